What follows belongs to an exercise in optimizing a design on an open flow for small area; a production flow would make more cautious choices. Where RTL was checked, it was by simulation tests only, not by an equivalence proof against the original. The runs stand in the order in which they began. Some may have run side by side, so a run need not build on the results above it, and the first need not be the original design. The series may have gaps, and a smaller design here may also do less where the tests do not look. The RTL of run 3 was laid out without a check of its function. Power and IR drop assume default switching activity.

`flow/run.sh`:
```
#!/bin/bash
# synth_recipe.tcl (not shown) runs the flow's synth.tcl, then flattens the netlist and writes it again
# the make line also repeats each setting of config.mk as NAME=value (left out here)
make -C /OpenROAD-flow-scripts/flow DESIGN_CONFIG=/design/flow/config.mk WORK_HOME=/design/flow/orfs CLKGATE_MAP_FILE= SYNTH_SCRIPT=/design/flow/synth_recipe.tcl finish
```
`flow/config.mk`:
```
export PLATFORM = sky130hd
export DESIGN_NAME = spi_denetleyici
export DESIGN_NICKNAME = spi_denetleyici
export VERILOG_FILES = /design/flow/design.v
export SDC_FILE = /design/flow/constraint.sdc
export NUM_CORES = 4
export LEC_CHECK = 0
export CAP_MARGIN = 20
export CORE_MARGIN = 2
export CORE_UTILIZATION = 40
export SLEW_MARGIN = 20
```
`flow/constraint.sdc`:
```
create_clock -name core_clock -period 8.0 [get_ports {clk_i}]
set_input_delay 1.6000 -clock core_clock [delete_from_list [all_inputs] [get_ports {clk_i}]]
set_output_delay 1.6000 -clock core_clock [all_outputs]
set_load 0.01 [all_outputs]
```
`flow/design.v`:
```
`timescale 1ps / 1ps
module spi_denetleyici (
   input clk_i,
   input rst_i,
   input  [ 7:0] wb_adr_i,
   input  [31:0] wb_dat_i,
   input         wb_we_i,
   input         wb_stb_i,
   input  [ 3:0] wb_sel_i,
   input         wb_cyc_i,
   output        wb_ack_o,
   output [31:0] wb_dat_o,
   input  [3:0] qspi_data_i,
   output [3:0] qspi_data_o,
   output [3:0] qspi_data_oe,
   output spi_cs_o,
   output spi_sck_o
);
   localparam [4:0]
   IDLE  = 5'b00001,
   WRITE = 5'b00010,
   READ  = 5'b00100,
   DUMMY = 5'b01000,
   INST  = 5'b10000;
   localparam [1:0]
   sr = 2'b01,
   dr = 2'b10,
   qr = 2'b11;
   reg [319:0] control_register_r;
   reg [3:0] word_ctr;
   reg [4:0] state;
   reg [31:0] t_buffer;
   reg [31:0] r_buffer;
   wire new_inst = wb_stb_i;  
   reg [10:0] bit_ctr;
   wire [31:0] QSPI_CCR = control_register_r[0 +: 32];
   wire [31:0] QSPI_ADR = control_register_r[32 +: 32];
   wire [7:0] instruction_value = QSPI_CCR[7:0];
   wire [1:0] data_mod = QSPI_CCR[9:8];
   wire write_flash = QSPI_CCR[10];
   wire [4:0] dummy_cycles = QSPI_CCR[15:11];
   wire [8:0] data_size = QSPI_CCR[24:16];
   wire [5:0] prescale = QSPI_CCR[30:25];
   wire [2:0] data_rate = (data_mod==2'b11) ? 3'd4 : (data_mod==2'b10) ? 3'd2 : 3'd1;
   reg ack;
   assign wb_ack_o = ack || wb_stb_i && (wb_adr_i!=0);
   reg inst_flag;
   reg clock_en;
   reg [5:0] prescale_ctr;
   always @(posedge clk_i) begin
      if(rst_i) begin
         prescale_ctr <= 0;
         clock_en <= 0;
      end
      else begin
         if(prescale_ctr < prescale) begin
            clock_en <= 0;
            prescale_ctr <= prescale_ctr + 1;
         end
         else begin
            clock_en <= 1;
            prescale_ctr <= 0;
         end
      end
   end
   wire busy = state != IDLE;
   wire [4:0] t_idx = {1'b0, word_ctr} + 5'd2;
   wire [5:0] rd_idx = wb_adr_i[7:2];
   reg [31:0] rd_data;
   reg [31:0] t_next;
   integer k;
   always @(*) begin
      rd_data = 32'b0;
      t_next = 32'b0;
      for(k=0; k<10; k=k+1) begin
         if(rd_idx == k) rd_data = control_register_r[32*k +: 32];
         if(t_idx == k) t_next = control_register_r[32*k +: 32];
      end
   end
   assign wb_dat_o = rd_data;
   wire [4:0] r_idx = {1'b0, word_ctr} + 5'd1;
   reg [31:0] r_next;
   always @(*) begin
      case(data_mod)
      dr: r_next = {r_buffer[29:0], qspi_data_i[1:0]};
      qr: r_next = {r_buffer[27:0], qspi_data_i[3:0]};
      default: r_next = {r_buffer[30:0], qspi_data_i[0]};
      endcase
   end
   wire [31:0] bit_left = {21'b0, bit_ctr} - {29'b0, data_rate};
   reg [1:0] out_mod;
   assign qspi_data_o  = out_mod==2'b11 ? t_buffer[31:28] :
                         out_mod==2'b10 ? {t_buffer[31:30],2'b00} :
                         out_mod==2'b01 ? {3'b000, t_buffer[31]} : 4'b0000;
   assign qspi_data_oe = out_mod==2'b11 ? 4'b1111 :
                         out_mod==2'b10 ? 4'b1100 :
                         out_mod==2'b01 ? 4'b0001 : 4'b0000;
   integer i;
   always @(posedge clk_i) begin
      if(rst_i) begin
         control_register_r <= 320'b0;
         inst_flag <= 0;
         state <= IDLE;
         word_ctr <= 0;
         bit_ctr <= 0;
         t_buffer <= 0;
         r_buffer <= 0;
         ack <= 0;
         out_mod <= 2'b01;
      end
      else begin
         if(wb_we_i && ~busy) begin
            for(i=0; i<10; i=i+1)
               if(rd_idx == i) control_register_r[32*i +: 32] <= wb_dat_i;
            if(wb_adr_i==0 && !wb_ack_o) begin
               inst_flag <= 1;
            end
         end
         if (clock_en) begin
            case(state)
            IDLE: begin
               ack <= 0;
               if(new_inst && inst_flag) begin
                  state <= INST;
                  bit_ctr <= (QSPI_ADR==32'b0) ? 11'd8 : 11'd32;
                  t_buffer <= (QSPI_ADR==32'b0) ? {instruction_value, 24'b0} : {instruction_value, QSPI_ADR[23:0]};
               end
            end
            INST: begin
               if(bit_ctr != 0) begin
                  t_buffer <= t_buffer << 1;
                  bit_ctr <= bit_ctr - 1;
                  inst_flag <= 0;
                  if(bit_ctr==1) begin
                     out_mod <= (!write_flash) ? 2'b00 : data_mod;
                     if(dummy_cycles!=0) begin
                        state <= DUMMY;
                        bit_ctr <= {6'b0, dummy_cycles};
                     end
                     else begin
                        state <= (write_flash) ? WRITE : READ;
                        bit_ctr <= ({2'b0, data_size}+11'd1)<<3;
                        word_ctr <= 1;
                        t_buffer <= control_register_r[64 +: 32];
                     end
                  end
               end
            end
            DUMMY: begin
               if(bit_ctr != 0) begin
                  bit_ctr <= bit_ctr - 1;
               end
               else begin
                  state <= (write_flash) ? WRITE : READ;
                  bit_ctr <= ({2'b0, data_size}+11'd1)<<3;
                  word_ctr <= 1;
                  t_buffer <= control_register_r[64 +: 32];
               end
            end
            WRITE: begin
               if(bit_ctr != 0) begin
                  bit_ctr <= bit_ctr - data_rate;
                  t_buffer <= t_buffer << data_rate;
                  if(bit_left[4:0]==5'b0) begin
                     word_ctr <= word_ctr + 1;
                     t_buffer <= t_next;
                  end
               end
               else begin
                  ack <= 1;
                  state <= IDLE;
                  bit_ctr <= 0;
                  out_mod <= 2'b01;
               end
            end
            READ: begin
               if(bit_ctr != 0) begin
                  r_buffer <= r_next;
                  bit_ctr <= bit_ctr - data_rate;
                  if(bit_left[4:0]==5'b0) begin
                     word_ctr <= word_ctr + 1;
                     for(i=0; i<10; i=i+1)
                        if(r_idx == i) control_register_r[32*i +: 32] <= r_next;
                  end
               end
               else begin
                  ack <= 1;
                  state <= IDLE;
                  bit_ctr <= 0;
                  out_mod <= 2'b01;
               end
            end
            default: ;
            endcase
         end
      end
   end
   assign spi_cs_o = (state==IDLE);
   assign spi_sck_o = busy && ((prescale==0) || clock_en);
endmodule
```
==> flow_metrics.py, run 1 <==
metrics = {
    "drt": {
        "dr.pass1.iters": 9,
        "vias_per_cell": 7.059,
        "ant_nets": 0,
        "drc_errors": 0,
        "finalWirelength_um": 129800,
        "vias": 28710,
        "wl_per_cell_um": 31.92,
        "drt-initial-drc-count": 4533,
    },
    "critical_path": {
        "end_kind": "output port",
        "reg2regPathDepth": 11,
        "reg2reg_from": "control_register_r[9]$_SDFF_PP0_",
        "crit_required_ns": 6.40,
        "rrSetupSlack_ns": 3.08,
        "critPathLaunchType": "primary input",
        "crit_path_max_fanout": 21,
        "endpoint": "wb_dat_o[6]",
        "path_class": "in -> out",
        "crit_path_start": "wb_adr_i[5]",
        "r2r_end": "control_register_r[89]$_SDFF_PP0_",
        "worst_ep_arrival_time_ns": 5.31,
    },
    "timing": {
        "fin_crit_ns": 6.909,
        "setup_viol": 0,
        "fmax_mhz": 144.7,
        "rsz0062_at_grt": "false",
        "slew_headroom_pct": 14.16,
        "setup_ws_ns": 1.091,
        "fin_skew_ns": 0.02404,
        "worst_pin_slew_ns": 1.283,
        "tns_ns": 0,
        "period_share_pct": 86.36,
        "slew_violations": 0,
        "hold_viol": 0,
    },
    "synth": {
        "synthCells": 3308,
        "synth_top_family_by_area": "compound AO/OA/AOI/OAI gates",
        "synth-edff-count": 0,
        "netlist_area_um2": 26200,
        "synth_compound_area_share_pct": 28.79,
        "synth_area_per_cell_um2": 7.920,
        "synthXorXnorAreaFrac_pct": 0.5683,
        "synth_simple_gate_area_share_pct": 16.30,
        "async_reset_ff_share_pct": 0,
        "synth_ff_type": "dfxtp_1",
        "synth-seq-cells": 414,
        "yosysUniqueCellTypes": 85,
        "synthAdderAreaFrac_pct": 0.8883,
        "yosysWarnings": 1,
        "synth.yosys.seq_area_share_pct": 31.63,
        "synth.mux.area_fraction_pct": 15.52,
    },
    "floorplanning": {
        "io_pins": 96,
        "dieArea_um2": 67560,
        "start_util_pct": 40.57,
        "die_h_um": 259.9,
        "rows": 93,
        "coreArea_um2": 64580,
        "die-width_um": 259.9,
    },
    "pwr": {
        "p_leak_uw": 0.009629,
        "power_frac_seq_pct": 43.2,
        "internal_power_uw": 3594,
        "p_per_area_nw_per_um2": 166.3,
        "pwr-share-comb_pct": 6.8,
        "p_sw_uw": 1284,
        "power_frac_clock_pct": 50.1,
        "p_sw_share_pct": 26.33,
        "ir_drop_v": 0.0001628,
    },
    "global_route": {
        "grt_pass1_vias": 26980,
        "grt_usage_pct": 37.29,
        "grt_pass1_wl_um": 187100,
        "grt_max_degree": 101,
        "grt_antenna_before_repair": 7,
        "overflow": 0,
    },
    "clock_tree": {
        "post_cts_resized": 0,
        "cts-buffers-inserted": 51,
        "post_cts_buffers": 0,
        "clockBufferDepth": 3,
        "ctsHoldBuffers": 0,
        "clk_pin_slew_ns": 0.06,
        "cts_tree": "done",
        "clockRootBuffer": "clkbuf_16",
        "htreeDepth": 2,
        "cts.sinks": 414,
        "clkLatencyLatePin_ns": 0.63,
    },
    "run": {
        "cap_violations": 0,
    },
    "place": {
        "dpl_cell_area_um2": 27540,
        "hpwl_um": 80360,
        "dp_slack_ns": 1.298,
        "dp.cells": 3966,
        "io_buffers": 90,
        "gp_congestion": 1.013,
    },
    "layout": {
        "nets": 3239,
        "fin_util_pct": 45.42,
        "fin_area_um2": 29330,
        "final_cells": 4068,
        "areaGrowthSynthToFinish_pct": 11.96,
        "drive_gt1_share_pct": 8.227,
    },
    "run_status": {
        "run_status": "complete, no violations",
    },
    "worst_hold_path": {
        "hp-class": "reg -> reg",
    },
}
-- Yosys cell counts (all sizes together), types with 10 or more instances --
master,n,area share [%]
a211oi,311,8.9
a21oi,161,3.1
a221o,24,0.92
a221oi,74,2.5
a22oi,66,1.9
a2bb2oi,13,0.43
a311oi,36,1.2
a31oi,18,0.43
and2,13,0.32
and3,16,0.38
buf,119,2.2
clkbuf,262,3.8
dfxtp,414,32
ha,17,0.81
inv,24,0.34
mux2i,377,14
mux4,11,0.95
nand2,245,3.5
nand2b,19,0.45
nand3,62,1.2
nor2,497,7.1
nor3,31,0.65
nor4,18,0.48
o2111ai,20,0.69
o211ai,42,1.2
o21ai,184,3.6
o22ai,46,1.1
o31ai,10,0.29
or3,20,0.48
or4,24,0.72
xor2,10,0.33
-- kinds of logic after synthesis --
logic type | count (synthesis)
buf+inv | 408
mux | 392
fa+ha+maj | 18
xor+xnor | 17
flops | 414
compound gates | 1079
simple gates | 980
-- registers in the layout (all words and copies together) (netlist names) --
signal and count:
bit_ctr 11, control_register_r 320, state 5, prescale_ctr 6, t_buffer 32, word_ctr 4, out_mod 2, inst_flag 1
clock_en 1, r_buffer 31, ack 1
-- metal layers --
layer | vias to the layer above | wire (um) | track usage, %
li1 | 12090 | - | -
met1 | 13750 | 49640 | 48.15
met2 | 2297 | 52710 | 53.16
met3 | 573 | 17810 | 11.71
met4 | 8 | 9631 | 24.54
met5 | - | 46 | 0
-- area by class of cell --
type                    count  area, um2
diodes                      4      10.01
clock buffers              76       1523
clock inverters            18      197.7
fillers                  6319      35250
inverters                  27      101.3
multi-input cells        2486      16470
flip-flops and latches    414       8295
well taps                 855       1070
repair buffers            188       1667
-- power by group through the flow --
stage	logic [uW]	registers [uW]	clock network, uW
2_1_floorplan	197	2140	0
3_3_place_gp	310	2150	0
3_5_place_dp	315	2150	0
4_1_cts	316	2100	2440
5_1_grt	343	2110	2510
6_report	331	2110	2440
-- through the flow --
step | total power [uW] | hold WS (ns)
after CTS | 4856 | 0.4633
after floorplan | 2334 | 0.4252
final | 4878 | 0.4635
after global placement | 2459 | 0.4420
after global routing | 4962 | 0.4915
after detailed placement | 2464 | 0.4547
-- cell usage in the layout, fill, tap and decap left out, types with 73 or more instances in the layout --
cell / count
o21ai_0: 180
a211oi_1: 311
clkdlybuf4s50_1: 87
mux2i_1: 377
a221oi_1: 73
nand2_1: 234
nor2_1: 493
a21oi_1: 157
dfxtp_1: 412
buf_4: 93
-- worst min-delay path by stage --
stage,startpoint,to,cells past startpoint
6_report,r_buffer[30]$_SDFFE_PP0P_,r_buffer[30]$_SDFFE_PP0P_,2
5_1_grt,prescale_ctr[0]$_SDFF_PP0_,prescale_ctr[0]$_SDFF_PP0_,1
4_1_cts,r_buffer[30]$_SDFFE_PP0P_,r_buffer[30]$_SDFFE_PP0P_,2
3_5_place_dp,r_buffer[30]$_SDFFE_PP0P_,r_buffer[30]$_SDFFE_PP0P_,2
3_3_place_gp,r_buffer[30]$_SDFFE_PP0P_,r_buffer[30]$_SDFFE_PP0P_,2
2_1_floorplan,prescale_ctr[0]$_SDFF_PP0_,prescale_ctr[0]$_SDFF_PP0_,1
-- critical path, cell delays in order --
cell	delay (ns)
clkdlybuf4s50_1	0.54
nor4b_2	0.38
buf_4	0.47
nand3_1	0.83
o22ai_1	0.44
a21oi_1	0.07
a221o_1	0.39
clkdlybuf4s50_1	0.55
==> inputs of run 2 (changes only) <==
==> flow/design.v (replaced) <==
`timescale 1ps / 1ps
module spi_denetleyici (
   input clk_i,
   input rst_i,
   input  [ 7:0] wb_adr_i,
   input  [31:0] wb_dat_i,
   input         wb_we_i,
   input         wb_stb_i,
   input  [ 3:0] wb_sel_i,
   input         wb_cyc_i,
   output        wb_ack_o,
   output [31:0] wb_dat_o,
   input  [3:0] qspi_data_i,
   output [3:0] qspi_data_o,
   output [3:0] qspi_data_oe,
   output spi_cs_o,
   output spi_sck_o
);
   localparam [1:0] S_IDLE = 2'd0, S_INST = 2'd1, S_DUMMY = 2'd2, S_DATA = 2'd3;
   reg [31:0] rf0, rf1, rf2, rf3, rf4, rf5, rf6, rf7, rf8, rf9;
   reg [1:0]  state;
   reg [3:0]  word_ctr;
   reg [10:0] bit_ctr;
   reg [31:0] t_buffer;
   reg [31:0] r_buffer;
   reg        ack;
   reg        inst_flag;
   reg        clock_en;
   reg [5:0]  prescale_ctr;
   wire [7:0] instruction_value = rf0[7:0];
   wire [1:0] data_mod = rf0[9:8];
   wire write_flash = rf0[10];
   wire [4:0] dummy_cycles = rf0[15:11];
   wire [8:0] data_size = rf0[24:16];
   wire [5:0] prescale = rf0[30:25];
   wire x4 = data_mod == 2'b11;
   wire x2 = data_mod == 2'b10;
   wire x1 = ~x4 & ~x2;
   wire idle = state == S_IDLE;
   wire st_inst = state == S_INST;
   wire st_dummy = state == S_DUMMY;
   wire st_data = state == S_DATA;
   wire nrst = ~rst_i;
   assign wb_ack_o = ack | (wb_stb_i & (wb_adr_i != 8'd0));
   always @(posedge clk_i) begin
      if (rst_i) begin
         prescale_ctr <= 6'd0;
         clock_en <= 1'b0;
      end else if (prescale_ctr < prescale) begin
         clock_en <= 1'b0;
         prescale_ctr <= prescale_ctr + 6'd1;
      end else begin
         clock_en <= 1'b1;
         prescale_ctr <= 6'd0;
      end
   end
   wire bc_zero = bit_ctr == 11'd0;
   wire bc_one = bit_ctr == 11'd1;
   wire word_end = bit_ctr[4:0] == {2'b0, x4, x2, x1};
   wire adr0 = rf1 == 32'd0;
   wire dummy0 = dummy_cycles == 5'd0;
   wire [10:0] nbits = {data_size + 9'd1, 3'b000};
   wire start = clock_en & idle & wb_stb_i & inst_flag;
   wire inst_tick = clock_en & st_inst;
   wire inst_end = inst_tick & bc_one;
   wire dum_end = clock_en & st_dummy & bc_zero;
   wire enter = (inst_end & dummy0) | dum_end;
   wire data_tick = clock_en & st_data & ~bc_zero;
   wire adv = data_tick & word_end;
   wire store = adv & ~write_flash;
   wire wload = enter | (adv & write_flash);
   wire bus_we = wb_we_i & idle;
   always @(posedge clk_i) begin
      if (rst_i) begin
         state <= S_IDLE;
         word_ctr <= 4'd0;
         bit_ctr <= 11'd0;
         ack <= 1'b0;
         inst_flag <= 1'b0;
      end else begin
         if (bus_we & (wb_adr_i == 8'd0) & ~ack)
            inst_flag <= 1'b1;
         if (inst_tick)
            inst_flag <= 1'b0;
         if (clock_en & idle) ack <= 1'b0;
         if (clock_en & st_data & bc_zero) ack <= 1'b1;
         if (start) word_ctr <= 4'd0;
         if (enter | adv) word_ctr <= word_ctr + 4'd1;
         if (start) state <= S_INST;
         if (inst_end) state <= dummy0 ? S_DATA : S_DUMMY;
         if (dum_end) state <= S_DATA;
         if (clock_en & st_data & bc_zero) state <= S_IDLE;
         if (start) bit_ctr <= adr0 ? 11'd8 : 11'd32;
         if (clock_en & (st_inst | st_dummy) & ~bc_zero) bit_ctr <= bit_ctr - 11'd1;
         if (data_tick) bit_ctr <= bit_ctr - {8'd0, x4, x2, x1};
         if (inst_end & ~dummy0) bit_ctr <= {6'd0, dummy_cycles};
         if (enter) bit_ctr <= nbits;
      end
   end
   wire [5:0] rd_idx = wb_adr_i[7:2];
   wire [9:0] rsel;      
   wire [9:0] wen;       
   wire [9:2] usel;      
   genvar g;
   generate
      for (g = 0; g < 10; g = g + 1) begin : dec
         assign rsel[g] = rd_idx == g;
         if (g == 0) begin : w0
            assign wen[g] = rst_i | (bus_we & rsel[g]);
         end else begin : wn
            assign wen[g] = rst_i | (bus_we & rsel[g]) | (store & (word_ctr == g - 1));
         end
         if (g >= 2) begin : u
            assign usel[g] = nrst & wload & (word_ctr == g - 2);
         end
      end
   endgenerate
   wire usel_i = nrst & start;
   wire t_shift = inst_tick | (data_tick & write_flash);
   wire h1 = nrst & ~wload & (inst_tick | (data_tick & write_flash & x1));
   wire h2 = nrst & ~wload & data_tick & write_flash & x2;
   wire h4 = nrst & ~wload & data_tick & write_flash & x4;
   wire t_en = rst_i | start | t_shift | enter;
   wire r_en = rst_i | (data_tick & ~write_flash);
   wire idle_nr = nrst & idle;
   wire busy_nr = nrst & ~idle;
   wire bx4 = busy_nr & x4;
   wire bx2 = busy_nr & x2;
   wire bx1 = busy_nr & x1;
   wire [31:0] iw = {instruction_value, rf1[23:0]};
   wire [31:0] wd;       
   wire [31:0] t_d;      
   wire [31:0] rdat;
   generate
      for (g = 0; g < 32; g = g + 1) begin : dp
         wire ra, rb, rc, rd;
         g_a222oi ra_i (.a1(rsel[0]), .a2(rf0[g]), .b1(rsel[1]), .b2(rf1[g]), .c1(rsel[2]), .c2(rf2[g]), .y(ra));
         g_a222oi rb_i (.a1(rsel[3]), .a2(rf3[g]), .b1(rsel[4]), .b2(rf4[g]), .c1(rsel[5]), .c2(rf5[g]), .y(rb));
         g_a222oi rc_i (.a1(rsel[6]), .a2(rf6[g]), .b1(rsel[7]), .b2(rf7[g]), .c1(rsel[8]), .c2(rf8[g]), .y(rc));
         g_nand2  rd_i (.a(rsel[9]), .b(rf9[g]), .y(rd));
         g_nand4  ro_i (.a(ra), .b(rb), .c(rc), .d(rd), .y(rdat[g]));
         wire ta, tb, tc, td;
         g_a222oi ta_i (.a1(usel[2]), .a2(rf2[g]), .b1(usel[3]), .b2(rf3[g]), .c1(usel[4]), .c2(rf4[g]), .y(ta));
         g_a222oi tb_i (.a1(usel[5]), .a2(rf5[g]), .b1(usel[6]), .b2(rf6[g]), .c1(usel[7]), .c2(rf7[g]), .y(tb));
         g_a222oi tc_i (.a1(usel[8]), .a2(rf8[g]), .b1(usel[9]), .b2(rf9[g]), .c1(usel_i), .c2(iw[g]), .y(tc));
         if (g >= 4) begin : sh4
            g_a222oi td_i (.a1(h1), .a2(t_buffer[g-1]), .b1(h2), .b2(t_buffer[g-2]), .c1(h4), .c2(t_buffer[g-4]), .y(td));
         end else if (g >= 2) begin : sh2
            g_a22oi td_i (.a1(h1), .a2(t_buffer[g-1]), .b1(h2), .b2(t_buffer[g-2]), .y(td));
         end else if (g == 1) begin : sh1
            g_nand2 td_i (.a(h1), .b(t_buffer[0]), .y(td));
         end else begin : sh0
            assign td = 1'b1;
         end
         if (g >= 1) begin : t4
            g_nand4 to_i (.a(ta), .b(tb), .c(tc), .d(td), .y(t_d[g]));
         end else begin : t3
            g_nand3 to_i (.a(ta), .b(tb), .c(tc), .y(t_d[g]));
         end
         if (g >= 4) begin : wd4
            wire wa, wc;
            g_a222oi wa_i (.a1(idle_nr), .a2(wb_dat_i[g]), .b1(bx4), .b2(r_buffer[g-4]), .c1(bx2), .c2(r_buffer[g-2]), .y(wa));
            g_nand2  wc_i (.a(bx1), .b(r_buffer[g-1]), .y(wc));
            g_nand2  wo_i (.a(wa), .b(wc), .y(wd[g]));
         end
      end
   endgenerate
   assign wd[3] = (idle_nr & wb_dat_i[3]) | (bx4 & qspi_data_i[3]) | (bx2 & r_buffer[1]) | (bx1 & r_buffer[2]);
   assign wd[2] = (idle_nr & wb_dat_i[2]) | (bx4 & qspi_data_i[2]) | (bx2 & r_buffer[0]) | (bx1 & r_buffer[1]);
   assign wd[1] = (idle_nr & wb_dat_i[1]) | ((bx4 | bx2) & qspi_data_i[1]) | (bx1 & r_buffer[0]);
   assign wd[0] = (idle_nr & wb_dat_i[0]) | (busy_nr & qspi_data_i[0]);
   assign wb_dat_o = rdat;
   always @(posedge clk_i) begin
      if (wen[0]) rf0 <= wd;
      if (wen[1]) rf1 <= wd;
      if (wen[2]) rf2 <= wd;
      if (wen[3]) rf3 <= wd;
      if (wen[4]) rf4 <= wd;
      if (wen[5]) rf5 <= wd;
      if (wen[6]) rf6 <= wd;
      if (wen[7]) rf7 <= wd;
      if (wen[8]) rf8 <= wd;
      if (wen[9]) rf9 <= wd;
      if (r_en) r_buffer <= wd;
      if (t_en) t_buffer <= t_d;
   end
   wire [1:0] out_mod = (st_dummy | st_data) ? (write_flash ? data_mod : 2'b00) : 2'b01;
   assign qspi_data_o  = out_mod == 2'b11 ? t_buffer[31:28] :
                         out_mod == 2'b10 ? {t_buffer[31:30], 2'b00} :
                         out_mod == 2'b01 ? {3'b000, t_buffer[31]} : 4'b0000;
   assign qspi_data_oe = out_mod == 2'b11 ? 4'b1111 :
                         out_mod == 2'b10 ? 4'b1100 :
                         out_mod == 2'b01 ? 4'b0001 : 4'b0000;
   assign spi_cs_o = idle;
   assign spi_sck_o = ~idle & ((prescale == 6'd0) | clock_en);
endmodule
module g_a222oi (input a1, input a2, input b1, input b2, input c1, input c2, output y);
   assign y = ~((a1 & a2) | (b1 & b2) | (c1 & c2));
endmodule
module g_a22oi (input a1, input a2, input b1, input b2, output y);
   assign y = ~((a1 & a2) | (b1 & b2));
endmodule
module g_nand2 (input a, input b, output y);
   assign y = ~(a & b);
endmodule
module g_nand3 (input a, input b, input c, output y);
   assign y = ~(a & b & c);
endmodule
module g_nand4 (input a, input b, input c, input d, output y);
   assign y = ~(a & b & c & d);
endmodule
--- a/flow/config.mk
+++ b/flow/config.mk
@@ -11 +11,2 @@
 export SLEW_MARGIN = 20
+export SYNTH_HIERARCHICAL = 1
==> run 2 against run 1 <==
Critical path depth up 1; still clean on timing, DRC and antenna; synthesized cell count down 64%; clock-buffer cell count down 24; area after synthesis down 32%; non-clock buffer count down 56; global-route usage down 11 points.
==> flow_metrics.py, run 2 <==
metrics = {
    "synth": {
        "synthTopCellsByArea": "edfxtp_1 (65%), a222oi_1 (14%), dfxtp_1 (2.9%)",
        "synth.yosys.seq_area_share_pct": 67.76,
        "synthTopCellsByCount": "edfxtp_1 (383), a222oi_1 (248), nand2_1 (122), nand4_1 (68), nor2_1 (43)",
        "synthCells": 1190,
        "synth_ff_type": "edfxtp_1",
        "netlist.top_cell.by_area": "edfxtp_1",
        "async_reset_ff_share_pct": 0,
        "synth-seq-cells": 409,
        "yosysMostFrequentCell": "edfxtp_1",
        "synth_area_per_cell_um2": 14.91,
        "synth-edff-count": 383,
        "netlist_area_um2": 17740,
        "yosysWarnings": 7,
        "yosysUniqueCellTypes": 71,
        "yosys.area.top_type_share_pct": 64.82,
    },
    "critical_path": {
        "worst_ep_arrival_time_ns": 5.02,
        "path_class": "in -> out",
        "cp_slowest_cell": "inv_1",
        "critPathLaunchType": "primary input",
        "rrSetupSlack_ns": 4.01,
        "reg2regPathDepth": 7,
        "r2r_end": "rf6[27]$_DFFE_PP_",
        "crit_path_max_fanout": 19,
        "path_buf_inv": 4,
        "crit_family": "buffers and inverters",
        "crit_top_cell": "clkdlybuf4s50_1",
        "crit_required_ns": 6.40,
        "endpoint": "wb_dat_o[7]",
        "critPathMaxStageDelay_ns": 0.81,
        "cp.depth": 9,
        "reg2reg_from": "rf0[9]$_DFFE_PP_",
        "end_kind": "output port",
        "crit_path_start": "wb_adr_i[5]",
        "cp_cell_sequence": "clkdlybuf4s50_1 > nor3_1 > nand2b_1 > or3_1 > inv_1 > buf_4 > a222oi_1 > nand4_1 > clkdlybuf4s50_1",
    },
    "timing": {
        "fin_hold_ws_ns": 0.4807,
        "slew_violations": 0,
        "worst_pin_slew_ns": 1.188,
        "fmax_mhz": 151.1,
        "fin_skew_ns": 0.03098,
        "setup_viol": 0,
        "period_share_pct": 82.71,
        "tns_ns": 0,
        "rsz0062_at_grt": "false",
        "fin_crit_ns": 6.617,
        "hold_viol": 0,
        "slew_headroom_pct": 20.80,
    },
    "floorplanning": {
        "coreArea_um2": 44030,
        "die-width_um": 214.6,
        "die_h_um": 214.6,
        "io_pins": 96,
        "start_util_pct": 40.30,
        "dieArea_um2": 46060,
        "rows": 77,
    },
    "clock_tree": {
        "clockRootBuffer": "clkbuf_16",
        "post_cts_buffers": 0,
        "clockBufferDepth": 3,
        "cts.sinks": 409,
        "htreeDepth": 2,
        "ctsHoldBuffers": 0,
        "post_cts_resized": 0,
        "clkLatencyLatePin_ns": 0.59,
        "clk_pin_slew_ns": 0.05,
        "cts_tree": "done",
        "cts-buffers-inserted": 43,
    },
    "drt": {
        "met3_length_um": 9366,
        "drt-initial-drc-count": 3355,
        "ant_nets": 0,
        "vias_per_cell": 7.113,
        "vias": 14000,
        "drt-met1-wl_um": 23070,
        "wl_per_cell_um": 31.65,
        "routed-wl-met2_um": 27360,
        "topRoutingLayerUsed": "met4",
        "dr.pass1.iters": 13,
        "finalWirelength_um": 62290,
        "drc_errors": 0,
    },
    "place": {
        "gp_congestion": 0.8918,
        "hpwl_um": 35590,
        "dp.cells": 1890,
        "io_buffers": 90,
    },
    "worst_hold_path": {
        "hp-class": "reg -> reg",
        "whs_path_depth": 1,
    },
    "global_route": {
        "grt_antenna_before_repair": 0,
        "grt_pass1_vias": 13500,
        "grt_max_degree": 48,
        "overflow": 0,
        "grt_pass1_wl_um": 89650,
        "grt_usage_pct": 26.41,
    },
    "pwr": {
        "power_uw": 4725,
        "ir_drop_v": 0.0001656,
        "p_per_area_nw_per_um2": 224.9,
        "p_leak_uw": 0.007125,
    },
    "layout": {
        "n_antenna_cell": 0,
        "areaGrowthSynthToFinish_pct": 18.39,
        "final_cells": 1968,
        "drive_gt1_share_pct": 10.32,
        "final_common_cell": "edfxtp_1",
        "layout_common_cells": "edfxtp_1 (383), a222oi_1 (248), nand2_1 (122), clkdlybuf4s50_1 (89), nand4_1 (68)",
        "fin_util_pct": 47.71,
        "nets": 1419,
    },
    "run": {
        "cap_violations": 0,
    },
    "run_status": {
        "run_status": "complete, no violations",
    },
}
==> run 2: cell count changes in the layout (fill, tap and decap cells not counted), sizes merged, moves of 60 or more <==
cell	before	now
dfxtp	414	26
nand4	9	69
a211oi	311	10
o21ai	184	12
nand2	245	123
a21oi	161	24
nor2	497	43
a222oi	6	248
a22oi	66	6
edfxtp	0	383
a221oi	74	3
mux2i	377	7
==> run 2: area by class of cell <==
cell class / count / area [um2]
Sequential cell: 409 / 12020
Tap cell: 592 / 740.7
Multi-Input combinational cell: 741 / 5597
Clock inverter: 25 / 249.0
Clock buffer: 52 / 1110
Inverter: 17 / 63.81
Fill cell: 3801 / 23020
Timing Repair Buffer: 132 / 1224
==> run 2: per-layer routing <==
metal,track usage [%],vias to the layer above
li1,-,5723
met1,36.70,6808
met2,39.90,1289
met3,6.156,178
met4,11.06,0
met5,0,-
==> run 2: worst register-to-register path, stage by stage (launching register included) <==
cell      delay, ns
edfxtp_1       0.77
nand2_1        0.35
ha_1           0.49
and4_1         0.33
nand2_1        0.15
nor4b_1        0.63
a221o_2        0.28
buf_4          0.57
==> run 2: where the power goes <==
part | internal (uW) | switching (uW)
Clock | 1120 | 825
Combinational | 73.4 | 148
Sequential | 2480 | 83.3
Total | 3670 | 1060
==> run 2: logic make-up (layout without fill, tap and decap cells) <==
family / Yosys count / count (layout) / share of synthesized area [%]
DFF: 409 / 409 / 67.76
and+or+nand+nor: 350 / 350 / 10.11
AOI/OAI and AO/OA: 346 / 346 / 18.08
buffers and inverters: 40 / 226 / 1.276
adders and majority gates: 22 / 22 / 1.594
xor gates and xnor gates: 16 / 16 / 0.7899
muxes: 7 / 7 / 0.3949
==> run 2: worst min-delay path by stage <==
stage / start / endpoint / slack (ns)
detailed placement: inst_flag$_SDFFE_PP0P_ / inst_flag$_SDFFE_PP0P_ / 0.48
finish: prescale_ctr[0]$_SDFF_PP0_ / prescale_ctr[0]$_SDFF_PP0_ / 0.48
CTS: prescale_ctr[0]$_SDFF_PP0_ / prescale_ctr[0]$_SDFF_PP0_ / 0.49
global placement: inst_flag$_SDFFE_PP0P_ / inst_flag$_SDFFE_PP0P_ / 0.45
global route: prescale_ctr[0]$_SDFF_PP0_ / prescale_ctr[0]$_SDFF_PP0_ / 0.50
floorplan: inst_flag$_SDFFE_PP0P_ / inst_flag$_SDFFE_PP0P_ / 0.44
==> run 2: per-module statistics from Yosys (local to each module, per instance) <==
| module | flip-flops and latches | cells | copies in the design |
|---|---|---|---|
| g_a222oi | 0 | 1 | 248 |
| g_a22oi | 0 | 1 | 2 |
| g_nand2 | 0 | 1 | 89 |
| g_nand3 | 0 | 1 | 1 |
| g_nand4 | 0 | 1 | 63 |
| spi_denetleyici | 409 | 787 | 1 |
==> run 2: stage by stage <==
step           setup slack (ns)  instance area, um2
2_1_floorplan             1.980               17740
3_3_place_gp              1.448               19610
3_5_place_dp              1.465               19620
4_1_cts                   1.455               20980
5_1_grt                   1.194               21010
6_report                  1.383               21010
==> inputs of run 3 (changes only) <==
--- a/flow/design.v
+++ b/flow/design.v
@@ -56,8 +56,11 @@
    end
-   wire bc_zero = bit_ctr == 11'd0;
-   wire bc_one = bit_ctr == 11'd1;
-   wire word_end = bit_ctr[4:0] == {2'b0, x4, x2, x1};
+   wire lo0 = bit_ctr[2:0] == 3'd0;
+   wire hi0 = bit_ctr[10:3] == 8'h00;
+   wire hi1 = bit_ctr[10:3] == 8'hff;
+   wire bc_zero = hi0 & lo0;
+   wire bc_one = hi0 & (bit_ctr[2:0] == 3'd1);
+   wire d_end = hi1 & lo0;
+   wire word_end = (bit_ctr[4:3] == 2'b11) & (bit_ctr[2:0] == {x4, x2, x1});
    wire adr0 = rf1 == 32'd0;
    wire dummy0 = dummy_cycles == 5'd0;
-   wire [10:0] nbits = {data_size + 9'd1, 3'b000};
    wire start = clock_en & idle & wb_stb_i & inst_flag;
@@ -67,3 +70,4 @@
    wire enter = (inst_end & dummy0) | dum_end;
-   wire data_tick = clock_en & st_data & ~bc_zero;
+   wire data_tick = clock_en & st_data & ~d_end;
+   wire data_end = clock_en & st_data & d_end;
    wire adv = data_tick & word_end;
@@ -72,2 +76,4 @@
    wire bus_we = wb_we_i & idle;
+   wire [2:0] bc_step = st_data ? {x4, x2, x1} : 3'd1;
+   wire [10:0] bc_dec = bit_ctr - {8'd0, bc_step};
    always @(posedge clk_i) begin
@@ -85,3 +91,3 @@
          if (clock_en & idle) ack <= 1'b0;
-         if (clock_en & st_data & bc_zero) ack <= 1'b1;
+         if (data_end) ack <= 1'b1;
          if (start) word_ctr <= 4'd0;
@@ -91,8 +97,7 @@
          if (dum_end) state <= S_DATA;
-         if (clock_en & st_data & bc_zero) state <= S_IDLE;
+         if (data_end) state <= S_IDLE;
          if (start) bit_ctr <= adr0 ? 11'd8 : 11'd32;
-         if (clock_en & (st_inst | st_dummy) & ~bc_zero) bit_ctr <= bit_ctr - 11'd1;
-         if (data_tick) bit_ctr <= bit_ctr - {8'd0, x4, x2, x1};
-         if (inst_end & ~dummy0) bit_ctr <= {6'd0, dummy_cycles};
-         if (enter) bit_ctr <= nbits;
+         else if (enter) bit_ctr <= {data_size[7:0], 3'b000};
+         else if (inst_end) bit_ctr <= {6'd0, dummy_cycles};
+         else if (inst_tick | (clock_en & st_dummy) | data_tick) bit_ctr <= bc_dec;
       end
--- a/flow/config.mk
+++ b/flow/config.mk
@@ -10,2 +10,3 @@
 export CORE_UTILIZATION = 40
+export CTS_BUF_LIST = sky130_fd_sc_hd__clkbuf_4
 export SLEW_MARGIN = 20
==> run 3 against run 2 <==
Design area shrank 2.8%; sequential power is essentially flat; critical path depth shrank 1; combinational power shrank 4%; largest cell class unchanged; largest power group unchanged; synthesized cell count shrank 4.0%; register-to-register slack lost 0.06 ns; die area shrank 2.7%; routed wire length shrank 0.99%; first-iteration DRC count shrank 3.6%; clock-buffer cell count grew 96; critical endpoint is now wb_dat_o[4].
==> flow_metrics.py, run 3 <==
metrics = {
    "clock_tree": {
        "clkLatencyLatePin_ns": 0.83,
        "post_cts_resized": 0,
        "clockRootBuffer": "clkbuf_4",
        "cts_tree": "done",
        "cts-buffers-inserted": 102,
        "ctsHoldBuffers": 0,
        "post_cts_buffers": 0,
        "htreeDepth": 3,
        "clk_pin_slew_ns": 0.07,
        "clockBufferDepth": 3,
        "cts.sinks": 409,
    },
    "worst_hold_path": {
        "hp-start": "inst_flag$_SDFFE_PP0P_",
        "hp-class": "reg -> reg",
        "whs_endpoint": "inst_flag$_SDFFE_PP0P_",
        "whs_path_depth": 1,
    },
    "timing": {
        "tns_ns": 0,
        "fin_crit_ns": 6.249,
        "fin_hold_ws_ns": 0.4745,
        "fin_skew_ns": 0.06143,
        "fmax_mhz": 160.0,
        "rsz0062_at_grt": "false",
        "worst_pin_slew_ns": 1.218,
        "period_share_pct": 78.11,
        "slew_headroom_pct": 18.83,
        "hold_viol": 0,
        "setup_viol": 0,
        "slew_violations": 0,
    },
    "critical_path": {
        "crit_required_ns": 6.40,
        "end_kind": "output port",
        "worst_ep_arrival_time_ns": 4.65,
        "reg2regPathDepth": 7,
        "path_class": "in -> out",
        "rrSetupSlack_ns": 3.95,
        "critPathLaunchType": "primary input",
        "crit_path_max_fanout": 22,
        "r2r_end": "t_buffer[26]$_DFFE_PP_",
        "reg2reg_from": "rf0[11]$_DFFE_PP_",
    },
    "layout": {
        "fin_util_pct": 47.71,
        "fin_area_um2": 20420,
        "nets": 1422,
        "final_common_cell": "edfxtp_1",
        "drive_gt1_share_pct": 17.25,
        "areaGrowthSynthToFinish_pct": 18.33,
        "layout_common_cells": "edfxtp_1 (383), a222oi_1 (248), clkbuf_4 (148), nand2_1 (125), clkdlybuf4s50_1 (89)",
    },
    "global_route": {
        "grt_pass1_wl_um": 87820,
        "grt_antenna_before_repair": 2,
        "overflow": 0,
        "grt_max_degree": 40,
        "grt_usage_pct": 27.20,
        "grt_pass1_vias": 13510,
    },
    "synth": {
        "synth_area_per_cell_um2": 15.11,
        "synth-seq-cells": 409,
        "synthTopCellsByArea": "edfxtp_1 (67%), a222oi_1 (14%), dfxtp_1 (3.0%)",
        "synthCells": 1142,
        "yosysWarnings": 7,
        "synth_ff_type": "edfxtp_1",
        "async_reset_ff_share_pct": 0,
        "yosysUniqueCellTypes": 62,
        "yosysMostFrequentCell": "edfxtp_1",
        "synth.yosys.seq_area_share_pct": 69.68,
        "netlist.top_cell.by_area": "edfxtp_1",
        "synth-edff-count": 383,
        "netlist_area_um2": 17250,
        "yosys.area.top_type_share_pct": 66.66,
        "synthTopCellsByCount": "edfxtp_1 (383), a222oi_1 (248), nand2_1 (125), nand4_1 (67), nor2_1 (46)",
    },
    "floorplanning": {
        "die_h_um": 211.7,
        "dieArea_um2": 44810,
        "rows": 76,
        "die-width_um": 211.7,
        "io_pins": 96,
        "coreArea_um2": 42790,
        "start_util_pct": 40.32,
    },
    "drt": {
        "drt-initial-drc-count": 3235,
        "finalWirelength_um": 61680,
        "drc_errors": 0,
        "ant_nets": 0,
        "dr.pass1.iters": 11,
        "vias_per_cell": 6.979,
        "wl_per_cell_um": 31.36,
        "vias": 13730,
    },
    "place": {
        "dpl_cell_area_um2": 19140,
        "hpwl_um": 34220,
        "io_buffers": 90,
        "gp_congestion": 0.8457,
    },
    "pwr": {
        "ir_drop_v": 0.00009622,
        "p_leak_uw": 0.006991,
        "p_per_area_nw_per_um2": 221.3,
        "power_uw": 4518,
    },
    "run": {
        "cap_violations": 0,
    },
    "run_status": {
        "run_status": "complete, no violations",
    },
}
-- run 3: cell types whose count changed in the layout (fill, tap and decap cells not counted), sizes merged, moves of 4 or more --
cell	before	now
mux2i	7	3
clkinv	20	15
and3	11	2
o21ai	12	19
nand3	22	15
clkbuf	52	148
a21oi	24	19
or2	0	7
ha	21	13
-- run 3: metrics by stage --
stage          setup WS [ns]  instances
5_1_grt                1.675       1967
3_5_place_dp           1.844       1797
3_3_place_gp           1.858       1797
2_1_floorplan          2.177       1142
4_1_cts                1.827       1966
6_report               1.751       1967
-- run 3: final cells by class --
| cell class | count | area [um2] |
|---|---|---|
| Antenna cell | 1 | 2.502 |
| Timing Repair Buffer | 129 | 1189 |
| Multi-Input combinational cell | 699 | 5194 |
| Clock buffer | 148 | 1111 |
| Sequential cell | 409 | 12020 |
| Fill cell | 3758 | 22380 |
| Inverter | 14 | 52.55 |
| Tap cell | 546 | 683.2 |
| Clock inverter | 21 | 162.7 |
-- run 3: where the power goes --
| group | switching, uW | leakage (uW) | internal, uW | total, uW |
|---|---|---|---|---|
| clock network | 836 | 0.000768 | 911 | 1750 |
| logic | 144 | 0.00209 | 68.5 | 213 |
| registers | 82.9 | 0.00413 | 2480 | 2560 |
| total | 1060 | 0.00699 | 3460 | 4520 |
-- run 3: worst max-delay path: stages --
cell and delay, ns:
clkdlybuf4s50_1 0.42, nor3_1 0.25, nand2_1 0.29, nor2_4 0.86, buf_4 0.37, a222oi_1 0.10
nand4_1 0.17, clkdlybuf4s50_1 0.57
-- run 3: Yosys stat by module (local to each module, per instance) --
module | cells | cell area (um2) | times used
g_a222oi | 1 | 10.01 | 248
g_a22oi | 1 | 12.51 | 2
g_nand2 | 1 | 3.754 | 89
g_nand3 | 1 | 5.005 | 1
g_nand4 | 1 | 6.256 | 63
spi_denetleyici | 739 | 14010 | 1
-- run 3: cells by family (layout without fill, tap and decap cells) --
kind of cell | after synthesis | count (layout) | synth area share (%)
DFF | 409 | 409 | 69.68
and+or+nand+nor | 337 | 337 | 9.798
AOI/OAI and AO/OA | 335 | 335 | 17.96
buffers and inverters | 34 | 312 | 0.8267
adders and majority gates | 14 | 14 | 1.059
xor gates and xnor gates | 10 | 10 | 0.5076
muxes | 3 | 3 | 0.1741
other | 0 | 1 | 0
-- run 3: worst max path at each step --
stage                     start      endpoint
finish              wb_adr_i[5]   wb_dat_o[4]
global route        wb_adr_i[2]  wb_dat_o[20]
CTS                 wb_adr_i[5]   wb_dat_o[4]
detailed placement  wb_adr_i[5]   wb_dat_o[4]
global placement    wb_adr_i[5]   wb_dat_o[4]
floorplan           wb_adr_i[5]   wb_dat_o[0]
-- run 3: layer usage --
metal / wire, um / GRT usage [%] / vias up
met3: 8702 / 6.720 / 213
met5: 0 / 0 / -
met1: 22310 / 35.93 / 6625
li1: - / - / 5691
met2: 27770 / 42.18 / 1199
met4: 2896 / 13.11 / 0
==> inputs of run 4 (changes only) <==
--- a/flow/design.v
+++ b/flow/design.v
@@ -123,13 +123,20 @@
    wire usel_i = nrst & start;
-   wire t_shift = inst_tick | (data_tick & write_flash);
-   wire h1 = nrst & ~wload & (inst_tick | (data_tick & write_flash & x1));
-   wire h2 = nrst & ~wload & data_tick & write_flash & x2;
-   wire h4 = nrst & ~wload & data_tick & write_flash & x4;
-   wire t_en = rst_i | start | t_shift | enter;
-   wire r_en = rst_i | (data_tick & ~write_flash);
+   wire [1:0] bl = bit_ctr[1:0];
+   wire nib_last = x4 | (x2 & (bl == 2'd2)) | (x1 & (bl == 2'd1));
+   wire t_sh4 = (inst_tick & (bl == 2'd1)) | (data_tick & write_flash & nib_last);
+   wire h4 = nrst & ~wload & t_sh4;
+   wire t_en = rst_i | start | t_sh4 | enter;
+   wire rd_tick = data_tick & ~write_flash;
+   wire r_en = rst_i | (rd_tick & nib_last);
+   wire rs3_en = rd_tick & ~x4 & (bl == 2'd0);
+   wire rs2_en = rd_tick & ((x1 & (bl == 2'd3)) | (x2 & (bl == 2'd0)));
+   wire rs1_en = rd_tick & x1 & (bl == 2'd2);
+   reg rs3, rs2, rs1;
+   always @(posedge clk_i) begin
+      if (rs3_en) rs3 <= x2 ? qspi_data_i[1] : qspi_data_i[0];
+      if (rs2_en) rs2 <= qspi_data_i[0];
+      if (rs1_en) rs1 <= qspi_data_i[0];
+   end
    wire idle_nr = nrst & idle;
    wire busy_nr = nrst & ~idle;
-   wire bx4 = busy_nr & x4;
-   wire bx2 = busy_nr & x2;
-   wire bx1 = busy_nr & x1;
    wire [31:0] iw = {instruction_value, rf1[23:0]};
@@ -151,26 +158,13 @@
          if (g >= 4) begin : sh4
-            g_a222oi td_i (.a1(h1), .a2(t_buffer[g-1]), .b1(h2), .b2(t_buffer[g-2]), .c1(h4), .c2(t_buffer[g-4]), .y(td));
-         end else if (g >= 2) begin : sh2
-            g_a22oi td_i (.a1(h1), .a2(t_buffer[g-1]), .b1(h2), .b2(t_buffer[g-2]), .y(td));
-         end else if (g == 1) begin : sh1
-            g_nand2 td_i (.a(h1), .b(t_buffer[0]), .y(td));
+            g_nand2 td_i (.a(h4), .b(t_buffer[g-4]), .y(td));
+            g_nand4 to_i (.a(ta), .b(tb), .c(tc), .d(td), .y(t_d[g]));
+            g_a22o wd_i (.a1(idle_nr), .a2(wb_dat_i[g]), .b1(busy_nr), .b2(r_buffer[g-4]), .y(wd[g]));
          end else begin : sh0
-            assign td = 1'b1;
-         end
-         if (g >= 1) begin : t4
-            g_nand4 to_i (.a(ta), .b(tb), .c(tc), .d(td), .y(t_d[g]));
-         end else begin : t3
             g_nand3 to_i (.a(ta), .b(tb), .c(tc), .y(t_d[g]));
          end
-         if (g >= 4) begin : wd4
-            wire wa, wc;
-            g_a222oi wa_i (.a1(idle_nr), .a2(wb_dat_i[g]), .b1(bx4), .b2(r_buffer[g-4]), .c1(bx2), .c2(r_buffer[g-2]), .y(wa));
-            g_nand2  wc_i (.a(bx1), .b(r_buffer[g-1]), .y(wc));
-            g_nand2  wo_i (.a(wa), .b(wc), .y(wd[g]));
-         end
       end
    endgenerate
-   assign wd[3] = (idle_nr & wb_dat_i[3]) | (bx4 & qspi_data_i[3]) | (bx2 & r_buffer[1]) | (bx1 & r_buffer[2]);
-   assign wd[2] = (idle_nr & wb_dat_i[2]) | (bx4 & qspi_data_i[2]) | (bx2 & r_buffer[0]) | (bx1 & r_buffer[1]);
-   assign wd[1] = (idle_nr & wb_dat_i[1]) | ((bx4 | bx2) & qspi_data_i[1]) | (bx1 & r_buffer[0]);
+   assign wd[3] = (idle_nr & wb_dat_i[3]) | (busy_nr & (x4 ? qspi_data_i[3] : rs3));
+   assign wd[2] = (idle_nr & wb_dat_i[2]) | (busy_nr & (x4 ? qspi_data_i[2] : rs2));
+   assign wd[1] = (idle_nr & wb_dat_i[1]) | (busy_nr & (x1 ? rs1 : qspi_data_i[1]));
    assign wd[0] = (idle_nr & wb_dat_i[0]) | (busy_nr & qspi_data_i[0]);
@@ -192,5 +186,17 @@
    wire [1:0] out_mod = (st_dummy | st_data) ? (write_flash ? data_mod : 2'b00) : 2'b01;
-   assign qspi_data_o  = out_mod == 2'b11 ? t_buffer[31:28] :
-                         out_mod == 2'b10 ? {t_buffer[31:30], 2'b00} :
-                         out_mod == 2'b01 ? {3'b000, t_buffer[31]} : 4'b0000;
+   wire om1 = out_mod == 2'b01;
+   wire om2 = out_mod == 2'b10;
+   wire om3 = out_mod == 2'b11;
+   reg x1_bit;
+   always @(*)
+      case (bl)
+         2'd0: x1_bit = t_buffer[31];
+         2'd3: x1_bit = t_buffer[30];
+         2'd2: x1_bit = t_buffer[29];
+         default: x1_bit = t_buffer[28];
+      endcase
+   assign qspi_data_o[0] = (om1 & x1_bit) | (om3 & t_buffer[28]);
+   assign qspi_data_o[1] = om3 & t_buffer[29];
+   assign qspi_data_o[2] = (om3 & t_buffer[30]) | (om2 & (bl[1] ? t_buffer[28] : t_buffer[30]));
+   assign qspi_data_o[3] = (om3 & t_buffer[31]) | (om2 & (bl[1] ? t_buffer[29] : t_buffer[31]));
    assign qspi_data_oe = out_mod == 2'b11 ? 4'b1111 :
@@ -207,2 +213,5 @@
 endmodule
+module g_a22o (input a1, input a2, input b1, input b2, output y);
+   assign y = (a1 & a2) | (b1 & b2);
+endmodule
 module g_nand2 (input a, input b, output y);
--- a/flow/config.mk
+++ b/flow/config.mk
@@ -10,3 +10,5 @@
 export CORE_UTILIZATION = 40
-export CTS_BUF_LIST = sky130_fd_sc_hd__clkbuf_4
+export CTS_BUF_LIST = sky130_fd_sc_hd__clkbuf_16
+export CTS_CLUSTER_DIAMETER = 80
+export CTS_CLUSTER_SIZE = 24
 export SLEW_MARGIN = 20
==> run 4 against run 3 <==
Still clean; die area down 2.5%; maximum frequency down 2.7%; hold slack worse by 0.0073 ns; critical path depth unchanged; combinational power down 2%; cell count down 11%; global-route usage down 2.7 points; clock power down 29%; sequential share of layout area up 3.2 points; largest power group unchanged; highest routed layer unchanged.
==> flow_metrics.py, run 4 <==
metrics = {
    "pwr": {
        "p_per_area_nw_per_um2": 206.9,
        "internal_power_uw": 3088,
        "ir_drop_v": 0.0001431,
        "power_frac_clock_pct": 31.0,
        "pwr-share-comb_pct": 5.2,
        "power_uw": 4003,
        "power_frac_seq_pct": 63.8,
        "p_sw_uw": 914.8,
        "p_leak_uw": 0.006382,
        "p_sw_share_pct": 22.85,
    },
    "global_route": {
        "grt_max_degree": 37,
        "grt_pass1_wl_um": 79490,
        "grtUsageMet3_pct": 4.749,
        "grt_pass1_vias": 11970,
        "overflow": 0,
        "grt_usage_pct": 24.51,
        "use_met2_pct": 37.68,
        "grt_antenna_before_repair": 1,
        "met1_usage_pct": 35.38,
        "grt.busiest_layer": "met2",
    },
    "critical_path": {
        "r2r_end": "t_buffer[28]$_DFFE_PP_",
        "rrSetupSlack_ns": 3.74,
        "path_class": "in -> out",
        "reg2reg_from": "rf0[11]$_DFFE_PP_",
        "worst_ep_arrival_time_ns": 4.83,
        "critPathLaunchType": "primary input",
        "end_kind": "output port",
        "reg2regPathDepth": 9,
        "crit_path_max_fanout": 23,
        "crit_required_ns": 6.40,
    },
    "floorplanning": {
        "io_pins": 96,
        "die_h_um": 209.0,
        "die-width_um": 209.0,
        "start_util_pct": 40.34,
        "dieArea_um2": 43670,
        "coreArea_um2": 41670,
        "rows": 75,
    },
    "layout": {
        "drive_gt1_share_pct": 8.678,
        "nets": 1269,
        "layout_common_cells": "edfxtp_1 (383), a222oi_1 (192), clkdlybuf4s50_1 (90), nand2_1 (87), nand4_1 (64)",
        "final_common_cell": "edfxtp_1",
        "final_cells": 1750,
        "fin_area_um2": 19350,
        "areaGrowthSynthToFinish_pct": 15.13,
    },
    "worst_hold_path": {
        "whs_endpoint": "prescale_ctr[0]$_SDFF_PP0_",
        "hp-class": "reg -> reg",
        "whs_path_depth": 1,
        "hp-start": "prescale_ctr[0]$_SDFF_PP0_",
    },
    "timing": {
        "rsz0062_at_grt": "false",
        "fin_crit_ns": 6.425,
        "fin_skew_ns": 0.02178,
        "period_share_pct": 80.31,
        "worst_pin_slew_ns": 1.153,
        "fin_hold_ws_ns": 0.4672,
        "slew_headroom_pct": 23.10,
        "fmax_mhz": 155.6,
        "tns_ns": 0,
        "setup_viol": 0,
        "slew_violations": 0,
        "hold_viol": 0,
    },
    "synth": {
        "synth_area_per_cell_um2": 15.63,
        "synth-edff-count": 383,
        "netlist_area_um2": 16810,
        "synth_ff_type": "edfxtp_1",
        "synth.yosys.seq_area_share_pct": 71.53,
        "synthTopCellsByCount": "edfxtp_1 (383), a222oi_1 (192), nand2_1 (87), nand4_1 (64), nor2_1 (43)",
        "yosys.area.top_type_share_pct": 68.43,
        "yosysUniqueCellTypes": 59,
        "yosysMostFrequentCell": "edfxtp_1",
        "netlist.top_cell.by_area": "edfxtp_1",
        "synth-seq-cells": 409,
        "synthTopCellsByArea": "edfxtp_1 (68%), a222oi_1 (11%), dfxtp_1 (3.1%)",
        "yosysWarnings": 7,
        "async_reset_ff_share_pct": 0,
        "synthCells": 1075,
    },
    "clock_tree": {
        "cts_tree": "done",
        "ctsHoldBuffers": 0,
        "clockBufferDepth": 3,
        "cts.sinks": 409,
        "clk_pin_slew_ns": 0.09,
        "clkLatencyLatePin_ns": 0.56,
        "post_cts_buffers": 0,
        "htreeDepth": 1,
        "post_cts_resized": 0,
        "cts-buffers-inserted": 23,
        "clockRootBuffer": "clkbuf_16",
    },
    "drt": {
        "drc_errors": 0,
        "wl_per_cell_um": 31.21,
        "vias_per_cell": 6.918,
        "ant_nets": 0,
        "finalWirelength_um": 54620,
        "dr.pass1.iters": 13,
        "vias": 12110,
        "drt-initial-drc-count": 2884,
    },
    "place": {
        "dpl_cell_area_um2": 18610,
        "dp.cells": 1715,
        "hpwl_um": 32140,
        "gp_congestion": 0.8613,
        "io_buffers": 90,
    },
    "run": {
        "cap_violations": 0,
    },
    "run_status": {
        "run_status": "complete, no violations",
    },
}
## run 4: cell count changes after synthesis, sizes merged, moves of 4 or more
cell    before  now
and2        14   10
o21ai       19   15
a222oi     248  192
or3          4    8
a22oi        5    1
nor3        20   16
nand2      125   87
nand3       15   20
a22o         0   31
clkbuf      14   18
## run 4: worst max-delay path, stage by stage
cell	delay (ns)
clkdlybuf4s50_1	0.43
nor3_1	0.35
nand2_1	0.30
nor2_4	0.84
buf_4	0.36
a222oi_1	0.14
nand4_1	0.22
clkdlybuf4s50_1	0.57
## run 4: metal layers
layer	up-vias	wire, um	share of wire [%]
li1	5063	-	-
met1	5940	21290	39
met2	974	24340	45
met3	130	7196	13
met4	0	1797	3.3
met5	-	0	0
## run 4: cells by family after synthesis
| group | synth area share (%) |
|---|---|
| adders and majority gates | 1.087 |
| AOI/OAI and AO/OA | 16.04 |
| muxes | 0.4392 |
| and+or+nand+nor | 9.381 |
| buffers and inverters | 0.9529 |
| xor gates and xnor gates | 0.5732 |
| DFF | 71.53 |
## run 4: how the worst max path moves through the flow
stage / from / endpoint / slack [ns] / cells after the start
finish: wb_adr_i[5] / wb_dat_o[31] / 1.57 / 8
global route: wb_adr_i[5] / wb_dat_o[9] / 1.45 / 8
CTS: wb_adr_i[4] / wb_dat_o[20] / 1.68 / 7
detailed placement: wb_adr_i[4] / wb_dat_o[20] / 1.68 / 7
global placement: wb_adr_i[4] / wb_dat_o[20] / 1.69 / 7
floorplan: wb_adr_i[4] / wb_dat_o[0] / 1.96 / 4
## run 4: per-module statistics from Yosys, one instance, submodules excluded
module	area, um2	flip-flops and latches	copies in the design
spi_denetleyici	14020	409	1
g_a222oi	10.01	0	192
g_nand2	3.754	0	60
g_a22o	8.758	0	28
g_nand3	5.005	0	4
g_nand4	6.256	0	60
## run 4: cell type report
cell class | instances | area (um2)
inverters | 15 | 56.30
clock buffers | 23 | 575.6
flip-flops and latches | 409 | 12020
well taps | 539 | 674.4
repair buffers | 125 | 1184
fillers | 3646 | 22320
clock inverters | 10 | 98.84
multi-input cells | 628 | 4736
diodes | 1 | 2.502
## run 4: power groups by stage
stage          sequential (uW)  clock (uW)  combinational (uW)
2_1_floorplan             2560           0                97.3
3_3_place_gp              2600           0                 202
3_5_place_dp              2600           0                 204
4_1_cts                   2550        1250                 205
5_1_grt                   2560        1320                 222
6_report                  2550        1240                 209
## run 4: metrics by stage
step           utilization (%)  worst slack, ns
2_1_floorplan                -            1.961
3_3_place_gp             44.68            1.688
6_report                 46.44            1.575
5_1_grt                  46.43            1.452
3_5_place_dp             44.68            1.679
4_1_cts                  46.29            1.677
==> inputs of run 5 (changes only) <==
--- a/flow/config.mk
+++ b/flow/config.mk
@@ -10,5 +10,5 @@
 export CORE_UTILIZATION = 40
-export CTS_BUF_LIST = sky130_fd_sc_hd__clkbuf_16
-export CTS_CLUSTER_DIAMETER = 80
-export CTS_CLUSTER_SIZE = 24
+export CTS_BUF_LIST = sky130_fd_sc_hd__clkbuf_8
+export CTS_CLUSTER_DIAMETER = 60
+export CTS_CLUSTER_SIZE = 16
 export SLEW_MARGIN = 20
==> run 5 against run 4 <==
Still clean; power decreased by 1.4%; maximum frequency grew 0.13%; critical path depth unchanged; largest cell class unchanged.
==> flow_metrics.py, run 5 <==
metrics = {
    "synth": {
        "synth.yosys.seq_area_share_pct": 71.53,
        "synth_compound_area_share_pct": 16.04,
        "synth.mux.area_fraction_pct": 0.4392,
        "yosysWarnings": 7,
        "synthCells": 1075,
        "synth-edff-count": 383,
        "synth-seq-cells": 409,
        "async_reset_ff_share_pct": 0,
        "synth_simple_gate_area_share_pct": 9.381,
        "yosys.area.top_type_share_pct": 68.43,
        "netlist_area_um2": 16810,
        "synthAdderAreaFrac_pct": 1.087,
        "synth_ff_type": "edfxtp_1",
        "synthXorXnorAreaFrac_pct": 0.5733,
        "netlist.top_cell.by_area": "edfxtp_1",
        "yosysMostFrequentCell": "edfxtp_1",
        "synth_top_family_by_area": "compound AO/OA/AOI/OAI gates",
        "yosysUniqueCellTypes": 59,
        "synth_area_per_cell_um2": 15.63,
        "synthTopCellsByCount": "edfxtp_1 (383), a222oi_1 (192), nand2_1 (87), nand4_1 (64), nor2_1 (43)",
        "synthTopCellsByArea": "edfxtp_1 (68%), a222oi_1 (11%), dfxtp_1 (3.1%)",
    },
    "clock_tree": {
        "cts.sinks": 409,
        "clkLatencyLatePin_ns": 0.60,
        "post_cts_buffers": 0,
        "cts-buffers-inserted": 35,
        "cts_tree": "done",
        "clockBufferDepth": 3,
        "post_cts_resized": 0,
        "ctsHoldBuffers": 0,
        "clockRootBuffer": "clkbuf_8",
        "htreeDepth": 2,
        "clk_pin_slew_ns": 0.10,
    },
    "timing": {
        "slew_headroom_pct": 23.29,
        "period_share_pct": 80.21,
        "worst_pin_slew_ns": 1.151,
        "fin_skew_ns": 0.03937,
        "tns_ns": 0,
        "fmax_mhz": 155.8,
        "setup_viol": 0,
        "rsz0062_at_grt": "false",
        "fin_crit_ns": 6.417,
        "hold_viol": 0,
        "slew_violations": 0,
    },
    "global_route": {
        "grt_max_degree": 37,
        "grt_pass1_wl_um": 79850,
        "overflow": 0,
        "grt_antenna_before_repair": 0,
        "grt_usage_pct": 24.78,
        "grt_pass1_vias": 12030,
    },
    "pwr": {
        "p_per_area_nw_per_um2": 204.5,
        "p_sw_share_pct": 23.65,
        "internal_power_uw": 3015,
        "power_frac_seq_pct": 64.7,
        "pwr-share-comb_pct": 5.3,
        "p_leak_uw": 0.006380,
        "p_sw_uw": 933.8,
        "power_frac_clock_pct": 30.1,
        "ir_drop_v": 0.0001067,
    },
    "floorplanning": {
        "start_util_pct": 40.34,
        "rows": 75,
        "dieArea_um2": 43670,
        "die-width_um": 209.0,
        "io_pins": 96,
        "coreArea_um2": 41670,
        "die_h_um": 209.0,
    },
    "worst_hold_path": {
        "hp-class": "reg -> reg",
    },
    "critical_path": {
        "crit_top_cell": "clkdlybuf4s50_1",
        "cp_slowest_cell": "nor2_4",
        "cp_cell_sequence": "clkdlybuf4s50_1 > nor3_1 > nand2_1 > nor2_4 > buf_4 > a222oi_1 > nand4_1 > clkdlybuf4s50_1",
        "crit_required_ns": 6.40,
        "critPathMaxStageDelay_ns": 0.83,
        "critPathLaunchType": "primary input",
        "path_class": "in -> out",
        "worst_ep_arrival_time_ns": 4.82,
        "crit_path_max_fanout": 23,
        "end_kind": "output port",
    },
    "drt": {
        "vias": 12200,
        "drc_errors": 0,
        "dr.pass1.iters": 10,
        "finalWirelength_um": 55050,
        "wl_per_cell_um": 31.14,
        "vias_per_cell": 6.902,
        "ant_nets": 0,
        "drt-initial-drc-count": 2808,
    },
    "run": {
        "cap_violations": 0,
    },
    "layout": {
        "areaGrowthSynthToFinish_pct": 14.90,
        "final_common_cell": "edfxtp_1",
        "drive_gt1_share_pct": 9.764,
        "fin_util_pct": 46.35,
        "nets": 1281,
        "n_antenna_cell": 0,
        "fin_area_um2": 19310,
        "layout_common_cells": "edfxtp_1 (383), a222oi_1 (192), clkdlybuf4s50_1 (90), nand2_1 (87), nand4_1 (64)",
    },
    "place": {
        "hpwl_um": 32140,
        "io_buffers": 90,
        "dpl_cell_area_um2": 18610,
        "gp_congestion": 0.8613,
    },
    "run_status": {
        "run_status": "complete, no violations",
    },
}
run 5: changes by cell type in the layout (fill, tap and decap cells not counted), moves of 2 or more:
cell / delta
clkbuf_16: -23
clkbuf_8: +36
clkinv_1: +3
clkinv_4: +2
clkinv_8: -2
inv_6: -3
run 5: logic make-up (layout without fill, tap and decap cells):
kind of cell / after synthesis / after routing
AOI/OAI and AO/OA: 295 / 295
DFF: 409 / 409
adders and majority gates: 14 / 14
muxes: 6 / 6
xor gates and xnor gates: 11 / 11
and+or+nand+nor: 302 / 302
buffers and inverters: 38 / 192
run 5: critical path, delay by kind of cell:
kind / cells / cell delay [ns]
compound gates: 1 / 0.14
buf+inv: 3 / 1.35
simple gates: 4 / 1.69
run 5: layout make-up:
class | instances | area (um2)
Clock buffer | 36 | 495.5
Clock inverter | 16 | 142.6
Fill cell | 3668 | 22360
Inverter | 15 | 56.30
Multi-Input combinational cell | 628 | 4736
Sequential cell | 409 | 12020
Tap cell | 539 | 674.4
Timing Repair Buffer | 125 | 1184
run 5: path summary, 6_finish.rpt:
| check | start | end | slack [ns] | cells after the start |
|---|---|---|---|---|
| setup / recovery | wb_adr_i[5] | wb_dat_o[3] | 1.58 | 8 |
| hold / removal | inst_flag$_SDFFE_PP0P_ | inst_flag$_SDFFE_PP0P_ | 0.48 | 1 |
| setup reg to reg | rf0[11]$_DFFE_PP_ | t_buffer[28]$_DFFE_PP_ | 3.75 | 9 |
| hold reg to reg | inst_flag$_SDFFE_PP0P_ | inst_flag$_SDFFE_PP0P_ | 0.48 | 1 |
run 5: modules after synthesis (local to each module, per instance):
module / flip-flops and latches / cell area (um2)
spi_denetleyici: 409 / 14020
g_a222oi: 0 / 10.01
g_a22o: 0 / 8.758
g_nand4: 0 / 6.256
g_nand3: 0 / 5.005
g_nand2: 0 / 3.754
run 5: stage by stage:
step                      hold slack [ns]  worst slack (ns)  std cells  power (uW)
final                              0.4835             1.583       1768        3949
after CTS                          0.4855             1.677       1767        3955
after global routing               0.5112             1.484       1768        4064
after global placement             0.4470             1.688       1715        2798
after floorplan                    0.4252             1.961       1075        2660
after detailed placement           0.4517             1.679       1715        2803
run 5: power groups by stage:
stage          registers, uW  clock network [uW]  logic (uW)
3_5_place_dp            2600                   0         204
6_report                2550                1190         209
5_1_grt                 2560                1280         221
3_3_place_gp            2600                   0         202
2_1_floorplan           2560                   0        97.3
4_1_cts                 2550                1200         205
run 5: layer usage:
metal	share of wire [%]	up-vias	GRT usage, %
li1	-	5084	-
met1	40	6055	35.65
met2	44	915	37.45
met3	12	148	4.824
met4	3.6	0	9.212
met5	0	-	0
==> inputs of run 6 (changes only) <==
==> flow/flow/run.sh (new file) <==
#!/bin/bash
set -e
export BUFFER_PORTS_ARGS="-buffer_cell sky130_fd_sc_hd__buf_1"
bash standard.sh > standard.log 2>&1
==> flow/standard.sh (new file) <==
#!/bin/bash
# synth_recipe.tcl (not shown) runs the flow's synth.tcl, then flattens the netlist and writes it again
# the make line also repeats each setting of config.mk as NAME=value (left out here)
make -C /OpenROAD-flow-scripts/flow DESIGN_CONFIG=/design/flow/config.mk WORK_HOME=/design/flow/orfs CLKGATE_MAP_FILE= SYNTH_SCRIPT=/design/flow/synth_recipe.tcl "${@:-finish}"
removed: flow/run.sh
==> run 6 against run 5 <==
Synthesized cell count unchanged; clock power about the same; via count down 0.19%; still clean on timing, DRC and antenna; largest cell class unchanged.
==> flow_metrics.py, run 6 <==
metrics = {
    "drt": {
        "met3_length_um": 7580,
        "drt-met1-wl_um": 21700,
        "dr.pass1.iters": 12,
        "ant_nets": 0,
        "drt-initial-drc-count": 2584,
        "vias": 12180,
        "wl_per_cell_um": 31.31,
        "drc_errors": 0,
        "finalWirelength_um": 55330,
        "vias_per_cell": 6.892,
        "routed-wl-met2_um": 24140,
        "topRoutingLayerUsed": "met5",
    },
    "clock_tree": {
        "clockRootBuffer": "clkbuf_8",
        "cts.sinks": 409,
        "cts-buffers-inserted": 34,
        "clockBufferDepth": 3,
        "htreeDepth": 2,
        "clkLatencyLatePin_ns": 0.59,
        "clk_pin_slew_ns": 0.09,
        "post_cts_resized": 0,
        "post_cts_buffers": 0,
        "cts_tree": "done",
        "ctsHoldBuffers": 0,
    },
    "pwr": {
        "p_sw_uw": 909.5,
        "p_per_area_nw_per_um2": 210.8,
        "power_frac_seq_pct": 64.7,
        "power_frac_clock_pct": 30.6,
        "internal_power_uw": 3036,
        "p_sw_share_pct": 23.05,
        "power_uw": 3946,
        "ir_drop_v": 0.0001220,
        "pwr-share-comb_pct": 4.7,
        "p_leak_uw": 0.006156,
    },
    "run": {
        "cap_violations": 0,
    },
    "global_route": {
        "overflow": 0,
        "grt_max_degree": 37,
        "grt_pass1_vias": 11870,
        "grt_pass1_wl_um": 79120,
        "grt_usage_pct": 24.88,
        "grt_antenna_before_repair": 2,
    },
    "critical_path": {
        "critPathLaunchType": "primary input",
        "reg2regPathDepth": 9,
        "crit_family": "simple AND/OR/NAND/NOR gates",
        "crit_path_max_fanout": 18,
        "crit_top_cell": "buf_1",
        "worst_ep_arrival_time_ns": 4.25,
        "cp_cell_sequence": "buf_1 > nor3_1 > nand2_1 > nor2_2 > buf_4 > a222oi_1 > nand4_1 > buf_1",
        "path_buf_inv": 3,
        "end_kind": "output port",
        "cp_slowest_cell": "nor2_2",
        "critPathMaxStageDelay_ns": 0.92,
        "r2r_end": "t_buffer[28]$_DFFE_PP_",
        "cp.depth": 8,
        "crit_required_ns": 6.40,
        "rrSetupSlack_ns": 3.52,
        "reg2reg_from": "rf0[11]$_DFFE_PP_",
        "path_class": "in -> out",
    },
    "synth": {
        "yosysWarnings": 7,
        "synth_area_per_cell_um2": 15.63,
        "synth-edff-count": 383,
        "netlist_area_um2": 16810,
        "synthTopCellsByCount": "edfxtp_1 (383), a222oi_1 (192), nand2_1 (87), nand4_1 (64), nor2_1 (43)",
        "async_reset_ff_share_pct": 0,
        "synth_ff_type": "edfxtp_1",
        "synth.yosys.seq_area_share_pct": 71.53,
        "yosys.area.top_type_share_pct": 68.43,
        "synth-seq-cells": 409,
        "synthCells": 1075,
        "synthTopCellsByArea": "edfxtp_1 (68%), a222oi_1 (11%), dfxtp_1 (3.1%)",
        "yosysUniqueCellTypes": 59,
        "netlist.top_cell.by_area": "edfxtp_1",
        "yosysMostFrequentCell": "edfxtp_1",
    },
    "floorplanning": {
        "dieArea_um2": 43670,
        "io_pins": 96,
        "die-width_um": 209.0,
        "coreArea_um2": 41670,
        "rows": 75,
        "start_util_pct": 40.34,
        "die_h_um": 209.0,
    },
    "timing": {
        "fin_skew_ns": 0.02952,
        "hold_viol": 0,
        "setup_viol": 0,
        "worst_pin_slew_ns": 1.167,
        "setup_ws_ns": 2.154,
        "period_share_pct": 73.08,
        "fin_crit_ns": 5.846,
        "slew_headroom_pct": 22.23,
        "rsz0062_at_grt": "false",
        "slew_violations": 0,
        "fmax_mhz": 171.1,
        "tns_ns": 0,
    },
    "layout": {
        "nets": 1281,
        "layout_common_cells": "edfxtp_1 (383), a222oi_1 (192), buf_1 (89), nand2_1 (87), nand4_1 (64)",
        "n_antenna_cell": 0,
        "final_common_cell": "edfxtp_1",
        "fillers": 3698,
        "final_cells": 1767,
        "drive_gt1_share_pct": 9.853,
        "areaGrowthSynthToFinish_pct": 11.40,
    },
    "run_status": {
        "run_status": "complete, no violations",
    },
    "place": {
        "io_buffers": 90,
        "dp.cells": 1717,
        "dp_slack_ns": 2.269,
        "gp_congestion": 0.8644,
        "hpwl_um": 31780,
    },
    "worst_hold_path": {
        "hp-class": "reg -> reg",
        "whs_endpoint": "prescale_ctr[0]$_SDFF_PP0_",
        "hp-start": "prescale_ctr[0]$_SDFF_PP0_",
        "whs_path_depth": 1,
    },
}
-- run 6: cell counts after synthesis --
Identical to the previous run, type by type.
-- run 6: power groups by stage --
| stage | registers, uW | logic (uW) | clock network (uW) |
|---|---|---|---|
| global route | 2560 | 197 | 1300 |
| global placement | 2590 | 181 | 0 |
| CTS | 2550 | 184 | 1220 |
| finish | 2550 | 185 | 1210 |
| detailed placement | 2600 | 184 | 0 |
| floorplan | 2560 | 97.3 | 0 |
-- run 6: cell families after synthesis --
group / after synthesis / synth area share [%]
AO/OA/AOI/OAI: 295 / 16.04
flip-flops: 409 / 71.53
buffers and inverters: 38 / 0.9529
XOR/XNOR: 11 / 0.5732
AND/OR/NAND/NOR: 302 / 9.381
adder cells (fa/ha/maj): 14 / 1.087
multiplexers: 6 / 0.4392
-- run 6: worst reg2reg max path, cell delays in order, from the launching register on --
cell	delay, ns
edfxtp_1	0.55
or4_1	0.57
or4_1	0.46
a21oi_4	0.39
a31oi_1	0.16
nor4b_2	0.40
and2_1	0.86
buf_4	0.52
a222oi_1	0.18
nand4_1	0.22
-- run 6: worst max path at each step --
stage                   endpoint   startpoint  slack, ns
floorplan            wb_dat_o[0]  wb_adr_i[4]       1.96
global route         wb_dat_o[3]  wb_adr_i[5]       2.10
detailed placement  wb_dat_o[17]  wb_adr_i[5]       2.27
finish              wb_dat_o[17]  wb_adr_i[5]       2.15
global placement    wb_dat_o[21]  wb_adr_i[5]       2.33
CTS                 wb_dat_o[17]  wb_adr_i[5]       2.26
-- run 6: metrics by stage --
step	area (um2)	util [%]	hold WS, ns
3_5_place_dp	18070	43.36	0.4563
2_1_floorplan	16810	-	0.4252
6_report	18720	44.93	0.4691
5_1_grt	18720	44.93	0.5026
4_1_cts	18720	44.93	0.4797
3_3_place_gp	18070	43.36	0.4469
-- run 6: layout make-up --
type	instances	area, um2	share of cell area (%)
clock buffers	35	481.7	2.573
clock inverters	15	172.7	0.9223
inverters	15	56.30	0.3007
multi-input cells	628	4706	25.14
flip-flops and latches	409	12020	64.21
well taps	539	674.4	3.602
repair buffers	126	609.3	3.255
-- run 6: routing by layer --
layer | vias up | global-route usage (%)
met4 | 2 | 8.768
met1 | 6040 | 35.59
met2 | 935 | 37.39
met5 | - | 0
li1 | 5072 | -
met3 | 130 | 5.726
-- run 6: Yosys stat by module (local to each module, per instance) --
module,cells,cell area [um2],copies in the design,flops+latches
spi_denetleyici,731,14020,1,409
g_a222oi,1,10.01,192,0
g_a22o,1,8.758,28,0
g_nand4,1,6.256,60,0
g_nand3,1,5.005,4,0
g_nand2,1,3.754,60,0
==> inputs of run 7 (changes only) <==
==> flow/run.sh (new file) <==
#!/bin/bash
# synth_recipe.tcl (not shown) runs the flow's synth.tcl, then flattens the netlist and writes it again
# the make line also repeats each setting of config.mk as NAME=value (left out here)
make -C /OpenROAD-flow-scripts/flow DESIGN_CONFIG=/design/flow/config.mk WORK_HOME=/design/flow/orfs CLKGATE_MAP_FILE= SYNTH_SCRIPT=/design/flow/synth_recipe.tcl finish
--- a/flow/config.mk
+++ b/flow/config.mk
@@ -7,3 +7,3 @@
 export LEC_CHECK = 0
-export CAP_MARGIN = 20
+export CAP_MARGIN = 5
 export CORE_MARGIN = 2
@@ -13,3 +13,3 @@
 export CTS_CLUSTER_SIZE = 16
-export SLEW_MARGIN = 20
+export SLEW_MARGIN = 5
 export SYNTH_HIERARCHICAL = 1
removed: flow/flow/run.sh
removed: flow/standard.sh
==> run 7 against run 6 <==
Area after synthesis did not move; clock skew is 0.0079 ns higher; die area unchanged; design area grew 2.8%; critical path depth stayed put; critical endpoint is now wb_dat_o[31]; non-clock buffer count fell by 2; hold slack gained 0.015 ns; first-iteration DRC count grew 7.0%; routed wire length decreased by 0.50%; clock-buffer cell count rose by 1; highest routed layer is now met4; flip-flop and latch count is the same; sequential power about the same; still clean.
==> flow_metrics.py, run 7 <==
metrics = {
    "pwr": {
        "p_per_area_nw_per_um2": 205.1,
        "ir_drop_v": 0.0001071,
        "p_leak_uw": 0.006358,
    },
    "critical_path": {
        "cp_slowest_cell": "nor2_4",
        "crit_required_ns": 6.40,
        "worst_ep_arrival_time_ns": 4.81,
        "path_buf_inv": 3,
        "crit_family": "simple AND/OR/NAND/NOR gates",
        "end_kind": "output port",
        "path_class": "in -> out",
        "crit_path_start": "wb_adr_i[5]",
        "crit_path_max_fanout": 23,
        "critPathMaxStageDelay_ns": 0.83,
        "reg2reg_from": "rf0[11]$_DFFE_PP_",
        "cp_cell_sequence": "clkdlybuf4s50_1 > nor3_1 > nand2_1 > nor2_4 > buf_4 > a222oi_1 > nand4_1 > clkdlybuf4s50_1",
        "critPathLaunchType": "primary input",
        "crit_top_cell": "clkdlybuf4s50_1",
    },
    "layout": {
        "final_common_cell": "edfxtp_1",
        "n_antenna_cell": 0,
        "layout_common_cells": "edfxtp_1 (383), a222oi_1 (192), clkdlybuf4s50_1 (90), nand2_1 (87), nand4_1 (64)",
        "drive_gt1_share_pct": 9.691,
        "areaGrowthSynthToFinish_pct": 14.55,
        "fin_util_pct": 46.21,
        "final_cells": 1767,
        "nets": 1280,
    },
    "clock_tree": {
        "cts.sinks": 409,
        "clockRootBuffer": "clkbuf_8",
        "cts_tree": "done",
        "clk_pin_slew_ns": 0.10,
        "ctsHoldBuffers": 0,
        "post_cts_resized": 0,
        "cts-buffers-inserted": 35,
        "post_cts_buffers": 0,
        "clkLatencyLatePin_ns": 0.60,
        "clockBufferDepth": 3,
        "htreeDepth": 2,
    },
    "floorplanning": {
        "dieArea_um2": 43670,
        "die_h_um": 209.0,
        "io_pins": 96,
        "start_util_pct": 40.34,
        "die-width_um": 209.0,
        "coreArea_um2": 41670,
        "rows": 75,
    },
    "synth": {
        "synthCells": 1075,
        "yosys.area.top_type_share_pct": 68.43,
        "yosysWarnings": 7,
        "synth_ff_type": "edfxtp_1",
        "synth_area_per_cell_um2": 15.63,
        "yosysMostFrequentCell": "edfxtp_1",
        "yosysUniqueCellTypes": 59,
        "synthTopCellsByCount": "edfxtp_1 (383), a222oi_1 (192), nand2_1 (87), nand4_1 (64), nor2_1 (43)",
        "netlist.top_cell.by_area": "edfxtp_1",
        "synthTopCellsByArea": "edfxtp_1 (68%), a222oi_1 (11%), dfxtp_1 (3.1%)",
        "synth.yosys.seq_area_share_pct": 71.53,
        "async_reset_ff_share_pct": 0,
        "synth-edff-count": 383,
        "netlist_area_um2": 16810,
        "synth-seq-cells": 409,
    },
    "drt": {
        "drt-initial-drc-count": 2766,
        "ant_nets": 0,
        "dr.pass1.iters": 13,
        "finalWirelength_um": 55060,
        "drc_errors": 0,
        "wl_per_cell_um": 31.16,
        "vias": 12220,
        "vias_per_cell": 6.915,
    },
    "global_route": {
        "grt_pass1_vias": 12030,
        "grt_antenna_before_repair": 0,
        "overflow": 0,
        "grt_pass1_wl_um": 79850,
        "grt_usage_pct": 24.78,
        "grt_max_degree": 37,
    },
    "place": {
        "io_buffers": 90,
        "gp_congestion": 0.8613,
        "dp.cells": 1715,
        "hpwl_um": 32140,
    },
    "timing": {
        "period_share_pct": 80.16,
        "worst_pin_slew_ns": 1.269,
        "fin_crit_ns": 6.413,
        "rsz0062_at_grt": "false",
        "slew_violations": 0,
        "slew_headroom_pct": 15.38,
        "setup_viol": 0,
        "fin_skew_ns": 0.03742,
        "hold_viol": 0,
        "tns_ns": 0,
        "fmax_mhz": 155.9,
    },
    "run": {
        "cap_violations": 0,
    },
    "run_status": {
        "run_status": "complete, no violations",
    },
    "worst_hold_path": {
        "hp-start": "inst_flag$_SDFFE_PP0P_",
        "hp-class": "reg -> reg",
    },
}
## run 7: cell counts after synthesis
No cell type changed its count.
## run 7: layout make-up
cell class                 count  area (um2)
sequential                   409       12020
inverter                      15       56.30
clock buffer                  36       495.5
fill                        3678       22410
timing repair buffer         124        1156
tap                          539       674.4
multi-input combinational    628        4706
clock inverter                16       142.6
## run 7: where the power goes
part	total, uW	internal, uW	switching, uW
Clock	1190	468	721
Combinational	206	69.1	137
Sequential	2550	2480	78.2
## run 7: stage by stage
step	instance area, um2	total power (uW)	hold WS (ns)	setup WS (ns)
floorplan	16810	2660	0.4252	1.961
global placement	18610	2798	0.4470	1.688
detailed placement	18610	2803	0.4517	1.679
CTS	19250	3955	0.4855	1.677
global route	19250	4062	0.5112	1.484
finish	19250	3949	0.4836	1.587
## run 7: modules after synthesis, one instance, submodules excluded
module,flip-flops and latches,cells inside,times used,cell area [um2]
spi_denetleyici,409,731,1,14020
g_nand3,0,1,4,5.005
g_nand2,0,1,60,3.754
g_a222oi,0,1,192,10.01
g_nand4,0,1,60,6.256
g_a22o,0,1,28,8.758
## run 7: final timing paths
| check | endpoint | slack [ns] | cells after the start |
|---|---|---|---|
| worst max-delay path | wb_dat_o[31] | 1.59 | 8 |
| worst min-delay path | inst_flag$_SDFFE_PP0P_ | 0.48 | 1 |
| worst max register to register | t_buffer[31]$_DFFE_PP_ | 3.77 | 9 |
| worst min register to register | inst_flag$_SDFFE_PP0P_ | 0.48 | 1 |
## run 7: kinds of logic after synthesis
family | Yosys count | share of synthesized area, %
muxes | 6 | 0.4392
and+or+nand+nor | 302 | 9.381
DFF | 409 | 71.53
AOI/OAI and AO/OA | 295 | 16.04
buffers and inverters | 38 | 0.9529
xor gates and xnor gates | 11 | 0.5732
adders and majority gates | 14 | 1.087
## run 7: routing by layer
metal	vias to the layer above	wire [um]	track usage, %
met5	-	0	0
met4	0	1987	9.212
met3	144	7008	4.824
met2	977	24150	37.45
met1	6018	21910	35.65
li1	5079	-	-
==> inputs of run 8 (changes only) <==
--- a/flow/design.v
+++ b/flow/design.v
@@ -77,3 +77,5 @@
    wire [2:0] bc_step = st_data ? {x4, x2, x1} : 3'd1;
-   wire [10:0] bc_dec = bit_ctr - {8'd0, bc_step};
+   wire [3:0] bc_lo = {1'b0, bit_ctr[2:0]} - {1'b0, bc_step};
+   wire [7:0] bc_hi = bit_ctr[10:3] - {7'd0, bc_lo[3]};
+   wire [10:0] bc_dec = {bc_hi, bc_lo[2:0]};
    always @(posedge clk_i) begin
@@ -127,3 +129,3 @@
    wire h4 = nrst & ~wload & t_sh4;
-   wire t_en = rst_i | start | t_sh4 | enter;
+   wire t_hold = nrst & ~(start | t_sh4 | enter);
    wire rd_tick = data_tick & ~write_flash;
@@ -158,3 +160,3 @@
          if (g >= 4) begin : sh4
-            g_nand2 td_i (.a(h4), .b(t_buffer[g-4]), .y(td));
+            g_a222oi td_i (.a1(h4), .a2(t_buffer[g-4]), .b1(t_hold), .b2(t_buffer[g]), .c1(1'b0), .c2(1'b0), .y(td));
             g_nand4 to_i (.a(ta), .b(tb), .c(tc), .d(td), .y(t_d[g]));
@@ -162,3 +164,4 @@
          end else begin : sh0
-            g_nand3 to_i (.a(ta), .b(tb), .c(tc), .y(t_d[g]));
+            g_nand2 td_i (.a(t_hold), .b(t_buffer[g]), .y(td));
+            g_nand4 to_i (.a(ta), .b(tb), .c(tc), .d(td), .y(t_d[g]));
          end
@@ -183,3 +186,3 @@
       if (r_en) r_buffer <= wd;
-      if (t_en) t_buffer <= t_d;
+      t_buffer <= t_d;
    end
==> flow/flow/run.sh (new file) <==
#!/bin/bash
set -e
export BUFFER_PORTS_ARGS="-buffer_cell sky130_fd_sc_hd__buf_1"
bash standard.sh > standard.log 2>&1
==> flow/standard.sh (new file) <==
#!/bin/bash
# synth_recipe.tcl (not shown) runs the flow's synth.tcl, then flattens the netlist and writes it again
# the make line also repeats each setting of config.mk as NAME=value (left out here)
make -C /OpenROAD-flow-scripts/flow DESIGN_CONFIG=/design/flow/config.mk WORK_HOME=/design/flow/orfs CLKGATE_MAP_FILE= SYNTH_SCRIPT=/design/flow/synth_recipe.tcl "${@:-finish}"
removed: flow/run.sh
==> run 8 against run 7 <==
Critical path type unchanged; via count grew 2.9%; area after synthesis shrank 0.33%; flip-flop and latch count is the same; critical endpoint is now wb_dat_o[20]; first-iteration DRC count shrank 2.6%; combinational power grew 3%; die area shrank 0.32%; still clean; non-clock buffer count grew 1.
==> flow_metrics.py, run 8 <==
metrics = {
    "drt": {
        "ant_nets": 0,
        "vias_per_cell": 6.866,
        "drc_errors": 0,
        "vias": 12580,
        "dr.pass1.iters": 13,
        "finalWirelength_um": 58410,
        "drt-initial-drc-count": 2694,
        "wl_per_cell_um": 31.88,
    },
    "place": {
        "dp.cells": 1773,
        "hpwl_um": 32410,
        "dpl_cell_area_um2": 18230,
        "gp_congestion": 0.8306,
        "dp_slack_ns": 2.182,
        "io_buffers": 90,
    },
    "run": {
        "cap_violations": 0,
    },
    "synth": {
        "yosys.area.top_type_share_pct": 62.92,
        "netlist.top_cell.by_area": "edfxtp_1",
        "yosysWarnings": 7,
        "yosysUniqueCellTypes": 65,
        "yosysMostFrequentCell": "edfxtp_1",
        "synthTopCellsByCount": "edfxtp_1 (351), a222oi_1 (220), nand4_1 (69), nand2_1 (66), dfxtp_1 (58)",
        "synth.yosys.seq_area_share_pct": 69.85,
        "async_reset_ff_share_pct": 0,
        "synth-seq-cells": 409,
        "synth_area_per_cell_um2": 15.52,
        "synthTopCellsByArea": "edfxtp_1 (63%), a222oi_1 (13%), dfxtp_1 (6.9%)",
        "synth_ff_type": "edfxtp_1",
        "synth-edff-count": 351,
        "synthCells": 1079,
        "netlist_area_um2": 16750,
    },
    "pwr": {
        "p_sw_uw": 954.6,
        "power_frac_seq_pct": 64.1,
        "p_per_area_nw_per_um2": 210.4,
        "ir_drop_v": 0.0001589,
        "pwr-share-comb_pct": 5.4,
        "p_sw_share_pct": 23.99,
        "power_frac_clock_pct": 30.6,
        "internal_power_uw": 3024,
        "p_leak_uw": 0.006375,
    },
    "timing": {
        "setup_ws_ns": 2.196,
        "worst_pin_slew_ns": 1.221,
        "fmax_mhz": 172.3,
        "period_share_pct": 72.56,
        "slew_violations": 0,
        "hold_viol": 0,
        "fin_skew_ns": 0.03817,
        "fin_crit_ns": 5.804,
        "rsz0062_at_grt": "false",
        "slew_headroom_pct": 18.61,
        "setup_viol": 0,
        "tns_ns": 0,
    },
    "floorplanning": {
        "coreArea_um2": 41110,
        "die-width_um": 208.6,
        "die_h_um": 208.6,
        "rows": 74,
        "start_util_pct": 40.75,
        "io_pins": 96,
        "dieArea_um2": 43530,
    },
    "global_route": {
        "grt_usage_pct": 26.21,
        "grt_antenna_before_repair": 0,
        "grt_pass1_wl_um": 83590,
        "overflow": 0,
        "grt_pass1_vias": 12450,
        "grt_max_degree": 44,
    },
    "critical_path": {
        "rrSetupSlack_ns": 3.99,
        "critPathLaunchType": "primary input",
        "crit_path_start": "wb_adr_i[5]",
        "reg2reg_from": "rf0[9]$_DFFE_PP_",
        "end_kind": "output port",
        "path_class": "in -> out",
        "r2r_end": "t_buffer[14]$_DFF_P_",
        "worst_ep_arrival_time_ns": 4.20,
        "crit_required_ns": 6.40,
        "endpoint": "wb_dat_o[20]",
        "reg2regPathDepth": 9,
        "crit_path_max_fanout": 18,
    },
    "run_status": {
        "run_status": "complete, no violations",
    },
    "clock_tree": {
        "clkLatencyLatePin_ns": 0.58,
        "clockBufferDepth": 3,
        "cts-buffers-inserted": 35,
        "cts_tree": "done",
        "clk_pin_slew_ns": 0.09,
        "htreeDepth": 2,
        "cts.sinks": 409,
        "post_cts_resized": 0,
        "ctsHoldBuffers": 0,
        "clockRootBuffer": "clkbuf_8",
        "post_cts_buffers": 0,
    },
    "layout": {
        "fin_util_pct": 45.99,
        "fin_area_um2": 18910,
        "layout_common_cells": "edfxtp_1 (351), a222oi_1 (220), buf_1 (89), nand4_1 (69), nand2_1 (66)",
        "final_common_cell": "edfxtp_1",
        "nets": 1348,
        "n_antenna_cell": 0,
        "drive_gt1_share_pct": 10.00,
        "final_cells": 1832,
        "areaGrowthSynthToFinish_pct": 12.87,
    },
    "worst_hold_path": {
        "hp-class": "reg -> reg",
    },
}
-- run 8: cell families (layout without fill, tap and decap cells) --
kind of cell,Yosys count,after routing,share of synthesized area [%]
flip-flops,409,409,69.85
adder cells (fa/ha/maj),17,17,1.315
AND/OR/NAND/NOR,272,272,8.702
other,1,56,0.02239
multiplexers,7,7,0.5154
AO/OA/AOI/OAI,326,326,18.06
buffers and inverters,37,203,1.008
XOR/XNOR,10,10,0.5228
-- run 8: metrics by stage --
step / power (uW) / hold WS, ns
after floorplan: 2668 / 0.4252
after global placement: 2797 / 0.4477
after detailed placement: 2803 / 0.4492
after CTS: 3993 / 0.4732
after global routing: 4098 / 0.4865
final: 3979 / 0.4730
-- run 8: worst min path at each step --
| stage | startpoint | to | slack, ns | depth (start not counted) |
|---|---|---|---|---|
| detailed placement | prescale_ctr[0]$_SDFF_PP0_ | prescale_ctr[0]$_SDFF_PP0_ | 0.45 | 1 |
| global route | prescale_ctr[0]$_SDFF_PP0_ | prescale_ctr[0]$_SDFF_PP0_ | 0.49 | 1 |
| global placement | prescale_ctr[0]$_SDFF_PP0_ | prescale_ctr[0]$_SDFF_PP0_ | 0.45 | 1 |
| CTS | prescale_ctr[0]$_SDFF_PP0_ | prescale_ctr[0]$_SDFF_PP0_ | 0.47 | 1 |
| floorplan | prescale_ctr[0]$_SDFF_PP0_ | prescale_ctr[0]$_SDFF_PP0_ | 0.43 | 1 |
| finish | prescale_ctr[0]$_SDFF_PP0_ | prescale_ctr[0]$_SDFF_PP0_ | 0.47 | 1 |
-- run 8: routing by layer --
metal / global-route usage (%) / share of wire, % / up-vias
li1: - / - / 5241
met4: 9.803 / 3.7 / 0
met1: 35.76 / 38 / 6202
met5: 0 / 0 / -
met3: 6.402 / 13 / 150
met2: 40.80 / 45 / 985
-- run 8: cell type report --
cell class                      count  area, um2
Fill cell                        3688      22200
Sequential cell                   409      11700
Multi-Input combinational cell    688       5191
Tap cell                          532      665.6
Timing Repair Buffer              125      601.8
Clock buffer                       37      509.2
Clock inverter                     22      166.4
Inverter                           19      71.32
-- run 8: worst max-delay path, stage by stage --
cell      delay (ns)
buf_1           0.08
nor3_1          0.30
nand2_1         0.28
nor2_2          0.82
buf_4           0.50
a222oi_1        0.19
nand4_1         0.23
buf_1           0.18
-- run 8: per-module statistics from Yosys (local to each module, per instance) --
module / cells / flops+latches
g_nand4: 1 / 0
g_nand2: 1 / 0
g_a222oi: 1 / 0
g_a22o: 1 / 0
spi_denetleyici: 731 / 409
-- run 8: power by group through the flow --
stage                     registers, uW  logic, uW  clock network, uW
final                              2550        213               1220
after global placement             2590        207                  0
after CTS                          2540        211               1240
after floorplan                    2550        117                  0
after global routing               2560        229               1310
after detailed placement           2590        210                  0
==> inputs of run 9 (changes only) <==
--- a/flow/design.v
+++ b/flow/design.v
@@ -160,4 +160,4 @@
          if (g >= 4) begin : sh4
-            g_a222oi td_i (.a1(h4), .a2(t_buffer[g-4]), .b1(t_hold), .b2(t_buffer[g]), .c1(1'b0), .c2(1'b0), .y(td));
-            g_nand4 to_i (.a(ta), .b(tb), .c(tc), .d(td), .y(t_d[g]));
+            g_a22o td_i (.a1(h4), .a2(t_buffer[g-4]), .b1(t_hold), .b2(t_buffer[g]), .y(td));
+            g_nand4b to_i (.a_n(td), .b(ta), .c(tb), .d(tc), .y(t_d[g]));
             g_a22o wd_i (.a1(idle_nr), .a2(wb_dat_i[g]), .b1(busy_nr), .b2(r_buffer[g-4]), .y(wd[g]));
@@ -219,2 +219,5 @@
 endmodule
+module g_nand4b (input a_n, input b, input c, input d, output y);
+   assign y = ~(~a_n & b & c & d);
+endmodule
 module g_nand2 (input a, input b, output y);
==> run 9 against run 8 <==
Clock-buffer cell count unchanged; power increased by 0.78%; flip-flop and latch count unchanged; clock skew increased by 0.0013 ns; largest cell class unchanged; design area decreased by 0.19%; still clean on timing, DRC and antenna; via count decreased by 1.3%; critical endpoint is now wb_dat_o[21]; global-route usage decreased by 0.18 points.
==> flow_metrics.py, run 9 <==
metrics = {
    "clock_tree": {
        "clk_pin_slew_ns": 0.08,
        "ctsHoldBuffers": 0,
        "clockRootBuffer": "clkbuf_8",
        "post_cts_resized": 0,
        "cts-buffers-inserted": 36,
        "clockBufferDepth": 3,
        "htreeDepth": 2,
        "post_cts_buffers": 0,
        "clkLatencyLatePin_ns": 0.61,
        "cts_tree": "done",
        "cts.sinks": 409,
    },
    "worst_hold_path": {
        "hp-start": "prescale_ctr[0]$_SDFF_PP0_",
        "whs_path_depth": 1,
        "whs_endpoint": "prescale_ctr[0]$_SDFF_PP0_",
        "hp-class": "reg -> reg",
    },
    "pwr": {
        "p_sw_share_pct": 24.02,
        "p_per_area_nw_per_um2": 212.5,
        "power_uw": 4010,
        "pwr-share-comb_pct": 4.8,
        "internal_power_uw": 3046,
        "p_sw_uw": 963.2,
        "p_leak_uw": 0.006301,
        "power_frac_seq_pct": 62.8,
        "power_frac_clock_pct": 32.4,
        "ir_drop_v": 0.0001211,
    },
    "synth": {
        "synth-edff-count": 351,
        "synthTopCellsByArea": "edfxtp_1 (63%), a222oi_1 (11%), dfxtp_1 (6.9%)",
        "async_reset_ff_share_pct": 0,
        "synth.yosys.seq_area_share_pct": 69.72,
        "netlist.top_cell.by_area": "edfxtp_1",
        "yosys.area.top_type_share_pct": 62.80,
        "synthTopCellsByCount": "edfxtp_1 (351), a222oi_1 (192), nand2_1 (66), dfxtp_1 (58), a22o_1 (56)",
        "yosysWarnings": 7,
        "synth_ff_type": "edfxtp_1",
        "synth-seq-cells": 409,
        "synth_area_per_cell_um2": 15.57,
        "yosysMostFrequentCell": "edfxtp_1",
        "synthCells": 1078,
        "yosysUniqueCellTypes": 64,
        "netlist_area_um2": 16780,
    },
    "drt": {
        "wl_per_cell_um": 32.22,
        "ant_nets": 0,
        "finalWirelength_um": 57750,
        "vias_per_cell": 6.925,
        "drc_errors": 0,
        "dr.pass1.iters": 8,
        "vias": 12410,
        "drt-initial-drc-count": 2619,
    },
    "timing": {
        "period_share_pct": 74.76,
        "slew_headroom_pct": 18.93,
        "setup_viol": 0,
        "tns_ns": 0,
        "rsz0062_at_grt": "false",
        "fin_skew_ns": 0.03946,
        "hold_viol": 0,
        "worst_pin_slew_ns": 1.210,
        "slew_violations": 0,
        "fmax_mhz": 167.2,
        "fin_crit_ns": 5.981,
    },
    "place": {
        "io_buffers": 90,
        "hpwl_um": 32750,
        "gp_congestion": 0.8337,
    },
    "global_route": {
        "grt_pass1_vias": 12080,
        "grt_antenna_before_repair": 0,
        "grt_pass1_wl_um": 82460,
        "grt_usage_pct": 26.03,
        "grt_max_degree": 44,
        "overflow": 0,
    },
    "floorplanning": {
        "die_h_um": 208.8,
        "rows": 75,
        "io_pins": 96,
        "dieArea_um2": 43610,
        "coreArea_um2": 41670,
        "die-width_um": 208.8,
        "start_util_pct": 40.28,
    },
    "critical_path": {
        "reg2regPathDepth": 6,
        "path_class": "in -> out",
        "reg2reg_from": "rf0[8]$_DFFE_PP_",
        "critPathMaxStageDelay_ns": 0.94,
        "crit_required_ns": 6.40,
        "cp_cell_sequence": "buf_1 > or4b_2 > nor3_2 > buf_4 > a222oi_1 > nand4_1 > buf_1",
        "crit_path_max_fanout": 14,
        "crit_top_cell": "buf_1",
        "critPathLaunchType": "primary input",
        "cp_slowest_cell": "nor3_2",
        "end_kind": "output port",
        "r2r_end": "rf1[19]$_DFFE_PP_",
        "worst_ep_arrival_time_ns": 4.38,
        "rrSetupSlack_ns": 4.36,
    },
    "layout": {
        "final_common_cell": "edfxtp_1",
        "n_antenna_cell": 0,
        "drive_gt1_share_pct": 10.93,
        "fin_util_pct": 45.29,
        "layout_common_cells": "edfxtp_1 (351), a222oi_1 (192), buf_1 (89), nand2_1 (66), dfxtp_1 (58)",
        "areaGrowthSynthToFinish_pct": 12.44,
        "nets": 1297,
    },
    "run": {
        "cap_violations": 0,
    },
    "run_status": {
        "run_status": "complete, no violations",
    },
}
[run 9: layout make-up]
type | instances | area, um2
clock buffers | 37 | 509.2
clock inverters | 27 | 257.7
fillers | 3759 | 22790
inverters | 19 | 71.32
multi-input cells | 632 | 5025
flip-flops and latches | 409 | 11700
well taps | 539 | 674.4
repair buffers | 129 | 631.9
[run 9: worst max path at each step]
| stage | start | endpoint | slack, ns |
|---|---|---|---|
| after floorplan | wb_adr_i[4] | wb_dat_o[0] | 1.95 |
| after global placement | wb_adr_i[4] | wb_dat_o[21] | 2.12 |
| after detailed placement | wb_adr_i[4] | wb_dat_o[21] | 2.10 |
| after CTS | wb_adr_i[4] | wb_dat_o[21] | 2.10 |
| after global routing | wb_adr_i[4] | wb_dat_o[20] | 2.01 |
| final | wb_adr_i[4] | wb_dat_o[21] | 2.02 |
[run 9: logic make-up after synthesis]
| family | count (synthesis) | share of synthesized area [%] |
|---|---|---|
| buffers and inverters | 37 | 1.006 |
| AOI/OAI and AO/OA | 326 | 17.82 |
| DFF | 409 | 69.72 |
| muxes | 7 | 0.5144 |
| xor gates and xnor gates | 10 | 0.5219 |
| and+or+nand+nor | 272 | 9.103 |
| adders and majority gates | 17 | 1.312 |
[run 9: power by group through the flow]
stage	registers, uW	clock network [uW]	logic [uW]
CTS	2510	1320	189
global placement	2560	0	186
floorplan	2530	0	96.4
detailed placement	2560	0	188
global route	2530	1400	203
finish	2520	1300	191
[run 9: worst max-delay path: cells and delay by family]
kind	cells	cell delay, ns
simple gates	3	1.92
buf+inv	3	0.71
compound gates	1	0.14
[run 9: modules after synthesis (local to each module, per instance)]
module           copies in the design  area, um2  cells inside
g_a222oi                          192      10.01             1
g_a22o                             56      8.758             1
g_nand2                            36      3.754             1
g_nand4                            36      6.256             1
g_nand4b                           28      8.758             1
spi_denetleyici                     1      13760           730
[run 9: per-layer routing]
metal	vias up	global-route usage [%]	share of wire, %
met5	-	0	0
met4	0	10.32	4.0
met3	160	6.988	14
met2	993	38.85	43
met1	6102	36.28	39
li1	5155	-	-
[run 9: metrics by stage]
step | setup WS, ns | std cells | instance area [um2] | hold WS (ns)
6_report | 2.019 | 1792 | 18870 | 0.4775
5_1_grt | 2.007 | 1792 | 18870 | 0.5088
4_1_cts | 2.103 | 1792 | 18870 | 0.4807
3_5_place_dp | 2.103 | 1728 | 18100 | 0.4612
3_3_place_gp | 2.116 | 1728 | 18100 | 0.4450
2_1_floorplan | 1.946 | 1078 | 16780 | 0.4252
==> inputs of run 10 (changes only) <==
--- a/flow/config.mk
+++ b/flow/config.mk
@@ -7,9 +7,9 @@
 export LEC_CHECK = 0
-export CAP_MARGIN = 5
+export CAP_MARGIN = 0
 export CORE_MARGIN = 2
-export CORE_UTILIZATION = 40
+export CORE_UTILIZATION = 50
 export CTS_BUF_LIST = sky130_fd_sc_hd__clkbuf_8
-export CTS_CLUSTER_DIAMETER = 60
-export CTS_CLUSTER_SIZE = 16
-export SLEW_MARGIN = 5
+export CTS_CLUSTER_DIAMETER = 50
+export CTS_CLUSTER_SIZE = 20
+export SLEW_MARGIN = 0
 export SYNTH_HIERARCHICAL = 1
==> run 10 against run 9 <==
Die area shrank 20%; design area barely moved; routed wire length decreased by 0.15%; critical path type unchanged; largest cell class unchanged; highest routed layer unchanged.
==> flow_metrics.py, run 10 <==
metrics = {
    "timing": {
        "period_share_pct": 67.40,
        "fin_skew_ns": 0.03091,
        "fmax_mhz": 185.5,
        "worst_pin_slew_ns": 1.314,
        "slew_violations": 0,
        "rsz0062_at_grt": "false",
        "setup_viol": 0,
        "slew_headroom_pct": 12.42,
        "fin_crit_ns": 5.392,
        "tns_ns": 0,
        "hold_viol": 0,
    },
    "layout": {
        "fin_area_um2": 18850,
        "n_antenna_cell": 0,
        "layout_common_cells": "edfxtp_1 (351), a222oi_1 (192), buf_1 (89), nand2_1 (66), dfxtp_1 (58)",
        "fillers": 2730,
        "final_common_cell": "edfxtp_1",
        "fin_util_pct": 56.65,
        "nets": 1296,
        "final_cells": 1702,
        "drive_gt1_share_pct": 11.64,
        "areaGrowthSynthToFinish_pct": 12.33,
    },
    "pwr": {
        "ir_drop_v": 0.0001398,
        "power_uw": 4148,
        "p_leak_uw": 0.006323,
        "p_per_area_nw_per_um2": 220.0,
    },
    "global_route": {
        "overflow": 0,
        "grt_pass1_wl_um": 82140,
        "grt_max_degree": 44,
        "grt_pass1_vias": 12110,
        "grt_antenna_before_repair": 1,
        "grt_usage_pct": 32.52,
    },
    "clock_tree": {
        "cts-buffers-inserted": 37,
        "ctsHoldBuffers": 0,
        "clkLatencyLatePin_ns": 0.62,
        "clk_pin_slew_ns": 0.09,
        "cts_tree": "done",
        "clockRootBuffer": "clkbuf_8",
        "cts.sinks": 409,
        "htreeDepth": 2,
        "clockBufferDepth": 3,
        "post_cts_buffers": 0,
        "post_cts_resized": 0,
    },
    "place": {
        "hpwl_um": 31880,
        "dpl_cell_area_um2": 17970,
        "gp_congestion": 0.8842,
        "dp.cells": 1635,
        "io_buffers": 90,
    },
    "synth": {
        "yosys.area.top_type_share_pct": 62.80,
        "async_reset_ff_share_pct": 0,
        "synth-seq-cells": 409,
        "synthCells": 1078,
        "synth-edff-count": 351,
        "yosysUniqueCellTypes": 64,
        "yosysMostFrequentCell": "edfxtp_1",
        "synth_ff_type": "edfxtp_1",
        "netlist_area_um2": 16780,
        "synthTopCellsByCount": "edfxtp_1 (351), a222oi_1 (192), nand2_1 (66), dfxtp_1 (58), a22o_1 (56)",
        "netlist.top_cell.by_area": "edfxtp_1",
        "yosysWarnings": 7,
        "synth.yosys.seq_area_share_pct": 69.72,
        "synth_area_per_cell_um2": 15.57,
        "synthTopCellsByArea": "edfxtp_1 (63%), a222oi_1 (11%), dfxtp_1 (6.9%)",
    },
    "floorplanning": {
        "dieArea_um2": 35050,
        "start_util_pct": 50.43,
        "die_h_um": 187.2,
        "io_pins": 96,
        "die-width_um": 187.2,
        "coreArea_um2": 33280,
        "rows": 67,
    },
    "critical_path": {
        "path_class": "in -> out",
        "end_kind": "output port",
        "worst_ep_arrival_time_ns": 3.79,
        "critPathLaunchType": "primary input",
        "crit_required_ns": 6.40,
        "crit_path_max_fanout": 33,
    },
    "drt": {
        "drc_errors": 0,
        "drt-met1-wl_um": 21440,
        "met3_length_um": 8131,
        "vias_per_cell": 7.388,
        "vias": 12570,
        "finalWirelength_um": 57660,
        "wl_per_cell_um": 33.88,
        "drt-initial-drc-count": 2895,
        "ant_nets": 0,
        "routed-wl-met2_um": 25430,
        "topRoutingLayerUsed": "met4",
        "dr.pass1.iters": 10,
    },
    "run_status": {
        "run_status": "complete, no violations",
    },
    "run": {
        "cap_violations": 0,
    },
    "worst_hold_path": {
        "hp-class": "reg -> reg",
    },
}
## run 10: modules after synthesis (local to each module, per instance)
module / copies in the design / cells
g_a222oi: 192 / 1
g_a22o: 56 / 1
g_nand2: 36 / 1
g_nand4: 36 / 1
g_nand4b: 28 / 1
spi_denetleyici: 1 / 730
## run 10: worst paths after layout
check | start | end | slack (ns) | cells past startpoint
hold / removal | prescale_ctr[0]$_SDFF_PP0_ | prescale_ctr[0]$_SDFF_PP0_ | 0.47 | 1
setup / recovery | wb_adr_i[4] | wb_dat_o[21] | 2.61 | 7
hold reg to reg | prescale_ctr[0]$_SDFF_PP0_ | prescale_ctr[0]$_SDFF_PP0_ | 0.47 | 1
setup reg to reg | rf0[9]$_DFFE_PP_ | t_buffer[31]$_DFF_P_ | 3.75 | 9
## run 10: final cells by class
class | count | area, um2 | share of cell area [%]
multi-input cells | 632 | 5020 | 26.63
flip-flops and latches | 409 | 11700 | 62.07
well taps | 448 | 560.5 | 2.973
inverters | 19 | 71.32 | 0.3783
clock buffers | 40 | 550.5 | 2.920
repair buffers | 127 | 616.8 | 3.272
clock inverters | 27 | 331.6 | 1.759
## run 10: layer usage
metal	up-vias	GRT usage, %
met3	178	7.223
met5	-	0
met4	0	14.56
met2	1081	48.98
met1	6156	45.57
li1	5159	-
## run 10: power by group
group | internal (uW) | total, uW | switching (uW)
combinational | 46.2 | 188 | 141
sequential | 2450 | 2520 | 74.9
clock | 641 | 1440 | 799
## run 10: metrics by stage
stage,hold slack (ns),worst slack [ns]
finish,0.4719,2.608
global route,0.4906,2.576
CTS,0.4728,2.694
detailed placement,0.4501,2.702
global placement,0.4436,2.706
floorplan,0.4252,1.946
## run 10: cell families after synthesis
| kind of cell | count (synthesis) | synth area share (%) |
|---|---|---|
| compound gates | 326 | 17.82 |
| xor+xnor | 10 | 0.5219 |
| fa+ha+maj | 17 | 1.312 |
| buf+inv | 37 | 1.006 |
| flops | 409 | 69.72 |
| mux | 7 | 0.5144 |
| simple gates | 272 | 9.103 |
## run 10: worst max-delay path, cell delays in order
cell and delay, ns:
buf_1 0.09, or4b_2 0.73, nor3_2 0.13, buf_4 0.61, a222oi_1 0.21, nand4_1 0.23
buf_1 0.18
==> inputs of run 11 (changes only) <==
--- a/flow/design.v
+++ b/flow/design.v
@@ -77,5 +77,3 @@
    wire [2:0] bc_step = st_data ? {x4, x2, x1} : 3'd1;
-   wire [3:0] bc_lo = {1'b0, bit_ctr[2:0]} - {1'b0, bc_step};
-   wire [7:0] bc_hi = bit_ctr[10:3] - {7'd0, bc_lo[3]};
-   wire [10:0] bc_dec = {bc_hi, bc_lo[2:0]};
+   wire [10:0] bc_dec = bit_ctr - {8'd0, bc_step};
    always @(posedge clk_i) begin
@@ -129,3 +127,3 @@
    wire h4 = nrst & ~wload & t_sh4;
-   wire t_hold = nrst & ~(start | t_sh4 | enter);
+   wire t_en = rst_i | start | t_sh4 | enter;
    wire rd_tick = data_tick & ~write_flash;
@@ -160,8 +158,7 @@
          if (g >= 4) begin : sh4
-            g_a22o td_i (.a1(h4), .a2(t_buffer[g-4]), .b1(t_hold), .b2(t_buffer[g]), .y(td));
-            g_nand4b to_i (.a_n(td), .b(ta), .c(tb), .d(tc), .y(t_d[g]));
+            g_nand2 td_i (.a(h4), .b(t_buffer[g-4]), .y(td));
+            g_nand4 to_i (.a(ta), .b(tb), .c(tc), .d(td), .y(t_d[g]));
             g_a22o wd_i (.a1(idle_nr), .a2(wb_dat_i[g]), .b1(busy_nr), .b2(r_buffer[g-4]), .y(wd[g]));
          end else begin : sh0
-            g_nand2 td_i (.a(t_hold), .b(t_buffer[g]), .y(td));
-            g_nand4 to_i (.a(ta), .b(tb), .c(tc), .d(td), .y(t_d[g]));
+            g_nand3 to_i (.a(ta), .b(tb), .c(tc), .y(t_d[g]));
          end
@@ -186,3 +183,3 @@
       if (r_en) r_buffer <= wd;
-      t_buffer <= t_d;
+      if (t_en) t_buffer <= t_d;
    end
@@ -219,5 +216,2 @@
 endmodule
-module g_nand4b (input a_n, input b, input c, input d, output y);
-   assign y = ~(~a_n & b & c & d);
-endmodule
 module g_nand2 (input a, input b, output y);
--- a/flow/config.mk
+++ b/flow/config.mk
@@ -7,9 +7,9 @@
 export LEC_CHECK = 0
-export CAP_MARGIN = 0
+export CAP_MARGIN = 5
 export CORE_MARGIN = 2
-export CORE_UTILIZATION = 50
+export CORE_UTILIZATION = 40
 export CTS_BUF_LIST = sky130_fd_sc_hd__clkbuf_8
-export CTS_CLUSTER_DIAMETER = 50
-export CTS_CLUSTER_SIZE = 20
-export SLEW_MARGIN = 0
+export CTS_CLUSTER_DIAMETER = 60
+export CTS_CLUSTER_SIZE = 16
+export SLEW_MARGIN = 5
 export SYNTH_HIERARCHICAL = 1
==> run 11 against run 10 <==
Largest cell class unchanged; hold slack worse by 0.0028 ns; global-route usage down 7.6 points; routed wire length decreased by 4.0%; sequential share of layout area grew 2.1 points; sequential power about the same; die area is 25% higher; critical path depth is 1 higher; combinational power hardly changed; clock power is 16% lower; critical path type unchanged; first-iteration DRC count down 11%; setup slack got worse by 0.45 ns; non-clock buffer count is 1 lower.
==> flow_metrics.py, run 11 <==
metrics = {
    "run_status": {
        "run_status": "complete, no violations",
    },
    "synth": {
        "yosysUniqueCellTypes": 59,
        "synth-seq-cells": 409,
        "synthTopCellsByArea": "edfxtp_1 (68%), a222oi_1 (11%), dfxtp_1 (3.1%)",
        "netlist.top_cell.by_area": "edfxtp_1",
        "synthCells": 1075,
        "yosys.area.top_type_share_pct": 68.43,
        "synthTopCellsByCount": "edfxtp_1 (383), a222oi_1 (192), nand2_1 (87), nand4_1 (64), nor2_1 (43)",
        "yosysMostFrequentCell": "edfxtp_1",
        "yosysWarnings": 7,
        "synth-edff-count": 383,
        "netlist_area_um2": 16810,
        "synth.yosys.seq_area_share_pct": 71.53,
        "synth_ff_type": "edfxtp_1",
        "synth_area_per_cell_um2": 15.63,
        "async_reset_ff_share_pct": 0,
    },
    "layout": {
        "nets": 1281,
        "areaGrowthSynthToFinish_pct": 11.40,
        "n_antenna_cell": 0,
        "fillers": 3698,
        "fin_util_pct": 44.93,
        "fin_area_um2": 18720,
        "layout_common_cells": "edfxtp_1 (383), a222oi_1 (192), buf_1 (89), nand2_1 (87), nand4_1 (64)",
        "drive_gt1_share_pct": 9.853,
        "final_cells": 1767,
        "final_common_cell": "edfxtp_1",
    },
    "drt": {
        "dr.pass1.iters": 12,
        "ant_nets": 0,
        "vias_per_cell": 6.892,
        "drc_errors": 0,
        "drt-initial-drc-count": 2584,
        "finalWirelength_um": 55330,
        "vias": 12180,
        "wl_per_cell_um": 31.31,
    },
    "run": {
        "cap_violations": 0,
    },
    "critical_path": {
        "path_class": "in -> out",
        "end_kind": "output port",
        "reg2reg_from": "rf0[11]$_DFFE_PP_",
        "cp_cell_sequence": "buf_1 > nor3_1 > nand2_1 > nor2_2 > buf_4 > a222oi_1 > nand4_1 > buf_1",
        "path_buf_inv": 3,
        "cp_slowest_cell": "nor2_2",
        "critPathLaunchType": "primary input",
        "crit_path_max_fanout": 18,
        "critPathMaxStageDelay_ns": 0.92,
        "rrSetupSlack_ns": 3.52,
        "worst_ep_arrival_time_ns": 4.25,
        "reg2regPathDepth": 9,
        "r2r_end": "t_buffer[28]$_DFFE_PP_",
        "crit_required_ns": 6.40,
        "crit_family": "simple AND/OR/NAND/NOR gates",
        "crit_top_cell": "buf_1",
    },
    "timing": {
        "fin_skew_ns": 0.02952,
        "slew_headroom_pct": 22.23,
        "hold_viol": 0,
        "fin_crit_ns": 5.846,
        "worst_pin_slew_ns": 1.167,
        "slew_violations": 0,
        "setup_viol": 0,
        "rsz0062_at_grt": "false",
        "fin_hold_ws_ns": 0.4691,
        "period_share_pct": 73.08,
        "fmax_mhz": 171.1,
        "tns_ns": 0,
    },
    "clock_tree": {
        "clk_pin_slew_ns": 0.09,
        "cts.sinks": 409,
        "ctsHoldBuffers": 0,
        "post_cts_buffers": 0,
        "clockRootBuffer": "clkbuf_8",
        "clockBufferDepth": 3,
        "cts-buffers-inserted": 34,
        "cts_tree": "done",
        "post_cts_resized": 0,
        "clkLatencyLatePin_ns": 0.59,
        "htreeDepth": 2,
    },
    "floorplanning": {
        "io_pins": 96,
        "rows": 75,
        "dieArea_um2": 43670,
        "start_util_pct": 40.34,
        "die_h_um": 209.0,
        "coreArea_um2": 41670,
        "die-width_um": 209.0,
    },
    "pwr": {
        "p_leak_uw": 0.006156,
        "p_per_area_nw_per_um2": 210.8,
        "ir_drop_v": 0.0001220,
    },
    "global_route": {
        "grt_max_degree": 37,
        "overflow": 0,
        "grt_antenna_before_repair": 2,
        "grt_pass1_vias": 11870,
        "grt_usage_pct": 24.88,
        "grt_pass1_wl_um": 79120,
    },
    "worst_hold_path": {
        "whs_endpoint": "prescale_ctr[0]$_SDFF_PP0_",
        "whs_path_depth": 1,
        "hp-start": "prescale_ctr[0]$_SDFF_PP0_",
        "hp-class": "reg -> reg",
    },
    "place": {
        "dpl_cell_area_um2": 18070,
        "dp.cells": 1717,
        "gp_congestion": 0.8644,
        "io_buffers": 90,
        "hpwl_um": 31780,
    },
}
run 11: changes by cell type after synthesis, moves of 7 or more:
cell       previous run  this run
dfxtp_1              58        26
edfxtp_1            351       383
nand4b_1             29         2
a22o_1               56        31
nand4_1              41        64
nand2_1              66        87
clkbuf_1              7        18
nand3_1              12        20
o21ai_0               7        14
o2bb2ai_1             7         0
run 11: cell families (layout without fill, tap and decap cells):
logic type,count (synthesis),count (layout),synth area share (%)
buffers and inverters,38,191,0.9529
AND/OR/NAND/NOR,302,302,9.381
AO/OA/AOI/OAI,295,295,16.04
flip-flops,409,409,71.53
adder cells (fa/ha/maj),14,14,1.087
multiplexers,6,6,0.4392
XOR/XNOR,11,11,0.5732
run 11: worst reg2reg max path, delay by kind of cell, from the launching register on:
family	cells	cell delay [ns]
AO/OA/AOI/OAI	3	0.73
buffers and inverters	1	0.52
AND/OR/NAND/NOR	5	2.51
flip-flops	1	0.55
run 11: per-layer routing:
metal	up-vias	track usage, %	wire, um
met5	-	0	9
li1	5072	-	-
met3	130	5.726	7580
met2	935	37.39	24140
met1	6040	35.59	21700
met4	2	8.768	1898
run 11: where the power goes:
part	internal [uW]	total (uW)	switching [uW]	leakage, uW
logic	45.8	185	140	0.00170
registers	2480	2550	75.8	0.00411
clock network	515	1210	694	0.000344
total	3040	3950	909	0.00616
run 11: how the worst max path moves through the flow:
stage | cells past startpoint | end | slack, ns | from
final | 8 | wb_dat_o[17] | 2.15 | wb_adr_i[5]
after CTS | 8 | wb_dat_o[17] | 2.26 | wb_adr_i[5]
after floorplan | 4 | wb_dat_o[0] | 1.96 | wb_adr_i[4]
after detailed placement | 8 | wb_dat_o[17] | 2.27 | wb_adr_i[5]
after global placement | 8 | wb_dat_o[21] | 2.33 | wb_adr_i[5]
after global routing | 8 | wb_dat_o[3] | 2.10 | wb_adr_i[5]
run 11: area by class of cell:
type	count	area (um2)	area share (%)
Tap cell	539	674.4	3.602
Sequential cell	409	12020	64.21
Clock inverter	15	172.7	0.9223
Timing Repair Buffer	126	609.3	3.255
Inverter	15	56.30	0.3007
Multi-Input combinational cell	628	4706	25.14
Clock buffer	35	481.7	2.573
run 11: per-module statistics from Yosys (local to each module, per instance):
module | cell area (um2) | copies in the design
g_a22o | 8.758 | 28
g_nand3 | 5.005 | 4
g_nand2 | 3.754 | 60
spi_denetleyici | 14020 | 1
g_nand4 | 6.256 | 60
g_a222oi | 10.01 | 192
run 11: per-stage QoR:
step / worst slack, ns / total power [uW]
floorplan: 1.961 / 2660
global placement: 2.325 / 2775
detailed placement: 2.269 / 2780
CTS: 2.261 / 3956
global route: 2.099 / 4058
finish: 2.154 / 3946
==> inputs of run 12 (changes only) <==
==> flow/flow/run.sh (replaced) <==
#!/bin/bash
set -e
export BUFFER_PORTS_ARGS="-buffer_cell sky130_fd_sc_hd__buf_1"
export CTS_ARGS="-sink_clustering_enable -repair_clock_nets -dont_use_dummy_load -buf_list sky130_fd_sc_hd__clkbuf_8 -sink_clustering_size 16 -sink_clustering_max_diameter 60"
bash standard.sh > standard.log 2>&1
==> run 12 against run 11 <==
Still clean; area after synthesis stayed put; sequential power barely moved; non-clock buffer count unchanged; clock skew increased by 0.044 ns; combinational power is essentially flat; maximum frequency fell by 0.80%; hold slack got worse by 0.0019 ns; die area is the same; utilization decreased by 0.44 points; sequential share of layout area rose by 0.63 points; critical path type unchanged.
==> flow_metrics.py, run 12 <==
metrics = {
    "run_status": {
        "run_status": "complete, no violations",
    },
    "clock_tree": {
        "htreeDepth": 2,
        "cts.sinks": 409,
        "clkLatencyLatePin_ns": 0.59,
        "post_cts_resized": 0,
        "clockBufferDepth": 3,
        "clockRootBuffer": "clkbuf_8",
        "post_cts_buffers": 0,
        "cts_tree": "done",
        "clk_pin_slew_ns": 0.08,
        "cts-buffers-inserted": 34,
        "ctsHoldBuffers": 0,
    },
    "timing": {
        "worst_pin_slew_ns": 1.154,
        "period_share_pct": 73.67,
        "hold_viol": 0,
        "slew_headroom_pct": 22.99,
        "slew_violations": 0,
        "setup_viol": 0,
        "fin_crit_ns": 5.893,
        "fin_skew_ns": 0.07383,
        "tns_ns": 0,
        "setup_ws_ns": 2.107,
        "fmax_mhz": 169.7,
        "rsz0062_at_grt": "false",
    },
    "layout": {
        "areaGrowthSynthToFinish_pct": 10.32,
        "fillers": 3708,
        "multi_input_area_um2": 4706,
        "final_common_cell": "edfxtp_1",
        "fin_area_um2": 18540,
        "nets": 1281,
        "drive_gt1_share_pct": 8.993,
        "layout_common_cells": "edfxtp_1 (383), a222oi_1 (192), buf_1 (89), nand2_1 (87), nand4_1 (64)",
        "ff_latch_area_um2": 12020,
        "final_cells": 1753,
    },
    "place": {
        "dp.cells": 1717,
        "io_buffers": 90,
        "dpl_cell_area_um2": 18070,
        "hpwl_um": 31780,
        "gp_congestion": 0.8644,
        "dp_slack_ns": 2.269,
    },
    "pwr": {
        "p_leak_uw": 0.006056,
        "power_uw": 3757,
        "ir_drop_v": 0.0001052,
        "p_per_area_nw_per_um2": 202.6,
    },
    "synth": {
        "synth-edff-count": 383,
        "yosysMostFrequentCell": "edfxtp_1",
        "synthXorXnorAreaFrac_pct": 0.5733,
        "synthCells": 1075,
        "yosys.area.top_type_share_pct": 68.43,
        "synth_area_per_cell_um2": 15.63,
        "yosysWarnings": 7,
        "synth.mux.area_fraction_pct": 0.4392,
        "netlist_area_um2": 16810,
        "synth_simple_gate_area_share_pct": 9.381,
        "async_reset_ff_share_pct": 0,
        "yosysUniqueCellTypes": 59,
        "synth-seq-cells": 409,
        "synth_top_family_by_area": "compound AO/OA/AOI/OAI gates",
        "synth_ff_type": "edfxtp_1",
        "synth_compound_area_share_pct": 16.04,
        "netlist.top_cell.by_area": "edfxtp_1",
        "synth.yosys.seq_area_share_pct": 71.53,
        "synthTopCellsByCount": "edfxtp_1 (383), a222oi_1 (192), nand2_1 (87), nand4_1 (64), nor2_1 (43)",
        "synthTopCellsByArea": "edfxtp_1 (68%), a222oi_1 (11%), dfxtp_1 (3.1%)",
        "synthAdderAreaFrac_pct": 1.087,
    },
    "global_route": {
        "overflow": 0,
        "met1_usage_pct": 35.61,
        "grtUsageMet3_pct": 5.561,
        "grt_pass1_vias": 11830,
        "grt_usage_pct": 24.85,
        "grt.busiest_layer": "met2",
        "grt_max_degree": 37,
        "grt_pass1_wl_um": 78980,
        "use_met2_pct": 37.21,
        "grt_antenna_before_repair": 2,
    },
    "drt": {
        "dr.pass1.iters": 9,
        "vias": 12260,
        "drt-initial-drc-count": 2607,
        "finalWirelength_um": 55350,
        "drc_errors": 0,
        "ant_nets": 0,
        "vias_per_cell": 6.995,
        "wl_per_cell_um": 31.57,
    },
    "floorplanning": {
        "start_util_pct": 40.34,
        "io_pins": 96,
        "die-width_um": 209.0,
        "dieArea_um2": 43670,
        "die_h_um": 209.0,
        "coreArea_um2": 41670,
        "rows": 75,
    },
    "worst_hold_path": {
        "whs_path_depth": 1,
        "hp-class": "reg -> reg",
        "hp-start": "prescale_ctr[0]$_SDFF_PP0_",
        "whs_endpoint": "prescale_ctr[0]$_SDFF_PP0_",
    },
    "critical_path": {
        "end_kind": "output port",
        "rrSetupSlack_ns": 3.46,
        "reg2regPathDepth": 9,
        "crit_path_max_fanout": 18,
        "reg2reg_from": "rf0[11]$_DFFE_PP_",
        "r2r_end": "t_buffer[28]$_DFFE_PP_",
        "worst_ep_arrival_time_ns": 4.29,
        "path_class": "in -> out",
        "crit_required_ns": 6.40,
        "critPathLaunchType": "primary input",
    },
    "run": {
        "cap_violations": 0,
    },
}
==> run 12: cell types whose count changed in the layout (fill, tap and decap cells not counted), sizes merged <==
cell	before	now
clkinvlp	1	0
clkinv	3	0
bufinv	3	0
diode	0	2
inv	23	15
clkbuf	36	35
==> run 12: critical path, stage by stage <==
cell and delay [ns]:
buf_1 0.09, nor3_1 0.25, nand2_1 0.29, nor2_2 0.96
buf_4 0.50, a222oi_1 0.18, nand4_1 0.21, buf_1 0.19
==> run 12: worst max path at each step <==
stage              endpoint         from  slack [ns]  cells after the start
4_1_cts        wb_dat_o[17]  wb_adr_i[5]        2.26                      8
3_5_place_dp   wb_dat_o[17]  wb_adr_i[5]        2.27                      8
3_3_place_gp   wb_dat_o[21]  wb_adr_i[5]        2.33                      8
2_1_floorplan   wb_dat_o[0]  wb_adr_i[4]        1.96                      4
6_report       wb_dat_o[17]  wb_adr_i[5]        2.11                      8
5_1_grt         wb_dat_o[3]  wb_adr_i[5]        2.10                      8
==> run 12: metrics by stage <==
step | hold slack (ns) | utilization, %
2_1_floorplan | 0.4252 | -
3_3_place_gp | 0.4469 | 43.36
3_5_place_dp | 0.4563 | 43.36
4_1_cts | 0.4769 | 44.49
5_1_grt | 0.5006 | 44.49
6_report | 0.4672 | 44.50
==> run 12: power by group <==
part / internal [uW] / switching [uW]
combinational: 45.8 / 140
sequential: 2480 / 75.9
clock: 383 / 636
total: 2900 / 852
==> run 12: final cells by class <==
class / count / area share [%]
Timing Repair Buffer: 126 / 3.287
Tap cell: 539 / 3.637
Multi-Input combinational cell: 628 / 25.38
Antenna cell: 2 / 0.02699
Clock buffer: 34 / 2.524
Inverter: 15 / 0.3037
Sequential cell: 409 / 64.84
==> run 12: cells by family after synthesis <==
family	count (synthesis)
multiplexers	6
AND/OR/NAND/NOR	302
XOR/XNOR	11
flip-flops	409
adder cells (fa/ha/maj)	14
buffers and inverters	38
AO/OA/AOI/OAI	295
==> run 12: metal layers <==
| metal | vias to the layer above | part of all wire, % |
|---|---|---|
| met5 | - | 0.016 |
| met4 | 2 | 3.8 |
| met3 | 139 | 13 |
| met2 | 983 | 44 |
| met1 | 6075 | 40 |
| li1 | 5063 | - |
==> run 12: per-module statistics from Yosys, one instance, submodules excluded <==
module	area, um2	cells	flip-flops and latches
g_nand3	5.005	1	0
spi_denetleyici	14020	731	409
g_nand4	6.256	1	0
g_a22o	8.758	1	0
g_nand2	3.754	1	0
g_a222oi	10.01	1	0
==> inputs of run 13 (changes only) <==
--- a/flow/design.v
+++ b/flow/design.v
@@ -77,3 +77,5 @@
    wire [2:0] bc_step = st_data ? {x4, x2, x1} : 3'd1;
-   wire [10:0] bc_dec = bit_ctr - {8'd0, bc_step};
+   wire [3:0] bc_lo = {1'b0, bit_ctr[2:0]} - {1'b0, bc_step};
+   wire [7:0] bc_hi = bit_ctr[10:3] - {7'd0, bc_lo[3]};
+   wire [10:0] bc_dec = {bc_hi, bc_lo[2:0]};
    always @(posedge clk_i) begin
@@ -127,3 +129,3 @@
    wire h4 = nrst & ~wload & t_sh4;
-   wire t_en = rst_i | start | t_sh4 | enter;
+   wire t_hold = nrst & ~(start | t_sh4 | enter);
    wire rd_tick = data_tick & ~write_flash;
@@ -158,7 +160,8 @@
          if (g >= 4) begin : sh4
-            g_nand2 td_i (.a(h4), .b(t_buffer[g-4]), .y(td));
-            g_nand4 to_i (.a(ta), .b(tb), .c(tc), .d(td), .y(t_d[g]));
+            g_a22o td_i (.a1(h4), .a2(t_buffer[g-4]), .b1(t_hold), .b2(t_buffer[g]), .y(td));
+            g_nand4b to_i (.a_n(td), .b(ta), .c(tb), .d(tc), .y(t_d[g]));
             g_a22o wd_i (.a1(idle_nr), .a2(wb_dat_i[g]), .b1(busy_nr), .b2(r_buffer[g-4]), .y(wd[g]));
          end else begin : sh0
-            g_nand3 to_i (.a(ta), .b(tb), .c(tc), .y(t_d[g]));
+            g_nand2 td_i (.a(t_hold), .b(t_buffer[g]), .y(td));
+            g_nand4 to_i (.a(ta), .b(tb), .c(tc), .d(td), .y(t_d[g]));
          end
@@ -183,3 +186,3 @@
       if (r_en) r_buffer <= wd;
-      if (t_en) t_buffer <= t_d;
+      t_buffer <= t_d;
    end
@@ -216,2 +219,5 @@
 endmodule
+module g_nand4b (input a_n, input b, input c, input d, output y);
+   assign y = ~(~a_n & b & c & d);
+endmodule
 module g_nand2 (input a, input b, output y);
==> run 13 against run 12 <==
Still clean on timing, DRC and antenna; critical endpoint is now wb_dat_o[21]; setup slack worse by 0.10 ns; via count increased by 0.73%; critical path type unchanged; power increased by 0.40%.
==> flow_metrics.py, run 13 <==
metrics = {
    "place": {
        "hpwl_um": 32750,
        "io_buffers": 90,
        "dpl_cell_area_um2": 18100,
        "gp_congestion": 0.8337,
    },
    "synth": {
        "yosysMostFrequentCell": "edfxtp_1",
        "synthCells": 1078,
        "synth.yosys.seq_area_share_pct": 69.72,
        "synthTopCellsByCount": "edfxtp_1 (351), a222oi_1 (192), nand2_1 (66), dfxtp_1 (58), a22o_1 (56)",
        "netlist_area_um2": 16780,
        "synth_area_per_cell_um2": 15.57,
        "async_reset_ff_share_pct": 0,
        "yosysWarnings": 7,
        "synth-edff-count": 351,
        "synth_ff_type": "edfxtp_1",
        "netlist.top_cell.by_area": "edfxtp_1",
        "synth-seq-cells": 409,
        "yosysUniqueCellTypes": 64,
        "synthTopCellsByArea": "edfxtp_1 (63%), a222oi_1 (11%), dfxtp_1 (6.9%)",
        "yosys.area.top_type_share_pct": 62.80,
    },
    "layout": {
        "nets": 1297,
        "areaGrowthSynthToFinish_pct": 10.83,
        "fin_area_um2": 18600,
        "n_antenna_cell": 0,
        "final_common_cell": "edfxtp_1",
        "drive_gt1_share_pct": 9.959,
        "layout_common_cells": "edfxtp_1 (351), a222oi_1 (192), buf_1 (89), nand2_1 (66), dfxtp_1 (58)",
    },
    "drt": {
        "vias": 12350,
        "drt-initial-drc-count": 2605,
        "drc_errors": 0,
        "vias_per_cell": 7.002,
        "wl_per_cell_um": 32.72,
        "dr.pass1.iters": 12,
        "ant_nets": 0,
        "finalWirelength_um": 57720,
    },
    "clock_tree": {
        "ctsHoldBuffers": 0,
        "post_cts_resized": 0,
        "cts_tree": "done",
        "htreeDepth": 2,
        "post_cts_buffers": 0,
        "cts-buffers-inserted": 36,
        "clk_pin_slew_ns": 0.05,
        "clkLatencyLatePin_ns": 0.61,
        "clockRootBuffer": "clkbuf_8",
        "clockBufferDepth": 3,
        "cts.sinks": 409,
    },
    "timing": {
        "fin_skew_ns": 0.09311,
        "fmax_mhz": 166.7,
        "setup_viol": 0,
        "fin_crit_ns": 5.997,
        "period_share_pct": 74.97,
        "hold_viol": 0,
        "slew_violations": 0,
        "worst_pin_slew_ns": 1.241,
        "slew_headroom_pct": 16.82,
        "fin_hold_ws_ns": 0.4695,
        "tns_ns": 0,
        "rsz0062_at_grt": "false",
    },
    "worst_hold_path": {
        "hp-start": "prescale_ctr[0]$_SDFF_PP0_",
        "whs_endpoint": "prescale_ctr[0]$_SDFF_PP0_",
        "whs_path_depth": 1,
        "hp-class": "reg -> reg",
    },
    "critical_path": {
        "crit_path_max_fanout": 14,
        "end_kind": "output port",
        "reg2regPathDepth": 6,
        "rrSetupSlack_ns": 4.39,
        "worst_ep_arrival_time_ns": 4.40,
        "path_class": "in -> out",
        "crit_required_ns": 6.40,
        "critPathLaunchType": "primary input",
        "reg2reg_from": "rf0[8]$_DFFE_PP_",
        "r2r_end": "rf1[19]$_DFFE_PP_",
    },
    "pwr": {
        "p_per_area_nw_per_um2": 202.8,
        "p_sw_uw": 874.9,
        "power_frac_clock_pct": 28.2,
        "p_sw_share_pct": 23.20,
        "power_frac_seq_pct": 66.7,
        "ir_drop_v": 0.0001201,
        "p_leak_uw": 0.006131,
        "pwr-share-comb_pct": 5.1,
        "internal_power_uw": 2897,
    },
    "run_status": {
        "run_status": "complete, no violations",
    },
    "floorplanning": {
        "start_util_pct": 40.28,
        "coreArea_um2": 41670,
        "die_h_um": 208.8,
        "rows": 75,
        "dieArea_um2": 43610,
        "die-width_um": 208.8,
        "io_pins": 96,
    },
    "global_route": {
        "grt_pass1_vias": 12050,
        "grt_pass1_wl_um": 81990,
        "grt_max_degree": 44,
        "grt_antenna_before_repair": 0,
        "grt_usage_pct": 25.90,
        "overflow": 0,
    },
    "run": {
        "cap_violations": 0,
    },
}
run 13: area by class of cell:
type / instances / area, um2
flip-flops and latches: 409 / 11700
repair buffers: 129 / 631.9
clock buffers: 36 / 495.5
fillers: 3775 / 23070
multi-input cells: 632 / 5025
well taps: 539 / 674.4
inverters: 19 / 71.32
run 13: how the worst max path moves through the flow:
stage | from | end | cells past startpoint
6_report | wb_adr_i[4] | wb_dat_o[21] | 7
5_1_grt | wb_adr_i[4] | wb_dat_o[20] | 7
4_1_cts | wb_adr_i[4] | wb_dat_o[21] | 7
3_5_place_dp | wb_adr_i[4] | wb_dat_o[21] | 7
3_3_place_gp | wb_adr_i[4] | wb_dat_o[21] | 7
2_1_floorplan | wb_adr_i[4] | wb_dat_o[0] | 4
run 13: critical path, cell delays in order:
cell and delay, ns:
buf_1 0.09, or4b_2 0.75, nor3_2 0.96, buf_4 0.45, a222oi_1 0.14, nand4_1 0.21, buf_1 0.18
run 13: cell families (layout without fill, tap and decap cells):
group,Yosys count,count (layout),share of synthesized area (%)
and+or+nand+nor,272,272,9.103
adders and majority gates,17,17,1.312
muxes,7,7,0.5144
AOI/OAI and AO/OA,326,326,17.82
xor gates and xnor gates,10,10,0.5219
buffers and inverters,37,184,1.006
DFF,409,409,69.72
run 13: metal layers:
metal,wire length (um),vias to the layer above,GRT usage [%]
met5,0,-,0
met2,25060,1004,38.83
met4,2151,0,10.12
li1,-,5119,-
met3,8061,143,6.297
met1,22450,6086,36.42
run 13: power by group through the flow:
stage                     clock, uW  combinational (uW)  sequential [uW]
final                          1060                 191             2520
after detailed placement          0                 188             2560
after global routing           1150                 202             2530
after CTS                      1080                 189             2510
after floorplan                   0                96.4             2530
after global placement            0                 186             2560
run 13: per-stage QoR:
stage          setup WS, ns  std cells  util (%)  power, uW
6_report              2.003       1764     44.64       3772
3_5_place_dp          2.103       1728     43.45       2751
3_3_place_gp          2.116       1728     43.45       2746
5_1_grt               2.007       1764     44.64       3880
4_1_cts               2.103       1764     44.64       3779
2_1_floorplan         1.946       1078         -       2629
run 13: Yosys stat by module, one instance, submodules excluded:
module / flops+latches / cells inside / times used / cell area [um2]
spi_denetleyici: 409 / 730 / 1 / 13760
g_nand4: 0 / 1 / 36 / 6.256
g_nand2: 0 / 1 / 36 / 3.754
g_a222oi: 0 / 1 / 192 / 10.01
g_a22o: 0 / 1 / 56 / 8.758
g_nand4b: 0 / 1 / 28 / 8.758
==> inputs of run 14 (changes only) <==
--- a/flow/design.v
+++ b/flow/design.v
@@ -77,5 +77,3 @@
    wire [2:0] bc_step = st_data ? {x4, x2, x1} : 3'd1;
-   wire [3:0] bc_lo = {1'b0, bit_ctr[2:0]} - {1'b0, bc_step};
-   wire [7:0] bc_hi = bit_ctr[10:3] - {7'd0, bc_lo[3]};
-   wire [10:0] bc_dec = {bc_hi, bc_lo[2:0]};
+   wire [10:0] bc_dec = bit_ctr - {8'd0, bc_step};
    always @(posedge clk_i) begin
@@ -129,3 +127,3 @@
    wire h4 = nrst & ~wload & t_sh4;
-   wire t_hold = nrst & ~(start | t_sh4 | enter);
+   wire t_en = rst_i | start | t_sh4 | enter;
    wire rd_tick = data_tick & ~write_flash;
@@ -160,8 +158,7 @@
          if (g >= 4) begin : sh4
-            g_a22o td_i (.a1(h4), .a2(t_buffer[g-4]), .b1(t_hold), .b2(t_buffer[g]), .y(td));
-            g_nand4b to_i (.a_n(td), .b(ta), .c(tb), .d(tc), .y(t_d[g]));
+            g_nand2 td_i (.a(h4), .b(t_buffer[g-4]), .y(td));
+            g_nand4 to_i (.a(ta), .b(tb), .c(tc), .d(td), .y(t_d[g]));
             g_a22o wd_i (.a1(idle_nr), .a2(wb_dat_i[g]), .b1(busy_nr), .b2(r_buffer[g-4]), .y(wd[g]));
          end else begin : sh0
-            g_nand2 td_i (.a(t_hold), .b(t_buffer[g]), .y(td));
-            g_nand4 to_i (.a(ta), .b(tb), .c(tc), .d(td), .y(t_d[g]));
+            g_nand3 to_i (.a(ta), .b(tb), .c(tc), .y(t_d[g]));
          end
@@ -186,3 +183,3 @@
       if (r_en) r_buffer <= wd;
-      t_buffer <= t_d;
+      if (t_en) t_buffer <= t_d;
    end
@@ -219,5 +216,2 @@
 endmodule
-module g_nand4b (input a_n, input b, input c, input d, output y);
-   assign y = ~(~a_n & b & c & d);
-endmodule
 module g_nand2 (input a, input b, output y);
==> flow/flow/run.sh (replaced) <==
#!/bin/bash
set -e
export BUFFER_PORTS_ARGS="-buffer_cell sky130_fd_sc_hd__buf_1"
export CTS_ARGS="-sink_clustering_enable -repair_clock_nets -dont_use_dummy_load -buf_list sky130_fd_sc_hd__clkbuf_16 -sink_clustering_size 24 -sink_clustering_max_diameter 80"
bash standard.sh > standard.log 2>&1
==> run 14 against run 13 <==
Still clean on timing, DRC and antenna; cell count fell by 1.4%; via count shrank 0.78%; hold slack got worse by 0.0041 ns; critical path depth is 1 higher; critical path type unchanged; critical endpoint is now wb_dat_o[17].
==> flow_metrics.py, run 14 <==
metrics = {
    "pwr": {
        "p_leak_uw": 0.006083,
        "ir_drop_v": 0.0001552,
        "p_per_area_nw_per_um2": 207.3,
    },
    "synth": {
        "synth_ff_type": "edfxtp_1",
        "yosysMostFrequentCell": "edfxtp_1",
        "synthTopCellsByArea": "edfxtp_1 (68%), a222oi_1 (11%), dfxtp_1 (3.1%)",
        "netlist.top_cell.by_area": "edfxtp_1",
        "synth.yosys.seq_area_share_pct": 71.53,
        "synthAdderAreaFrac_pct": 1.087,
        "synth-edff-count": 383,
        "async_reset_ff_share_pct": 0,
        "synthTopCellsByCount": "edfxtp_1 (383), a222oi_1 (192), nand2_1 (87), nand4_1 (64), nor2_1 (43)",
        "synth_top_family_by_area": "compound AO/OA/AOI/OAI gates",
        "synth-seq-cells": 409,
        "synth.mux.area_fraction_pct": 0.4392,
        "synth_area_per_cell_um2": 15.63,
        "synth_simple_gate_area_share_pct": 9.381,
        "synthCells": 1075,
        "netlist_area_um2": 16810,
        "synth_compound_area_share_pct": 16.04,
        "yosysWarnings": 7,
        "yosys.area.top_type_share_pct": 68.43,
        "synthXorXnorAreaFrac_pct": 0.5733,
        "yosysUniqueCellTypes": 59,
    },
    "run_status": {
        "run_status": "complete, no violations",
    },
    "global_route": {
        "grt_pass1_vias": 11690,
        "grt_max_degree": 37,
        "grt_usage_pct": 24.55,
        "overflow": 0,
        "grt_pass1_wl_um": 78530,
        "grt_antenna_before_repair": 0,
    },
    "floorplanning": {
        "die-width_um": 209.0,
        "dieArea_um2": 43670,
        "rows": 75,
        "start_util_pct": 40.34,
        "coreArea_um2": 41670,
        "io_pins": 96,
        "die_h_um": 209.0,
    },
    "clock_tree": {
        "clkLatencyLatePin_ns": 0.57,
        "htreeDepth": 1,
        "cts.sinks": 409,
        "cts_tree": "done",
        "clk_pin_slew_ns": 0.08,
        "ctsHoldBuffers": 0,
        "cts-buffers-inserted": 22,
        "post_cts_resized": 0,
        "clockRootBuffer": "clkbuf_16",
        "post_cts_buffers": 0,
        "clockBufferDepth": 3,
    },
    "worst_hold_path": {
        "hp-class": "reg -> reg",
    },
    "layout": {
        "areaGrowthSynthToFinish_pct": 10.78,
        "n_antenna_cell": 0,
        "final_common_cell": "edfxtp_1",
        "fillers": 3703,
        "nets": 1269,
        "layout_common_cells": "edfxtp_1 (383), a222oi_1 (192), buf_1 (89), nand2_1 (87), nand4_1 (64)",
        "drive_gt1_share_pct": 8.083,
        "fin_util_pct": 44.68,
    },
    "timing": {
        "rsz0062_at_grt": "false",
        "slew_violations": 0,
        "period_share_pct": 72.87,
        "hold_viol": 0,
        "fin_crit_ns": 5.829,
        "worst_pin_slew_ns": 1.146,
        "fmax_mhz": 171.5,
        "tns_ns": 0,
        "fin_skew_ns": 0.06226,
        "slew_headroom_pct": 23.60,
        "setup_viol": 0,
    },
    "critical_path": {
        "crit_top_cell": "buf_1",
        "path_class": "in -> out",
        "end_kind": "output port",
        "cp_slowest_cell": "nor2_2",
        "critPathLaunchType": "primary input",
        "crit_family": "simple AND/OR/NAND/NOR gates",
        "worst_ep_arrival_time_ns": 4.23,
        "crit_path_max_fanout": 18,
        "critPathMaxStageDelay_ns": 0.92,
        "cp_cell_sequence": "buf_1 > nor3_1 > nand2_1 > nor2_2 > buf_4 > a222oi_1 > nand4_1 > buf_1",
        "crit_required_ns": 6.40,
        "path_buf_inv": 3,
    },
    "place": {
        "gp_congestion": 0.8644,
        "io_buffers": 90,
        "hpwl_um": 31780,
    },
    "drt": {
        "drt-initial-drc-count": 2740,
        "wl_per_cell_um": 31.63,
        "dr.pass1.iters": 10,
        "finalWirelength_um": 55000,
        "vias": 12260,
        "vias_per_cell": 7.048,
        "drc_errors": 0,
        "ant_nets": 0,
    },
    "run": {
        "cap_violations": 0,
    },
}
[run 14: changes by cell type after synthesis, sizes merged, moves of 5 or more]
cell,delta
a21o,-5
dfxtp,-32
or4,+5
o2bb2ai,-7
a22o,-25
nand2,+21
nand4b,-27
nand4,+23
buf,-6
edfxtp,+32
clkbuf,+11
o21ai,+7
nand3,+7
[run 14: modules after synthesis (local to each module, per instance)]
module,copies in the design,cell area (um2),cells inside
spi_denetleyici,1,14020,731
g_a222oi,192,10.01,1
g_a22o,28,8.758,1
g_nand4,60,6.256,1
g_nand3,4,5.005,1
g_nand2,60,3.754,1
[run 14: logic make-up after synthesis]
kind of cell,after synthesis
fa+ha+maj,14
simple gates,302
xor+xnor,11
buf+inv,38
compound gates,295
flops,409
mux,6
[run 14: metrics by stage]
step	setup slack, ns	total power, uW	std cells	hold WS, ns	cell area [um2]
after detailed placement	2.269	2780	1717	0.4563	18070
after floorplan	1.961	2660	1075	0.4252	16810
final	2.171	3860	1739	0.4655	18620
after global placement	2.325	2775	1717	0.4469	18070
after global routing	2.103	3959	1739	0.4925	18620
after CTS	2.259	3862	1739	0.4752	18620
[run 14: power by group]
group	internal [uW]	switching, uW
Clock	491	632
Sequential	2480	75.5
Combinational	45.8	140
Total	3010	848
[run 14: worst paths after layout]
| path | endpoint | from | cells past startpoint | slack [ns] |
|---|---|---|---|---|
| worst max-delay path | wb_dat_o[17] | wb_adr_i[5] | 8 | 2.17 |
| worst min-delay path | prescale_ctr[0]$_SDFF_PP0_ | prescale_ctr[0]$_SDFF_PP0_ | 1 | 0.47 |
| worst max register to register | t_buffer[28]$_DFFE_PP_ | rf0[11]$_DFFE_PP_ | 9 | 3.48 |
| worst min register to register | prescale_ctr[0]$_SDFF_PP0_ | prescale_ctr[0]$_SDFF_PP0_ | 1 | 0.47 |
[run 14: final cells by class]
class,instances,area (um2),area share (%)
clock buffer,22,550.5,2.957
inverter,15,56.30,0.3024
multi-input combinational,628,4706,25.28
sequential,409,12020,64.57
tap,539,674.4,3.622
timing repair buffer,126,609.3,3.273
[run 14: metal layers]
| layer | share of wire [%] | track usage (%) | wire length (um) |
|---|---|---|---|
| met1 | 39 | 35.96 | 21670 |
| met2 | 44 | 37.53 | 23990 |
| met5 | 0 | 0 | 0 |
| met3 | 14 | 4.494 | 7475 |
| met4 | 3.4 | 7.118 | 1871 |
==> inputs of run 15 (changes only) <==
==> flow/flow/run.sh (replaced) <==
#!/bin/bash
set -e
export BUFFER_PORTS_ARGS="-buffer_cell sky130_fd_sc_hd__buf_1"
export CTS_ARGS="-sink_clustering_enable -repair_clock_nets -dont_use_dummy_load -buf_list sky130_fd_sc_hd__clkbuf_8 -sink_clustering_size 18 -sink_clustering_max_diameter 55"
bash standard.sh > standard.log 2>&1
==> run 15 against run 14 <==
Largest cell class unchanged; utilization down 0.30 points; area after synthesis is the same; maximum frequency is 1.3% lower; clock power fell by 13%; synthesized cell count stayed put; critical path depth did not move; still clean on timing, DRC and antenna; setup slack got worse by 0.080 ns.
==> flow_metrics.py, run 15 <==
metrics = {
    "run_status": {
        "run_status": "complete, no violations",
    },
    "floorplanning": {
        "rows": 75,
        "die_h_um": 209.0,
        "io_pins": 96,
        "start_util_pct": 40.34,
        "dieArea_um2": 43670,
        "die-width_um": 209.0,
        "coreArea_um2": 41670,
    },
    "layout": {
        "nets": 1278,
        "final_cells": 1748,
        "drive_gt1_share_pct": 8.768,
        "final_common_cell": "edfxtp_1",
        "fillers": 3724,
        "fin_area_um2": 18490,
        "areaGrowthSynthToFinish_pct": 10.04,
        "n_antenna_cell": 0,
        "layout_common_cells": "edfxtp_1 (383), a222oi_1 (192), buf_1 (89), nand2_1 (87), nand4_1 (64)",
        "fin_util_pct": 44.39,
    },
    "global_route": {
        "grt_usage_pct": 24.75,
        "grt_pass1_vias": 11810,
        "grt_antenna_before_repair": 0,
        "grt_max_degree": 37,
        "grt_pass1_wl_um": 79010,
        "overflow": 0,
    },
    "drt": {
        "vias_per_cell": 6.962,
        "finalWirelength_um": 55200,
        "drc_errors": 0,
        "ant_nets": 0,
        "wl_per_cell_um": 31.58,
        "drt-initial-drc-count": 2608,
        "dr.pass1.iters": 10,
        "vias": 12170,
    },
    "critical_path": {
        "end_kind": "output port",
        "critPathLaunchType": "primary input",
        "path_class": "in -> out",
        "crit_required_ns": 6.40,
        "worst_ep_arrival_time_ns": 4.31,
        "crit_path_max_fanout": 18,
    },
    "synth": {
        "netlist_area_um2": 16810,
        "synth_ff_type": "edfxtp_1",
        "synthCells": 1075,
        "synthTopCellsByCount": "edfxtp_1 (383), a222oi_1 (192), nand2_1 (87), nand4_1 (64), nor2_1 (43)",
        "synth-edff-count": 383,
        "yosysWarnings": 7,
        "synth.yosys.seq_area_share_pct": 71.53,
        "yosysMostFrequentCell": "edfxtp_1",
        "async_reset_ff_share_pct": 0,
        "synth_area_per_cell_um2": 15.63,
        "synthTopCellsByArea": "edfxtp_1 (68%), a222oi_1 (11%), dfxtp_1 (3.1%)",
        "synth-seq-cells": 409,
        "netlist.top_cell.by_area": "edfxtp_1",
        "yosys.area.top_type_share_pct": 68.43,
        "yosysUniqueCellTypes": 59,
    },
    "pwr": {
        "power_frac_clock_pct": 26.2,
        "pwr-share-comb_pct": 5.0,
        "p_per_area_nw_per_um2": 200.4,
        "p_leak_uw": 0.006035,
        "p_sw_uw": 841.4,
        "internal_power_uw": 2866,
        "ir_drop_v": 0.0001155,
        "power_frac_seq_pct": 68.8,
        "p_sw_share_pct": 22.70,
    },
    "run": {
        "cap_violations": 0,
    },
    "clock_tree": {
        "clockRootBuffer": "clkbuf_8",
        "clockBufferDepth": 3,
        "clk_pin_slew_ns": 0.08,
        "cts-buffers-inserted": 31,
        "clkLatencyLatePin_ns": 0.68,
        "cts.sinks": 409,
        "htreeDepth": 1,
        "cts_tree": "done",
        "post_cts_buffers": 0,
        "post_cts_resized": 0,
        "ctsHoldBuffers": 0,
    },
    "place": {
        "dpl_cell_area_um2": 18070,
        "dp.cells": 1717,
        "hpwl_um": 31780,
        "gp_congestion": 0.8644,
        "io_buffers": 90,
    },
    "worst_hold_path": {
        "hp-class": "reg -> reg",
    },
    "timing": {
        "fin_skew_ns": 0.08824,
        "fmax_mhz": 169.2,
        "worst_pin_slew_ns": 1.160,
        "period_share_pct": 73.86,
        "fin_crit_ns": 5.909,
        "hold_viol": 0,
        "slew_violations": 0,
        "slew_headroom_pct": 22.60,
        "rsz0062_at_grt": "false",
        "tns_ns": 0,
        "setup_viol": 0,
    },
}
-- run 15: cells by family (layout without fill, tap and decap cells) --
logic type	after synthesis	after routing	synth area share [%]
DFF	409	409	71.53
and+or+nand+nor	302	302	9.381
AOI/OAI and AO/OA	295	295	16.04
buffers and inverters	38	172	0.9529
adders and majority gates	14	14	1.087
xor gates and xnor gates	11	11	0.5732
muxes	6	6	0.4392
-- run 15: power by group through the flow --
stage / Sequential [uW] / Combinational (uW) / Clock (uW)
2_1_floorplan: 2560 / 97.3 / 0
3_3_place_gp: 2590 / 181 / 0
3_5_place_dp: 2600 / 184 / 0
4_1_cts: 2550 / 184 / 987
5_1_grt: 2560 / 196 / 1060
6_report: 2550 / 185 / 970
-- run 15: worst max-delay path: stages --
cell	delay, ns
buf_1	0.09
nor3_1	0.25
nand2_1	0.29
nor2_2	0.96
buf_4	0.51
a222oi_1	0.19
nand4_1	0.21
buf_1	0.19
-- run 15: through the flow --
stage               hold slack (ns)  setup WS, ns  power (uW)
detailed placement           0.4563         2.269        2780
global placement             0.4469         2.325        2775
CTS                          0.4773         2.259        3719
finish                       0.4674         2.091        3707
global route                 0.5028         2.100        3819
floorplan                    0.4252         1.961        2660
-- run 15: final cells by class --
type	count	area (um2)	area share, %
sequential	409	12020	65.00
multi-input combinational	628	4706	25.44
tap	539	674.4	3.647
timing repair buffer	126	609.3	3.295
clock buffer	31	426.7	2.307
inverter	15	56.30	0.3044
-- run 15: layer usage --
layer | vias to the layer above | global-route usage, % | part of all wire (%)
met1 | 6036 | 35.79 | 39
li1 | 5055 | - | -
met5 | - | 0 | 0
met2 | 955 | 37.10 | 43
met3 | 123 | 5.020 | 13
met4 | 0 | 9.113 | 3.9
-- run 15: Yosys stat by module, one instance, submodules excluded --
module | flops+latches | area [um2]
g_nand3 | 0 | 5.005
spi_denetleyici | 409 | 14020
g_nand4 | 0 | 6.256
g_a22o | 0 | 8.758
g_a222oi | 0 | 10.01
g_nand2 | 0 | 3.754
-- run 15: worst paths after layout --
| path | slack, ns | to | depth (start not counted) | startpoint |
|---|---|---|---|---|
| setup / recovery | 2.09 | wb_dat_o[17] | 8 | wb_adr_i[5] |
| hold / removal | 0.47 | prescale_ctr[0]$_SDFF_PP0_ | 1 | prescale_ctr[0]$_SDFF_PP0_ |
| setup reg to reg | 3.53 | t_buffer[28]$_DFFE_PP_ | 9 | rf0[12]$_DFFE_PP_ |
| hold reg to reg | 0.47 | prescale_ctr[0]$_SDFF_PP0_ | 1 | prescale_ctr[0]$_SDFF_PP0_ |
==> inputs of run 16 (changes only) <==
==> flow/flow/run.sh (replaced) <==
#!/bin/bash
set -e
export BUFFER_PORTS_ARGS="-buffer_cell sky130_fd_sc_hd__buf_1"
export CTS_ARGS="-sink_clustering_enable -repair_clock_nets -dont_use_dummy_load -buf_list sky130_fd_sc_hd__clkbuf_8 -sink_clustering_size 16 -sink_clustering_max_diameter 60"
bash standard.sh > standard.log 2>&1
--- a/flow/config.mk
+++ b/flow/config.mk
@@ -10,5 +10,3 @@
 export CORE_UTILIZATION = 40
-export CTS_BUF_LIST = sky130_fd_sc_hd__clkbuf_8
-export CTS_CLUSTER_DIAMETER = 60
-export CTS_CLUSTER_SIZE = 16
+export PLACE_DENSITY = 0.9
 export SLEW_MARGIN = 5
==> run 16 against run 15 <==
Clock-buffer cell count shrank 2; combinational power is essentially flat; routed wire length shrank 3.9%; via count grew 4.3%; design area shrank 0.76%; power shrank 0.66%; global-route usage shrank 1.4 points.
==> flow_metrics.py, run 16 <==
metrics = {
    "drt": {
        "wl_per_cell_um": 30.64,
        "vias": 12690,
        "drc_errors": 0,
        "dr.pass1.iters": 13,
        "drt-initial-drc-count": 3845,
        "vias_per_cell": 7.325,
        "ant_nets": 0,
        "finalWirelength_um": 53060,
    },
    "global_route": {
        "grt_pass1_wl_um": 76540,
        "overflow": 0,
        "grt_usage_pct": 23.37,
        "met1_usage_pct": 30.64,
        "grt_pass1_vias": 12410,
        "grt.busiest_layer": "met2",
        "grtUsageMet3_pct": 9.333,
        "use_met2_pct": 34.02,
        "grt_max_degree": 37,
        "grt_antenna_before_repair": 2,
    },
    "layout": {
        "final_common_cell": "edfxtp_1",
        "fillers": 3590,
        "areaGrowthSynthToFinish_pct": 9.210,
        "n_antenna_cell": 0,
        "final_cells": 1732,
        "nets": 1262,
        "drive_gt1_share_pct": 8.131,
        "layout_common_cells": "edfxtp_1 (383), a222oi_1 (192), buf_1 (90), nand2_1 (87), nand4_1 (64)",
    },
    "synth": {
        "yosysUniqueCellTypes": 59,
        "netlist_area_um2": 16810,
        "synth-seq-cells": 409,
        "synthCells": 1075,
        "synth-edff-count": 383,
        "yosysMostFrequentCell": "edfxtp_1",
        "netlist.top_cell.by_area": "edfxtp_1",
        "async_reset_ff_share_pct": 0,
        "yosysWarnings": 7,
        "synthTopCellsByCount": "edfxtp_1 (383), a222oi_1 (192), nand2_1 (87), nand4_1 (64), nor2_1 (43)",
        "synthTopCellsByArea": "edfxtp_1 (68%), a222oi_1 (11%), dfxtp_1 (3.1%)",
        "synth.yosys.seq_area_share_pct": 71.53,
        "yosys.area.top_type_share_pct": 68.43,
        "synth_area_per_cell_um2": 15.63,
        "synth_ff_type": "edfxtp_1",
    },
    "timing": {
        "setup_ws_ns": 1.741,
        "rsz0062_at_grt": "false",
        "fin_crit_ns": 6.259,
        "period_share_pct": 78.24,
        "tns_ns": 0,
        "slew_violations": 0,
        "setup_viol": 0,
        "slew_headroom_pct": 13.16,
        "hold_viol": 0,
        "worst_pin_slew_ns": 1.298,
        "fmax_mhz": 159.8,
        "fin_skew_ns": 0.04840,
    },
    "pwr": {
        "p_per_area_nw_per_um2": 200.6,
        "p_leak_uw": 0.005952,
        "ir_drop_v": 0.0001329,
    },
    "place": {
        "gp_congestion": 0.9000,
        "hpwl_um": 30570,
        "dp.cells": 1703,
        "dp_slack_ns": 2.135,
        "io_buffers": 90,
    },
    "clock_tree": {
        "post_cts_resized": 0,
        "clockRootBuffer": "clkbuf_8",
        "cts_tree": "done",
        "ctsHoldBuffers": 0,
        "clk_pin_slew_ns": 0.11,
        "clockBufferDepth": 3,
        "htreeDepth": 1,
        "post_cts_buffers": 0,
        "cts-buffers-inserted": 29,
        "clkLatencyLatePin_ns": 0.61,
        "cts.sinks": 409,
    },
    "floorplanning": {
        "die_h_um": 209.0,
        "die-width_um": 209.0,
        "rows": 75,
        "start_util_pct": 40.34,
        "coreArea_um2": 41670,
        "io_pins": 96,
        "dieArea_um2": 43670,
    },
    "critical_path": {
        "path_class": "in -> out",
        "crit_required_ns": 6.40,
        "critPathLaunchType": "primary input",
        "crit_path_max_fanout": 21,
        "rrSetupSlack_ns": 3.85,
        "reg2reg_from": "rf0[9]$_DFFE_PP_",
        "worst_ep_arrival_time_ns": 4.66,
        "reg2regPathDepth": 6,
        "r2r_end": "rf6[23]$_DFFE_PP_",
        "end_kind": "output port",
    },
    "worst_hold_path": {
        "hp-start": "inst_flag$_SDFFE_PP0P_",
        "hp-class": "reg -> reg",
        "whs_endpoint": "inst_flag$_SDFFE_PP0P_",
        "whs_path_depth": 1,
    },
    "run": {
        "cap_violations": 0,
    },
    "run_status": {
        "run_status": "complete, no violations",
    },
}
[run 16: cell counts after synthesis]
Identical to the previous run, type by type.
[run 16: cell families (layout without fill, tap and decap cells)]
kind of cell	count (synthesis)	after routing	share of synthesized area, %
flops	409	409	71.53
simple gates	302	302	9.381
compound gates	295	295	16.04
buf+inv	38	156	0.9529
fa+ha+maj	14	14	1.087
xor+xnor	11	11	0.5732
mux	6	6	0.4392
[run 16: layer usage]
metal | vias to the layer above | share of wire [%] | routed length, um
li1 | 5025 | - | -
met1 | 5880 | 32 | 16760
met2 | 1511 | 42 | 22390
met3 | 269 | 21 | 10930
met4 | 2 | 5.6 | 2976
met5 | - | 0.024 | 13
[run 16: critical path: stages]
cell and delay, ns:
buf_1 0.09, or4b_2 0.80, nor3_4 1.03, buf_4 0.51, a222oi_1 0.17, nand4_1 0.25, buf_1 0.18
[run 16: how the worst max path moves through the flow]
stage / to / start / slack, ns / cells past startpoint
6_report: wb_dat_o[21] / wb_adr_i[4] / 1.74 / 7
5_1_grt: wb_dat_o[21] / wb_adr_i[4] / 1.83 / 7
4_1_cts: wb_dat_o[9] / wb_adr_i[4] / 2.13 / 7
3_5_place_dp: wb_dat_o[9] / wb_adr_i[4] / 2.13 / 7
3_3_place_gp: wb_dat_o[31] / wb_adr_i[4] / 2.21 / 7
2_1_floorplan: wb_dat_o[0] / wb_adr_i[4] / 1.96 / 4
[run 16: layout make-up]
| cell class | instances | area (um2) | share of cell area (%) |
|---|---|---|---|
| Clock buffer | 29 | 399.1 | 2.175 |
| Inverter | 15 | 56.30 | 0.3068 |
| Multi-Input combinational cell | 628 | 4700 | 25.60 |
| Sequential cell | 409 | 12020 | 65.50 |
| Tap cell | 539 | 674.4 | 3.674 |
| Timing Repair Buffer | 112 | 503.0 | 2.740 |
[run 16: where the power goes]
part / internal, uW / total (uW) / switching [uW]
combinational: 43.2 / 183 / 140
sequential: 2480 / 2560 / 81.4
clock: 324 / 941 / 617
total: 2840 / 3680 / 838
[run 16: per-module statistics from Yosys (local to each module, per instance)]
module           cells  flip-flops and latches
g_nand4              1                       0
g_a22o               1                       0
g_a222oi             1                       0
spi_denetleyici    731                     409
g_nand2              1                       0
g_nand3              1                       0
[run 16: stage by stage]
stage | cell area (um2) | total power, uW | hold slack [ns] | utilization (%)
final | 18350 | 3682 | 0.4836 | 44.05
after global routing | 18350 | 3766 | 0.5016 | 44.05
after CTS | 18350 | 3661 | 0.4821 | 44.04
after detailed placement | 17950 | 2776 | 0.4579 | 43.08
after global placement | 17950 | 2758 | 0.4482 | 43.08
after floorplan | 16810 | 2660 | 0.4252 | -
==> inputs of run 17 (changes only) <==
==> flow/flow/run.sh (replaced) <==
#!/bin/bash
set -e
export BUFFER_PORTS_ARGS="-buffer_cell sky130_fd_sc_hd__buf_1"
export CTS_ARGS="-sink_clustering_enable -repair_clock_nets -dont_use_dummy_load -buf_list sky130_fd_sc_hd__clkbuf_8 -sink_clustering_size 18 -sink_clustering_max_diameter 55"
bash standard.sh > standard.log 2>&1
--- a/flow/config.mk
+++ b/flow/config.mk
@@ -10,3 +10,3 @@
 export CORE_UTILIZATION = 40
-export PLACE_DENSITY = 0.9
+export PLACE_DENSITY = 0.8
 export SLEW_MARGIN = 5
==> run 17 against run 16 <==
Clock-buffer cell count shrank 1; power shrank 0.64%; critical path depth is the same; global-route usage shrank 0.14 points; combinational power is essentially flat; maximum frequency grew 5.2%; area after synthesis is the same; design area is essentially flat; highest routed layer is now met4; via count shrank 2.9%; flip-flop and latch count is the same; first-iteration DRC count shrank 12%.
==> flow_metrics.py, run 17 <==
metrics = {
    "timing": {
        "hold_viol": 0,
        "worst_pin_slew_ns": 1.262,
        "fin_skew_ns": 0.1202,
        "fmax_mhz": 168.0,
        "rsz0062_at_grt": "false",
        "setup_viol": 0,
        "tns_ns": 0,
        "fin_hold_ws_ns": 0.4780,
        "setup_ws_ns": 2.048,
        "period_share_pct": 74.40,
        "slew_headroom_pct": 15.87,
        "slew_violations": 0,
        "fin_crit_ns": 5.952,
    },
    "clock_tree": {
        "post_cts_resized": 0,
        "clkLatencyLatePin_ns": 0.66,
        "clockRootBuffer": "clkbuf_8",
        "ctsHoldBuffers": 0,
        "htreeDepth": 1,
        "cts_tree": "done",
        "cts.sinks": 409,
        "post_cts_buffers": 0,
        "clk_pin_slew_ns": 0.10,
        "cts-buffers-inserted": 28,
        "clockBufferDepth": 3,
    },
    "pwr": {
        "p_sw_share_pct": 22.59,
        "p_per_area_nw_per_um2": 199.2,
        "power_frac_clock_pct": 25.2,
        "internal_power_uw": 2832,
        "pwr-share-comb_pct": 4.9,
        "power_uw": 3659,
        "p_leak_uw": 0.005968,
        "p_sw_uw": 826.6,
        "ir_drop_v": 0.0001627,
        "power_frac_seq_pct": 69.8,
    },
    "synth": {
        "synth.yosys.seq_area_share_pct": 71.53,
        "synthCells": 1075,
        "yosysMostFrequentCell": "edfxtp_1",
        "synthTopCellsByCount": "edfxtp_1 (383), a222oi_1 (192), nand2_1 (87), nand4_1 (64), nor2_1 (43)",
        "synth-edff-count": 383,
        "async_reset_ff_share_pct": 0,
        "synthTopCellsByArea": "edfxtp_1 (68%), a222oi_1 (11%), dfxtp_1 (3.1%)",
        "synth-seq-cells": 409,
        "netlist_area_um2": 16810,
        "yosysUniqueCellTypes": 59,
        "yosysWarnings": 7,
        "synth_area_per_cell_um2": 15.63,
        "synth_ff_type": "edfxtp_1",
        "netlist.top_cell.by_area": "edfxtp_1",
        "yosys.area.top_type_share_pct": 68.43,
    },
    "global_route": {
        "grt_antenna_before_repair": 0,
        "grt_max_degree": 37,
        "use_met2_pct": 33.64,
        "met1_usage_pct": 31.53,
        "grt_usage_pct": 23.23,
        "grt.busiest_layer": "met2",
        "grtUsageMet3_pct": 8.957,
        "grt_pass1_wl_um": 75920,
        "overflow": 0,
        "grt_pass1_vias": 11900,
    },
    "drt": {
        "vias": 12320,
        "ant_nets": 0,
        "vias_per_cell": 7.094,
        "finalWirelength_um": 52240,
        "drt-initial-drc-count": 3402,
        "dr.pass1.iters": 13,
        "wl_per_cell_um": 30.09,
        "drc_errors": 0,
    },
    "critical_path": {
        "crit_required_ns": 6.40,
        "crit_path_max_fanout": 18,
        "path_class": "in -> out",
        "critPathLaunchType": "primary input",
        "end_kind": "output port",
        "reg2regPathDepth": 9,
        "worst_ep_arrival_time_ns": 4.35,
    },
    "floorplanning": {
        "start_util_pct": 40.34,
        "coreArea_um2": 41670,
        "die-width_um": 209.0,
        "io_pins": 96,
        "dieArea_um2": 43670,
        "rows": 75,
        "die_h_um": 209.0,
    },
    "run_status": {
        "run_status": "complete, no violations",
    },
    "place": {
        "dp_slack_ns": 2.136,
        "io_buffers": 90,
        "gp_congestion": 0.8564,
        "hpwl_um": 29710,
    },
    "run": {
        "cap_violations": 0,
    },
    "layout": {
        "n_antenna_cell": 0,
        "areaGrowthSynthToFinish_pct": 9.291,
        "nets": 1266,
        "final_common_cell": "edfxtp_1",
        "layout_common_cells": "edfxtp_1 (383), a222oi_1 (192), buf_1 (90), nand2_1 (87), nand4_1 (64)",
        "fillers": 3642,
        "drive_gt1_share_pct": 7.937,
    },
    "worst_hold_path": {
        "whs_path_depth": 2,
        "hp-class": "reg -> reg",
    },
}
run 17: cell types whose count changed in the layout (fill, tap and decap cells not counted):
cell and delta:
and2_2 -6, clkbuf_8 -1, a21oi_1 +1, buf_4 +5, a21oi_2 -1, a221o_2 +1
a221o_1 -1, and2_1 +6
run 17: layout make-up:
class | count | area (um2) | area share [%]
multi-input combinational | 628 | 4690 | 25.53
clock buffer | 28 | 385.4 | 2.098
sequential | 409 | 12020 | 65.45
tap | 539 | 674.4 | 3.672
timing repair buffer | 117 | 540.5 | 2.943
inverter | 15 | 56.30 | 0.3065
run 17: path summary, 6_finish.rpt:
path,startpoint,slack (ns),to
worst min-delay path,rf0[23]$_DFFE_PP_,0.48,bit_ctr[10]$_SDFFE_PP0P_
worst max-delay path,wb_adr_i[4],2.05,wb_dat_o[14]
worst max register to register,rf0[11]$_DFFE_PP_,3.63,t_buffer[28]$_DFFE_PP_
worst min register to register,rf0[23]$_DFFE_PP_,0.48,bit_ctr[10]$_SDFFE_PP0P_
run 17: kinds of logic (layout without fill, tap and decap cells):
logic type / count (synthesis) / in the layout / synth area share [%]
buffers and inverters: 38 / 160 / 0.9529
AOI/OAI and AO/OA: 295 / 295 / 16.04
DFF: 409 / 409 / 71.53
xor gates and xnor gates: 11 / 11 / 0.5732
and+or+nand+nor: 302 / 302 / 9.381
adders and majority gates: 14 / 14 / 1.087
muxes: 6 / 6 / 0.4392
run 17: power groups by stage:
stage	clock, uW	sequential, uW	combinational [uW]
floorplan	0	2560	97.3
global placement	0	2590	171
detailed placement	0	2600	175
CTS	921	2550	176
global route	991	2560	190
finish	924	2550	180
run 17: per-stage QoR:
step	instance area, um2	utilization, %	instances
2_1_floorplan	16810	-	1075
6_report	18370	44.08	1736
3_3_place_gp	17980	43.16	1708
5_1_grt	18370	44.08	1736
4_1_cts	18370	44.08	1736
3_5_place_dp	17980	43.16	1708
run 17: per-module statistics from Yosys, one instance, submodules excluded:
module           copies in the design  flip-flops and latches
g_nand4                            60                       0
g_a222oi                          192                       0
g_nand2                            60                       0
g_nand3                             4                       0
g_a22o                             28                       0
spi_denetleyici                     1                     409
run 17: routing by layer:
layer	vias up	share of wire, %
met1	5794	34
met2	1297	42
met4	0	4.7
li1	5031	-
met5	-	0
met3	193	19
run 17: critical path, cell delays in order:
cell and delay [ns]:
buf_1 0.09, or4b_2 0.80, nor3_4 0.82, buf_4 0.47
a222oi_1 0.17, nand4_1 0.22, buf_1 0.17
==> inputs of run 18 (changes only) <==
==> flow/flow/run.sh (replaced) <==
#!/bin/bash
set -e
export BUFFER_PORTS_ARGS="-buffer_cell sky130_fd_sc_hd__buf_1"
export CTS_ARGS="-sink_clustering_enable -repair_clock_nets -dont_use_dummy_load -buf_list sky130_fd_sc_hd__clkbuf_8 -sink_clustering_size 16 -sink_clustering_max_diameter 60"
bash standard.sh > standard.log 2>&1
==> run 18 against run 17 <==
Flip-flop and latch count did not move; clock skew fell by 0.063 ns; clock power grew 0.9%; critical endpoint is now wb_dat_o[31]; largest cell class unchanged.
==> flow_metrics.py, run 18 <==
metrics = {
    "run_status": {
        "run_status": "complete, no violations",
    },
    "pwr": {
        "power_frac_seq_pct": 69.7,
        "p_sw_share_pct": 22.47,
        "pwr-share-comb_pct": 4.9,
        "ir_drop_v": 0.0001334,
        "internal_power_uw": 2843,
        "p_sw_uw": 823.9,
        "p_leak_uw": 0.005976,
        "power_frac_clock_pct": 25.4,
        "p_per_area_nw_per_um2": 199.5,
    },
    "layout": {
        "fillers": 3639,
        "layout_common_cells": "edfxtp_1 (383), a222oi_1 (192), buf_1 (90), nand2_1 (87), nand4_1 (64)",
        "drive_gt1_share_pct": 8.013,
        "nets": 1267,
        "n_antenna_cell": 0,
        "final_cells": 1737,
        "final_common_cell": "edfxtp_1",
        "areaGrowthSynthToFinish_pct": 9.373,
    },
    "synth": {
        "synth.yosys.seq_area_share_pct": 71.53,
        "synthTopCellsByCount": "edfxtp_1 (383), a222oi_1 (192), nand2_1 (87), nand4_1 (64), nor2_1 (43)",
        "netlist_area_um2": 16810,
        "synthCells": 1075,
        "synthTopCellsByArea": "edfxtp_1 (68%), a222oi_1 (11%), dfxtp_1 (3.1%)",
        "yosysWarnings": 7,
        "yosys.area.top_type_share_pct": 68.43,
        "synth_ff_type": "edfxtp_1",
        "synth_area_per_cell_um2": 15.63,
        "synth-edff-count": 383,
        "yosysUniqueCellTypes": 59,
        "synth-seq-cells": 409,
        "async_reset_ff_share_pct": 0,
        "yosysMostFrequentCell": "edfxtp_1",
        "netlist.top_cell.by_area": "edfxtp_1",
    },
    "critical_path": {
        "crit_path_max_fanout": 18,
        "path_buf_inv": 3,
        "cp_slowest_cell": "nor3_4",
        "crit_required_ns": 6.40,
        "critPathLaunchType": "primary input",
        "end_kind": "output port",
        "path_class": "in -> out",
        "worst_ep_arrival_time_ns": 4.40,
        "crit_family": "simple AND/OR/NAND/NOR gates",
        "crit_top_cell": "buf_1",
        "cp_cell_sequence": "buf_1 > or4b_2 > nor3_4 > buf_4 > a222oi_1 > nand4_1 > buf_1",
        "critPathMaxStageDelay_ns": 0.85,
    },
    "clock_tree": {
        "clkLatencyLatePin_ns": 0.63,
        "ctsHoldBuffers": 0,
        "post_cts_resized": 0,
        "cts.sinks": 409,
        "cts-buffers-inserted": 29,
        "htreeDepth": 1,
        "cts_tree": "done",
        "clockRootBuffer": "clkbuf_8",
        "clockBufferDepth": 3,
        "clk_pin_slew_ns": 0.10,
        "post_cts_buffers": 0,
    },
    "timing": {
        "fin_hold_ws_ns": 0.4830,
        "setup_viol": 0,
        "slew_headroom_pct": 16.29,
        "tns_ns": 0,
        "rsz0062_at_grt": "false",
        "slew_violations": 0,
        "fin_skew_ns": 0.05706,
        "worst_pin_slew_ns": 1.256,
        "fin_crit_ns": 5.997,
        "fmax_mhz": 166.7,
        "hold_viol": 0,
        "period_share_pct": 74.96,
    },
    "run": {
        "cap_violations": 0,
    },
    "place": {
        "hpwl_um": 29710,
        "dp.cells": 1708,
        "gp_congestion": 0.8564,
        "io_buffers": 90,
    },
    "drt": {
        "vias_per_cell": 7.161,
        "dr.pass1.iters": 10,
        "vias": 12440,
        "wl_per_cell_um": 30.33,
        "drt-initial-drc-count": 3292,
        "finalWirelength_um": 52680,
        "drc_errors": 0,
        "ant_nets": 0,
    },
    "global_route": {
        "grt_antenna_before_repair": 0,
        "grt_pass1_wl_um": 76290,
        "grt_pass1_vias": 11980,
        "grt_max_degree": 37,
        "grt_usage_pct": 23.28,
        "overflow": 0,
    },
    "floorplanning": {
        "dieArea_um2": 43670,
        "io_pins": 96,
        "coreArea_um2": 41670,
        "die-width_um": 209.0,
        "die_h_um": 209.0,
        "rows": 75,
        "start_util_pct": 40.34,
    },
    "worst_hold_path": {
        "hp-class": "reg -> reg",
    },
}
[run 18: final timing paths]
| path | startpoint | end | slack, ns | cells after the start |
|---|---|---|---|---|
| hold reg to reg | inst_flag$_SDFFE_PP0P_ | inst_flag$_SDFFE_PP0P_ | 0.48 | 1 |
| setup reg to reg | rf0[11]$_DFFE_PP_ | t_buffer[28]$_DFFE_PP_ | 3.73 | 9 |
| hold / removal | inst_flag$_SDFFE_PP0P_ | inst_flag$_SDFFE_PP0P_ | 0.48 | 1 |
| setup / recovery | wb_adr_i[4] | wb_dat_o[31] | 2.00 | 7 |
[run 18: kinds of logic after synthesis]
family	count (synthesis)	share of synthesized area (%)
mux	6	0.4392
xor+xnor	11	0.5732
flops	409	71.53
compound gates	295	16.04
simple gates	302	9.381
fa+ha+maj	14	1.087
buf+inv	38	0.9529
[run 18: final cells by class]
cell class | count | area, um2 | area share (%)
clock buffers | 29 | 399.1 | 2.171
inverters | 15 | 56.30 | 0.3063
multi-input cells | 628 | 4690 | 25.51
flip-flops and latches | 409 | 12020 | 65.40
well taps | 539 | 674.4 | 3.669
repair buffers | 117 | 540.5 | 2.941
[run 18: worst reg2reg max path, cell delays in order, from the launching register on]
cell      delay (ns)
edfxtp_1        0.53
or4_1           0.57
or4_1           0.47
a21oi_4         0.38
a31oi_1         0.17
nor4b_2         0.41
and2_1          0.58
buf_4           0.52
a222oi_1        0.19
nand4_1         0.21
[run 18: power by group through the flow]
stage | Combinational [uW] | Clock [uW] | Sequential (uW)
2_1_floorplan | 97.3 | 0 | 2560
4_1_cts | 176 | 935 | 2550
3_5_place_dp | 175 | 0 | 2600
6_report | 181 | 932 | 2550
3_3_place_gp | 171 | 0 | 2590
5_1_grt | 190 | 1000 | 2560
[run 18: per-layer routing]
metal	GRT usage, %	up-vias	routed length, um
met5	0	-	0
met4	9.433	0	2443
met3	8.461	187	10170
met2	33.82	1368	22180
met1	31.75	5855	17880
li1	-	5029	-
[run 18: Yosys stat by module, one instance, submodules excluded]
module | area (um2) | times used | cells inside | flip-flops and latches
spi_denetleyici | 14020 | 1 | 731 | 409
g_nand3 | 5.005 | 4 | 1 | 0
g_nand4 | 6.256 | 60 | 1 | 0
g_a22o | 8.758 | 28 | 1 | 0
g_nand2 | 3.754 | 60 | 1 | 0
g_a222oi | 10.01 | 192 | 1 | 0
[run 18: per-stage QoR]
stage	power, uW	worst slack, ns	cell area [um2]	util, %
4_1_cts	3660	2.133	18380	44.12
3_3_place_gp	2762	2.192	17980	43.16
5_1_grt	3756	2.011	18380	44.12
2_1_floorplan	2660	1.961	16810	-
3_5_place_dp	2773	2.136	17980	43.16
6_report	3667	2.003	18380	44.12
==> inputs of run 19 (changes only) <==
--- a/flow/config.mk
+++ b/flow/config.mk
@@ -10,2 +10,3 @@
 export CORE_UTILIZATION = 40
+export GPL_TIMING_DRIVEN = 0
 export PLACE_DENSITY = 0.8
==> run 19 against run 18 <==
Hold slack worse by 0.012 ns; flip-flop and latch count unchanged; critical path type unchanged; clock power about the same; power up 0.63%; synthesized cell count unchanged.
==> flow_metrics.py, run 19 <==
metrics = {
    "run_status": {
        "run_status": "complete, no violations",
    },
    "pwr": {
        "p_per_area_nw_per_um2": 193.1,
        "p_sw_share_pct": 22.60,
        "pwr-share-comb_pct": 5.6,
        "ir_drop_v": 0.0001297,
        "internal_power_uw": 2856,
        "power_uw": 3690,
        "power_frac_clock_pct": 25.3,
        "power_frac_seq_pct": 69.2,
        "p_leak_uw": 0.006245,
        "p_sw_uw": 834.1,
    },
    "layout": {
        "final_common_cell": "edfxtp_1",
        "drive_gt1_share_pct": 10.29,
        "nets": 1303,
        "multi_input_area_um2": 4760,
        "fin_area_um2": 19110,
        "ff_latch_area_um2": 12020,
        "n_antenna_cell": 0,
        "fillers": 3563,
        "areaGrowthSynthToFinish_pct": 13.71,
        "layout_common_cells": "edfxtp_1 (383), a222oi_1 (192), nand2_1 (87), buf_1 (87), nand4_1 (64)",
    },
    "synth": {
        "netlist.top_cell.by_area": "edfxtp_1",
        "synth.yosys.seq_area_share_pct": 71.53,
        "synth-edff-count": 383,
        "yosysUniqueCellTypes": 59,
        "synthCells": 1075,
        "netlist_area_um2": 16810,
        "synth-seq-cells": 409,
        "synthTopCellsByCount": "edfxtp_1 (383), a222oi_1 (192), nand2_1 (87), nand4_1 (64), nor2_1 (43)",
        "synthTopCellsByArea": "edfxtp_1 (68%), a222oi_1 (11%), dfxtp_1 (3.1%)",
        "yosysMostFrequentCell": "edfxtp_1",
        "yosysWarnings": 7,
        "yosys.area.top_type_share_pct": 68.43,
        "synth_ff_type": "edfxtp_1",
        "synth_area_per_cell_um2": 15.63,
        "async_reset_ff_share_pct": 0,
    },
    "place": {
        "hpwl_um": 35730,
        "gp_congestion": 0.8459,
        "dpl_cell_area_um2": 18710,
        "io_buffers": 87,
    },
    "timing": {
        "rsz0062_at_grt": "false",
        "slew_violations": 0,
        "worst_pin_slew_ns": 1.426,
        "fmax_mhz": 174.5,
        "setup_viol": 0,
        "fin_skew_ns": 0.04364,
        "fin_crit_ns": 5.730,
        "fin_hold_ws_ns": 0.4714,
        "slew_headroom_pct": 4.950,
        "period_share_pct": 71.63,
        "hold_viol": 0,
    },
    "floorplanning": {
        "rows": 75,
        "dieArea_um2": 43670,
        "die-width_um": 209.0,
        "io_pins": 96,
        "coreArea_um2": 41670,
        "start_util_pct": 40.34,
        "die_h_um": 209.0,
    },
    "global_route": {
        "grt_usage_pct": 24.39,
        "grt.busiest_layer": "met2",
        "grt_pass1_wl_um": 79470,
        "grt_antenna_before_repair": 0,
        "grt_max_degree": 33,
        "grt_pass1_vias": 12500,
        "met1_usage_pct": 33.38,
        "use_met2_pct": 35.53,
        "overflow": 0,
        "grtUsageMet3_pct": 8.070,
    },
    "drt": {
        "ant_nets": 0,
        "vias": 12920,
        "dr.pass1.iters": 14,
        "drt-initial-drc-count": 3275,
        "vias_per_cell": 7.284,
        "finalWirelength_um": 54880,
        "wl_per_cell_um": 30.95,
        "drc_errors": 0,
    },
    "critical_path": {
        "path_buf_inv": 4,
        "cp_slowest_cell": "or4b_2",
        "path_class": "in -> out",
        "crit_required_ns": 6.40,
        "critPathMaxStageDelay_ns": 0.81,
        "crit_family": "simple AND/OR/NAND/NOR gates",
        "end_kind": "output port",
        "crit_top_cell": "buf_1",
        "crit_path_start": "wb_adr_i[4]",
        "reg2reg_from": "rf0[11]$_DFFE_PP_",
        "critPathLaunchType": "primary input",
        "crit_path_max_fanout": 10,
        "worst_ep_arrival_time_ns": 4.13,
        "cp_cell_sequence": "buf_1 > or4b_2 > nor3_2 > buf_6 > buf_8 > a222oi_1 > nand4_1 > buf_1",
    },
    "clock_tree": {
        "ctsHoldBuffers": 0,
        "clk_pin_slew_ns": 0.10,
        "cts-buffers-inserted": 29,
        "cts.sinks": 409,
        "post_cts_resized": 0,
        "htreeDepth": 1,
        "clockRootBuffer": "clkbuf_8",
        "post_cts_buffers": 0,
        "clockBufferDepth": 3,
        "cts_tree": "done",
        "clkLatencyLatePin_ns": 0.63,
    },
    "worst_hold_path": {
        "hp-class": "reg -> reg",
        "hp-start": "prescale_ctr[0]$_SDFF_PP0_",
    },
    "run": {
        "cap_violations": 0,
    },
}
run 19: cell counts after synthesis:
Identical to the previous run, type by type.
run 19: routing by layer:
layer | up-vias | routed length [um]
li1 | 5111 | -
met1 | 6091 | 18160
met2 | 1450 | 23020
met3 | 263 | 10680
met4 | 0 | 3021
met5 | - | 0
run 19: power by group through the flow:
| stage | Combinational, uW | Clock (uW) | Sequential, uW |
|---|---|---|---|
| finish | 206 | 932 | 2550 |
| global route | 214 | 1000 | 2560 |
| CTS | 200 | 927 | 2550 |
| detailed placement | 199 | 0 | 2590 |
| global placement | 170 | 0 | 2590 |
| floorplan | 97.3 | 0 | 2560 |
run 19: area by class of cell:
type	count	share of cell area (%)
clock buffer	29	2.089
tap	539	3.529
sequential	409	62.90
multi-input combinational	628	24.91
buffer	23	0.5434
timing repair buffer	130	5.735
inverter	15	0.2946
run 19: path summary, 6_finish.rpt:
path                                      to  slack (ns)  depth (start not counted)
setup / recovery                wb_dat_o[11]        2.27                          8
hold / removal    prescale_ctr[0]$_SDFF_PP0_        0.47                          1
setup reg to reg      t_buffer[28]$_DFFE_PP_        4.04                          8
hold reg to reg   prescale_ctr[0]$_SDFF_PP0_        0.47                          1
run 19: worst reg2reg max path, delay by kind of cell, from the launching register on:
family           cells  cell delay [ns]
flip-flops           1             0.54
AO/OA/AOI/OAI        3             0.66
AND/OR/NAND/NOR      5             2.54
run 19: cell families (layout without fill, tap and decap cells):
group	after synthesis	in the layout	synth area share (%)
AOI/OAI and AO/OA	295	295	16.04
xor gates and xnor gates	11	11	0.5732
adders and majority gates	14	14	1.087
buffers and inverters	38	197	0.9529
DFF	409	409	71.53
muxes	6	6	0.4392
and+or+nand+nor	302	302	9.381
run 19: through the flow:
stage	TNS [ns]	util, %	setup WS [ns]	cells
after floorplan	0	-	1.961	1075
after global placement	-30.13	42.74	-1.047	1701
after detailed placement	0	44.91	2.393	1744
after CTS	0	45.87	2.357	1773
after global routing	0	45.87	2.295	1773
final	0	45.87	2.270	1773
run 19: per-module statistics from Yosys, one instance, submodules excluded:
module | flip-flops and latches | area [um2] | times used | cells
g_a222oi | 0 | 10.01 | 192 | 1
spi_denetleyici | 409 | 14020 | 1 | 731
g_nand4 | 0 | 6.256 | 60 | 1
g_nand2 | 0 | 3.754 | 60 | 1
g_nand3 | 0 | 5.005 | 4 | 1
g_a22o | 0 | 8.758 | 28 | 1
==> inputs of run 20 (changes only) <==
--- a/flow/config.mk
+++ b/flow/config.mk
@@ -9,4 +9,3 @@
 export CORE_MARGIN = 2
-export CORE_UTILIZATION = 40
-export GPL_TIMING_DRIVEN = 0
+export CORE_UTILIZATION = 55
 export PLACE_DENSITY = 0.8
==> run 20 against run 19 <==
Clock-buffer cell count increased by 1; routed wire length decreased by 5.4%; clock skew increased by 0.00092 ns; maximum frequency decreased by 4.9%; design area decreased by 4.6%; flip-flop and latch count unchanged; hold slack improved by 0.0073 ns; critical path depth decreased by 1; clock power increased by 0.9%; combinational power decreased by 12%; largest cell class unchanged.
==> flow_metrics.py, run 20 <==
metrics = {
    "global_route": {
        "grt_pass1_wl_um": 74540,
        "grtUsageMet3_pct": 9.118,
        "grt_antenna_before_repair": 0,
        "use_met2_pct": 48.56,
        "grt_usage_pct": 32.18,
        "grt.busiest_layer": "met2",
        "overflow": 0,
        "grt_pass1_vias": 12090,
        "grt_max_degree": 37,
        "met1_usage_pct": 43.50,
    },
    "pwr": {
        "ir_drop_v": 0.0001770,
        "p_leak_uw": 0.005989,
        "p_per_area_nw_per_um2": 201.6,
    },
    "synth": {
        "synth_top_family_by_area": "compound AO/OA/AOI/OAI gates",
        "synth.yosys.seq_area_share_pct": 71.53,
        "async_reset_ff_share_pct": 0,
        "synth_area_per_cell_um2": 15.63,
        "synthAdderAreaFrac_pct": 1.087,
        "yosysWarnings": 7,
        "yosysMostFrequentCell": "edfxtp_1",
        "synthTopCellsByCount": "edfxtp_1 (383), a222oi_1 (192), nand2_1 (87), nand4_1 (64), nor2_1 (43)",
        "synthTopCellsByArea": "edfxtp_1 (68%), a222oi_1 (11%), dfxtp_1 (3.1%)",
        "netlist_area_um2": 16810,
        "synth_simple_gate_area_share_pct": 9.381,
        "synth_compound_area_share_pct": 16.04,
        "synth_ff_type": "edfxtp_1",
        "yosysUniqueCellTypes": 59,
        "synth-seq-cells": 409,
        "synthXorXnorAreaFrac_pct": 0.5733,
        "yosys.area.top_type_share_pct": 68.43,
        "synth-edff-count": 383,
        "synthCells": 1075,
        "netlist.top_cell.by_area": "edfxtp_1",
        "synth.mux.area_fraction_pct": 0.4392,
    },
    "worst_hold_path": {
        "whs_endpoint": "inst_flag$_SDFFE_PP0P_",
        "hp-start": "inst_flag$_SDFFE_PP0P_",
        "hp-class": "reg -> reg",
        "whs_path_depth": 1,
    },
    "layout": {
        "layout_common_cells": "edfxtp_1 (383), a222oi_1 (192), buf_1 (90), nand2_1 (87), nand4_1 (64)",
        "drive_gt1_share_pct": 8.243,
        "n_antenna_cell": 0,
        "nets": 1270,
        "areaGrowthSynthToFinish_pct": 8.458,
        "final_common_cell": "edfxtp_1",
    },
    "run": {
        "cap_violations": 0,
    },
    "timing": {
        "slew_headroom_pct": 12.22,
        "setup_viol": 0,
        "setup_ws_ns": 1.973,
        "worst_pin_slew_ns": 1.317,
        "fin_crit_ns": 6.027,
        "fin_hold_ws_ns": 0.4787,
        "hold_viol": 0,
        "rsz0062_at_grt": "false",
        "fin_skew_ns": 0.04455,
        "period_share_pct": 75.34,
        "fmax_mhz": 165.9,
        "slew_violations": 0,
        "tns_ns": 0,
    },
    "floorplanning": {
        "dieArea_um2": 31970,
        "io_pins": 96,
        "rows": 64,
        "die_h_um": 178.8,
        "coreArea_um2": 30350,
        "start_util_pct": 55.38,
        "die-width_um": 178.8,
    },
    "drt": {
        "vias_per_cell": 7.815,
        "ant_nets": 0,
        "wl_per_cell_um": 32.52,
        "drc_errors": 0,
        "vias": 12480,
        "drt-initial-drc-count": 2724,
        "dr.pass1.iters": 11,
        "finalWirelength_um": 51930,
    },
    "place": {
        "hpwl_um": 28930,
        "io_buffers": 90,
        "dp_slack_ns": 2.117,
        "gp_congestion": 0.8760,
    },
    "critical_path": {
        "worst_ep_arrival_time_ns": 4.43,
        "r2r_end": "t_buffer[30]$_DFFE_PP_",
        "rrSetupSlack_ns": 3.76,
        "path_buf_inv": 3,
        "critPathLaunchType": "primary input",
        "end_kind": "output port",
        "cp_slowest_cell": "nor3_2",
        "reg2reg_from": "rf0[11]$_DFFE_PP_",
        "critPathMaxStageDelay_ns": 0.79,
        "path_class": "in -> out",
        "reg2regPathDepth": 8,
        "cp_cell_sequence": "buf_1 > or4b_2 > nor3_2 > buf_4 > a222oi_1 > nand4_1 > buf_1",
        "crit_family": "simple AND/OR/NAND/NOR gates",
        "crit_required_ns": 6.40,
        "crit_top_cell": "buf_1",
        "crit_path_max_fanout": 24,
    },
    "run_status": {
        "run_status": "complete, no violations",
    },
    "clock_tree": {
        "cts-buffers-inserted": 30,
        "clk_pin_slew_ns": 0.09,
        "clockRootBuffer": "clkbuf_8",
        "post_cts_buffers": 0,
        "cts.sinks": 409,
        "clockBufferDepth": 3,
        "post_cts_resized": 0,
        "clkLatencyLatePin_ns": 0.62,
        "htreeDepth": 1,
        "ctsHoldBuffers": 0,
        "cts_tree": "done",
    },
}
## run 20: layout make-up
type	count	area, um2
multi-input cells	628	4686
inverters	15	56.30
well taps	396	495.5
flip-flops and latches	409	12020
clock buffers	30	412.9
repair buffers	119	555.5
fillers	2240	12120
## run 20: kinds of logic after synthesis
kind of cell	Yosys count
AOI/OAI and AO/OA	295
buffers and inverters	38
DFF	409
muxes	6
adders and majority gates	14
and+or+nand+nor	302
xor gates and xnor gates	11
## run 20: worst max-delay path by stage
stage,start,to,depth (start not counted)
2_1_floorplan,wb_adr_i[4],wb_dat_o[0],4
3_3_place_gp,wb_adr_i[4],wb_dat_o[31],7
3_5_place_dp,wb_adr_i[4],wb_dat_o[31],7
4_1_cts,wb_adr_i[4],wb_dat_o[31],7
5_1_grt,wb_adr_i[4],wb_dat_o[21],7
6_report,wb_adr_i[4],wb_dat_o[17],7
## run 20: per-module statistics from Yosys (local to each module, per instance)
module / copies in the design / flip-flops and latches / area, um2
g_nand2: 60 / 0 / 3.754
spi_denetleyici: 1 / 409 / 14020
g_nand4: 60 / 0 / 6.256
g_a222oi: 192 / 0 / 10.01
g_nand3: 4 / 0 / 5.005
g_a22o: 28 / 0 / 8.758
## run 20: report_power, final
group	internal, uW	switching, uW	total, uW
Clock	334	606	940
Sequential	2480	77.4	2550
Combinational	43.3	137	181
Total	2850	821	3670
## run 20: stage by stage
step | instances | utilization (%) | instance area (um2) | power [uW]
2_1_floorplan | 1075 | - | 16810 | 2660
3_3_place_gp | 1567 | 58.69 | 17810 | 2761
3_5_place_dp | 1567 | 58.69 | 17810 | 2771
4_1_cts | 1597 | 60.05 | 18220 | 3668
5_1_grt | 1597 | 60.06 | 18230 | 3768
6_report | 1597 | 60.06 | 18230 | 3675
## run 20: metal layers
| layer | share of wire, % | routed length, um |
|---|---|---|
| met4 | 5.1 | 2666 |
| met1 | 33 | 17090 |
| met2 | 43 | 22400 |
| met3 | 19 | 9775 |
| met5 | 0 | 0 |
==> inputs of run 21 (changes only) <==
--- a/flow/config.mk
+++ b/flow/config.mk
@@ -9,4 +9,4 @@
 export CORE_MARGIN = 2
-export CORE_UTILIZATION = 55
-export PLACE_DENSITY = 0.8
+export CORE_UTILIZATION = 40
+export PLACE_DENSITY = 0.85
 export SLEW_MARGIN = 5
==> run 21 against run 20 <==
Critical path type unchanged; setup slack better by 0.55 ns; synthesized cell count did not move; clock-buffer cell count is 1 lower; maximum frequency rose by 10%; register-to-register slack worse by 0.24 ns; still clean; largest power group unchanged; via count grew 1.5%; power down 0.27%; routed wire length rose by 2.3%; global-route usage fell by 8.8 points; flip-flop and latch count unchanged.
==> flow_metrics.py, run 21 <==
metrics = {
    "pwr": {
        "power_frac_seq_pct": 69.8,
        "pwr-share-comb_pct": 5.0,
        "p_leak_uw": 0.005973,
        "p_sw_share_pct": 22.41,
        "p_per_area_nw_per_um2": 199.4,
        "power_frac_clock_pct": 25.3,
        "internal_power_uw": 2843,
        "p_sw_uw": 821.1,
        "ir_drop_v": 0.0001314,
    },
    "place": {
        "gp_congestion": 0.8772,
        "io_buffers": 90,
        "hpwl_um": 30710,
        "dp.cells": 1708,
    },
    "critical_path": {
        "critPathLaunchType": "primary input",
        "end_kind": "output port",
        "path_class": "in -> out",
        "crit_family": "buffers and inverters",
        "crit_top_cell": "buf_1",
        "worst_ep_arrival_time_ns": 3.87,
        "crit_required_ns": 6.40,
        "cp_slowest_cell": "buf_4",
        "crit_path_max_fanout": 26,
        "cp_cell_sequence": "buf_1 > nand2b_1 > nor2_2 > buf_4 > a222oi_1 > nand4_1 > buf_1",
        "path_buf_inv": 3,
        "critPathMaxStageDelay_ns": 0.56,
    },
    "synth": {
        "synth-edff-count": 383,
        "synth-seq-cells": 409,
        "netlist.top_cell.by_area": "edfxtp_1",
        "synth.mux.area_fraction_pct": 0.4392,
        "synth_compound_area_share_pct": 16.04,
        "async_reset_ff_share_pct": 0,
        "synth_area_per_cell_um2": 15.63,
        "yosysWarnings": 7,
        "synthTopCellsByCount": "edfxtp_1 (383), a222oi_1 (192), nand2_1 (87), nand4_1 (64), nor2_1 (43)",
        "synthAdderAreaFrac_pct": 1.087,
        "synthCells": 1075,
        "yosysUniqueCellTypes": 59,
        "synth.yosys.seq_area_share_pct": 71.53,
        "synthXorXnorAreaFrac_pct": 0.5733,
        "synth_simple_gate_area_share_pct": 9.381,
        "synthTopCellsByArea": "edfxtp_1 (68%), a222oi_1 (11%), dfxtp_1 (3.1%)",
        "synth_top_family_by_area": "compound AO/OA/AOI/OAI gates",
        "netlist_area_um2": 16810,
        "synth_ff_type": "edfxtp_1",
        "yosysMostFrequentCell": "edfxtp_1",
        "yosys.area.top_type_share_pct": 68.43,
    },
    "drt": {
        "dr.pass1.iters": 13,
        "vias_per_cell": 7.290,
        "vias": 12660,
        "ant_nets": 0,
        "wl_per_cell_um": 30.57,
        "finalWirelength_um": 53100,
        "drc_errors": 0,
        "drt-initial-drc-count": 3577,
    },
    "global_route": {
        "grt_max_degree": 37,
        "grt_pass1_vias": 12250,
        "grt_pass1_wl_um": 76270,
        "overflow": 0,
        "grt_usage_pct": 23.33,
        "grt_antenna_before_repair": 0,
    },
    "layout": {
        "n_antenna_cell": 0,
        "nets": 1267,
        "layout_common_cells": "edfxtp_1 (383), a222oi_1 (192), buf_1 (90), nand2_1 (87), nand4_1 (64)",
        "final_cells": 1737,
        "areaGrowthSynthToFinish_pct": 9.344,
        "drive_gt1_share_pct": 8.097,
        "fin_util_pct": 44.11,
        "ff_latch_area_um2": 12020,
        "final_common_cell": "edfxtp_1",
        "fillers": 3614,
        "multi_input_area_um2": 4684,
    },
    "timing": {
        "period_share_pct": 68.41,
        "setup_viol": 0,
        "worst_pin_slew_ns": 1.299,
        "fin_skew_ns": 0.04037,
        "hold_viol": 0,
        "fin_crit_ns": 5.473,
        "tns_ns": 0,
        "slew_headroom_pct": 13.42,
        "rsz0062_at_grt": "false",
        "slew_violations": 0,
        "fmax_mhz": 182.7,
        "fin_hold_ws_ns": 0.4804,
    },
    "clock_tree": {
        "htreeDepth": 1,
        "cts_tree": "done",
        "post_cts_buffers": 0,
        "clockRootBuffer": "clkbuf_8",
        "clockBufferDepth": 3,
        "cts.sinks": 409,
        "cts-buffers-inserted": 29,
        "clk_pin_slew_ns": 0.10,
        "clkLatencyLatePin_ns": 0.63,
        "ctsHoldBuffers": 0,
        "post_cts_resized": 0,
    },
    "run_status": {
        "run_status": "complete, no violations",
    },
    "floorplanning": {
        "die-width_um": 209.0,
        "coreArea_um2": 41670,
        "die_h_um": 209.0,
        "start_util_pct": 40.34,
        "io_pins": 96,
        "dieArea_um2": 43670,
        "rows": 75,
    },
    "run": {
        "cap_violations": 0,
    },
    "worst_hold_path": {
        "hp-class": "reg -> reg",
    },
}
## run 21: cell counts after synthesis
No cell type changed its count.
## run 21: cells by family after synthesis
kind of cell,count (synthesis)
AOI/OAI and AO/OA,295
xor gates and xnor gates,11
adders and majority gates,14
buffers and inverters,38
DFF,409
muxes,6
and+or+nand+nor,302
## run 21: routing by layer
metal	wire, um	vias to the layer above	GRT usage [%]
li1	-	5028	-
met2	22670	1443	35.09
met1	17040	5947	30.43
met4	2873	0	10.34
met3	10520	244	8.431
met5	0	-	0
## run 21: per-stage QoR
step	setup WS (ns)	cell area, um2	total power (uW)
2_1_floorplan	1.961	16810	2660
3_3_place_gp	2.769	17980	2759
3_5_place_dp	2.685	17980	2773
4_1_cts	2.679	18380	3649
5_1_grt	2.529	18380	3747
6_report	2.527	18380	3665
## run 21: power groups by stage
stage	combinational [uW]	clock, uW	sequential (uW)
2_1_floorplan	97.3	0	2560
3_3_place_gp	170	0	2590
3_5_place_dp	175	0	2600
4_1_cts	176	923	2550
5_1_grt	189	993	2560
6_report	183	926	2560
## run 21: path summary, 6_finish.rpt
kind / from / to / slack [ns] / cells past startpoint
min: prescale_ctr[0]$_SDFF_PP0_ / prescale_ctr[0]$_SDFF_PP0_ / 0.48 / 1
max reg2reg: rf0[11]$_DFFE_PP_ / t_buffer[31]$_DFFE_PP_ / 3.52 / 9
max: wb_adr_i[2] / wb_dat_o[21] / 2.53 / 7
min reg2reg: prescale_ctr[0]$_SDFF_PP0_ / prescale_ctr[0]$_SDFF_PP0_ / 0.48 / 1
## run 21: final cells by class
class	instances	share of cell area, %
Timing Repair Buffer	117	2.941
Tap cell	539	3.670
Inverter	15	0.3064
Clock buffer	29	2.172
Multi-Input combinational cell	628	25.49
Sequential cell	409	65.42
## run 21: modules after synthesis, one instance, submodules excluded
module	times used	flip-flops and latches	area, um2
g_a222oi	192	0	10.01
g_a22o	28	0	8.758
g_nand2	60	0	3.754
g_nand3	4	0	5.005
g_nand4	60	0	6.256
spi_denetleyici	1	409	14020

## what the ideal ports hide
How much do the figures lean on ideal ports? The routed layouts below were timed once more, with nothing changed but the port constraints. Step 1, drivers: a clkbuf_16 drives clk_i and a buf_2 each remaining input, both assumed. Step 2 moves the port delays by t, midway between the first and last clock arrival at a register: inputs arrive t later, outputs are due t later. That takes back most of the time a late clock gives input paths. Slacks: ideal / step 1 / step 2; pairs: ideal / step 1.
run	t (ns)	slack for setup (ns)	worst register clock-pin slew, ns	pins driven straight from the clock port
run 1	0.686	1.091 / 1.056 / 1.056	0.07 / 0.07	1
run 2	0.635	1.383 / 1.358 / 1.358	0.06 / 0.06	1
run 3	0.842	1.751 / 1.730 / 1.730	0.08 / 0.08	1
run 4	0.605	1.575 / 1.546 / 1.546	0.10 / 0.10	1
run 5	0.631	1.583 / 1.554 / 1.554	0.10 / 0.10	1
run 6	0.627	2.154 / 2.130 / 2.130	0.11 / 0.11	1
run 7	0.633	1.587 / 1.559 / 1.559	0.10 / 0.10	1
run 8	0.617	2.196 / 2.176 / 2.176	0.10 / 0.10	1
run 9	0.639	2.019 / 1.998 / 1.998	0.11 / 0.11	1
run 10	0.654	2.608 / 2.587 / 2.587	0.12 / 0.12	1
run 11	0.627	2.154 / 2.130 / 2.130	0.11 / 0.11	1
run 12	0.607	2.107 / 2.083 / 2.083	0.10 / 0.10	1
run 13	0.614	2.003 / 1.982 / 1.982	0.10 / 0.10	1
run 14	0.592	2.171 / 2.147 / 2.147	0.09 / 0.09	1
run 15	0.689	2.091 / 2.068 / 2.068	0.12 / 0.12	1
run 16	0.635	1.741 / 1.721 / 1.721	0.11 / 0.11	1
run 17	0.649	2.048 / 2.026 / 2.026	0.11 / 0.11	1
run 18	0.645	2.003 / 1.981 / 1.981	0.11 / 0.11	1
run 19	0.655	2.270 / 2.245 / 2.245	0.10 / 0.10	1
run 20	0.643	1.973 / 1.952 / 1.952	0.10 / 0.10	1
run 21	0.650	2.527 / 2.455 / 2.455	0.10 / 0.10	1
After both steps every run listed still meets setup and hold. The setup slack of run 21, which loses most, moves by -0.072 ns with the drivers and by -0.072 ns with both steps.
